This is an optimization exercise on Yosys and OpenROAD, whose aim is small area, not a production implementation. RTL that was checked went through simulation tests only; none was proved equivalent to the original. Order is by start time. A run may have started before the one above it ended, and the first run may already hold edits. Not every run is shown, and edits may drop behaviour that the tests do not exercise. Only the layout flow was run in runs 4 and 5; the RTL was not checked for function there. No activity file was given, so power comes from the tool's default toggle rates.

`design/flow/design.v`:
```
`timescale 1ns / 1ps
module ROM(
    input [4:0] address,
    output reg [5:0] data
    );
	always @ (address)
	begin
		case(address)
			0: data = 6'b100000;
			1: data = 6'b100011;
			2: data = 6'b101001;
			3: data = 6'b110000;
			4: data = 6'b111010;
			5: data = 6'b111010;
			6: data = 6'b111010;
			7: data = 6'b111111;
			8: data = 6'b111111;
			9: data = 6'b111111;
			10: data = 6'b111010;
			11: data = 6'b111010;
			12: data = 6'b110000;
			13: data = 6'b101001;
			14: data = 6'b100100;
			15: data = 6'b011110;
			16: data = 6'b010110;
			17: data = 6'b010010;
			18: data = 6'b001100;
			19: data = 6'b001000;
			20: data = 6'b000100;
			21: data = 6'b000100;
			22: data = 6'b000010;
			23: data = 6'b000010;
			24: data = 6'b000010;
			25: data = 6'b000100;
			26: data = 6'b001100;
			27: data = 6'b010010;
			28: data = 6'b010110;
			29: data = 6'b110000;
			30: data = 6'b111110;
			31: data = 6'b100010;
			default: data = 6'b000000;
		endcase
	end
endmodule
`timescale 1ns / 1ps
module Clk_Div(
    input clk_in,
    input reset,
    output clk_out
    );
	parameter divider = 1;
	reg [31:0] counter;
	reg clk_div_buff;
	assign clk_out = clk_div_buff;
	always @ (posedge clk_in)
	begin
		if (reset)
		begin
			clk_div_buff = 1'b0;
			counter = 32'h0;
		end
		else if (counter == (50000000 / divider) / 2)
		begin
			clk_div_buff = !clk_div_buff;
			counter = 32'h0;
		end
		else
			counter = counter + 1;
		begin
		end
	end
endmodule
`timescale 1ns / 1ps
module MainSound(
    input clk,
    input reset,
    input [31:0] note,
    output reg [5:0] sample
    );
	 parameter
		DO4_FEQ_Key = 32'h80000000,
		DO4sot_FEQ_Key = 32'h40000000,
		RE4_FEQ_Key = 32'h20000000,
		RE4sot_FEQ_Key	= 32'h10000000,
		MI4_FEQ_Key =32'h08000000,
		FA4_FEQ_Key = 32'h04000000,
		FA4sot_FEQ_Key = 32'h02000000,
		SOL4_FEQ_Key =32'h01000000,
		SOL4sot_FEQ_Key = 32'h00800000,
		LA4_FEQ_Key = 32'h00400000,
		LA4sot_FEQ_Key = 32'h00200000,
		SI4_FEQ_Key = 32'h00100000,
		DO5_FEQ_Key = 32'h00080000,
		DO5sot_FEQ_Key = 32'h00040000,
		RE5_FEQ_Key =32'h00020000,
		RE5sot_FEQ_Key	= 32'h00010000,
		MI5_FEQ_Key = 32'h00008000,
		FA5_FEQ_Key =32'h00004000,
		FA5sot_FEQ_Key = 32'h00002000,
		SOL5_FEQ_Key = 32'h00001000,
		SOL5sot_FEQ_Key = 32'h00000800,
		LA5_FEQ_Key = 32'h00000400,
		LA5sot_FEQ_Key = 32'h00000200,
		SI5_FEQ_Key = 32'h00000100,
		DO6_FEQ_Key = 32'h00000080,
		DO6sot_FEQ_Key = 32'h00000040,
		RE6_FEQ_Key = 32'h00000020,
		RE6sot_FEQ_Key	=32'h00000010,
		MI6_FEQ_Key = 32'h00000008,
		FA6_FEQ_Key = 32'h00000004,
		FA6sot_FEQ_Key =32'h00000002,
		SOL6_FEQ_Key = 32'h00000001;
	reg current_clk;
	wire DO4_clk, DO4sot_clk,RE4_clk, RE4sot_clk,MI4_clk,FA4_clk, FA4sot_clk,SOL4_clk, SOL4sot_clk,LA4_clk, LA4sot_clk,SI4_clk;
	wire DO5_clk, DO5sot_clk,RE5_clk, RE5sot_clk,MI5_clk,FA5_clk, FA5sot_clk,SOL5_clk, SOL5sot_clk,LA5_clk, LA5sot_clk,SI5_clk;
	wire DO6_clk, DO6sot_clk,RE6_clk, RE6sot_clk,MI6_clk,FA6_clk, FA6sot_clk,SOL6_clk, SOL6sot_clk,LA6_clk, LA6sot_clk,SI6_clk;
	Clk_Div #(.divider(261 * 32)) DO4(.clk_in(clk), .reset(reset), .clk_out(DO4_clk));
	Clk_Div #(.divider(277 * 32)) DO4sot(.clk_in(clk), .reset(reset), .clk_out(DO4sot_clk));
	Clk_Div #(.divider(293 * 32)) RE4(.clk_in(clk), .reset(reset), .clk_out(RE4_clk));
	Clk_Div #(.divider(311 * 32)) RE4sot(.clk_in(clk), .reset(reset), .clk_out(RE4sot_clk));
	Clk_Div #(.divider(329 * 32)) MI4(.clk_in(clk), .reset(reset), .clk_out(MI4_clk));
	Clk_Div #(.divider(349 * 32)) FA4(.clk_in(clk), .reset(reset), .clk_out(FA4_clk));
	Clk_Div #(.divider(340 * 32)) FA4sot(.clk_in(clk), .reset(reset), .clk_out(FA4sot_clk));
	Clk_Div #(.divider(391 * 32)) SOL4(.clk_in(clk), .reset(reset), .clk_out(SOL4_clk));
	Clk_Div #(.divider(415 * 32)) SOL4sot(.clk_in(clk), .reset(reset), .clk_out(SOL4sot_clk));
	Clk_Div #(.divider(440 * 32)) LA4(.clk_in(clk), .reset(reset), .clk_out(LA4_clk));
	Clk_Div #(.divider(466 * 32)) LA4sot(.clk_in(clk), .reset(reset), .clk_out(LA4sot_clk));
	Clk_Div #(.divider(494 * 32)) SI4(.clk_in(clk), .reset(reset), .clk_out(SI4_clk));
	Clk_Div #(.divider(523 * 32)) DO5(.clk_in(clk), .reset(reset), .clk_out(DO5_clk));
	Clk_Div #(.divider(554 * 32)) DO5sot(.clk_in(clk), .reset(reset), .clk_out(DO5sot_clk));
	Clk_Div #(.divider(587 * 32)) RE5(.clk_in(clk), .reset(reset), .clk_out(RE5_clk));
	Clk_Div #(.divider(622 * 32)) RE5sot(.clk_in(clk), .reset(reset), .clk_out(RE5sot_clk));
	Clk_Div #(.divider(659 * 32)) MI5(.clk_in(clk), .reset(reset), .clk_out(MI5_clk));
	Clk_Div #(.divider(698 * 32)) FA5(.clk_in(clk), .reset(reset), .clk_out(FA5_clk));
	Clk_Div #(.divider(739 * 32)) FA5sot(.clk_in(clk), .reset(reset), .clk_out(FA5sot_clk));
	Clk_Div #(.divider(783 * 32)) SOL5(.clk_in(clk), .reset(reset), .clk_out(SOL5_clk));
	Clk_Div #(.divider(830 * 32)) SOL5sot(.clk_in(clk), .reset(reset), .clk_out(SOL5sot_clk));
	Clk_Div #(.divider(880 * 32)) LA5(.clk_in(clk), .reset(reset), .clk_out(LA5_clk));
	Clk_Div #(.divider(932 * 32)) LA5sot(.clk_in(clk), .reset(reset), .clk_out(LA5sot_clk));
	Clk_Div #(.divider(987 * 32)) SI5(.clk_in(clk), .reset(reset), .clk_out(SI5_clk));
	Clk_Div #(.divider(1046 * 32)) DO6(.clk_in(clk), .reset(reset), .clk_out(DO6_clk));
	Clk_Div #(.divider(1108 * 32)) DO6sot(.clk_in(clk), .reset(reset), .clk_out(DO6sot_clk));
	Clk_Div #(.divider(1174 * 32)) RE6(.clk_in(clk), .reset(reset), .clk_out(RE6_clk));
	Clk_Div #(.divider(1244 * 32)) RE6sot(.clk_in(clk), .reset(reset), .clk_out(RE6sot_clk));
	Clk_Div #(.divider(1318 * 32)) MI6(.clk_in(clk), .reset(reset), .clk_out(MI6_clk));
	Clk_Div #(.divider(1396 * 32)) FA6(.clk_in(clk), .reset(reset), .clk_out(FA6_clk));
	Clk_Div #(.divider(1479 * 32)) FA6sot(.clk_in(clk), .reset(reset), .clk_out(FA6sot_clk));
	Clk_Div #(.divider(1567 * 32)) SOL6(.clk_in(clk), .reset(reset), .clk_out(SOL6_clk));
	wire [5:0] current_sample;
	reg [4:0] current_address;
	ROM samples_rom(current_address, current_sample);
	reg next_clk;
	always @ (*)
	begin
		case(note)
		DO4_FEQ_Key:next_clk = DO4_clk;
		DO4sot_FEQ_Key:next_clk = DO4sot_clk;
		RE4_FEQ_Key :next_clk = RE4_clk;
		RE4sot_FEQ_Key	:next_clk = RE4sot_clk;
		MI4_FEQ_Key:next_clk = MI4_clk;
		FA4_FEQ_Key:next_clk = FA4_clk;
		FA4sot_FEQ_Key:next_clk = FA4sot_clk;
		SOL4_FEQ_Key :next_clk = SOL4_clk;
		SOL4sot_FEQ_Key:next_clk = SOL4sot_clk;
		LA4_FEQ_Key:next_clk = LA4_clk;
		LA4sot_FEQ_Key :next_clk = LA4sot_clk;
		SI4_FEQ_Key :next_clk = SI4_clk;
		DO5_FEQ_Key :next_clk = DO5_clk;
		DO5sot_FEQ_Key :next_clk = DO5sot_clk;
		RE5_FEQ_Key :next_clk = RE5_clk;
		RE5sot_FEQ_Key	:next_clk = RE5sot_clk;
		MI5_FEQ_Key :next_clk = MI5_clk;
		FA5_FEQ_Key :next_clk = FA5_clk;
		FA5sot_FEQ_Key :next_clk = FA5sot_clk;
		SOL5_FEQ_Key :next_clk = SOL5_clk;
		SOL5sot_FEQ_Key :next_clk = SOL5sot_clk;
		LA5_FEQ_Key :next_clk = LA5_clk;
		LA5sot_FEQ_Key :next_clk = LA5sot_clk;
		SI5_FEQ_Key :next_clk = SI5_clk;
		DO6_FEQ_Key:next_clk = DO6_clk;
		DO6sot_FEQ_Key :next_clk = DO6sot_clk;
		RE6_FEQ_Key :next_clk = RE6_clk;
		RE6sot_FEQ_Key	:next_clk = RE6sot_clk;
		MI6_FEQ_Key :next_clk = MI6_clk;
		FA6_FEQ_Key :next_clk = FA6_clk;
		FA6sot_FEQ_Key :next_clk = FA6sot_clk;
		SOL6_FEQ_Key :next_clk = SOL6_clk;
			default: next_clk = current_clk;
		endcase
	end
	always @ (posedge clk)
	begin
		if (reset)
		begin
			sample <= 6'b0;
			current_clk <= 1'b0;
			current_address <= 5'b0;
		end
		else
		begin
			current_clk <= next_clk;
			if (next_clk && !current_clk)
			begin
				sample <= current_sample;
				if(current_address < 32)
					current_address <= current_address + 1;
				else
					current_address <= 0;
			end
		end
	end
endmodule
`timescale 1ns / 1ps
module Logica_VGA(
    input clock,
	 input en,
	 input reset,
	 input [5:0]tecla,
    output reg [2:0] RGB,
	 output reg H_sync,
    output reg V_sync
    );
	reg[9:0] H_count;
	reg[9:0] V_count;
	always @ (posedge clock)
	if (en)
	begin
		if(reset)
			{H_count, V_count, RGB} = {10'd0, 10'd0, 3'b0};
		else
		begin
			if(H_count == 799)
			begin
				H_count = 0;
				if(V_count == 524)
					V_count = 0;
				else
					V_count = V_count + 1;
			end
			else
				H_count = H_count + 1;
		end
		if(V_count >= 490 && V_count < 492)
			V_sync = 0;
		else
			V_sync = 1;
		if(H_count >= 656 && H_count < 752)
			H_sync = 0;
		else
			H_sync = 1;
		if(H_count < 640 && V_count < 480)
		begin
		 	if(V_count > 12 && V_count <= 228||V_count > 252 && V_count <= 468)
			begin
				if(H_count >=12 && H_count <= 43) 
					begin
						if (tecla == 6'b000001 && V_count > 12 && V_count <= 228)
							RGB = 3'b101;
						else
						begin
							if (tecla == 6'b010001 && V_count > 252 && V_count <= 468)
								RGB = 3'b101;
							else
								RGB = 3'b111;
						end
					end
				else
				begin
					if(H_count >=51 && H_count <= 82) 
						begin
							if (tecla == 6'b000010 && V_count > 12 && V_count <= 228)
							RGB = 3'b101;
							else
							begin
								if (tecla == 6'b010010 && V_count > 252 && V_count <= 468)
									RGB = 3'b101;
								else
									RGB = 3'b111;
							end
						end
					else
					begin
						if(H_count >=90 && H_count <= 121) 
						begin	
							if (tecla == 6'b000011 && V_count > 12 && V_count <= 228)
								RGB = 3'b101;
							else
							begin
								if (tecla == 6'b010011 && V_count > 252 && V_count <= 468)
									RGB = 3'b101;
								else
									RGB = 3'b111;
							end
						end	
						else
						begin
							if(H_count >=129 && H_count <= 160) 
							begin
								if (tecla == 6'b000100 && V_count > 12 && V_count <= 228)
									RGB = 3'b101;
								else
								begin
									if (tecla == 6'b010100 && V_count > 252 && V_count <= 468)
										RGB = 3'b101;
									else
										RGB = 3'b111;
								end
							end	
							else
							begin
								if(H_count >=168 && H_count <= 199) 
								begin
									if (tecla == 6'b000101 && V_count > 12 && V_count <= 228)
										RGB = 3'b101;
									else
									begin
										if (tecla == 6'b010101 && V_count > 252 && V_count <= 468)
											RGB = 3'b101;
										else
											RGB = 3'b111;
									end
								end	
								else
								begin
									if(H_count >=207 && H_count <= 238) 
									begin
										if (tecla == 6'b000110 && V_count > 12 && V_count <= 228)
											RGB = 3'b101;
										else
										begin
											if (tecla == 6'b010110 && V_count > 252 && V_count <= 468)
												RGB = 3'b101;
											else
												RGB = 3'b111;
										end
									end
									else
									begin
										if(H_count >=246 && H_count <= 277) 
										begin
											if (tecla == 6'b000111 && V_count > 12 && V_count <= 228)
												RGB = 3'b101;
											else
											begin
												if (tecla == 6'b010111 && V_count > 252 && V_count <= 468)
													RGB = 3'b101;
												else
													RGB = 3'b111;
											end
										end	
										else
										begin
											if(H_count >=285 && H_count <= 316) 
											begin
												if (tecla == 6'b001000 && V_count > 12 && V_count <= 228)
													RGB = 3'b101;
												else
												begin
													if (tecla == 6'b011000 && V_count > 252 && V_count <= 468)
														RGB = 3'b101;
													else
														RGB = 3'b111;
												end
											end
											else 
											begin
												if(H_count >=324 && H_count <= 355) 
												begin
													if (tecla == 6'b001001 && V_count > 12 && V_count <= 228)
														RGB = 3'b101;
													else
													begin
														if (tecla == 6'b011001 && V_count > 252 && V_count <= 468)
															RGB = 3'b101;
														else
															RGB = 3'b111;
													end
												end
												else
												begin
													if(H_count >=363 && H_count <= 394) 
													begin
															if (tecla == 6'b001010 && V_count > 12 && V_count <= 228)
																RGB = 3'b101;
															else
															begin
																if (tecla == 6'b011010 && V_count > 252 && V_count <= 468)
																	RGB = 3'b101;
																else
																	RGB = 3'b111;
															end
													end	
													else
													begin
														if(H_count >=402 && H_count <= 433) 
														begin
															if (tecla == 6'b001011 && V_count > 12 && V_count <= 228)
																RGB = 3'b101;
															else
															begin
																if (tecla == 6'b011011 && V_count > 252 && V_count <= 468)
																	RGB = 3'b101;
																else
																	RGB = 3'b111;
															end
														end	
														else
														begin
															if(H_count >=441 && H_count <= 472) 
															begin
																if (tecla == 6'b001100 && V_count > 12 && V_count <= 228)
																	RGB = 3'b101;
																else
																begin
																	if (tecla == 6'b011100 && V_count > 252 && V_count <= 468)
																		RGB = 3'b101;
																	else
																		RGB = 3'b111;
																end
															end
															else
															begin
																if(H_count >=480 && H_count <= 511) 
																begin
																	if (tecla == 6'b001101 && V_count > 12 && V_count <= 228)
																		RGB = 3'b101;
																	else
																	begin
																		if (tecla == 6'b011101 && V_count > 252 && V_count <= 468)
																			RGB = 3'b101;
																		else
																			RGB = 3'b111;
																	end
																end
																else
																begin
																	if(H_count >=519 && H_count <= 550) 
																	begin
																		if (tecla == 6'b001110 && V_count > 12 && V_count <= 228)
																			RGB = 3'b101;
																		else
																		begin
																			if (tecla == 6'b011110 && V_count > 252 && V_count <= 468)
																				RGB = 3'b101;
																			else
																				RGB = 3'b111;
																		end
																	end
																	else 
																	begin
																		if(H_count >=558 && H_count <= 589) 
																		begin
																			if (tecla == 6'b001111 && V_count > 12 && V_count <= 228)
																				RGB = 3'b101;
																			else
																			begin
																				if (tecla == 6'b011111 && V_count > 252 && V_count <= 468)
																					RGB = 3'b101;
																				else
																					RGB = 3'b111;
																			end
																		end	
																		else
																		begin
																			if(H_count >= 597 && H_count <= 628) 
																			begin
																				if (tecla == 6'b010000 && V_count > 12 && V_count <= 228)
																					RGB = 3'b101;
																				else
																				begin
																					if (tecla == 6'b100000 && V_count > 252 && V_count <= 468)
																						RGB = 3'b101;
																					else
																						RGB = 3'b111;
																				end
																			end
																			else
																				RGB = 3'b000;	
																		end	
																	end	
																end		
															end		
														end				 
													end		
												end
											end
										end 		
									end
								end
							end
						end	
					end	
				end	
			end
			else 
			  RGB = 3'b000;	
		end
		else
			RGB = 3'b000;
	end
endmodule
`timescale 1ns / 1ps
module Piano_VGA(
    input clk50mhz,
    input reset,
	 input [5:0] tecla,
    output [2:0] RGB,
    output H_sync,
    output V_sync
    );
	reg vga_clk;
	always @ (posedge clk50mhz)
		begin
			if (reset)
				vga_clk <= 1'b0;
			else
				vga_clk <= !vga_clk;
		end
	wire vga_en = reset | !vga_clk;
	Logica_VGA vga_logic (clk50mhz, vga_en, reset, tecla, RGB, H_sync, V_sync);
endmodule
`timescale 1ns / 1ps
module Main_Piano_VGA(
	input clock,
	input reset,
	input [5:0] teclas,
	output H_sync,
	output V_sync,
	output [2:0]RGB,
	output [5:0]sound4
	 );
reg [31:0] teclasSound;
reg [31:0] teclasSound_q;	 
Piano_VGA vga(clock,reset, teclas, RGB, H_sync, V_sync);
always @(*)
begin
	case (teclas)
		6'b000000: teclasSound = 32'h00000000;
		6'b000001: teclasSound = 32'h00000001;
		6'b000010: teclasSound = 32'h00000002;
		6'b000011: teclasSound = 32'h00000004;
		6'b000100: teclasSound = 32'h00000008;
		6'b000101: teclasSound = 32'h00000010;
		6'b000110: teclasSound = 32'h00000020;
		6'b000111: teclasSound = 32'h00000040;
		6'b001000: teclasSound = 32'h00000080;
		6'b001001: teclasSound = 32'h00000100;
		6'b001010: teclasSound = 32'h00000200;
		6'b001011: teclasSound = 32'h00000400;
		6'b001100: teclasSound = 32'h00000800;
		6'b001101: teclasSound = 32'h00001000;
		6'b001110: teclasSound = 32'h00002000;
		6'b001111: teclasSound = 32'h00004000;
		6'b010000: teclasSound = 32'h00008000;
		6'b010001: teclasSound = 32'h00010000;
		6'b010010: teclasSound = 32'h00020000;
		6'b010011: teclasSound = 32'h00040000;
		6'b010100: teclasSound = 32'h00080000;
		6'b010101: teclasSound = 32'h00100000;
		6'b010110: teclasSound = 32'h00200000;
		6'b010111: teclasSound = 32'h00400000;
		6'b011000: teclasSound = 32'h00800000;
		6'b011001: teclasSound = 32'h01000000;
		6'b011010: teclasSound = 32'h02000000;
		6'b011011: teclasSound = 32'h04000000;
		6'b011100: teclasSound = 32'h08000000;
		6'b011101: teclasSound = 32'h10000000;
		6'b011110: teclasSound = 32'h20000000;
		6'b011111: teclasSound = 32'h40000000;
		6'b100000: teclasSound = 32'h80000000;
		default: teclasSound = teclasSound_q;
	endcase
end
always @(posedge clock)
begin
	if (reset)
		teclasSound_q <= 32'h00000000;
	else
		teclasSound_q <= teclasSound;
end
MainSound sound(clock,reset,teclasSound,sound4);
endmodule
```
`design/flow/run.sh`:
```
#!/bin/bash
# synth_recipe.tcl (not shown) runs the flow's synth.tcl, then flattens the netlist and writes it again
# the make line also repeats each setting of config.mk as NAME=value (left out here)
make -C /OpenROAD-flow-scripts/flow DESIGN_CONFIG=/design/flow/config.mk WORK_HOME=/design/flow/orfs CLKGATE_MAP_FILE= SYNTH_SCRIPT=/design/flow/synth_recipe.tcl finish
```
`design/flow/constraint.sdc`:
```
create_clock -name core_clock -period 20.0 [get_ports {clock}]
set_input_delay 4.0000 -clock core_clock [delete_from_list [all_inputs] [get_ports {clock}]]
set_output_delay 4.0000 -clock core_clock [all_outputs]
set_load 0.01 [all_outputs]
```
`design/flow/config.mk`:
```
export PLATFORM = sky130hd
export DESIGN_NAME = Main_Piano_VGA
export DESIGN_NICKNAME = Main_Piano_VGA
export VERILOG_FILES = /design/flow/design.v
export SDC_FILE = /design/flow/constraint.sdc
export NUM_CORES = 4
export LEC_CHECK = 0
export CAP_MARGIN = 20
export CORE_MARGIN = 2
export CORE_UTILIZATION = 40
export SLEW_MARGIN = 20
```
==> results of run 1 <==
## Yosys cell counts, types with 6 or more instances
master / count / area (um2)
clkbuf_1: 165 / 619.3
nor2_1: 1230 / 4617
a31oi_1: 17 / 106.4
ha_1: 74 / 925.9
or4_1: 13 / 97.59
nand3b_1: 9 / 67.56
a211oi_1: 21 / 157.7
and3_1: 202 / 1264
nor3_1: 116 / 580.6
nand2b_1: 23 / 143.9
a22o_1: 7 / 61.31
and2_1: 42 / 262.8
o21ai_1: 19 / 95.09
a22oi_1: 15 / 112.6
dfxtp_1: 1101 / 22040
mux2i_1: 10 / 100.1
o22ai_1: 16 / 100.1
o211ai_1: 15 / 112.6
o21ai_0: 150 / 750.7
and4_1: 65 / 569.3
buf_1: 7 / 26.28
or2_2: 25 / 156.4
a21oi_1: 157 / 785.8
edfxtp_1: 24 / 720.7
nor4b_1: 60 / 525.5
nand3_1: 411 / 2057
nand4_1: 220 / 1376
nand2_1: 461 / 1730
buf_2: 30 / 150.1
xnor2_1: 286 / 2505
nor2b_1: 35 / 219.0
a2bb2oi_1: 6 / 52.55
or3_1: 132 / 825.8
nor4_1: 156 / 975.9
inv_1: 120 / 450.4
xor2_1: 620 / 5430
a21o_1: 8 / 60.06
o221ai_1: 11 / 96.34
a21boi_0: 7 / 52.55
## stage by stage
step | instance area (um2) | setup slack [ps] | utilization, % | instances
5_1_grt | 58450 | 11450 | 45.02 | 8037
6_report | 58450 | 11690 | 45.02 | 8037
3_3_place_gp | 54250 | 11010 | 41.79 | 7816
2_1_floorplan | 52430 | 13220 | - | 6232
3_5_place_dp | 54250 | 11010 | 41.79 | 7816
4_1_cts | 58450 | 11840 | 45.02 | 8037
## cells in the final DEF (no fill, tap or decap), types with 14 or more instances in the layout
| cell | Yosys | routed |
|---|---|---|
| a31oi_1 | 17 | 17 |
| nor4_1 | 156 | 156 |
| o211ai_1 | 15 | 15 |
| nor3_1 | 116 | 116 |
| buf_4 | 5 | 32 |
| clkinv_2 | 0 | 28 |
| or3_1 | 132 | 132 |
| a21oi_1 | 157 | 156 |
| clkdlybuf4s50_1 | 0 | 16 |
| nand2_1 | 461 | 461 |
| dfxtp_1 | 1101 | 1101 |
| and4_1 | 65 | 65 |
| xor2_1 | 620 | 620 |
| o21ai_2 | 3 | 20 |
| o22ai_1 | 16 | 16 |
| nand2b_1 | 23 | 23 |
| clkbuf_1 | 165 | 14 |
| ha_1 | 74 | 74 |
| nand4_1 | 220 | 220 |
| a22oi_1 | 15 | 15 |
| nor2b_1 | 35 | 35 |
| nor2_1 | 1230 | 1230 |
| and3_1 | 202 | 202 |
| or2_2 | 25 | 25 |
| clkbuf_16 | 0 | 121 |
| clkbuf_8 | 0 | 30 |
| nor4b_1 | 60 | 60 |
| o21ai_0 | 150 | 150 |
| nand3_1 | 411 | 411 |
| a211oi_1 | 21 | 21 |
| and2_1 | 42 | 42 |
| xnor2_1 | 286 | 286 |
| inv_1 | 120 | 119 |
| edfxtp_1 | 24 | 24 |
## critical path: cells and delay by family
kind	cells	cell delay, ps
AO/OA/AOI/OAI	6	2540
AND/OR/NAND/NOR	3	1210
buffers and inverters	1	870
multiplexers	1	310
## logic make-up after synthesis
group / after synthesis / synth area share [%]
AO/OA/AOI/OAI: 549 / 6.706
XOR/XNOR: 907 / 15.17
adder cells (fa/ha/maj): 74 / 1.766
buffers and inverters: 328 / 2.456
flip-flops: 1125 / 43.42
multiplexers: 17 / 0.3413
AND/OR/NAND/NOR: 3232 / 30.15
## cell type report
type / count / area share (%)
clock buffer: 165 / 5.977
clock inverter: 56 / 1.210
inverter: 121 / 0.7771
multi-input combinational: 4779 / 48.67
sequential: 1125 / 38.94
tap: 1742 / 3.729
timing repair buffer: 49 / 0.6936
## final timing paths
kind	start	end	depth (start not counted)	slack [ps]
setup / recovery	teclas[4]	sound.current_address[4]	11	11690
hold / removal	vga.vga_clk	vga.vga_clk	1	410
setup reg to reg	vga.vga_logic.H_count[0]	vga.vga_logic.RGB[1]	11	15120
hold reg to reg	vga.vga_clk	vga.vga_clk	1	410
## power by group through the flow
stage / sequential [mW] / combinational, mW / clock [mW]
6_report: 2.30 / 0.187 / 2.32
5_1_grt: 2.31 / 0.208 / 2.49
4_1_cts: 2.30 / 0.187 / 2.40
3_5_place_dp: 2.35 / 0.186 / 0
3_3_place_gp: 2.35 / 0.186 / 0
2_1_floorplan: 2.34 / 0.146 / 0
## routing by layer
metal  vias up  global-route usage [%]  routed length [um]
met5         -                       0                   0
met4         0                   4.574                2245
met3       150                   2.577                4407
met2       588                   25.89               49450
met1     19560                   22.31               55010
li1      21490                       -                   -
==> results.json, run 1 <==
{
  "status": "no timing/DRC/antenna violations",
  "gp_congestion": 0.8685,
  "clockPowerShare_pct": 48.2,
  "grt_max_degree": 57,
  "drive_above_1_share_pct": 5.099,
  "detail_route.first_pass.iterations": 5,
  "min_period_ps": 8314,
  "cts.sinks": 1125,
  "grt_pass1_vias": 38670,
  "fin_hold_ws_ps": 411.0,
  "grt_antenna_before_repair": 0,
  "rows": 132,
  "ys_ff_latch": 1125,
  "cts-root-buf": "clkbuf_16",
  "cts_resized": 0,
  "p_switching_mw": 1.096,
  "drt_wl_total_mm": 111.1,
  "die-height_um": 366.0,
  "crit_path_end_kind": "flip-flop",
  "dieArea_um2": 134000,
  "vias_per_cell": 5.199,
  "ir_drop_mv": 0.07075,
  "cts_buffers": 118,
  "clock_skew_ps": 67.37,
  "swShare_pct": 22.81,
  "dr.first_iter.drc_count": 2280,
  "seq_area_um2": 22760,
  "yosys_warnings": 37,
  "slowest_stage": "clkdlybuf4s50_1",
  "cts_tree": "built",
  "fillers": 12600,
  "critPathLaunchType": "primary input",
  "ys_types": 98,
  "multiInputGateArea_um2": 28440,
  "pwr-share-seq_pct": 47.9,
  "drv_cap": 0,
  "via_count": 41780,
  "clk_path_buf_depth": 3,
  "syn_to_final_growth_pct": 11.48,
  "tightest_slew_ps": 1071,
  "p_leak_nw": 20.51,
  "synth_edf_count": 24,
  "tns_ps": 0,
  "postRouteAntennaNets": 0,
  "wl_per_cell_um": 13.83,
  "arrival_ps": 8950,
  "cp_max_fo": 22,
  "portBuffers": 18,
  "drc_errors": 0,
  "async_reset_ff_share_pct": 0,
  "ys.flop_type": "dfxtp_1",
  "timing.fmax_mhz": 120.3,
  "min_path_type": "reg2reg",
  "syn_nets": 6314,
  "htreeDepth": 3,
  "grt_setup_unrepaired": "no",
  "max_stage_delay_ps": 870,
  "diodes": 0,
  "grt_pass1_wl_mm": 188.4,
  "relSlewSlack_pct": 28.35,
  "coreArea_um2": 129800,
  "p_int_mw": 3.710,
  "overflow": 0,
  "timing_worst_setup_path_type": "in2reg",
  "ys_seq_area_share_pct": 43.42,
  "setup_viol": 0,
  "layout.nets": 6276,
  "hold_viol": 0,
  "clk_latency_ps": 750,
  "fin_crit_sh_pct": 41.57,
  "netlist_instances": 6232,
  "syn_area_per_cell_um2": 8.412,
  "clkTransAtPathRegs_ps": 60,
  "die_w_um": 366.0,
  "drv_slew": 0,
  "grt_usage_pct": 16.13,
  "p_per_area_nw_per_um2": 82.23,
  "worstPathRequired_ps": 20630,
  "p_total_mw": 4.806,
  "io_pins": 19,
  "crit_chain": "clkdlybuf4s50_1 -> or3_1 -> o21ai_2 -> o22ai_1 -> a311oi_2 -> nand3_1 -> o221ai_1 -> a2111oi_4 -> a21oi_4 -> and3_1 -> mux2_1",
  "initial_utilization_pct": 40.39,
  "dp.final_hpwl_mm": 75.25,
  "combinationalPowerShare_pct": 3.9,
  "post_cts_buffers": 0,
  "postCtsHoldBufs": 0,
  "syn-cell-area_um2": 52430
}
==> inputs of run 2 (changes only) <==
==> design/flow/design.v (replaced) <==
`timescale 1ns / 1ps
module ROM(
    input [4:0] address,
    output reg [5:0] data
    );
	always @(*)
	begin
		case(address)
			0: data = 6'b100000;
			1: data = 6'b100011;
			2: data = 6'b101001;
			3: data = 6'b110000;
			4: data = 6'b111010;
			5: data = 6'b111010;
			6: data = 6'b111010;
			7: data = 6'b111111;
			8: data = 6'b111111;
			9: data = 6'b111111;
			10: data = 6'b111010;
			11: data = 6'b111010;
			12: data = 6'b110000;
			13: data = 6'b101001;
			14: data = 6'b100100;
			15: data = 6'b011110;
			16: data = 6'b010110;
			17: data = 6'b010010;
			18: data = 6'b001100;
			19: data = 6'b001000;
			20: data = 6'b000100;
			21: data = 6'b000100;
			22: data = 6'b000010;
			23: data = 6'b000010;
			24: data = 6'b000010;
			25: data = 6'b000100;
			26: data = 6'b001100;
			27: data = 6'b010010;
			28: data = 6'b010110;
			29: data = 6'b110000;
			30: data = 6'b111110;
			31: data = 6'b100010;
			default: data = 6'b000000;
		endcase
	end
endmodule
`timescale 1ns / 1ps
module Clk_Div #(
	parameter W = 4,
	parameter [W-1:0] TAPS = 0,
	parameter [W-1:0] S0 = 1,
	parameter [W-1:0] TERM = 0,
	parameter [W-1:0] MASK = 0,
	parameter FULL = 0
	)(
	input clk,
	input reset,
	output tick
	);
	reg [W-1:0] s;
	assign tick = ((s ^ TERM) & MASK) == {W{1'b0}};
	wire fb = ^(s & TAPS);
	always @(posedge clk)
		if (reset || (FULL == 0 && tick))
			s <= S0;
		else
			s <= {s[W-2:0], fb};
endmodule
`timescale 1ns / 1ps
module MainSound(
    input clk,
    input reset,
    input [5:0] teclas,
    input t2,
    output [5:0] sample
    );
	reg [3:0] p16;
	always @(posedge clk)
		if (reset) p16 <= 4'd0;
		else p16 <= p16 + {3'd0, t2};
	wire t8 = t2 & p16[0] & p16[1];
	wire t16 = t8 & p16[2];
	wire t32 = t16 & p16[3];
	wire t3;
	Clk_Div #(.W(2), .TAPS(2'd3), .S0(2'd1), .TERM(2'd2), .MASK(2'd1), .FULL(1)) c3(.clk(clk), .reset(reset), .tick(t3));
	wire t5;
	Clk_Div #(.W(3), .TAPS(3'd5), .S0(3'd1), .TERM(3'd5), .MASK(3'd6), .FULL(0)) c5(.clk(clk), .reset(reset), .tick(t5));
	wire t7;
	Clk_Div #(.W(3), .TAPS(3'd5), .S0(3'd1), .TERM(3'd4), .MASK(3'd3), .FULL(1)) c7(.clk(clk), .reset(reset), .tick(t7));
	wire t11;
	Clk_Div #(.W(4), .TAPS(4'd9), .S0(4'd1), .TERM(4'd12), .MASK(4'd3), .FULL(0)) c11(.clk(clk), .reset(reset), .tick(t11));
	wire t13;
	Clk_Div #(.W(4), .TAPS(4'd9), .S0(4'd1), .TERM(4'd2), .MASK(4'd13), .FULL(0)) c13(.clk(clk), .reset(reset), .tick(t13));
	wire t17;
	Clk_Div #(.W(5), .TAPS(5'd18), .S0(5'd23), .TERM(5'd6), .MASK(5'd25), .FULL(0)) c17(.clk(clk), .reset(reset), .tick(t17));
	wire t31;
	Clk_Div #(.W(5), .TAPS(5'd18), .S0(5'd1), .TERM(5'd16), .MASK(5'd15), .FULL(1)) c31(.clk(clk), .reset(reset), .tick(t31));
	wire t37;
	Clk_Div #(.W(6), .TAPS(6'd33), .S0(6'd1), .TERM(6'd56), .MASK(6'd7), .FULL(0)) c37(.clk(clk), .reset(reset), .tick(t37));
	wire t43;
	Clk_Div #(.W(6), .TAPS(6'd33), .S0(6'd62), .TERM(6'd10), .MASK(6'd53), .FULL(0)) c43(.clk(clk), .reset(reset), .tick(t43));
	wire t83;
	Clk_Div #(.W(7), .TAPS(7'd65), .S0(7'd41), .TERM(7'd34), .MASK(7'd85), .FULL(0)) c83(.clk(clk), .reset(reset), .tick(t83));
	wire t113;
	Clk_Div #(.W(7), .TAPS(7'd65), .S0(7'd1), .TERM(7'd80), .MASK(7'd47), .FULL(0)) c113(.clk(clk), .reset(reset), .tick(t113));
	wire t127;
	Clk_Div #(.W(7), .TAPS(7'd65), .S0(7'd1), .TERM(7'd64), .MASK(7'd63), .FULL(1)) c127(.clk(clk), .reset(reset), .tick(t127));
	wire t157;
	Clk_Div #(.W(8), .TAPS(8'd195), .S0(8'd215), .TERM(8'd188), .MASK(8'd79), .FULL(0)) c157(.clk(clk), .reset(reset), .tick(t157));
	wire t269;
	Clk_Div #(.W(9), .TAPS(9'd264), .S0(9'd2), .TERM(9'd470), .MASK(9'd175), .FULL(0)) c269(.clk(clk), .reset(reset), .tick(t269));
	wire t353;
	Clk_Div #(.W(9), .TAPS(9'd264), .S0(9'd285), .TERM(9'd305), .MASK(9'd207), .FULL(0)) c353(.clk(clk), .reset(reset), .tick(t353));
	wire t359;
	Clk_Div #(.W(9), .TAPS(9'd264), .S0(9'd100), .TERM(9'd305), .MASK(9'd207), .FULL(0)) c359(.clk(clk), .reset(reset), .tick(t359));
	wire t383;
	Clk_Div #(.W(9), .TAPS(9'd264), .S0(9'd34), .TERM(9'd102), .MASK(9'd491), .FULL(0)) c383(.clk(clk), .reset(reset), .tick(t383));
	wire t419;
	Clk_Div #(.W(9), .TAPS(9'd264), .S0(9'd347), .TERM(9'd20), .MASK(9'd491), .FULL(0)) c419(.clk(clk), .reset(reset), .tick(t419));
	wire t499;
	Clk_Div #(.W(9), .TAPS(9'd264), .S0(9'd8), .TERM(9'd272), .MASK(9'd239), .FULL(0)) c499(.clk(clk), .reset(reset), .tick(t499));
	wire t529;
	Clk_Div #(.W(10), .TAPS(10'd516), .S0(10'd233), .TERM(10'd641), .MASK(10'd311), .FULL(0)) c529(.clk(clk), .reset(reset), .tick(t529));
	wire t593;
	Clk_Div #(.W(10), .TAPS(10'd516), .S0(10'd699), .TERM(10'd641), .MASK(10'd311), .FULL(0)) c593(.clk(clk), .reset(reset), .tick(t593));
	wire t839;
	Clk_Div #(.W(10), .TAPS(10'd516), .S0(10'd380), .TERM(10'd40), .MASK(10'd983), .FULL(0)) c839(.clk(clk), .reset(reset), .tick(t839));
	wire t1999;
	Clk_Div #(.W(11), .TAPS(11'd1026), .S0(11'd21), .TERM(11'd1028), .MASK(11'd1019), .FULL(0)) c1999(.clk(clk), .reset(reset), .tick(t1999));
	wire t2239;
	Clk_Div #(.W(12), .TAPS(12'd2179), .S0(12'd3062), .TERM(12'd154), .MASK(12'd2549), .FULL(0)) c2239(.clk(clk), .reset(reset), .tick(t2239));
	reg [1:0] q9;
	wire l9 = q9[1];
	wire t9 = t3 & l9;
	always @(posedge clk)
		if (reset | t9) q9 <= 2'd0;
		else q9 <= q9 + {1'd0, t3};
	reg [8:0] q2375;
	wire l2375 = q2375[1] & q2375[3] & q2375[4] & q2375[6] & q2375[7] & q2375[8];
	wire t2375 = t5 & l2375;
	always @(posedge clk)
		if (reset | t2375) q2375 <= 9'd0;
		else q2375 <= q2375 + {8'd0, t5};
	reg [6:0] q1331;
	wire l1331 = q1331[3] & q1331[4] & q1331[5] & q1331[6];
	wire t1331 = t11 & l1331;
	always @(posedge clk)
		if (reset | t1331) q1331 <= 7'd0;
		else q1331 <= q1331 + {6'd0, t11};
	reg [31:0] o;
	wire d0 = t2 & t3 & t499;   
	wire d1 = t499;   
	wire d2 = t529;   
	wire d3 = t16 & t5 & t7;   
	wire d4 = t593;   
	wire d5 = t17 & t37;   
	wire d6 = t2 & t9 & t37;   
	wire d7 = t2 & t353;   
	wire d8 = t9 & t83;   
	wire d9 = t8 & t9 & t11;   
	wire d10 = t839;   
	wire d11 = t8 & t3 & t37;   
	wire d12 = t2 & t3 & t157;   
	wire d13 = t2 & t499;   
	wire d14 = t2 & t529;   
	wire d15 = t32 & t5 & t7;   
	wire d16 = t2 & t593;   
	wire d17 = t3 & t419;   
	wire d18 = t1331;   
	wire d19 = t17 & t83;   
	wire d20 = t2 & t9 & t83;   
	wire d21 = t2 & t7 & t113;   
	wire d22 = t3 & t13 & t43;   
	wire d23 = t16 & t3 & t37;   
	wire d24 = t7 & t269;   
	wire d25 = t1999;   
	wire d26 = t2 & t3 & t383;   
	wire d27 = t2239;   
	wire d28 = t2375;   
	wire d29 = t7 & t359;   
	wire d30 = t3 & t7 & t127;   
	wire d31 = t7 & t13 & t31;   
	always @(posedge clk)
		if (reset) o <= 32'd0;
		else o <= o ^ {d31, d30, d29, d28, d27, d26, d25, d24, d23, d22, d21, d20, d19, d18, d17, d16, d15, d14, d13, d12, d11, d10, d9, d8, d7, d6, d5, d4, d3, d2, d1, d0};
	reg [5:0] sel_q;
	wire take = ~teclas[5] | (teclas[4:0] == 5'd0);
	wire [5:0] s = take ? teclas : sel_q;
	reg lvl;
	wire lvl_n = (s == 6'd0) ? lvl : o[s[4:0]];
	wire step = lvl_n & ~lvl;
	reg [4:0] addr;
	reg played;
	wire [5:0] rom_q;
	ROM samples_rom(addr, rom_q);
	assign sample = played ? rom_q : 6'd0;
	always @(posedge clk)
		if (reset)
		begin
			sel_q <= 6'd0;
			lvl <= 1'b0;
			addr <= 5'd31;
			played <= 1'b0;
		end
		else
		begin
			sel_q <= s;
			lvl <= lvl_n;
			if (step)
			begin
				addr <= addr + 5'd1;
				played <= 1'b1;
			end
		end
endmodule
`timescale 1ns / 1ps
module Logica_VGA(
	input clock,
	input reset,
	input [5:0] tecla,
	output [2:0] RGB,
	output H_sync,
	output V_sync,
	output t2
	);
	reg [6:0] r2;
	reg [4:0] q;
	reg [9:0] V_count;
	reg pressed;
	wire qlast = q[4] & q[2];                                    
	wire rwrap = qlast ? (r2[5] & r2[2] & r2[1] & r2[0])         
	                   : (r2[6] & r2[3] & r2[2] & r2[0]);        
	wire [6:0] r2_n = rwrap ? 7'd0 : r2 + 7'd1;
	wire [4:0] q_n = rwrap ? (qlast ? 5'd0 : q + 5'd1) : q;
	wire vinc = qlast & (r2[3:0] == 4'hF) & ~r2[4];              
	wire vlast = V_count[9] & V_count[3] & V_count[2];           
	wire valid = tecla[5] ? (tecla[4:0] == 5'd0) : (tecla[4:0] != 5'd0);
	wire [4:0] ti = tecla[4:0] - 5'd1;
	wire lower = V_count[9] | V_count[8] | (V_count[7:4] == 4'hF);  
	wire match = valid & (q_n[3:0] == ti[3:0]) & (ti[4] == lower);
	always @(posedge clock)
		if (reset)
		begin
			r2 <= 7'd17;
			q <= 5'd20;
			V_count <= 10'd0;
			pressed <= 1'b0;
		end
		else
		begin
			r2 <= r2_n;
			q <= q_n;
			if (vinc)
				V_count <= vlast ? 10'd0 : V_count + 10'd1;
			if (r2[0])
				pressed <= match;
		end
	wire rows = (V_count > 12 && V_count <= 228) || (V_count > 252 && V_count <= 468);
	wire lit = ~q[4] & ~r2[6] & rows;
	assign RGB = {lit, lit & ~pressed, lit};
	assign H_sync = ~((q == 5'd16 && r2 >= 7'd40) || q == 5'd17 || (q == 5'd18 && r2 < 7'd76));
	assign V_sync = ~(V_count[9:1] == 9'd245);
	assign t2 = ~r2[0];
endmodule
`timescale 1ns / 1ps
module Piano_VGA(
	input clk50mhz,
	input reset,
	input [5:0] tecla,
	output [2:0] RGB,
	output H_sync,
	output V_sync,
	output t2
	);
	Logica_VGA vga_logic (clk50mhz, reset, tecla, RGB, H_sync, V_sync, t2);
endmodule
`timescale 1ns / 1ps
module Main_Piano_VGA(
	input clock,
	input reset,
	input [5:0] teclas,
	output H_sync,
	output V_sync,
	output [2:0]RGB,
	output [5:0]sound4
	);
	wire t2;
	Piano_VGA vga(clock, reset, teclas, RGB, H_sync, V_sync, t2);
	MainSound sound(clock, reset, teclas, t2, sound4);
endmodule
==> results.json, run 2 <==
{
  "largest_register_ffs": 32,
  "grtUsageMet3_pct": 2.496,
  "regMostFlops": "sound.o",
  "top_regs": "sound.o: 32 flops, sound.c2239.s: 12 flops, sound.c1999.s: 11 flops",
  "dp_cells": 1324,
  "post_cts_buffers": 0,
  "synth_most_common_cell": "dfxtp_1",
  "clk_latency_ps": 530,
  "cts_tree": "built",
  "wl_per_cell_um": 12.30,
  "netlist_instances": 1010,
  "ys_top_cells_by_count": "dfxtp_1, nor2_1, nor2b_1",
  "grt_pass1_wl_mm": 29.35,
  "drc_errors": 0,
  "fillers": 2357,
  "cts-root-buf": "clkbuf_16",
  "async_reset_ff_share_pct": 0,
  "drv_slew": 0,
  "cts_resized": 0,
  "layout.nets": 1060,
  "busiest_layer": "met2",
  "synth_largest_area_cell": "dfxtp_1",
  "arrival_ps": 9170,
  "clk_path_buf_depth": 3,
  "initial_utilization_pct": 40.48,
  "timing_worst_setup_path_type": "in2reg",
  "yosys_warnings": 27,
  "syn-cell-area_um2": 10110,
  "tns_ps": 0,
  "grt_max_degree": 111,
  "via_count": 6510,
  "final_common_cell": "dfxtp_1",
  "use_met2_pct": 20.26,
  "dieArea_um2": 26550,
  "fin_crit_sh_pct": 43.72,
  "grt_setup_unrepaired": "no",
  "relSlewSlack_pct": 39.19,
  "synth_edf_count": 0,
  "ys.flop_type": "dfxtp_1",
  "grt_usage_pct": 13.09,
  "timing.fmax_mhz": 114.4,
  "layout.cells.non_filler": 1375,
  "postRouteAntennaNets": 0,
  "ir_drop_mv": 0.06269,
  "worst_slack_ps": 11260,
  "multiInputGateArea_um2": 4441,
  "vias_per_cell": 4.735,
  "die-height_um": 163.0,
  "rows": 58,
  "syn_nets": 1046,
  "portBuffers": 18,
  "drive_above_1_share_pct": 6.986,
  "gp_congestion": 0.7862,
  "overflow": 0,
  "grt_antenna_before_repair": 0,
  "coreArea_um2": 24960,
  "die_w_um": 163.0,
  "diodes": 0,
  "io_pins": 19,
  "use_met1_pct": 18.64,
  "p_per_area_nw_per_um2": 106.4,
  "drv_cap": 0,
  "crit_path_end_kind": "flip-flop",
  "clkTransAtPathRegs_ps": 60,
  "fin_hold_ws_ps": 405.3,
  "min_path_type": "reg2reg",
  "postCtsHoldBufs": 0,
  "status": "no timing/DRC/antenna violations",
  "hold_viol": 0,
  "setup_viol": 0,
  "syn_area_per_cell_um2": 10.01,
  "min_period_ps": 8745,
  "grt_pass1_vias": 6134,
  "critPathLaunchType": "primary input",
  "seq_area_um2": 5405,
  "preCtsSetupSlack_ps": 10670,
  "synth.area.top_cells": "dfxtp_1, nor2_1, nor2b_1, xnor2_1, xor2_1",
  "drt_wl_total_mm": 16.91,
  "ys_ff_latch": 270,
  "p_leak_nw": 4.472,
  "worstPathRequired_ps": 20420,
  "detail_route.first_pass.iterations": 4,
  "clock_skew_ps": 7.540,
  "cts.sinks": 270,
  "cts_buffers": 28,
  "ys_seq_area_share_pct": 53.49,
  "tightest_slew_ps": 903.8,
  "yosysTopAreaCellShare_pct": 53.49,
  "cp_max_fo": 14,
  "dr.first_iter.drc_count": 425,
  "syn_to_final_growth_pct": 13.69,
  "htreeDepth": 1,
  "ys_types": 70,
  "dp.final_hpwl_mm": 10.97,
  "layout_common_cells": "dfxtp_1, nor2_1, nor2b_1, nand2_1"
}
==> run 2: worst paths after layout <==
path | start | end | slack (ps) | cells after the start
worst max-delay path | teclas[0] | sound.rom_q[2] | 11260 | 14
worst max register to register | sound.sel_q[0] | sound.rom_q[2] | 16220 | 9
worst min register to register | sound.c2239.s[3] | sound.c2239.s[4] | 410 | 1
worst min-delay path | sound.c2239.s[3] | sound.c2239.s[4] | 410 | 1
==> run 2: logic make-up after synthesis <==
logic type	count (synthesis)	share of synthesized area, %
flops	270	53.49
fa+ha+maj	28	3.467
compound gates	73	5.015
buf+inv	62	2.575
mux	24	3.442
xor+xnor	90	7.800
simple gates	463	24.22
==> run 2: final cells by class <==
class / instances / area share (%)
flip-flops and latches: 270 / 47.04
multi-input cells: 678 / 38.65
clock buffers: 42 / 7.525
well taps: 330 / 3.594
repair buffers: 19 / 1.644
inverters: 27 / 0.8821
clock inverters: 9 / 0.6643
==> run 2: where the power goes <==
part	total [mW]	switching [mW]	internal [mW]	leakage (nW)
Sequential	0.593	0.0192	0.574	2.22
Clock	0.515	0.205	0.310	0.469
Combinational	0.114	0.0609	0.0526	1.78
==> run 2: routing by layer <==
metal	wire length (um)	vias up	share of wire, %
li1	-	3399	-
met1	8820	3025	52
met2	7166	57	42
met3	591	29	3.5
met4	328	0	1.9
met5	0	-	0
==> run 2: worst max-delay path, cell delays in order <==
cell             delay (ps)
clkdlybuf4s50_1         610
inv_1                   130
ha_1                    220
nand3b_1                 80
ha_1                    610
mux2i_4                 610
mux4_2                  600
a21oi_2                 240
a2111oi_4               110
o21ai_2                 460
mux2i_1                 570
ha_1                    380
a2111o_1                370
and3_1                  180
==> run 2: metrics by stage <==
stage                     cell area [um2]  power, mW  utilization [%]
after floorplan                     10110     0.6913                -
after global placement              10550     0.7162            42.26
after detailed placement            10550     0.7185            42.26
after CTS                           11490      1.239            46.03
after global routing                11490      1.281            46.03
final                               11490      1.222            46.03
==> inputs of run 3 (changes only) <==
--- a/design/flow/config.mk
+++ b/design/flow/config.mk
@@ -9,3 +9,5 @@
 export CORE_MARGIN = 2
-export CORE_UTILIZATION = 40
+export CORE_UTILIZATION = 60
+export CTS_BUF_LIST = sky130_fd_sc_hd__clkbuf_4
+export CTS_CLUSTER_SIZE = 20
 export SLEW_MARGIN = 20
==> results.json, run 3 <==
{
  "largest_register_ffs": 32,
  "rows": 47,
  "busiest_layer": "met2",
  "use_met1_pct": 26.46,
  "async_reset_ff_share_pct": 0,
  "layout_common_cells": "dfxtp_1, nor2_1, clkbuf_4, nor2b_1, nand2_1",
  "post_cts_buffers": 0,
  "ys_seq_area_share_pct": 53.49,
  "cts_tree": "built",
  "ir_drop_mv": 0.06948,
  "dp.final_hpwl_mm": 12.08,
  "wl_per_cell_um": 13.65,
  "syn-cell-area_um2": 10110,
  "grt_antenna_before_repair": 1,
  "portBuffers": 18,
  "p_int_mw": 0.8429,
  "seq_area_um2": 5405,
  "drc_errors": 0,
  "pwr-share-seq_pct": 52.5,
  "cts-root-buf": "clkbuf_4",
  "grt_setup_unrepaired": "no",
  "clk_latency_ps": 640,
  "grt_pass1_wl_mm": 30.97,
  "use_met2_pct": 34.30,
  "critPathTopFamily": "compound AO/OA/AOI/OAI gates",
  "p_per_area_nw_per_um2": 101.3,
  "initial_utilization_pct": 61.16,
  "postRouteAntennaNets": 0,
  "yosysTopAreaCellShare_pct": 53.49,
  "p_switching_mw": 0.2898,
  "ys_top_cells_by_count": "dfxtp_1, nor2_1, nor2b_1",
  "timing.fmax_mhz": 115.2,
  "crit_path_end_kind": "flip-flop",
  "fin_crit_sh_pct": 43.42,
  "syn_to_final_growth_pct": 10.67,
  "drt_wl_total_mm": 18.08,
  "layout.nets": 1103,
  "io_pins": 19,
  "drv_slew": 0,
  "synth_largest_area_cell": "dfxtp_1",
  "grt_pass1_vias": 6881,
  "coreArea_um2": 16520,
  "status": "no timing/DRC/antenna violations",
  "cts_resized": 0,
  "die-height_um": 133.8,
  "tightest_slew_ps": 958.3,
  "grtUsageMet3_pct": 5.556,
  "ys.flop_type": "dfxtp_1",
  "regMostFlops": "sound.o",
  "overflow": 0,
  "top_regs": "sound.o: 32 flops, sound.c2239.s: 12 flops, sound.c1999.s: 11 flops",
  "timing_worst_setup_path_type": "in2reg",
  "relSlewSlack_pct": 35.52,
  "cp_max_fo": 14,
  "vias_per_cell": 5.220,
  "yosys_warnings": 27,
  "clockPowerShare_pct": 37.3,
  "min_period_ps": 8684,
  "min_path_type": "reg2reg",
  "clk_path_buf_depth": 3,
  "crit_chain": "clkdlybuf4s50_1 -> inv_1 -> ha_1 -> nand3b_1 -> ha_1 -> mux2i_4 -> mux4_2 -> a21oi_2 -> a2111oi_4 -> o21ai_2 -> nor3_1 -> a21oi_1 -> inv_1 -> ha_1 -> o311ai_1 -> o211ai_1",
  "critPathLaunchType": "primary input",
  "syn_area_per_cell_um2": 10.01,
  "postCtsHoldBufs": 0,
  "ys_types": 70,
  "htreeDepth": 3,
  "max_stage_delay_ps": 620,
  "synth_most_common_cell": "dfxtp_1",
  "clkTransAtPathRegs_ps": 60,
  "cts_buffers": 71,
  "fillers": 1291,
  "setup_viol": 0,
  "final_common_cell": "dfxtp_1",
  "path_common_cell": "ha_1",
  "dr.first_iter.drc_count": 318,
  "syn_nets": 1046,
  "p_leak_nw": 4.461,
  "dieArea_um2": 17900,
  "synth.area.top_cells": "dfxtp_1, nor2_1, nor2b_1, xnor2_1, xor2_1",
  "tns_ps": 0,
  "die_w_um": 133.8,
  "arrival_ps": 9180,
  "cts.sinks": 270,
  "synth_edf_count": 0,
  "worstPathRequired_ps": 20500,
  "grt_usage_pct": 21.05,
  "drv_cap": 0,
  "fin_util_pct": 67.68,
  "grt_max_degree": 95,
  "combinationalPowerShare_pct": 10.3,
  "detail_route.first_pass.iterations": 4,
  "ys_ff_latch": 270,
  "multiInputGateArea_um2": 4441,
  "swShare_pct": 25.58,
  "slowest_stage": "mux2i_4",
  "critical_path_buf_inv_count": 3,
  "netlist_instances": 1010,
  "gp_congestion": 0.8720,
  "clock_skew_ps": 22.92,
  "via_count": 6911,
  "drive_above_1_share_pct": 11.42,
  "hold_viol": 0
}
-- run 3: cell counts after synthesis --
Identical to the previous run, type by type.
-- run 3: metrics by stage --
| step | hold slack [ps] | power, mW | instance area, um2 | instances | setup WS [ps] |
|---|---|---|---|---|---|
| floorplan | 386.3 | 0.6913 | 10110 | 1010 | 12410 |
| global placement | 389.1 | 0.7130 | 10410 | 1214 | 10910 |
| detailed placement | 395.9 | 0.7214 | 10410 | 1214 | 10690 |
| CTS | 400.2 | 1.147 | 11180 | 1323 | 11360 |
| global route | 421.1 | 1.195 | 11180 | 1324 | 10850 |
| finish | 394.7 | 1.133 | 11180 | 1324 | 11320 |
-- run 3: power by group through the flow --
stage,Combinational [mW],Sequential [mW],Clock (mW)
finish,0.116,0.594,0.422
global route,0.131,0.598,0.466
CTS,0.117,0.594,0.436
detailed placement,0.116,0.606,0
global placement,0.109,0.604,0
floorplan,0.0930,0.598,0
-- run 3: logic make-up after synthesis --
kind of cell / count (synthesis) / synth area share, %
AO/OA/AOI/OAI: 73 / 5.015
XOR/XNOR: 90 / 7.800
adder cells (fa/ha/maj): 28 / 3.467
buffers and inverters: 62 / 2.575
flip-flops: 270 / 53.49
multiplexers: 24 / 3.442
AND/OR/NAND/NOR: 463 / 24.22
-- run 3: area by class of cell --
type / count / share of cell area (%)
diodes: 1 / 0.02237
clock buffers: 94 / 6.309
clock inverters: 15 / 0.6153
inverters: 27 / 0.9061
multi-input cells: 678 / 39.70
flip-flops and latches: 270 / 48.33
well taps: 220 / 2.461
repair buffers: 19 / 1.656
-- run 3: layer usage --
layer  share of wire [%]  wire length [um]
met3                 4.1               750
met4                 2.2               398
met5                   0                 0
met2                  48              8599
met1                  46              8328
-- run 3: worst register-to-register path, cell delays in order, from the launching register on --
cell	delay, ps
dfxtp_1	340
mux2i_4	430
mux4_2	600
a21oi_2	240
a2111oi_4	110
o21ai_2	480
nor3_1	120
a21oi_1	450
inv_1	220
ha_1	270
o311ai_1	310
o211ai_1	130
-- run 3: path summary, 6_finish.rpt --
path / startpoint / depth (start not counted) / slack (ps) / to
min reg2reg: sound.c43.s[1] / 1 / 390 / sound.c43.s[2]
max: teclas[0] / 16 / 11320 / sound.rom_q[1]
min: sound.c43.s[1] / 1 / 390 / sound.c43.s[2]
max reg2reg: sound.sel_q[0] / 11 / 16150 / sound.rom_q[1]
==> inputs of run 4 (changes only) <==
--- a/design/flow/design.v
+++ b/design/flow/design.v
@@ -225,3 +225,4 @@
 	reg [4:0] q;
-	reg [9:0] V_count;
+	reg [1:0] m;
+	reg [7:0] l;
 	reg pressed;
@@ -233,7 +234,10 @@
 	wire vinc = qlast & (r2[3:0] == 4'hF) & ~r2[4];              
-	wire vlast = V_count[9] & V_count[3] & V_count[2];           
+	wire lwrap = m[1] ? (l[5] & l[3] & l[2])                     
+	                  : (l[7] & l[6] & l[5] & l[3] & l[2] & l[1] & l[0]);  
 	wire valid = tecla[5] ? (tecla[4:0] == 5'd0) : (tecla[4:0] != 5'd0);
 	wire [4:0] ti = tecla[4:0] - 5'd1;
-	wire lower = V_count[9] | V_count[8] | (V_count[7:4] == 4'hF);  
-	wire match = valid & (q_n[3:0] == ti[3:0]) & (ti[4] == lower);
+	wire match = valid & (q_n[3:0] == ti[3:0]) & (ti[4] == m[0]);
+	always @(posedge clock)
+		if (r2[0])
+			pressed <= match;
 	always @(posedge clock)
@@ -243,4 +247,4 @@
 			q <= 5'd20;
-			V_count <= 10'd0;
-			pressed <= 1'b0;
+			m <= 2'd2;
+			l <= 8'd32;
 		end
@@ -251,7 +255,9 @@
 			if (vinc)
-				V_count <= vlast ? 10'd0 : V_count + 10'd1;
-			if (r2[0])
-				pressed <= match;
-		end
-	wire rows = (V_count > 12 && V_count <= 228) || (V_count > 252 && V_count <= 468);
+			begin
+				l <= lwrap ? 8'd0 : l + 8'd1;
+				if (lwrap)
+					m <= m[1] ? 2'd0 : m + 2'd1;
+			end
+		end
+	wire rows = ~m[1] & ~(l[7] & l[6] & (l[5] | (l[4] & l[3])));   
 	wire lit = ~q[4] & ~r2[6] & rows;
@@ -259,3 +265,3 @@
 	assign H_sync = ~((q == 5'd16 && r2 >= 7'd40) || q == 5'd17 || (q == 5'd18 && r2 < 7'd76));
-	assign V_sync = ~(V_count[9:1] == 9'd245);
+	assign V_sync = ~(m[0] & (l == 8'd237 || l == 8'd238));       
 	assign t2 = ~r2[0];
--- a/design/flow/config.mk
+++ b/design/flow/config.mk
@@ -9,5 +9,6 @@
 export CORE_MARGIN = 2
-export CORE_UTILIZATION = 60
-export CTS_BUF_LIST = sky130_fd_sc_hd__clkbuf_4
-export CTS_CLUSTER_SIZE = 20
+export CORE_UTILIZATION = 40
+export CTS_BUF_LIST = sky130_fd_sc_hd__clkbuf_16
+export CTS_CLUSTER_DIAMETER = 60
+export CTS_CLUSTER_SIZE = 30
 export SLEW_MARGIN = 20
==> results.json, run 4 <==
{
  "yosysTopAreaCellShare_pct": 53.97,
  "via_count": 6312,
  "ys_ff_latch": 270,
  "grt_usage_pct": 12.91,
  "synth_edf_count": 1,
  "synth_largest_area_cell": "dfxtp_1",
  "fin_crit_sh_pct": 43.88,
  "timing_worst_setup_path_type": "in2reg",
  "htreeDepth": 1,
  "reg2reg_from": "sound.sel_q[0]",
  "grt_pass1_vias": 5958,
  "post_cts_buffers": 0,
  "rows": 57,
  "drt_wl_total_mm": 16.71,
  "min_from": "sound.c2239.s[10]",
  "gp_congestion": 0.7883,
  "async_reset_ff_share_pct": 0,
  "overflow": 0,
  "largest_register_ffs": 32,
  "ir_drop_mv": 0.05584,
  "ys.flop_type": "dfxtp_1",
  "critPathLaunchType": "primary input",
  "cts_tree": "built",
  "postRouteAntennaNets": 0,
  "tightest_slew_ps": 1031,
  "status": "no timing/DRC/antenna violations",
  "crit_path_start": "teclas[0]",
  "postCtsHoldBufs": 0,
  "p_leak_nw": 4.329,
  "syn_area_per_cell_um2": 10.11,
  "final_common_cell": "dfxtp_1",
  "r2r_setup_slack_ps": 16070,
  "dr.first_iter.drc_count": 420,
  "vias_per_cell": 4.728,
  "syn-cell-area_um2": 9978,
  "grt_antenna_before_repair": 0,
  "worst_hold_path.endpoint": "sound.c2239.s[11]",
  "timing.fmax_mhz": 113.9,
  "holdPathStages": 1,
  "ys_top_cells_by_count": "dfxtp_1, nor2_1, nand2_1",
  "clkTransAtPathRegs_ps": 90,
  "crit_path_end_kind": "flip-flop",
  "cts_buffers": 19,
  "tns_ps": 0,
  "yosys_warnings": 27,
  "io_pins": 19,
  "grt_pass1_wl_mm": 28.81,
  "detail_route.first_pass.iterations": 4,
  "cp_max_fo": 17,
  "regMostFlops": "sound.o",
  "hold_viol": 0,
  "clk_path_buf_depth": 3,
  "synth_most_common_cell": "dfxtp_1",
  "p_per_area_nw_per_um2": 101.1,
  "layout.nets": 1036,
  "reg2reg_to": "sound.rom_q[4]",
  "synth.area.top_cells": "dfxtp_1, nor2_1, xnor2_1, nor2b_1, xor2_1",
  "arrival_ps": 9160,
  "r2r_cells": 10,
  "layout_common_cells": "dfxtp_1, nor2_1, nand2_1, nor2b_1, xnor2_1",
  "fillers": 2327,
  "ys_types": 67,
  "syn_to_final_growth_pct": 11.51,
  "die-height_um": 161.9,
  "clock_skew_ps": 21.89,
  "drv_slew": 0,
  "dp.final_hpwl_mm": 11.10,
  "ys_seq_area_share_pct": 54.27,
  "diodes": 0,
  "wl_per_cell_um": 12.52,
  "clk_latency_ps": 510,
  "grt_max_degree": 71,
  "drc_errors": 0,
  "netlist_instances": 987,
  "min_path_type": "reg2reg",
  "p_total_mw": 1.125,
  "fin_hold_ws_ps": 391.1,
  "cts-root-buf": "clkbuf_16",
  "die_w_um": 161.9,
  "multiInputGateArea_um2": 4339,
  "drv_cap": 0,
  "setup_viol": 0,
  "initial_utilization_pct": 40.91,
  "drive_above_1_share_pct": 6.627,
  "portBuffers": 18,
  "cts.sinks": 270,
  "relSlewSlack_pct": 30.64,
  "dieArea_um2": 26220,
  "min_period_ps": 8776,
  "seq_area_um2": 5415,
  "worstPathRequired_ps": 20390,
  "top_regs": "sound.o: 32 flops, sound.c2239.s: 12 flops, sound.c1999.s: 11 flops",
  "coreArea_um2": 24390,
  "grt_setup_unrepaired": "no",
  "syn_nets": 1024,
  "cts_resized": 0
}
[run 4: metrics by stage]
stage / setup slack, ps / util (%) / instances / area, um2
3_5_place_dp: 10740 / 42.82 / 1302 / 10440
4_1_cts: 11250 / 45.60 / 1335 / 11120
3_3_place_gp: 10830 / 42.82 / 1302 / 10440
5_1_grt: 10880 / 45.62 / 1335 / 11130
6_report: 11220 / 45.62 / 1335 / 11130
2_1_floorplan: 12370 / - / 987 / 9978
[run 4: cell families after synthesis]
| family | synth area share [%] |
|---|---|
| DFF | 54.27 |
| muxes | 3.611 |
| buffers and inverters | 2.282 |
| and+or+nand+nor | 24.29 |
| xor gates and xnor gates | 7.812 |
| adders and majority gates | 3.636 |
| AOI/OAI and AO/OA | 4.101 |
[run 4: area by class of cell]
| cell class | count | area share (%) |
|---|---|---|
| inverter | 22 | 0.7871 |
| clock inverter | 14 | 1.833 |
| sequential | 270 | 48.67 |
| multi-input combinational | 665 | 39.00 |
| timing repair buffer | 21 | 1.799 |
| clock buffer | 19 | 4.273 |
| tap | 324 | 3.643 |
[run 4: how the worst max path moves through the flow]
stage,endpoint,slack [ps]
6_report,sound.rom_q[4],11220
4_1_cts,sound.rom_q[4],11250
2_1_floorplan,sound.rom_q[4],12370
5_1_grt,sound.rom_q[4],10880
3_3_place_gp,sound.rom_q[4],10830
3_5_place_dp,sound.rom_q[4],10740
[run 4: worst max-delay path, cell delays in order]
cell	delay, ps
clkdlybuf4s50_1	560
inv_1	90
ha_1	200
nand3b_1	80
ha_1	600
mux2i_2	770
mux4_1	390
nor2_1	50
or4_4	590
a211oi_4	370
mux2i_1	550
inv_1	210
ha_1	250
a22o_1	210
mux2_2	260
[run 4: layer usage]
metal	GRT usage (%)	share of wire, %
met3	2.171	2.5
met2	20.08	43
met5	0	0
met1	18.71	53
met4	3.097	2.0
[run 4: where the power goes]
part / leakage (nW) / switching (mW) / internal, mW
Clock: 0.325 / 0.219 / 0.194
Combinational: 1.78 / 0.0613 / 0.0574
Sequential: 2.23 / 0.0192 / 0.574
Total: 4.33 / 0.300 / 0.825
==> inputs of run 5 (changes only) <==
--- a/design/flow/config.mk
+++ b/design/flow/config.mk
@@ -10,5 +10,5 @@
 export CORE_UTILIZATION = 40
-export CTS_BUF_LIST = sky130_fd_sc_hd__clkbuf_16
-export CTS_CLUSTER_DIAMETER = 60
-export CTS_CLUSTER_SIZE = 30
+export CTS_BUF_LIST = sky130_fd_sc_hd__clkbuf_8
+export CTS_CLUSTER_DIAMETER = 50
+export CTS_CLUSTER_SIZE = 16
 export SLEW_MARGIN = 20
==> results.json, run 5 <==
{
  "largest_register_ffs": 32,
  "cts-root-buf": "clkbuf_8",
  "drt_wl_total_mm": 16.71,
  "use_met2_pct": 19.73,
  "busiest_layer": "met2",
  "tightest_slew_ps": 1019,
  "synth_edf_count": 1,
  "wl_per_cell_um": 12.38,
  "cts.sinks": 270,
  "yosys.area_share.simple_pct": 24.29,
  "syn_area_per_cell_um2": 10.11,
  "io_pins": 19,
  "min_path_type": "reg2reg",
  "final_common_cell": "dfxtp_1",
  "final_cell_area_um2": 11050,
  "r2r_setup_slack_ps": 16100,
  "use_met1_pct": 18.78,
  "overflow": 0,
  "drive_above_1_share_pct": 7.797,
  "htreeDepth": 1,
  "cts_tree": "built",
  "rows": 57,
  "synth_compound_area_share_pct": 4.100,
  "synth_xor_xnor_area_share_pct": 7.812,
  "ys_top_cells_by_count": "dfxtp_1, nor2_1, nand2_1",
  "dieArea_um2": 26220,
  "layout.cells.non_filler": 1350,
  "yosysTopAreaCellShare_pct": 53.97,
  "netlist_instances": 987,
  "fillers": 2351,
  "ys_types": 67,
  "drc_errors": 0,
  "crit_path_end_kind": "flip-flop",
  "crit_path_start": "teclas[0]",
  "grt_max_degree": 71,
  "min_period_ps": 8686,
  "ys.flop_type": "dfxtp_1",
  "fin_crit_sh_pct": 43.43,
  "clk_path_buf_depth": 3,
  "vias_per_cell": 4.711,
  "syn_nets": 1024,
  "p_leak_nw": 4.322,
  "grt_usage_pct": 12.92,
  "timing.fmax_mhz": 115.1,
  "postCtsHoldBufs": 0,
  "dr.first_iter.drc_count": 382,
  "placed_area_um2": 10440,
  "regMostFlops": "sound.o",
  "post_cts_buffers": 0,
  "arrival_ps": 9130,
  "drv_slew": 0,
  "grt_pass1_wl_mm": 28.85,
  "critPathLaunchType": "primary input",
  "ir_drop_mv": 0.05830,
  "setup_viol": 0,
  "grt_pass1_vias": 6021,
  "synth_largest_area_cell": "dfxtp_1",
  "grt_antenna_before_repair": 0,
  "cp_max_fo": 17,
  "clkTransAtPathRegs_ps": 90,
  "coreArea_um2": 24390,
  "reg2reg_to": "sound.rom_q[4]",
  "diodes": 0,
  "die-height_um": 161.9,
  "worst_slack_ps": 11310,
  "synthMuxAreaShare_pct": 3.611,
  "synth_top_family_by_area": "simple AND/OR/NAND/NOR gates",
  "clk_latency_ps": 580,
  "p_per_area_nw_per_um2": 98.00,
  "tns_ps": 0,
  "p_total_mw": 1.083,
  "timing_worst_setup_path_type": "in2reg",
  "syn-cell-area_um2": 9978,
  "dp.final_hpwl_mm": 11.10,
  "top_regs": "sound.o: 32 flops, sound.c2239.s: 12 flops, sound.c1999.s: 11 flops",
  "drv_cap": 0,
  "grt_setup_unrepaired": "no",
  "cts_resized": 0,
  "synth_most_common_cell": "dfxtp_1",
  "cts_buffers": 28,
  "relSlewSlack_pct": 31.42,
  "yosys.area_share.adder_pct": 3.636,
  "yosys_warnings": 27,
  "hold_viol": 0,
  "syn_to_final_growth_pct": 10.78,
  "die_w_um": 161.9,
  "async_reset_ff_share_pct": 0,
  "layout.nets": 1046,
  "ys_seq_area_share_pct": 54.27,
  "via_count": 6360,
  "ys_ff_latch": 270,
  "initial_utilization_pct": 40.91,
  "preCtsSetupSlack_ps": 10740,
  "grtUsageMet3_pct": 2.298,
  "crit_path_end": "sound.rom_q[4]",
  "synth.area.top_cells": "dfxtp_1, nor2_1, xnor2_1, nor2b_1, xor2_1",
  "worstPathRequired_ps": 20440,
  "reg2reg_from": "sound.sel_q[0]",
  "gp_congestion": 0.7883,
  "portBuffers": 18,
  "clock_skew_ps": 42.33,
  "layout_common_cells": "dfxtp_1, nor2_1, nand2_1, nor2b_1, xnor2_1",
  "detail_route.first_pass.iterations": 4,
  "status": "no timing/DRC/antenna violations",
  "dp_cells": 1302,
  "r2r_cells": 13,
  "postRouteAntennaNets": 0
}
run 5: cell families (layout without fill, tap and decap cells):
family	Yosys count	count (layout)
and+or+nand+nor	462	462
DFF	270	270
xor gates and xnor gates	89	89
AOI/OAI and AO/OA	59	59
buffers and inverters	52	91
adders and majority gates	29	29
muxes	26	26
run 5: metal layers:
metal / share of wire, % / up-vias / wire (um)
met5: 0 / - / 0
met4: 2.1 / 0 / 359
met3: 2.7 / 27 / 459
met2: 42 / 56 / 7096
met1: 53 / 2967 / 8798
li1: - / 3310 / -
run 5: power breakdown:
part	leakage (nW)	switching, mW	internal, mW
sequential	2.23	0.0191	0.574
clock	0.313	0.208	0.165
combinational	1.78	0.0604	0.0575
run 5: stage by stage:
step	utilization, %	hold WS [ps]
after floorplan	-	386.3
after global placement	42.82	390.5
after detailed placement	42.82	393.8
after CTS	45.29	381.6
after global routing	45.32	401.8
final	45.32	379.9
run 5: final cells by class:
cell class              count  area, um2  share of cell area (%)
flip-flops and latches    270       5415                   48.99
clock buffers              30      412.9                   3.735
inverters                  22      87.58                  0.7923
well taps                 324      405.4                   3.667
repair buffers             22      207.7                   1.879
clock inverters            17      190.2                   1.720
multi-input cells         665       4335                   39.22
run 5: worst max-delay path, stage by stage:
cell and delay [ps]:
clkdlybuf4s50_1 560, inv_1 90, ha_1 200, nand3b_1 80, ha_1 600, mux2i_2 730
mux4_1 390, nor2_1 50, or4_4 590, a211oi_4 370, xor2_1 120, nor2_1 300
inv_1 160, ha_1 270, inv_1 80, a21oi_1 60, a22o_1 210, mux2_2 260
run 5: worst min-delay path by stage:
stage,startpoint,endpoint,slack [ps],cells after the start
after global placement,sound.c2239.s[10],sound.c2239.s[11],390,1
final,sound.c2239.s[10],sound.c2239.s[11],380,1
after detailed placement,sound.c2239.s[10],sound.c2239.s[11],390,1
after CTS,sound.c2239.s[10],sound.c2239.s[11],380,1
after floorplan,sound.c2239.s[10],sound.c2239.s[11],390,1
after global routing,sound.c419.s[2],sound.c419.s[3],400,1
==> inputs of run 6 (changes only) <==
--- a/design/flow/design.v
+++ b/design/flow/design.v
@@ -3,42 +3,16 @@
     input [4:0] address,
-    output reg [5:0] data
+    output [5:0] data
     );
-	always @(*)
-	begin
-		case(address)
-			0: data = 6'b100000;
-			1: data = 6'b100011;
-			2: data = 6'b101001;
-			3: data = 6'b110000;
-			4: data = 6'b111010;
-			5: data = 6'b111010;
-			6: data = 6'b111010;
-			7: data = 6'b111111;
-			8: data = 6'b111111;
-			9: data = 6'b111111;
-			10: data = 6'b111010;
-			11: data = 6'b111010;
-			12: data = 6'b110000;
-			13: data = 6'b101001;
-			14: data = 6'b100100;
-			15: data = 6'b011110;
-			16: data = 6'b010110;
-			17: data = 6'b010010;
-			18: data = 6'b001100;
-			19: data = 6'b001000;
-			20: data = 6'b000100;
-			21: data = 6'b000100;
-			22: data = 6'b000010;
-			23: data = 6'b000010;
-			24: data = 6'b000010;
-			25: data = 6'b000100;
-			26: data = 6'b001100;
-			27: data = 6'b010010;
-			28: data = 6'b010110;
-			29: data = 6'b110000;
-			30: data = 6'b111110;
-			31: data = 6'b100010;
-			default: data = 6'b000000;
-		endcase
-	end
+	localparam [31:0] ROW0 = 32'b00000000000000000010001110000110;
+	localparam [31:0] ROW1 = 32'b11011001110000111000111111110010;
+	localparam [31:0] ROW2 = 32'b01010110001101011100001110000000;
+	localparam [31:0] ROW3 = 32'b01000100000011001010111111110100;
+	localparam [31:0] ROW4 = 32'b01111000000000111001111111111000;
+	localparam [31:0] ROW5 = 32'b11100000000000000111111111111111;
+	assign data[0] = ROW0[address];
+	assign data[1] = ROW1[address];
+	assign data[2] = ROW2[address];
+	assign data[3] = ROW3[address];
+	assign data[4] = ROW4[address];
+	assign data[5] = ROW5[address];
 endmodule
@@ -51,3 +25,3 @@
 	parameter [W-1:0] MASK = 0,
-	parameter FULL = 0
+	parameter [W-1:0] DIFF = 0
 	)(
@@ -57,10 +31,13 @@
 	);
-	reg [W-1:0] s;
+	localparam [W-1:0] POL = {((W+1)/2){2'b10}};
+	reg [W-1:0] r;
+	wire [W-1:0] s = r ^ POL;
 	assign tick = ((s ^ TERM) & MASK) == {W{1'b0}};
 	wire fb = ^(s & TAPS);
-	always @(posedge clk)
-		if (reset || (FULL == 0 && tick))
-			s <= S0;
+	wire [W-1:0] nxt = {s[W-2:0], fb} ^ (DIFF & {W{tick}});
+	always @(posedge clk)
+		if (reset)
+			r <= S0 ^ POL;
 		else
-			s <= {s[W-2:0], fb};
+			r <= nxt ^ POL;
 endmodule
@@ -82,49 +59,49 @@
 	wire t3;
-	Clk_Div #(.W(2), .TAPS(2'd3), .S0(2'd1), .TERM(2'd2), .MASK(2'd1), .FULL(1)) c3(.clk(clk), .reset(reset), .tick(t3));
+	Clk_Div #(.W(2), .TAPS(2'd3), .S0(2'd1), .TERM(2'd2), .MASK(2'd1), .DIFF(2'd0)) c3(.clk(clk), .reset(reset), .tick(t3));
 	wire t5;
-	Clk_Div #(.W(3), .TAPS(3'd5), .S0(3'd1), .TERM(3'd5), .MASK(3'd6), .FULL(0)) c5(.clk(clk), .reset(reset), .tick(t5));
+	Clk_Div #(.W(3), .TAPS(3'd5), .S0(3'd5), .TERM(3'd3), .MASK(3'd3), .DIFF(3'd2)) c5(.clk(clk), .reset(reset), .tick(t5));
 	wire t7;
-	Clk_Div #(.W(3), .TAPS(3'd5), .S0(3'd1), .TERM(3'd4), .MASK(3'd3), .FULL(1)) c7(.clk(clk), .reset(reset), .tick(t7));
+	Clk_Div #(.W(3), .TAPS(3'd5), .S0(3'd1), .TERM(3'd4), .MASK(3'd3), .DIFF(3'd0)) c7(.clk(clk), .reset(reset), .tick(t7));
 	wire t11;
-	Clk_Div #(.W(4), .TAPS(4'd9), .S0(4'd1), .TERM(4'd12), .MASK(4'd3), .FULL(0)) c11(.clk(clk), .reset(reset), .tick(t11));
+	Clk_Div #(.W(4), .TAPS(4'd9), .S0(4'd1), .TERM(4'd12), .MASK(4'd3), .DIFF(4'd8)) c11(.clk(clk), .reset(reset), .tick(t11));
 	wire t13;
-	Clk_Div #(.W(4), .TAPS(4'd9), .S0(4'd1), .TERM(4'd2), .MASK(4'd13), .FULL(0)) c13(.clk(clk), .reset(reset), .tick(t13));
+	Clk_Div #(.W(4), .TAPS(4'd9), .S0(4'd13), .TERM(4'd7), .MASK(4'd7), .DIFF(4'd2)) c13(.clk(clk), .reset(reset), .tick(t13));
 	wire t17;
-	Clk_Div #(.W(5), .TAPS(5'd18), .S0(5'd23), .TERM(5'd6), .MASK(5'd25), .FULL(0)) c17(.clk(clk), .reset(reset), .tick(t17));
+	Clk_Div #(.W(5), .TAPS(5'd18), .S0(5'd22), .TERM(5'd9), .MASK(5'd22), .DIFF(5'd4)) c17(.clk(clk), .reset(reset), .tick(t17));
 	wire t31;
-	Clk_Div #(.W(5), .TAPS(5'd18), .S0(5'd1), .TERM(5'd16), .MASK(5'd15), .FULL(1)) c31(.clk(clk), .reset(reset), .tick(t31));
+	Clk_Div #(.W(5), .TAPS(5'd18), .S0(5'd1), .TERM(5'd16), .MASK(5'd15), .DIFF(5'd0)) c31(.clk(clk), .reset(reset), .tick(t31));
 	wire t37;
-	Clk_Div #(.W(6), .TAPS(6'd33), .S0(6'd1), .TERM(6'd56), .MASK(6'd7), .FULL(0)) c37(.clk(clk), .reset(reset), .tick(t37));
+	Clk_Div #(.W(6), .TAPS(6'd33), .S0(6'd7), .TERM(6'd34), .MASK(6'd28), .DIFF(6'd2)) c37(.clk(clk), .reset(reset), .tick(t37));
 	wire t43;
-	Clk_Div #(.W(6), .TAPS(6'd33), .S0(6'd62), .TERM(6'd10), .MASK(6'd53), .FULL(0)) c43(.clk(clk), .reset(reset), .tick(t43));
+	Clk_Div #(.W(6), .TAPS(6'd33), .S0(6'd24), .TERM(6'd14), .MASK(6'd45), .DIFF(6'd4)) c43(.clk(clk), .reset(reset), .tick(t43));
 	wire t83;
-	Clk_Div #(.W(7), .TAPS(7'd65), .S0(7'd41), .TERM(7'd34), .MASK(7'd85), .FULL(0)) c83(.clk(clk), .reset(reset), .tick(t83));
+	Clk_Div #(.W(7), .TAPS(7'd68), .S0(7'd19), .TERM(7'd89), .MASK(7'd39), .DIFF(7'd32)) c83(.clk(clk), .reset(reset), .tick(t83));
 	wire t113;
-	Clk_Div #(.W(7), .TAPS(7'd65), .S0(7'd1), .TERM(7'd80), .MASK(7'd47), .FULL(0)) c113(.clk(clk), .reset(reset), .tick(t113));
+	Clk_Div #(.W(7), .TAPS(7'd65), .S0(7'd1), .TERM(7'd80), .MASK(7'd47), .DIFF(7'd32)) c113(.clk(clk), .reset(reset), .tick(t113));
 	wire t127;
-	Clk_Div #(.W(7), .TAPS(7'd65), .S0(7'd1), .TERM(7'd64), .MASK(7'd63), .FULL(1)) c127(.clk(clk), .reset(reset), .tick(t127));
+	Clk_Div #(.W(7), .TAPS(7'd65), .S0(7'd1), .TERM(7'd64), .MASK(7'd63), .DIFF(7'd0)) c127(.clk(clk), .reset(reset), .tick(t127));
 	wire t157;
-	Clk_Div #(.W(8), .TAPS(8'd195), .S0(8'd215), .TERM(8'd188), .MASK(8'd79), .FULL(0)) c157(.clk(clk), .reset(reset), .tick(t157));
+	Clk_Div #(.W(8), .TAPS(8'd149), .S0(8'd223), .TERM(8'd107), .MASK(8'd205), .DIFF(8'd8)) c157(.clk(clk), .reset(reset), .tick(t157));
 	wire t269;
-	Clk_Div #(.W(9), .TAPS(9'd264), .S0(9'd2), .TERM(9'd470), .MASK(9'd175), .FULL(0)) c269(.clk(clk), .reset(reset), .tick(t269));
+	Clk_Div #(.W(9), .TAPS(9'd264), .S0(9'd479), .TERM(9'd487), .MASK(9'd231), .DIFF(9'd16)) c269(.clk(clk), .reset(reset), .tick(t269));
 	wire t353;
-	Clk_Div #(.W(9), .TAPS(9'd264), .S0(9'd285), .TERM(9'd305), .MASK(9'd207), .FULL(0)) c353(.clk(clk), .reset(reset), .tick(t353));
+	Clk_Div #(.W(9), .TAPS(9'd264), .S0(9'd153), .TERM(9'd324), .MASK(9'd127), .DIFF(9'd16)) c353(.clk(clk), .reset(reset), .tick(t353));
 	wire t359;
-	Clk_Div #(.W(9), .TAPS(9'd264), .S0(9'd100), .TERM(9'd305), .MASK(9'd207), .FULL(0)) c359(.clk(clk), .reset(reset), .tick(t359));
+	Clk_Div #(.W(9), .TAPS(9'd272), .S0(9'd410), .TERM(9'd477), .MASK(9'd127), .DIFF(9'd32)) c359(.clk(clk), .reset(reset), .tick(t359));
 	wire t383;
-	Clk_Div #(.W(9), .TAPS(9'd264), .S0(9'd34), .TERM(9'd102), .MASK(9'd491), .FULL(0)) c383(.clk(clk), .reset(reset), .tick(t383));
+	Clk_Div #(.W(9), .TAPS(9'd264), .S0(9'd443), .TERM(9'd205), .MASK(9'd495), .DIFF(9'd32)) c383(.clk(clk), .reset(reset), .tick(t383));
 	wire t419;
-	Clk_Div #(.W(9), .TAPS(9'd264), .S0(9'd347), .TERM(9'd20), .MASK(9'd491), .FULL(0)) c419(.clk(clk), .reset(reset), .tick(t419));
+	Clk_Div #(.W(9), .TAPS(9'd264), .S0(9'd461), .TERM(9'd238), .MASK(9'd383), .DIFF(9'd16)) c419(.clk(clk), .reset(reset), .tick(t419));
 	wire t499;
-	Clk_Div #(.W(9), .TAPS(9'd264), .S0(9'd8), .TERM(9'd272), .MASK(9'd239), .FULL(0)) c499(.clk(clk), .reset(reset), .tick(t499));
+	Clk_Div #(.W(9), .TAPS(9'd264), .S0(9'd494), .TERM(9'd511), .MASK(9'd510), .DIFF(9'd16)) c499(.clk(clk), .reset(reset), .tick(t499));
 	wire t529;
-	Clk_Div #(.W(10), .TAPS(10'd516), .S0(10'd233), .TERM(10'd641), .MASK(10'd311), .FULL(0)) c529(.clk(clk), .reset(reset), .tick(t529));
+	Clk_Div #(.W(10), .TAPS(10'd516), .S0(10'd1008), .TERM(10'd248), .MASK(10'd471), .DIFF(10'd512)) c529(.clk(clk), .reset(reset), .tick(t529));
 	wire t593;
-	Clk_Div #(.W(10), .TAPS(10'd516), .S0(10'd699), .TERM(10'd641), .MASK(10'd311), .FULL(0)) c593(.clk(clk), .reset(reset), .tick(t593));
+	Clk_Div #(.W(10), .TAPS(10'd516), .S0(10'd536), .TERM(10'd524), .MASK(10'd755), .DIFF(10'd512)) c593(.clk(clk), .reset(reset), .tick(t593));
 	wire t839;
-	Clk_Div #(.W(10), .TAPS(10'd516), .S0(10'd380), .TERM(10'd40), .MASK(10'd983), .FULL(0)) c839(.clk(clk), .reset(reset), .tick(t839));
+	Clk_Div #(.W(10), .TAPS(10'd516), .S0(10'd220), .TERM(10'd106), .MASK(10'd1022), .DIFF(10'd8)) c839(.clk(clk), .reset(reset), .tick(t839));
 	wire t1999;
-	Clk_Div #(.W(11), .TAPS(11'd1026), .S0(11'd21), .TERM(11'd1028), .MASK(11'd1019), .FULL(0)) c1999(.clk(clk), .reset(reset), .tick(t1999));
+	Clk_Div #(.W(11), .TAPS(11'd1026), .S0(11'd1457), .TERM(11'd730), .MASK(11'd1535), .DIFF(11'd4)) c1999(.clk(clk), .reset(reset), .tick(t1999));
 	wire t2239;
-	Clk_Div #(.W(12), .TAPS(12'd2179), .S0(12'd3062), .TERM(12'd154), .MASK(12'd2549), .FULL(0)) c2239(.clk(clk), .reset(reset), .tick(t2239));
+	Clk_Div #(.W(12), .TAPS(12'd2179), .S0(12'd412), .TERM(12'd1230), .MASK(12'd3767), .DIFF(12'd2048)) c2239(.clk(clk), .reset(reset), .tick(t2239));
 	reg [1:0] q9;
--- a/design/flow/config.mk
+++ b/design/flow/config.mk
@@ -9,6 +9,6 @@
 export CORE_MARGIN = 2
-export CORE_UTILIZATION = 40
-export CTS_BUF_LIST = sky130_fd_sc_hd__clkbuf_8
+export CORE_UTILIZATION = 70
+export CTS_BUF_LIST = sky130_fd_sc_hd__clkbuf_16
 export CTS_CLUSTER_DIAMETER = 50
-export CTS_CLUSTER_SIZE = 16
+export CTS_CLUSTER_SIZE = 30
 export SLEW_MARGIN = 20
==> results.json, run 6 <==
{
  "cts-root-buf": "clkbuf_16",
  "dieArea_um2": 14850,
  "grt_usage_pct": 25.11,
  "critical_path_buf_inv_count": 2,
  "rows": 43,
  "io_pins": 19,
  "final_common_cell": "dfxtp_1",
  "die_w_um": 121.9,
  "tightest_slew_ps": 905.4,
  "largest_register_ffs": 32,
  "ys_types": 62,
  "detail_route.first_pass.iterations": 5,
  "timing_worst_setup_path_type": "in2reg",
  "dr.first_iter.drc_count": 341,
  "status": "no timing/DRC/antenna violations",
  "syn_area_per_cell_um2": 9.543,
  "setup_viol": 0,
  "critPathTopFamily": "multiplexers",
  "relSlewSlack_pct": 39.64,
  "vias_per_cell": 5.556,
  "clk_latency_ps": 520,
  "cts_buffers": 19,
  "async_reset_ff_share_pct": 0,
  "min_path_type": "reg2reg",
  "critPathLaunchType": "primary input",
  "drive_above_1_share_pct": 5.034,
  "cp_max_fo": 19,
  "overflow": 0,
  "clock_skew_ps": 42.32,
  "htreeDepth": 1,
  "synth.area.top_cells": "dfxtp_1, nor2_1, nand2_1, xor2_1, ha_1",
  "synth_largest_area_cell": "dfxtp_1",
  "timing.fmax_mhz": 127.3,
  "min_period_ps": 7853,
  "grt_antenna_before_repair": 0,
  "fin_crit_sh_pct": 39.27,
  "layout.nets": 1059,
  "post_cts_buffers": 0,
  "coreArea_um2": 13720,
  "synth_edf_count": 1,
  "p_leak_nw": 4.279,
  "crit_path_end_kind": "flip-flop",
  "crit_chain": "clkdlybuf4s50_1 -> inv_1 -> ha_1 -> nand3b_1 -> ha_1 -> mux2i_4 -> mux4_2 -> nor2_1 -> a221oi_2 -> a22oi_2 -> nor3_1 -> or3b_1",
  "gp_congestion": 0.8332,
  "layout_common_cells": "dfxtp_1, nor2_1, nand2_1, xor2_1, xnor2_1",
  "drt_wl_total_mm": 18.34,
  "wl_per_cell_um": 15.12,
  "drv_cap": 0,
  "portBuffers": 18,
  "grt_max_degree": 90,
  "hold_viol": 0,
  "postCtsHoldBufs": 0,
  "syn_nets": 1058,
  "netlist_instances": 1019,
  "p_per_area_nw_per_um2": 102.4,
  "dp_cells": 1179,
  "clkTransAtPathRegs_ps": 90,
  "drv_slew": 0,
  "path_common_cell": "ha_1",
  "cts_tree": "built",
  "clk_path_buf_depth": 3,
  "ys_seq_area_share_pct": 54.45,
  "worstPathRequired_ps": 20360,
  "grt_pass1_vias": 6543,
  "top_regs": "sound.o: 32 flops, sound.c2239.r: 12 flops, sound.c1999.r: 11 flops",
  "die-height_um": 121.9,
  "initial_utilization_pct": 70.88,
  "ys_top_cells_by_count": "dfxtp_1, nor2_1, nand2_1",
  "layout.cells.non_filler": 1213,
  "yosysTopAreaCellShare_pct": 54.14,
  "regMostFlops": "sound.o",
  "arrival_ps": 8220,
  "slowest_stage": "clkdlybuf4s50_1",
  "dp.final_hpwl_mm": 12.43,
  "via_count": 6739,
  "syn-cell-area_um2": 9724,
  "syn_to_final_growth_pct": 9.483,
  "ir_drop_mv": 0.09649,
  "grt_pass1_wl_mm": 30.50,
  "diodes": 0,
  "grt_setup_unrepaired": "no",
  "max_stage_delay_ps": 820,
  "ys.flop_type": "dfxtp_1",
  "synth_most_common_cell": "dfxtp_1",
  "cts.sinks": 264,
  "postRouteAntennaNets": 0,
  "tns_ps": 0,
  "ys_ff_latch": 264,
  "yosys_warnings": 26,
  "cts_resized": 0,
  "drc_errors": 0
}
==> run 6: cell types whose count changed in the layout (fill, tap and decap cells not counted), sizes merged, moves of 12 or more <==
cell / previous run / this run
nand2: 77 / 140
nor2: 115 / 173
nor2b: 65 / 16
and2: 39 / 11
nand2b: 30 / 6
or3: 24 / 4
o21ai: 10 / 29
clkbuf: 31 / 19
==> run 6: logic make-up (layout without fill, tap and decap cells) <==
family,after synthesis,in the layout,synth area share (%)
flops,264,264,54.45
simple gates,453,453,21.42
fa+ha+maj,31,31,3.989
buf+inv,70,84,2.959
compound gates,86,86,5.764
xor+xnor,96,96,8.646
mux,19,19,2.766
==> run 6: final cells by class <==
class | count | area (um2)
sequential | 264 | 5295
multi-input combinational | 685 | 4141
fill | 925 | 3073
clock buffer | 19 | 475.5
tap | 180 | 225.2
clock inverter | 15 | 200.2
timing repair buffer | 21 | 200.2
inverter | 29 | 108.9
==> run 6: metrics by stage <==
stage	hold slack (ps)	utilization, %	total power [mW]	setup WS (ps)	cell area, um2
finish	372.8	77.60	1.090	12150	10650
global route	380.5	77.60	1.134	11920	10650
CTS	367.9	77.60	1.098	12160	10650
detailed placement	352.9	72.68	0.6986	11700	9971
global placement	345.0	72.68	0.6897	11780	9971
floorplan	343.4	-	0.6691	13330	9724
==> run 6: power breakdown <==
part           switching (mW)  internal (mW)
logic                  0.0549         0.0485
registers              0.0270          0.556
clock network           0.209          0.194
total                   0.291          0.799
==> run 6: path summary, 6_finish.rpt <==
kind	endpoint	slack, ps	from	cells past startpoint
setup / recovery	sound.addr[4]	12150	teclas[0]	12
hold / removal	sound.c157.r[2]	370	sound.c157.r[1]	1
setup reg to reg	sound.addr[4]	17420	sound.sel_q[0]	7
hold reg to reg	sound.c157.r[2]	370	sound.c157.r[1]	1
==> run 6: routing by layer <==
metal / up-vias / global-route usage, % / share of wire, %
met4: 0 / 5.316 / 1.6
met1: 3244 / 33.35 / 47
li1: 3390 / - / -
met3: 26 / 3.277 / 2.7
met2: 79 / 44.10 / 49
met5: - / 0 / 0
==> inputs of run 7 (changes only) <==
--- a/design/flow/config.mk
+++ b/design/flow/config.mk
@@ -10,5 +10,5 @@
 export CORE_UTILIZATION = 70
-export CTS_BUF_LIST = sky130_fd_sc_hd__clkbuf_16
-export CTS_CLUSTER_DIAMETER = 50
-export CTS_CLUSTER_SIZE = 30
+export CTS_BUF_LIST = sky130_fd_sc_hd__clkbuf_8
+export CTS_CLUSTER_DIAMETER = 40
+export CTS_CLUSTER_SIZE = 22
 export SLEW_MARGIN = 20
==> results.json, run 7 <==
{
  "arrival_ps": 8170,
  "r2r_setup_slack_ps": 17450,
  "p_total_mw": 1.091,
  "ys_ff_latch": 264,
  "layout_common_cells": "dfxtp_1, nor2_1, nand2_1, xor2_1, xnor2_1",
  "detail_route.first_pass.iterations": 5,
  "synth_top_family_by_area": "simple AND/OR/NAND/NOR gates",
  "syn_nets": 1058,
  "cts-root-buf": "clkbuf_8",
  "diodes": 0,
  "r2r_cells": 7,
  "top_regs": "sound.o: 32 flops, sound.c2239.r: 12 flops, sound.c1999.r: 11 flops",
  "worst_slack_ps": 12250,
  "dr.first_iter.drc_count": 310,
  "initial_utilization_pct": 70.88,
  "timing_worst_setup_path_type": "in2reg",
  "die-height_um": 121.9,
  "largest_register_ffs": 32,
  "synth_most_common_cell": "dfxtp_1",
  "netlist_instances": 1019,
  "hold_viol": 0,
  "reg2reg_to": "sound.addr[4]",
  "drc_errors": 0,
  "ys_types": 62,
  "ys.flop_type": "dfxtp_1",
  "drv_slew": 0,
  "synth_largest_area_cell": "dfxtp_1",
  "fin_crit_sh_pct": 38.77,
  "clock_skew_ps": 44.88,
  "layout.cells.non_filler": 1228,
  "htreeDepth": 1,
  "synthMuxAreaShare_pct": 2.766,
  "portBuffers": 18,
  "grt_max_degree": 90,
  "io_pins": 19,
  "grt_pass1_vias": 6565,
  "clk_latency_ps": 570,
  "rows": 43,
  "drv_cap": 0,
  "dieArea_um2": 14850,
  "reg2reg_from": "sound.sel_q[0]",
  "regMostFlops": "sound.o",
  "tightest_slew_ps": 899.4,
  "p_leak_nw": 4.308,
  "ir_drop_mv": 0.08349,
  "yosys.area_share.simple_pct": 21.42,
  "dp.final_hpwl_mm": 12.43,
  "p_per_area_nw_per_um2": 102.4,
  "cts.sinks": 264,
  "gp_congestion": 0.8332,
  "grt_setup_unrepaired": "no",
  "cts_tree": "built",
  "synth_xor_xnor_area_share_pct": 8.646,
  "drt_wl_total_mm": 18.26,
  "crit_path_start": "teclas[0]",
  "timing.fmax_mhz": 129.0,
  "crit_path_end": "sound.addr[4]",
  "layout.nets": 1068,
  "wl_per_cell_um": 14.87,
  "placed_area_um2": 9971,
  "via_count": 6761,
  "fin_hold_ws_ps": 347.5,
  "syn_to_final_growth_pct": 9.573,
  "ys_top_cells_by_count": "dfxtp_1, nor2_1, nand2_1",
  "synth.area.top_cells": "dfxtp_1, nor2_1, nand2_1, xor2_1, ha_1",
  "syn_area_per_cell_um2": 9.543,
  "crit_path_end_kind": "flip-flop",
  "overflow": 0,
  "die_w_um": 121.9,
  "cts_resized": 0,
  "post_cts_buffers": 0,
  "drive_above_1_share_pct": 6.202,
  "preCtsSetupSlack_ps": 11700,
  "yosysTopAreaCellShare_pct": 54.14,
  "cts_buffers": 28,
  "postCtsHoldBufs": 0,
  "syn-cell-area_um2": 9724,
  "grt_antenna_before_repair": 0,
  "grt_usage_pct": 24.75,
  "vias_per_cell": 5.506,
  "ys_seq_area_share_pct": 54.45,
  "synth_compound_area_share_pct": 5.764,
  "critPathLaunchType": "primary input",
  "setup_viol": 0,
  "yosys.area_share.adder_pct": 3.989,
  "min_path_type": "reg2reg",
  "worstPathRequired_ps": 20420,
  "async_reset_ff_share_pct": 0,
  "final_cell_area_um2": 10660,
  "fin_util_pct": 77.67,
  "status": "no timing/DRC/antenna violations",
  "relSlewSlack_pct": 40.04,
  "clkTransAtPathRegs_ps": 90,
  "final_common_cell": "dfxtp_1",
  "postRouteAntennaNets": 0,
  "coreArea_um2": 13720,
  "yosys_warnings": 26,
  "grt_pass1_wl_mm": 30.19,
  "tns_ps": 0,
  "synth_edf_count": 1,
  "cp_max_fo": 19,
  "dp_cells": 1179,
  "clk_path_buf_depth": 3,
  "min_period_ps": 7753
}
[run 7: cell counts after synthesis]
No cell type changed its count.
[run 7: how the worst min path moves through the flow]
stage / start / to / slack (ps) / cells after the start
floorplan: sound.c157.r[1] / sound.c157.r[2] / 340 / 1
CTS: sound.c529.r[5] / sound.c529.r[6] / 350 / 1
global route: sound.c529.r[5] / sound.c529.r[6] / 360 / 1
finish: sound.c529.r[5] / sound.c529.r[6] / 350 / 1
detailed placement: sound.c529.r[3] / sound.c529.r[4] / 350 / 1
global placement: sound.c2239.r[8] / sound.c2239.r[9] / 350 / 1
[run 7: power breakdown]
group	internal, mW	leakage, nW	switching [mW]
clock	0.221	0.355	0.183
sequential	0.557	2.18	0.0269
combinational	0.0485	1.77	0.0549
[run 7: kinds of logic after synthesis]
family          after synthesis
flops                       264
buf+inv                      70
compound gates               86
simple gates                453
mux                          19
xor+xnor                     96
fa+ha+maj                    31
[run 7: per-layer routing]
layer | global-route usage [%] | vias to the layer above | routed length, um
li1 | - | 3400 | -
met3 | 3.792 | 29 | 528
met4 | 5.172 | 0 | 255
met5 | 0 | - | 0
met1 | 32.72 | 3241 | 8602
met2 | 43.26 | 91 | 8874
[run 7: final cells by class]
type | count | area, um2
clock buffers | 34 | 467.9
multi-input cells | 685 | 4141
flip-flops and latches | 264 | 5295
clock inverters | 15 | 216.5
fillers | 947 | 3064
well taps | 180 | 225.2
repair buffers | 21 | 200.2
inverters | 29 | 108.9
[run 7: critical path: stages]
cell             delay (ps)
clkdlybuf4s50_1         820
inv_1                   180
ha_1                    230
nand3b_1                 80
ha_1                    730
mux2i_4                 520
mux4_2                  550
nor2_1                  130
a221oi_2                 50
a22oi_2                 400
nor3_1                  110
or3b_1                  350
==> inputs of run 8 (changes only) <==
==> design/flow/flow/run.sh (new file) <==
#!/bin/bash
# Standard layout with these changes: clock tree synthesis without dummy
# loads and with larger sink clusters, the smallest buffer on the ports, and
# power recovery (downsizing) after global routing.
export CTS_ARGS="-sink_clustering_enable -repair_clock_nets -dont_use_dummy_load -buf_list sky130_fd_sc_hd__clkbuf_8 -root_buf sky130_fd_sc_hd__clkbuf_16 -sink_clustering_buffer sky130_fd_sc_hd__clkbuf_16 -sink_clustering_size 45 -sink_clustering_max_diameter 45"
export BUFFER_PORTS_ARGS="-buffer_cell sky130_fd_sc_hd__buf_1"
export RECOVER_POWER=100
bash standard.sh > standard.log 2>&1
==> design/flow/standard.sh (new file) <==
#!/bin/bash
# synth_recipe.tcl (not shown) runs the flow's synth.tcl, then flattens the netlist and writes it again
# the make line also repeats each setting of config.mk as NAME=value (left out here)
make -C /OpenROAD-flow-scripts/flow DESIGN_CONFIG=/design/flow/config.mk WORK_HOME=/design/flow/orfs CLKGATE_MAP_FILE= SYNTH_SCRIPT=/design/flow/synth_recipe.tcl "${@:-finish}"
--- a/design/flow/config.mk
+++ b/design/flow/config.mk
@@ -9,6 +9,3 @@
 export CORE_MARGIN = 2
-export CORE_UTILIZATION = 70
-export CTS_BUF_LIST = sky130_fd_sc_hd__clkbuf_8
-export CTS_CLUSTER_DIAMETER = 40
-export CTS_CLUSTER_SIZE = 22
+export CORE_UTILIZATION = 80
 export SLEW_MARGIN = 20
removed: design/flow/run.sh
==> results.json, run 8 <==
{
  "yosysTopAreaCellShare_pct": 54.14,
  "cp_max_fo": 63,
  "combinationalPowerShare_pct": 9.9,
  "clk_path_buf_depth": 3,
  "failed_checks": "capacitance limit, slew limit",
  "clockPowerShare_pct": 33.1,
  "clk_latency_ps": 510,
  "fin_hold_ws_ps": 364.6,
  "pwr-share-seq_pct": 57.0,
  "min_path_type": "reg2reg",
  "layout_common_cells": "dfxtp_1, nor2_1, nand2_1, xor2_1, xnor2_1",
  "dp.final_hpwl_mm": 12.43,
  "cts_tree": "built",
  "r2r_cells": 6,
  "drv_slew": 201,
  "grt_pass1_vias": 6817,
  "htreeDepth": 1,
  "syn_area_per_cell_um2": 9.543,
  "dp_cells": 1145,
  "syn-cell-area_um2": 9724,
  "diodes": 0,
  "detail_route.first_pass.iterations": 5,
  "largest_register_ffs": 32,
  "crit_chain": "clkbuf_1 -> inv_1 -> clkbuf_1 -> o21ai_0 -> nor2_1",
  "final_common_cell": "dfxtp_1",
  "ys_seq_area_share_pct": 54.45,
  "top_regs": "sound.o: 32 flops, sound.c2239.r: 12 flops, sound.c1999.r: 11 flops",
  "via_count": 6822,
  "p_leak_nw": 4.140,
  "cts-root-buf": "clkbuf_16",
  "regMostFlops": "sound.o",
  "cts_buffers": 20,
  "ir_drop_mv": 0.09994,
  "grt_antenna_before_repair": 0,
  "tightest_slew_ps": 4201,
  "synth.area.top_cells": "dfxtp_1, nor2_1, nand2_1, xor2_1, ha_1",
  "cts.sinks": 264,
  "clkTransAtPathRegs_ps": 70,
  "p_int_mw": 0.7791,
  "async_reset_ff_share_pct": 0,
  "synth_most_common_cell": "dfxtp_1",
  "worst_slack_ps": 11150,
  "syn_nets": 1058,
  "preCtsSetupSlack_ps": 12120,
  "synth_largest_area_cell": "dfxtp_1",
  "initial_utilization_pct": 81.30,
  "relSlewSlack_pct": -180.1,
  "postCtsHoldBufs": 0,
  "status": "finished with violations",
  "ys_top_cells_by_count": "dfxtp_1, nor2_1, nand2_1",
  "die-height_um": 114.3,
  "grt_usage_pct": 29.29,
  "path_common_cell": "clkbuf_1",
  "clock_skew_ps": 57.34,
  "tns_ps": 0,
  "layout.nets": 1059,
  "netlist_instances": 1019,
  "slowest_stage": "clkbuf_1",
  "grt_pass1_wl_mm": 31.37,
  "holdPathStages": 1,
  "die_w_um": 114.3,
  "p_per_area_nw_per_um2": 99.65,
  "syn_to_final_growth_pct": 5.970,
  "fin_crit_sh_pct": 44.27,
  "dieArea_um2": 13050,
  "postRouteAntennaNets": 0,
  "p_total_mw": 1.027,
  "p_switching_mw": 0.2478,
  "io_pins": 19,
  "timing.fmax_mhz": 112.9,
  "layout.cells.non_filler": 1165,
  "drv_cap": 3,
  "drive_above_1_share_pct": 3.340,
  "min_from": "sound.c593.r[3]",
  "worstPathRequired_ps": 20370,
  "overflow": 0,
  "cts_resized": 0,
  "crit_path_start": "reset",
  "ys_ff_latch": 264,
  "timing_worst_setup_path_type": "in2reg",
  "ys_types": 62,
  "drt_wl_total_mm": 18.87,
  "drc_errors": 0,
  "reg2reg_from": "vga.vga_logic.r2[0]",
  "min_period_ps": 8854,
  "yosys_warnings": 26,
  "critPathLaunchType": "primary input",
  "hold_viol": 0,
  "vias_per_cell": 5.856,
  "max_stage_delay_ps": 1890,
  "grt_max_degree": 99,
  "rows": 40,
  "coreArea_um2": 11960,
  "post_cts_buffers": 0,
  "grt_setup_unrepaired": "no",
  "swShare_pct": 24.13,
  "ys.flop_type": "dfxtp_1",
  "dr.first_iter.drc_count": 589,
  "gp_congestion": 1.002,
  "crit_path_end_kind": "flip-flop",
  "wl_per_cell_um": 16.20,
  "arrival_ps": 9220,
  "synth_edf_count": 1,
  "portBuffers": 18,
  "setup_viol": 0
}
-- run 8: cell type report --
| type | instances | area, um2 |
|---|---|---|
| inverter | 29 | 108.9 |
| fill | 632 | 1657 |
| tap | 147 | 183.9 |
| multi-input combinational | 685 | 4141 |
| clock buffer | 20 | 500.5 |
| sequential | 264 | 5295 |
| timing repair buffer | 20 | 75.07 |
-- run 8: worst max-delay path: cells and delay by family --
family	cells	cell delay [ps]
buffers and inverters	3	3790
and+or+nand+nor	1	280
AOI/OAI and AO/OA	1	1060
-- run 8: kinds of logic (layout without fill, tap and decap cells) --
group                      Yosys count  count (layout)  synth area share, %
buffers and inverters               70              69                2.959
and+or+nand+nor                    453             453                21.42
adders and majority gates           31              31                3.989
muxes                               19              19                2.766
xor gates and xnor gates            96              96                8.646
AOI/OAI and AO/OA                   86              86                5.764
DFF                                264             264                54.45
-- run 8: per-layer routing --
metal	vias up	global-route usage, %	part of all wire, %
li1	3358	-	-
met4	0	10.16	2.8
met5	-	0	0
met2	183	52.02	50
met3	53	3.864	4.2
met1	3228	36.88	43
-- run 8: stage by stage --
step                utilization (%)  instance area (um2)
floorplan                         -                 9724
detailed placement            82.06                 9816
finish                        86.15                10300
global route                  86.15                10300
CTS                           86.24                10320
global placement              82.06                 9816
-- run 8: power groups by stage --
stage / logic [mW] / registers (mW) / clock network, mW
CTS: 0.101 / 0.585 / 0.344
global route: 0.113 / 0.589 / 0.362
detailed placement: 0.0970 / 0.596 / 0
global placement: 0.0908 / 0.593 / 0
floorplan: 0.0861 / 0.583 / 0
finish: 0.101 / 0.586 / 0.340
-- run 8: worst paths after layout --
check | slack [ps] | end
worst max-delay path | 11150 | sound.q2375[4]
worst min-delay path | 360 | sound.c593.r[4]
worst max register to register | 16780 | vga.vga_logic.l[3]
worst min register to register | 360 | sound.c593.r[4]
==> inputs of run 9 (changes only) <==
==> design/flow/flow/run.sh (replaced) <==
#!/bin/bash
# Standard layout with two changes: clock tree synthesis without dummy loads
# and with larger sink clusters, and the smallest buffer on the ports.
export CTS_ARGS="-sink_clustering_enable -repair_clock_nets -dont_use_dummy_load -buf_list sky130_fd_sc_hd__clkbuf_8 -root_buf sky130_fd_sc_hd__clkbuf_16 -sink_clustering_buffer sky130_fd_sc_hd__clkbuf_16 -sink_clustering_size 40 -sink_clustering_max_diameter 60"
export BUFFER_PORTS_ARGS="-buffer_cell sky130_fd_sc_hd__buf_1"
bash standard.sh > standard.log 2>&1
--- a/design/flow/config.mk
+++ b/design/flow/config.mk
@@ -9,3 +9,3 @@
 export CORE_MARGIN = 2
-export CORE_UTILIZATION = 80
+export CORE_UTILIZATION = 70
 export SLEW_MARGIN = 20
==> results.json, run 9 <==
{
  "grt_setup_unrepaired": "no",
  "crit_path_end_kind": "flip-flop",
  "cts_buffers": 15,
  "clk_latency_ps": 510,
  "critPathTopFamily": "multiplexers",
  "ys.flop_type": "dfxtp_1",
  "io_pins": 19,
  "grt_usage_pct": 24.47,
  "cp_max_fo": 19,
  "min_path_type": "reg2reg",
  "min_period_ps": 7555,
  "critPathLaunchType": "primary input",
  "pwr-share-seq_pct": 60.2,
  "dr.first_iter.drc_count": 396,
  "rows": 43,
  "p_switching_mw": 0.2343,
  "synth_largest_area_cell": "dfxtp_1",
  "yosys.area_share.adder_pct": 3.989,
  "cts_resized": 0,
  "clockPowerShare_pct": 29.7,
  "postRouteAntennaNets": 0,
  "largest_register_ffs": 32,
  "regMostFlops": "sound.o",
  "holdPathStages": 1,
  "swShare_pct": 24.15,
  "synth_most_common_cell": "dfxtp_1",
  "relSlewSlack_pct": 41.61,
  "async_reset_ff_share_pct": 0,
  "drv_cap": 0,
  "ys_top_cells_by_count": "dfxtp_1, nor2_1, nand2_1",
  "synth_top_family_by_area": "simple AND/OR/NAND/NOR gates",
  "p_total_mw": 0.9701,
  "overflow": 0,
  "grt_pass1_wl_mm": 29.81,
  "diodes": 0,
  "status": "no timing/DRC/antenna violations",
  "cts-root-buf": "clkbuf_16",
  "p_int_mw": 0.7358,
  "ys_types": 62,
  "ys_ff_latch": 264,
  "slowest_stage": "ha_1",
  "clk_path_buf_depth": 3,
  "layout_common_cells": "dfxtp_1, nor2_1, nand2_1, xor2_1, xnor2_1",
  "vias_per_cell": 5.580,
  "r2r_setup_slack_ps": 17130,
  "crit_chain": "buf_1 -> inv_1 -> ha_1 -> nand3b_1 -> ha_1 -> mux2i_4 -> mux4_2 -> nor2_1 -> a221oi_2 -> a22oi_2 -> nor3_1 -> or3b_1",
  "top_regs": "sound.o: 32 flops, sound.c2239.r: 12 flops, sound.c1999.r: 11 flops",
  "worstPathRequired_ps": 20290,
  "cts_tree": "built",
  "r2r_cells": 6,
  "postCtsHoldBufs": 0,
  "preCtsSetupSlack_ps": 12040,
  "combinationalPowerShare_pct": 10.1,
  "max_stage_delay_ps": 730,
  "via_count": 6663,
  "setup_viol": 0,
  "critical_path_buf_inv_count": 2,
  "tightest_slew_ps": 875.8,
  "syn_to_final_growth_pct": 5.429,
  "p_leak_nw": 4.099,
  "drt_wl_total_mm": 17.81,
  "fin_crit_sh_pct": 37.77,
  "synth.area.top_cells": "dfxtp_1, nor2_1, nand2_1, xor2_1, ha_1",
  "yosys_warnings": 26,
  "yosysTopAreaCellShare_pct": 54.14,
  "p_per_area_nw_per_um2": 94.63,
  "htreeDepth": 1,
  "drive_above_1_share_pct": 3.353,
  "syn_area_per_cell_um2": 9.543,
  "grt_pass1_vias": 6545,
  "gp_congestion": 0.8143,
  "ys_seq_area_share_pct": 54.45,
  "grt_antenna_before_repair": 0,
  "portBuffers": 18,
  "post_cts_buffers": 0,
  "worst_slack_ps": 12450,
  "layout.nets": 1055,
  "ir_drop_mv": 0.1063,
  "hold_viol": 0,
  "clock_skew_ps": 94.66,
  "cts.sinks": 264,
  "dp.final_hpwl_mm": 12.34,
  "syn-cell-area_um2": 9724,
  "arrival_ps": 7850,
  "wl_per_cell_um": 14.92,
  "synth_edf_count": 1,
  "dieArea_um2": 14850,
  "netlist_instances": 1019,
  "coreArea_um2": 13720,
  "synth_compound_area_share_pct": 5.764,
  "drv_slew": 0,
  "initial_utilization_pct": 70.88,
  "yosys.area_share.simple_pct": 21.42,
  "fin_hold_ws_ps": 328.0,
  "timing.fmax_mhz": 132.4,
  "path_common_cell": "ha_1",
  "synth_xor_xnor_area_share_pct": 8.646,
  "grt_max_degree": 110,
  "tns_ps": 0,
  "timing_worst_setup_path_type": "in2reg",
  "clkTransAtPathRegs_ps": 90,
  "die-height_um": 121.9,
  "die_w_um": 121.9,
  "reg2reg_from": "vga.vga_logic.r2[0]",
  "syn_nets": 1058,
  "min_from": "sound.c2239.r[4]",
  "detail_route.first_pass.iterations": 7,
  "worst_hold_path.endpoint": "sound.c2239.r[5]",
  "final_common_cell": "dfxtp_1",
  "reg2reg_to": "vga.vga_logic.l[6]",
  "synthMuxAreaShare_pct": 2.766,
  "drc_errors": 0
}
## run 9: worst reg2reg max path, cell delays in order, from the launching register on
cell     delay [ps]
dfxtp_1         850
ha_1            350
nand2_1         100
nor3_1          570
nand4_1         250
o21ai_1         480
nor2_1          100
## run 9: area by class of cell
type	instances	area, um2
multi-input cells	685	4141
repair buffers	21	106.4
flip-flops and latches	264	5295
inverters	29	108.9
well taps	180	225.2
clock buffers	15	375.4
fillers	985	3467
## run 9: metal layers
layer  part of all wire, %  vias to the layer above  track usage, %  routed length (um)
met5                     0                        -               0                   0
met4                   1.7                        0           5.891                 303
met3                   3.8                       30           4.026                 672
met2                    48                      109           42.81                8572
met1                    46                     3182           31.78                8260
li1                      -                     3342               -                   -
## run 9: worst max path at each step
stage,to,start,cells after the start,slack (ps)
finish,sound.addr[3],teclas[0],12,12450
global route,sound.addr[3],teclas[0],12,12120
CTS,sound.addr[3],teclas[0],12,12450
floorplan,sound.addr[4],teclas[0],13,13330
detailed placement,sound.addr[3],teclas[0],12,12040
global placement,sound.addr[3],teclas[0],12,12100
## run 9: logic make-up after synthesis
family,count (synthesis)
muxes,19
DFF,264
and+or+nand+nor,453
xor gates and xnor gates,96
buffers and inverters,70
AOI/OAI and AO/OA,86
adders and majority gates,31
## run 9: power groups by stage
stage / Sequential [mW] / Combinational (mW) / Clock (mW)
2_1_floorplan: 0.583 / 0.0861 / 0
3_3_place_gp: 0.593 / 0.0918 / 0
3_5_place_dp: 0.596 / 0.0979 / 0
4_1_cts: 0.584 / 0.0989 / 0.294
5_1_grt: 0.588 / 0.111 / 0.312
6_report: 0.584 / 0.0983 / 0.288
## run 9: per-stage QoR
stage,utilization (%),std cells,cell area (um2)
after floorplan,-,1019,9724
after global placement,71.85,1178,9857
after detailed placement,71.85,1178,9857
after CTS,74.58,1193,10230
after global routing,74.73,1194,10250
final,74.73,1194,10250
==> inputs of run 10 (changes only) <==
--- a/design/flow/design.v
+++ b/design/flow/design.v
@@ -5,8 +5,8 @@
     );
-	localparam [31:0] ROW0 = 32'b00000000000000000010001110000110;
-	localparam [31:0] ROW1 = 32'b11011001110000111000111111110010;
-	localparam [31:0] ROW2 = 32'b01010110001101011100001110000000;
-	localparam [31:0] ROW3 = 32'b01000100000011001010111111110100;
-	localparam [31:0] ROW4 = 32'b01111000000000111001111111111000;
-	localparam [31:0] ROW5 = 32'b11100000000000000111111111111111;
+	localparam [31:0] ROW0 = 32'b10001000010010001000000010000000;
+	localparam [31:0] ROW1 = 32'b11011101101100111110010010001011;
+	localparam [31:0] ROW2 = 32'b10000100101000001010001111110100;
+	localparam [31:0] ROW3 = 32'b11010001110011101010001010101000;
+	localparam [31:0] ROW4 = 32'b11010111101100101011110010001000;
+	localparam [31:0] ROW5 = 32'b11111011110010101101100011001000;
 	assign data[0] = ROW0[address];
@@ -167,2 +167,3 @@
 	reg [4:0] addr;
+	wire addr_fb = addr[4] ^ addr[1] ^ (addr[3:0] == 4'd0);
 	reg played;
@@ -176,3 +177,3 @@
 			lvl <= 1'b0;
-			addr <= 5'd31;
+			addr <= 5'd14;
 			played <= 1'b0;
@@ -185,3 +186,3 @@
 			begin
-				addr <= addr + 5'd1;
+				addr <= {addr[3:0], addr_fb};
 				played <= 1'b1;
==> results.json, run 10 <==
{
  "synth.area.top_cells": "dfxtp_1, nor2_1, xor2_1, nand2_1, xnor2_1",
  "worstPathRequired_ps": 20320,
  "final_common_cell": "dfxtp_1",
  "hold_viol": 0,
  "ys_ff_latch": 264,
  "drv_cap": 0,
  "clkTransAtPathRegs_ps": 90,
  "yosysTopAreaCellShare_pct": 56.08,
  "top_regs": "sound.o: 32 flops, sound.c2239.r: 12 flops, sound.c1999.r: 11 flops",
  "reg2reg_to": "vga.vga_logic.l[1]",
  "io_pins": 19,
  "initial_utilization_pct": 71.17,
  "fillers": 938,
  "clk_path_buf_depth": 3,
  "synth_edf_count": 1,
  "min_path_type": "reg2reg",
  "placed_area_um2": 9492,
  "portBuffers": 18,
  "ys_top_cells_by_count": "dfxtp_1, nor2_1, nand2_1",
  "ir_drop_mv": 0.07063,
  "ys_seq_area_share_pct": 56.40,
  "cts_resized": 0,
  "p_per_area_nw_per_um2": 94.17,
  "drv_slew": 0,
  "critPathLaunchType": "primary input",
  "diodes": 0,
  "worst_slack_ps": 12930,
  "grt_pass1_vias": 6049,
  "ys_types": 62,
  "preCtsSetupSlack_ps": 12500,
  "dp.final_hpwl_mm": 10.86,
  "layout_common_cells": "dfxtp_1, nor2_1, nand2_1, xor2_1, xnor2_1",
  "tns_ps": 0,
  "dr.first_iter.drc_count": 319,
  "p_leak_nw": 3.955,
  "grt_setup_unrepaired": "no",
  "rows": 42,
  "coreArea_um2": 13190,
  "dieArea_um2": 14350,
  "yosys_warnings": 26,
  "cp_max_fo": 15,
  "ys.flop_type": "dfxtp_1",
  "layout.nets": 985,
  "tightest_slew_ps": 802.2,
  "multiInputGateArea_um2": 3811,
  "grt_max_degree": 81,
  "setup_viol": 0,
  "min_period_ps": 7067,
  "clock_skew_ps": 78.61,
  "timing.fmax_mhz": 141.5,
  "synth_largest_area_cell": "dfxtp_1",
  "timing_worst_setup_path_type": "in2reg",
  "via_count": 6266,
  "htreeDepth": 1,
  "wl_per_cell_um": 13.93,
  "r2r_setup_slack_ps": 17180,
  "grt_usage_pct": 22.75,
  "drt_wl_total_mm": 15.74,
  "relSlewSlack_pct": 46.52,
  "crit_path_end_kind": "flip-flop",
  "clk_latency_ps": 510,
  "fin_util_pct": 74.81,
  "regMostFlops": "sound.o",
  "arrival_ps": 7390,
  "gp_congestion": 0.8718,
  "grt_antenna_before_repair": 0,
  "vias_per_cell": 5.545,
  "min_from": "sound.c83.r[3]",
  "netlist_instances": 964,
  "fin_crit_sh_pct": 35.34,
  "drc_errors": 0,
  "syn_to_final_growth_pct": 5.105,
  "cts_tree": "built",
  "seq_area_um2": 5295,
  "postRouteAntennaNets": 0,
  "final_cell_area_um2": 9867,
  "cts_buffers": 15,
  "synth_most_common_cell": "dfxtp_1",
  "largest_register_ffs": 32,
  "syn_nets": 993,
  "detail_route.first_pass.iterations": 4,
  "syn-cell-area_um2": 9388,
  "syn_area_per_cell_um2": 9.738,
  "die_w_um": 119.8,
  "worst_hold_path.endpoint": "sound.c83.r[4]",
  "drive_above_1_share_pct": 3.878,
  "p_total_mw": 0.9292,
  "r2r_cells": 6,
  "grt_pass1_wl_mm": 27.44,
  "cts.sinks": 264,
  "holdPathStages": 1,
  "status": "no timing/DRC/antenna violations",
  "async_reset_ff_share_pct": 0,
  "reg2reg_from": "vga.vga_logic.r2[0]",
  "overflow": 0,
  "postCtsHoldBufs": 0,
  "die-height_um": 119.8,
  "cts-root-buf": "clkbuf_16",
  "post_cts_buffers": 0
}
run 10: cell families after synthesis:
family	share of synthesized area, %
DFF	56.40
muxes	3.359
adders and majority gates	2.799
buffers and inverters	2.999
AOI/OAI and AO/OA	4.785
xor gates and xnor gates	8.956
and+or+nand+nor	20.70
run 10: through the flow:
stage,std cells,hold slack (ps)
6_report,1130,347.7
5_1_grt,1130,369.0
4_1_cts,1130,349.6
3_5_place_dp,1115,347.5
3_3_place_gp,1115,344.0
2_1_floorplan,964,343.4
run 10: routing by layer:
metal | wire length [um] | global-route usage [%]
met5 | 0 | 0
met2 | 7331 | 38.43
met3 | 372 | 2.947
met4 | 311 | 5.074
met1 | 7727 | 31.53
run 10: how the worst max path moves through the flow:
stage	slack [ps]	cells after the start	from	endpoint
finish	12930	12	teclas[0]	sound.addr[0]
CTS	12940	11	teclas[0]	sound.addr[0]
floorplan	13580	13	teclas[1]	sound.addr[0]
global placement	12630	11	teclas[0]	sound.addr[0]
global route	12690	12	teclas[0]	sound.addr[0]
detailed placement	12500	11	teclas[0]	sound.addr[0]
run 10: worst max-delay path, stage by stage:
cell and delay (ps):
buf_1 230, inv_1 100, ha_1 200, nand3b_1 80, ha_1 570, mux2i_4 610
mux2i_1 180, o22ai_1 220, a211oi_2 50, nor4_1 390, o21ba_1 410, mux2_4 330
run 10: area by class of cell:
class                   instances  share of cell area (%)
well taps                     176                   2.232
inverters                      21                  0.7989
clock buffers                  15                   3.804
multi-input cells             634                   38.63
repair buffers                 20                  0.8750
flip-flops and latches        264                   53.66
run 10: where the power goes:
part | switching, mW | total [mW] | internal, mW
registers | 0.0223 | 0.577 | 0.555
logic | 0.0364 | 0.0662 | 0.0298
clock network | 0.151 | 0.286 | 0.134
total | 0.210 | 0.929 | 0.719
==> inputs of run 11 (changes only) <==
==> design/flow/flow/run.sh (replaced) <==
#!/bin/bash
# Standard layout with two changes: clock tree synthesis without dummy loads
# and with larger sink clusters, and the smallest buffer on the ports.
export CTS_ARGS="-sink_clustering_enable -repair_clock_nets -dont_use_dummy_load -buf_list sky130_fd_sc_hd__clkbuf_8 -root_buf sky130_fd_sc_hd__clkbuf_16 -sink_clustering_buffer sky130_fd_sc_hd__clkbuf_16 -sink_clustering_size 35 -sink_clustering_max_diameter 45"
export BUFFER_PORTS_ARGS="-buffer_cell sky130_fd_sc_hd__buf_1"
bash standard.sh > standard.log 2>&1
--- a/design/flow/config.mk
+++ b/design/flow/config.mk
@@ -9,3 +9,3 @@
 export CORE_MARGIN = 2
-export CORE_UTILIZATION = 70
+export CORE_UTILIZATION = 75
 export SLEW_MARGIN = 20
==> results.json, run 11 <==
{
  "synth_most_common_cell": "dfxtp_1",
  "crit_path_end_kind": "flip-flop",
  "arrival_ps": 7420,
  "grt_max_degree": 94,
  "synth_edf_count": 1,
  "portBuffers": 18,
  "yosysTopAreaCellShare_pct": 56.08,
  "grt_pass1_vias": 6375,
  "clk_latency_ps": 520,
  "reg2reg_from": "vga.vga_logic.r2[0]",
  "overflow": 0,
  "p_leak_nw": 4.053,
  "postRouteAntennaNets": 0,
  "critPathTopFamily": "multiplexers",
  "clkTransAtPathRegs_ps": 70,
  "status": "no timing/DRC/antenna violations",
  "grt_antenna_before_repair": 0,
  "ys_top_cells_by_count": "dfxtp_1, nor2_1, nand2_1",
  "cts.sinks": 264,
  "netlist_instances": 964,
  "yosys_warnings": 26,
  "dp_cells": 1107,
  "fillers": 756,
  "regMostFlops": "sound.o",
  "holdPathStages": 1,
  "synth_largest_area_cell": "dfxtp_1",
  "coreArea_um2": 12110,
  "via_count": 6480,
  "grt_usage_pct": 27.09,
  "detail_route.first_pass.iterations": 5,
  "critical_path_buf_inv_count": 2,
  "cts_tree": "built",
  "path_common_cell": "ha_1",
  "reg2reg_to": "vga.vga_logic.l[2]",
  "die-height_um": 115.9,
  "async_reset_ff_share_pct": 0,
  "fin_crit_sh_pct": 35.21,
  "tightest_slew_ps": 948.0,
  "cts_buffers": 23,
  "wl_per_cell_um": 15.63,
  "vias_per_cell": 5.735,
  "post_cts_buffers": 0,
  "fin_hold_ws_ps": 367.2,
  "cts_resized": 0,
  "fin_util_pct": 83.04,
  "clk_path_buf_depth": 3,
  "initial_utilization_pct": 77.51,
  "r2r_cells": 6,
  "syn_nets": 993,
  "final_cell_area_um2": 10060,
  "final_common_cell": "dfxtp_1",
  "syn_to_final_growth_pct": 7.130,
  "min_path_type": "reg2reg",
  "dieArea_um2": 13430,
  "slowest_stage": "mux2i_4",
  "drv_slew": 0,
  "drt_wl_total_mm": 17.66,
  "worst_slack_ps": 12960,
  "layout.cells.non_filler": 1130,
  "ys_ff_latch": 264,
  "rows": 40,
  "largest_register_ffs": 32,
  "crit_path_start": "teclas[0]",
  "syn-cell-area_um2": 9388,
  "diodes": 0,
  "timing_worst_setup_path_type": "in2reg",
  "crit_path_end": "sound.addr[0]",
  "min_period_ps": 7042,
  "grt_setup_unrepaired": "no",
  "r2r_setup_slack_ps": 17250,
  "ys_seq_area_share_pct": 56.40,
  "io_pins": 19,
  "cts-root-buf": "clkbuf_16",
  "ys.flop_type": "dfxtp_1",
  "gp_congestion": 0.8490,
  "syn_area_per_cell_um2": 9.738,
  "grt_pass1_wl_mm": 29.35,
  "max_stage_delay_ps": 620,
  "die_w_um": 115.9,
  "dp.final_hpwl_mm": 11.52,
  "timing.fmax_mhz": 142.0,
  "tns_ps": 0,
  "ys_types": 62,
  "relSlewSlack_pct": 36.80,
  "preCtsSetupSlack_ps": 12500,
  "p_per_area_nw_per_um2": 100.8,
  "cp_max_fo": 15,
  "critPathLaunchType": "primary input",
  "setup_viol": 0,
  "synth.area.top_cells": "dfxtp_1, nor2_1, xor2_1, nand2_1, xnor2_1",
  "drc_errors": 0,
  "ir_drop_mv": 0.1033,
  "top_regs": "sound.o: 32 flops, sound.c2239.r: 12 flops, sound.c1999.r: 11 flops",
  "p_total_mw": 1.014,
  "placed_area_um2": 9482,
  "postCtsHoldBufs": 0,
  "drv_cap": 0,
  "dr.first_iter.drc_count": 413,
  "clock_skew_ps": 56.67,
  "layout_common_cells": "dfxtp_1, nor2_1, nand2_1, xor2_1, xnor2_1",
  "hold_viol": 0,
  "htreeDepth": 1,
  "worstPathRequired_ps": 20370,
  "drive_above_1_share_pct": 4.678,
  "crit_chain": "buf_1 -> inv_1 -> ha_1 -> nand3b_1 -> ha_1 -> mux2i_4 -> mux4_2 -> a211oi_1 -> nor3_1 -> o21ba_1 -> mux2_4",
  "layout.nets": 993,
  "cp.depth": 11
}
-- run 11: worst register-to-register path: stages, from the launching register on --
cell and delay [ps]:
dfxtp_1 790, ha_1 350, nand2_1 130, nor3_2 340, nor3b_1 580, or2_1 320
nor2_1 90
-- run 11: worst min-delay path by stage --
stage | from | end | slack [ps]
floorplan | sound.c157.r[1] | sound.c157.r[2] | 340
CTS | sound.c529.r[0] | sound.c529.r[1] | 370
global placement | sound.c157.r[5] | sound.c157.r[6] | 350
detailed placement | sound.c839.r[0] | sound.c839.r[1] | 350
finish | sound.c2239.r[8] | sound.c2239.r[9] | 370
global route | sound.c2239.r[8] | sound.c2239.r[9] | 370
-- run 11: cells by family (layout without fill, tap and decap cells) --
kind of cell    count (synthesis)  in the layout  synth area share [%]
compound gates                 67             67                 4.785
simple gates                  428            428                 20.70
xor+xnor                       96             96                 8.956
flops                         264            264                 56.40
mux                            22             22                 3.359
fa+ha+maj                      21             21                 2.799
buf+inv                        66             64                 2.999
-- run 11: cell type report --
| cell class | instances | area (um2) | share of cell area [%] |
|---|---|---|---|
| flip-flops and latches | 264 | 5295 | 52.65 |
| multi-input cells | 634 | 3811 | 37.90 |
| clock buffers | 23 | 575.6 | 5.723 |
| well taps | 168 | 210.2 | 2.090 |
| repair buffers | 20 | 86.33 | 0.8584 |
| inverters | 21 | 78.83 | 0.7838 |
-- run 11: report_power, final --
group	internal, mW	leakage (nW)	total [mW]	switching, mW
clock network	0.202	0.283	0.366	0.165
registers	0.556	2.18	0.579	0.0235
logic	0.0299	1.59	0.0683	0.0384
total	0.787	4.05	1.01	0.226
-- run 11: metal layers --
metal  vias to the layer above  track usage, %  share of wire [%]
met1                      3150           34.64                 44
li1                       3159               -                  -
met2                       139           47.33                 50
met3                        32           5.387                4.2
met4                         0           7.222                1.9
met5                         -               0                  0
==> inputs of run 12 (changes only) <==
==> design/flow/flow/run.sh (replaced) <==
#!/bin/bash
# Standard layout with two changes: clock tree synthesis without dummy loads
# and with larger sink clusters, and the smallest buffer on the ports.
export CTS_ARGS="-sink_clustering_enable -repair_clock_nets -dont_use_dummy_load -buf_list sky130_fd_sc_hd__clkbuf_8 -root_buf sky130_fd_sc_hd__clkbuf_8 -sink_clustering_buffer sky130_fd_sc_hd__clkbuf_8 -sink_clustering_size 20 -sink_clustering_max_diameter 40"
export BUFFER_PORTS_ARGS="-buffer_cell sky130_fd_sc_hd__buf_1"
bash standard.sh > standard.log 2>&1
--- a/design/flow/config.mk
+++ b/design/flow/config.mk
@@ -9,3 +9,3 @@
 export CORE_MARGIN = 2
-export CORE_UTILIZATION = 75
+export CORE_UTILIZATION = 70
 export SLEW_MARGIN = 20
==> results.json, run 12 <==
{
  "ys_top_cells_by_count": "dfxtp_1, nor2_1, nand2_1",
  "grt_pass1_vias": 6133,
  "arrival_ps": 7390,
  "cts_buffers": 28,
  "cts_resized": 0,
  "timing_worst_setup_path_type": "in2reg",
  "min_path_type": "reg2reg",
  "hold_viol": 0,
  "reg2reg_to": "vga.vga_logic.l[7]",
  "drv_slew": 0,
  "setup_viol": 0,
  "worst_hold_path.endpoint": "sound.c157.r[7]",
  "yosys_warnings": 26,
  "pwr-share-seq_pct": 62.4,
  "portBuffers": 18,
  "cts.sinks": 264,
  "status": "no timing/DRC/antenna violations",
  "top_regs": "sound.o: 32 flops, sound.c2239.r: 12 flops, sound.c1999.r: 11 flops",
  "gp_congestion": 0.8718,
  "crit_path_end_kind": "flip-flop",
  "largest_register_ffs": 32,
  "ys_ff_latch": 264,
  "overflow": 0,
  "async_reset_ff_share_pct": 0,
  "ys_seq_area_share_pct": 56.40,
  "die-height_um": 119.8,
  "post_cts_buffers": 0,
  "diodes": 0,
  "syn_to_final_growth_pct": 5.211,
  "synth_top_family_by_area": "simple AND/OR/NAND/NOR gates",
  "holdPathStages": 1,
  "yosysTopAreaCellShare_pct": 56.08,
  "netlist_instances": 964,
  "postCtsHoldBufs": 0,
  "ys_types": 62,
  "drv_cap": 0,
  "synth_edf_count": 1,
  "critPathLaunchType": "primary input",
  "min_period_ps": 6977,
  "htreeDepth": 1,
  "layout_common_cells": "dfxtp_1, nor2_1, nand2_1, xor2_1, xnor2_1",
  "syn-cell-area_um2": 9388,
  "combinationalPowerShare_pct": 7.1,
  "p_total_mw": 0.9258,
  "regMostFlops": "sound.o",
  "grt_setup_unrepaired": "no",
  "initial_utilization_pct": 71.17,
  "fin_hold_ws_ps": 340.9,
  "clk_path_buf_depth": 3,
  "reg2reg_from": "vga.vga_logic.r2[0]",
  "wl_per_cell_um": 14.06,
  "synth_xor_xnor_area_share_pct": 8.956,
  "clock_skew_ps": 60.69,
  "final_common_cell": "dfxtp_1",
  "coreArea_um2": 13190,
  "die_w_um": 119.8,
  "syn_nets": 993,
  "worstPathRequired_ps": 20410,
  "p_int_mw": 0.7090,
  "synth_most_common_cell": "dfxtp_1",
  "drt_wl_total_mm": 16.07,
  "drive_above_1_share_pct": 5.171,
  "relSlewSlack_pct": 46.42,
  "syn_area_per_cell_um2": 9.738,
  "multiInputGateArea_um2": 3811,
  "min_from": "sound.c157.r[6]",
  "fin_crit_sh_pct": 34.89,
  "seq_area_um2": 5295,
  "via_count": 6314,
  "detail_route.first_pass.iterations": 5,
  "fillers": 947,
  "synth_compound_area_share_pct": 4.785,
  "cts-root-buf": "clkbuf_8",
  "timing.fmax_mhz": 143.3,
  "tns_ps": 0,
  "yosys.area_share.adder_pct": 2.799,
  "clockPowerShare_pct": 30.4,
  "vias_per_cell": 5.524,
  "tightest_slew_ps": 803.6,
  "synth_largest_area_cell": "dfxtp_1",
  "rows": 42,
  "r2r_cells": 6,
  "swShare_pct": 23.42,
  "yosys.area_share.simple_pct": 20.70,
  "synthMuxAreaShare_pct": 3.359,
  "clkTransAtPathRegs_ps": 100,
  "p_per_area_nw_per_um2": 93.73,
  "layout.nets": 998,
  "postRouteAntennaNets": 0,
  "grt_usage_pct": 22.99,
  "cp_max_fo": 15,
  "cts_tree": "built",
  "grt_antenna_before_repair": 0,
  "grt_pass1_wl_mm": 27.66,
  "p_switching_mw": 0.2168,
  "dp.final_hpwl_mm": 10.86,
  "r2r_setup_slack_ps": 17210,
  "drc_errors": 0,
  "grt_max_degree": 81,
  "p_leak_nw": 3.971,
  "io_pins": 19,
  "dieArea_um2": 14350,
  "ir_drop_mv": 0.06777,
  "dr.first_iter.drc_count": 339,
  "synth.area.top_cells": "dfxtp_1, nor2_1, xor2_1, nand2_1, xnor2_1",
  "ys.flop_type": "dfxtp_1",
  "clk_latency_ps": 560
}
-- run 12: logic make-up after synthesis --
logic type / Yosys count
fa+ha+maj: 21
flops: 264
xor+xnor: 96
simple gates: 428
mux: 22
compound gates: 67
buf+inv: 66
-- run 12: worst max-delay path: stages --
cell      delay, ps
buf_1           230
inv_1           100
ha_1            200
nand3b_1         80
ha_1            570
mux2i_4         610
mux4_2          570
a211oi_1        280
nor3_1          110
o21ba_1         300
mux2_4          330
-- run 12: worst max-delay path by stage --
stage,slack (ps),cells past startpoint,endpoint,start
2_1_floorplan,13580,13,sound.addr[0],teclas[1]
3_3_place_gp,12630,11,sound.addr[0],teclas[0]
3_5_place_dp,12500,11,sound.addr[0],teclas[0]
4_1_cts,13060,11,sound.addr[0],teclas[0]
5_1_grt,12820,12,sound.addr[0],teclas[0]
6_report,13020,11,sound.addr[0],teclas[0]
-- run 12: layout make-up --
class | instances | area share [%]
Multi-Input combinational cell | 634 | 38.59
Sequential cell | 264 | 53.61
Inverter | 21 | 0.7981
Timing Repair Buffer | 20 | 0.8741
Tap cell | 176 | 2.230
Clock buffer | 28 | 3.902
-- run 12: layer usage --
metal  part of all wire, %  global-route usage (%)
met4                   1.8                   5.735
met5                     0                       0
met3                   3.2                   3.470
met2                    47                   38.79
met1                    48                   31.31
-- run 12: power groups by stage --
| stage | registers (mW) | logic (mW) | clock network (mW) |
|---|---|---|---|
| 2_1_floorplan | 0.579 | 0.0611 | 0 |
| 5_1_grt | 0.582 | 0.0756 | 0.311 |
| 3_5_place_dp | 0.589 | 0.0664 | 0 |
| 6_report | 0.578 | 0.0662 | 0.282 |
| 4_1_cts | 0.578 | 0.0669 | 0.290 |
| 3_3_place_gp | 0.587 | 0.0627 | 0 |
-- run 12: through the flow --
step	area (um2)	util, %	worst slack [ps]	cells
finish	9877	74.88	13020	1143
floorplan	9388	-	13580	964
detailed placement	9492	71.96	12500	1115
global placement	9492	71.96	12630	1115
global route	9877	74.88	12820	1143
CTS	9877	74.88	13060	1143
==> inputs of run 13 (changes only) <==
==> design/flow/flow/run.sh (replaced) <==
#!/bin/bash
export CTS_ARGS="-sink_clustering_enable -repair_clock_nets -dont_use_dummy_load -buf_list sky130_fd_sc_hd__clkbuf_16 -root_buf sky130_fd_sc_hd__clkbuf_16 -sink_clustering_buffer sky130_fd_sc_hd__clkbuf_16 -sink_clustering_size 34 -sink_clustering_max_diameter 90 -sink_clustering_levels 1"
export BUFFER_PORTS_ARGS="-buffer_cell sky130_fd_sc_hd__buf_1"
bash standard.sh > standard.log 2>&1
==> results.json, run 13 <==
{
  "tightest_slew_ps": 797.7,
  "syn-cell-area_um2": 9388,
  "syn_to_final_growth_pct": 4.038,
  "grt_pass1_wl_mm": 27.01,
  "setup_viol": 0,
  "ys_top_cells_by_count": "dfxtp_1, nor2_1, nand2_1",
  "dieArea_um2": 14350,
  "cts.sinks": 264,
  "min_period_ps": 7015,
  "tns_ps": 0,
  "layout_common_cells": "dfxtp_1, nor2_1, nand2_1, xor2_1, xnor2_1",
  "yosys_warnings": 26,
  "fin_crit_sh_pct": 35.07,
  "grt_usage_pct": 22.18,
  "arrival_ps": 7370,
  "min_path_type": "reg2reg",
  "syn_area_per_cell_um2": 9.738,
  "path_common_cell": "ha_1",
  "p_leak_nw": 3.906,
  "clkTransAtPathRegs_ps": 110,
  "ys.flop_type": "dfxtp_1",
  "drv_cap": 0,
  "portBuffers": 18,
  "rows": 42,
  "crit_chain": "buf_1 -> inv_1 -> ha_1 -> nand3b_1 -> ha_1 -> mux2i_4 -> mux4_2 -> a211oi_1 -> nor3_1 -> o21ba_1 -> mux2_4",
  "drc_errors": 0,
  "htreeDepth": 1,
  "ys_types": 62,
  "synth_largest_area_cell": "dfxtp_1",
  "fin_util_pct": 74.05,
  "grt_pass1_vias": 5975,
  "async_reset_ff_share_pct": 0,
  "cts-root-buf": "clkbuf_16",
  "final_common_cell": "dfxtp_1",
  "drv_slew": 0,
  "post_cts_buffers": 0,
  "grt_antenna_before_repair": 0,
  "ys_ff_latch": 264,
  "postRouteAntennaNets": 0,
  "ir_drop_mv": 0.08014,
  "critPathLaunchType": "primary input",
  "worstPathRequired_ps": 20360,
  "gp_congestion": 0.8718,
  "yosysTopAreaCellShare_pct": 56.08,
  "ys_seq_area_share_pct": 56.40,
  "wl_per_cell_um": 13.87,
  "regMostFlops": "sound.o",
  "cts_tree": "built",
  "timing.fmax_mhz": 142.6,
  "cp_max_fo": 15,
  "die_w_um": 119.8,
  "postCtsHoldBufs": 0,
  "clock_skew_ps": 23.48,
  "slowest_stage": "mux2i_4",
  "synth_edf_count": 1,
  "layout.nets": 981,
  "crit_path_end_kind": "flip-flop",
  "dp.final_hpwl_mm": 10.86,
  "critical_path_buf_inv_count": 2,
  "detail_route.first_pass.iterations": 5,
  "synth.area.top_cells": "dfxtp_1, nor2_1, xor2_1, nand2_1, xnor2_1",
  "placed_area_um2": 9492,
  "synth_most_common_cell": "dfxtp_1",
  "timing_worst_setup_path_type": "in2reg",
  "die-height_um": 119.8,
  "top_regs": "sound.o: 32 flops, sound.c2239.r: 12 flops, sound.c1999.r: 11 flops",
  "io_pins": 19,
  "drt_wl_total_mm": 15.62,
  "largest_register_ffs": 32,
  "vias_per_cell": 5.538,
  "via_count": 6236,
  "cts_buffers": 11,
  "cts_resized": 0,
  "drive_above_1_share_pct": 3.474,
  "max_stage_delay_ps": 610,
  "initial_utilization_pct": 71.17,
  "grt_max_degree": 81,
  "status": "no timing/DRC/antenna violations",
  "netlist_instances": 964,
  "clk_latency_ps": 460,
  "coreArea_um2": 13190,
  "hold_viol": 0,
  "clk_path_buf_depth": 3,
  "syn_nets": 993,
  "p_per_area_nw_per_um2": 90.82,
  "grt_setup_unrepaired": "no",
  "diodes": 0,
  "relSlewSlack_pct": 46.82,
  "critPathTopFamily": "multiplexers",
  "dr.first_iter.drc_count": 306,
  "overflow": 0,
  "final_cell_area_um2": 9767
}
[run 13: cell counts after synthesis]
No cell type changed its count.
[run 13: final timing paths]
kind                       start                 end  slack (ps)  cells after the start
min              sound.c269.r[4]     sound.c269.r[5]         370                      1
max reg2reg  vga.vga_logic.r2[0]  vga.vga_logic.l[7]       17240                      6
max                    teclas[0]       sound.addr[0]       12990                     11
min reg2reg      sound.c269.r[4]     sound.c269.r[5]         370                      1
[run 13: cell type report]
cell class	instances	area, um2
sequential	264	5295
tap	176	220.2
fill	954	3423
timing repair buffer	20	86.33
multi-input combinational	634	3811
clock buffer	11	275.3
inverter	21	78.83
[run 13: cell families after synthesis]
logic type	Yosys count	synth area share, %
AOI/OAI and AO/OA	67	4.785
xor gates and xnor gates	96	8.956
adders and majority gates	21	2.799
buffers and inverters	66	2.999
DFF	264	56.40
muxes	22	3.359
and+or+nand+nor	428	20.70
[run 13: through the flow]
stage / total power, mW / setup slack (ps) / std cells / hold WS (ps)
6_report: 0.8870 / 12990 / 1126 / 372.3
5_1_grt: 0.9253 / 12750 / 1126 / 383.9
4_1_cts: 0.8944 / 12990 / 1126 / 373.7
3_5_place_dp: 0.6556 / 12500 / 1115 / 347.5
3_3_place_gp: 0.6501 / 12630 / 1115 / 344.0
2_1_floorplan: 0.6399 / 13580 / 964 / 343.4
[run 13: routing by layer]
metal | vias up | GRT usage [%] | part of all wire, % | routed length (um)
met5 | - | 0 | 0 | 0
met4 | 0 | 2.868 | 0.70 | 110
met3 | 9 | 2.091 | 2.9 | 460
met2 | 65 | 38.46 | 47 | 7404
met1 | 3021 | 31.24 | 49 | 7642
li1 | 3141 | - | - | -
[run 13: power breakdown]
part / switching, mW / internal [mW] / total, mW
sequential: 0.0223 / 0.555 / 0.578
clock: 0.143 / 0.100 / 0.244
combinational: 0.0362 / 0.0298 / 0.0660
total: 0.202 / 0.685 / 0.887
==> inputs of run 14 (changes only) <==
==> design/flow/flow/run.sh (replaced) <==
#!/bin/bash
export CTS_ARGS="-sink_clustering_enable -repair_clock_nets -dont_use_dummy_load -buf_list sky130_fd_sc_hd__clkbuf_16 -root_buf sky130_fd_sc_hd__clkbuf_16 -sink_clustering_buffer sky130_fd_sc_hd__clkbuf_16 -sink_clustering_levels 1 -sink_clustering_size 30 -sink_clustering_max_diameter 120"
export BUFFER_PORTS_ARGS="-buffer_cell sky130_fd_sc_hd__buf_1"
bash standard.sh > standard.log 2>&1
==> results.json, run 14 <==
{
  "via_count": 6233,
  "timing_worst_setup_path_type": "in2reg",
  "largest_register_ffs": 32,
  "grt_pass1_vias": 6015,
  "synth_top_family_by_area": "simple AND/OR/NAND/NOR gates",
  "ir_drop_mv": 0.09194,
  "cts_tree": "built",
  "clockPowerShare_pct": 28.4,
  "syn-cell-area_um2": 9388,
  "syn_area_per_cell_um2": 9.738,
  "cts_buffers": 12,
  "critPathLaunchType": "primary input",
  "p_per_area_nw_per_um2": 91.79,
  "die_w_um": 119.8,
  "p_leak_nw": 3.918,
  "min_path_type": "reg2reg",
  "drv_slew": 0,
  "p_switching_mw": 0.2051,
  "grt_max_degree": 81,
  "coreArea_um2": 13190,
  "synth_largest_area_cell": "dfxtp_1",
  "cts-root-buf": "clkbuf_16",
  "async_reset_ff_share_pct": 0,
  "timing.fmax_mhz": 142.8,
  "grt_usage_pct": 22.58,
  "initial_utilization_pct": 71.17,
  "dieArea_um2": 14350,
  "clk_path_buf_depth": 3,
  "cts.sinks": 264,
  "synth.area.top_cells": "dfxtp_1, nor2_1, xor2_1, nand2_1, xnor2_1",
  "dr.first_iter.drc_count": 311,
  "synth_edf_count": 1,
  "pwr-share-seq_pct": 64.3,
  "fin_crit_sh_pct": 35.01,
  "drt_wl_total_mm": 15.78,
  "arrival_ps": 7360,
  "worst_slack_ps": 13000,
  "yosys.area_share.simple_pct": 20.70,
  "min_period_ps": 7001,
  "worstPathRequired_ps": 20360,
  "diodes": 0,
  "crit_path_end_kind": "flip-flop",
  "post_cts_buffers": 0,
  "rows": 42,
  "cp_max_fo": 15,
  "dp.final_hpwl_mm": 10.86,
  "die-height_um": 119.8,
  "synth_most_common_cell": "dfxtp_1",
  "tns_ps": 0,
  "preCtsSetupSlack_ps": 12500,
  "p_int_mw": 0.6937,
  "hold_viol": 0,
  "portBuffers": 18,
  "ys_seq_area_share_pct": 56.40,
  "gp_congestion": 0.8718,
  "placed_area_um2": 9492,
  "drv_cap": 0,
  "combinationalPowerShare_pct": 7.4,
  "drc_errors": 0,
  "grt_setup_unrepaired": "no",
  "yosys.area_share.adder_pct": 2.799,
  "final_common_cell": "dfxtp_1",
  "layout_common_cells": "dfxtp_1, nor2_1, nand2_1, xor2_1, xnor2_1",
  "drive_above_1_share_pct": 3.575,
  "ys_ff_latch": 264,
  "clock_skew_ps": 24.03,
  "synthMuxAreaShare_pct": 3.359,
  "detail_route.first_pass.iterations": 5,
  "setup_viol": 0,
  "ys.flop_type": "dfxtp_1",
  "yosys_warnings": 26,
  "grt_pass1_wl_mm": 27.28,
  "syn_to_final_growth_pct": 4.305,
  "grt_antenna_before_repair": 0,
  "regMostFlops": "sound.o",
  "io_pins": 19,
  "postCtsHoldBufs": 0,
  "syn_nets": 993,
  "layout.nets": 982,
  "vias_per_cell": 5.531,
  "postRouteAntennaNets": 0,
  "synth_compound_area_share_pct": 4.785,
  "htreeDepth": 1,
  "tightest_slew_ps": 801.8,
  "ys_top_cells_by_count": "dfxtp_1, nor2_1, nand2_1",
  "status": "no timing/DRC/antenna violations",
  "overflow": 0,
  "ys_types": 62,
  "netlist_instances": 964,
  "clk_latency_ps": 460,
  "yosysTopAreaCellShare_pct": 56.08,
  "synth_xor_xnor_area_share_pct": 8.956,
  "final_cell_area_um2": 9792,
  "clkTransAtPathRegs_ps": 100,
  "top_regs": "sound.o: 32 flops, sound.c2239.r: 12 flops, sound.c1999.r: 11 flops",
  "swShare_pct": 22.82,
  "relSlewSlack_pct": 46.55,
  "wl_per_cell_um": 14.00,
  "cts_resized": 0
}
[run 14: cell counts after synthesis]
Identical to the previous run, type by type.
[run 14: metrics by stage]
step / hold WS (ps) / utilization, % / power, mW / instances
finish: 359.7 / 74.24 / 0.8988 / 1127
global route: 385.7 / 74.24 / 0.9384 / 1127
CTS: 362.8 / 74.24 / 0.9070 / 1127
detailed placement: 347.5 / 71.96 / 0.6556 / 1115
global placement: 344.0 / 71.96 / 0.6501 / 1115
floorplan: 343.4 / - / 0.6399 / 964
[run 14: cell type report]
type	count	area, um2
timing repair buffer	20	86.33
clock buffer	12	300.3
multi-input combinational	634	3811
sequential	264	5295
tap	176	220.2
inverter	21	78.83
fill	957	3398
[run 14: metal layers]
layer  routed length, um  GRT usage, %
met1                7772         31.41
met2                7459         38.75
met3                 419         2.614
met4                 127         3.897
met5                   0             0
[run 14: power by group through the flow]
stage	sequential, mW	clock [mW]	combinational [mW]
2_1_floorplan	0.579	0	0.0611
3_3_place_gp	0.587	0	0.0627
3_5_place_dp	0.589	0	0.0664
4_1_cts	0.577	0.262	0.0673
5_1_grt	0.582	0.281	0.0760
6_report	0.578	0.255	0.0664
[run 14: final timing paths]
check	startpoint	end	slack (ps)	cells after the start
hold reg to reg	sound.c83.r[3]	sound.c83.r[4]	360	1
setup / recovery	teclas[0]	sound.addr[0]	13000	12
hold / removal	sound.c83.r[3]	sound.c83.r[4]	360	1
setup reg to reg	vga.vga_logic.r2[0]	vga.vga_logic.l[7]	17250	6
[run 14: cell families after synthesis]
group                    after synthesis
AO/OA/AOI/OAI                         67
XOR/XNOR                              96
AND/OR/NAND/NOR                      428
adder cells (fa/ha/maj)               21
flip-flops                           264
buffers and inverters                 66
multiplexers                          22
[run 14: critical path: stages]
cell	delay [ps]
buf_1	220
inv_1	100
ha_1	200
nand3b_1	80
ha_1	570
mux2i_4	610
mux2i_1	180
o22ai_1	220
a211oi_2	50
nor4_1	380
o21ba_1	410
mux2_4	330
==> inputs of run 15 (changes only) <==
==> design/flow/flow/run.sh (replaced) <==
#!/bin/bash
export CTS_ARGS="-sink_clustering_enable -repair_clock_nets -dont_use_dummy_load -buf_list sky130_fd_sc_hd__clkbuf_16 -root_buf sky130_fd_sc_hd__clkbuf_16 -sink_clustering_buffer sky130_fd_sc_hd__clkbuf_16 -sink_clustering_levels 1 -sink_clustering_size 34 -sink_clustering_max_diameter 90 -branching_point_buffers_distance 2000 -distance_between_buffers 2000"
export BUFFER_PORTS_ARGS="-buffer_cell sky130_fd_sc_hd__buf_1"
bash standard.sh > standard.log 2>&1
==> results.json, run 15 <==
{
  "clk_path_buf_depth": 3,
  "dieArea_um2": 14350,
  "synthMuxAreaShare_pct": 3.359,
  "largest_register_ffs": 32,
  "cts.sinks": 264,
  "fillers": 954,
  "dp.final_hpwl_mm": 10.86,
  "r2r_setup_slack_ps": 17240,
  "tns_ps": 0,
  "fin_hold_ws_ps": 372.3,
  "final_common_cell": "dfxtp_1",
  "portBuffers": 18,
  "wl_per_cell_um": 13.87,
  "clkTransAtPathRegs_ps": 110,
  "synth_largest_area_cell": "dfxtp_1",
  "gp_congestion": 0.8718,
  "drc_errors": 0,
  "grt_pass1_vias": 5975,
  "timing_worst_setup_path_type": "in2reg",
  "ys.flop_type": "dfxtp_1",
  "fin_crit_sh_pct": 35.07,
  "ys_types": 62,
  "synth_xor_xnor_area_share_pct": 8.956,
  "postCtsHoldBufs": 0,
  "yosys.area_share.simple_pct": 20.70,
  "drv_slew": 0,
  "layout_common_cells": "dfxtp_1, nor2_1, nand2_1, xor2_1, xnor2_1",
  "cts_buffers": 11,
  "diodes": 0,
  "cp_max_fo": 15,
  "cts_resized": 0,
  "timing.fmax_mhz": 142.6,
  "coreArea_um2": 13190,
  "overflow": 0,
  "vias_per_cell": 5.538,
  "netlist_instances": 964,
  "min_period_ps": 7015,
  "synth_compound_area_share_pct": 4.785,
  "tightest_slew_ps": 797.7,
  "grt_pass1_wl_mm": 27.01,
  "layout.nets": 981,
  "top_regs": "sound.o: 32 flops, sound.c2239.r: 12 flops, sound.c1999.r: 11 flops",
  "critPathLaunchType": "primary input",
  "grt_usage_pct": 22.18,
  "status": "no timing/DRC/antenna violations",
  "crit_path_end_kind": "flip-flop",
  "worstPathRequired_ps": 20360,
  "drive_above_1_share_pct": 3.474,
  "initial_utilization_pct": 71.17,
  "htreeDepth": 1,
  "arrival_ps": 7370,
  "via_count": 6236,
  "cts_tree": "built",
  "preCtsSetupSlack_ps": 12500,
  "syn-cell-area_um2": 9388,
  "drt_wl_total_mm": 15.62,
  "regMostFlops": "sound.o",
  "yosys_warnings": 26,
  "grt_max_degree": 81,
  "io_pins": 19,
  "ys_seq_area_share_pct": 56.40,
  "post_cts_buffers": 0,
  "syn_nets": 993,
  "postRouteAntennaNets": 0,
  "min_path_type": "reg2reg",
  "hold_viol": 0,
  "die_w_um": 119.8,
  "grt_setup_unrepaired": "no",
  "synth_top_family_by_area": "simple AND/OR/NAND/NOR gates",
  "yosysTopAreaCellShare_pct": 56.08,
  "worst_slack_ps": 12990,
  "die-height_um": 119.8,
  "p_total_mw": 0.8870,
  "setup_viol": 0,
  "grt_antenna_before_repair": 0,
  "relSlewSlack_pct": 46.82,
  "synth_most_common_cell": "dfxtp_1",
  "p_leak_nw": 3.906,
  "syn_area_per_cell_um2": 9.738,
  "ir_drop_mv": 0.08014,
  "yosys.area_share.adder_pct": 2.799,
  "clock_skew_ps": 23.48,
  "detail_route.first_pass.iterations": 5,
  "clk_latency_ps": 460,
  "p_per_area_nw_per_um2": 90.82,
  "dr.first_iter.drc_count": 306,
  "drv_cap": 0,
  "async_reset_ff_share_pct": 0,
  "ys_ff_latch": 264,
  "ys_top_cells_by_count": "dfxtp_1, nor2_1, nand2_1",
  "syn_to_final_growth_pct": 4.038,
  "synth.area.top_cells": "dfxtp_1, nor2_1, xor2_1, nand2_1, xnor2_1",
  "synth_edf_count": 1,
  "rows": 42,
  "cts-root-buf": "clkbuf_16"
}
[run 15: cell types whose count changed in the layout (fill, tap and decap cells not counted)]
cell	before	now
clkbuf_16	12	11
[run 15: area by class of cell]
type                            instances  area [um2]  share of cell area [%]
Multi-Input combinational cell        634        3811                   39.02
Inverter                               21       78.83                  0.8071
Tap cell                              176       220.2                   2.255
Clock buffer                           11       275.3                   2.818
Timing Repair Buffer                   20       86.33                  0.8839
Sequential cell                       264        5295                   54.21
[run 15: logic make-up after synthesis]
family                     Yosys count
AOI/OAI and AO/OA                   67
adders and majority gates           21
xor gates and xnor gates            96
buffers and inverters               66
and+or+nand+nor                    428
DFF                                264
muxes                               22
[run 15: final timing paths]
check,start,to,cells after the start
max,teclas[0],sound.addr[0],11
min,sound.c269.r[4],sound.c269.r[5],1
max reg2reg,vga.vga_logic.r2[0],vga.vga_logic.l[7],6
min reg2reg,sound.c269.r[4],sound.c269.r[5],1
[run 15: critical path, cell delays in order]
cell and delay [ps]:
buf_1 230, inv_1 100, ha_1 200, nand3b_1 80, ha_1 570, mux2i_4 610, mux4_2 570, a211oi_1 260
nor3_1 110, o21ba_1 290, mux2_4 330
[run 15: routing by layer]
metal  share of wire (%)  GRT usage, %  vias to the layer above
met3                 2.9         2.091                        9
met4                0.70         2.868                        0
met1                  49         31.24                     3021
li1                    -             -                     3141
met2                  47         38.46                       65
met5                   0             0                        -
[run 15: power breakdown]
part / total [mW] / switching, mW / internal [mW]
combinational: 0.0660 / 0.0362 / 0.0298
sequential: 0.578 / 0.0223 / 0.555
clock: 0.244 / 0.143 / 0.100
total: 0.887 / 0.202 / 0.685
[run 15: stage by stage]
step           instances  utilization, %  instance area (um2)
2_1_floorplan        964               -                 9388
3_3_place_gp        1115           71.96                 9492
3_5_place_dp        1115           71.96                 9492
4_1_cts             1126           74.05                 9767
5_1_grt             1126           74.05                 9767
6_report            1126           74.05                 9767
==> inputs of run 16 (changes only) <==
==> design/flow/flow/run.sh (replaced) <==
#!/bin/bash
# The standard layout (standard.sh) with two changes:
# - clock tree synthesis without dummy loads, with one level of sink
#   clusters of up to 34 flip-flops within 90 um, all on clkbuf_16;
# - the smallest buffer (buf_1) on the input and output ports.
export CTS_ARGS="-sink_clustering_enable -repair_clock_nets -dont_use_dummy_load -buf_list sky130_fd_sc_hd__clkbuf_16 -root_buf sky130_fd_sc_hd__clkbuf_16 -sink_clustering_buffer sky130_fd_sc_hd__clkbuf_16 -sink_clustering_levels 1 -sink_clustering_size 34 -sink_clustering_max_diameter 90"
export BUFFER_PORTS_ARGS="-buffer_cell sky130_fd_sc_hd__buf_1"
bash standard.sh > standard.log 2>&1
==> results.json, run 16 <==
{
  "status": "no timing/DRC/antenna violations",
  "p_int_mw": 0.6852,
  "ys.flop_type": "dfxtp_1",
  "netlist_instances": 964,
  "synth_largest_area_cell": "dfxtp_1",
  "rows": 42,
  "min_path_type": "reg2reg",
  "cp.depth": 11,
  "io_pins": 19,
  "dieArea_um2": 14350,
  "syn_nets": 993,
  "placed_area_um2": 9492,
  "fin_crit_sh_pct": 35.07,
  "ys_ff_latch": 264,
  "drc_errors": 0,
  "ir_drop_mv": 0.08014,
  "tns_ps": 0,
  "yosys.area_share.adder_pct": 2.799,
  "top_regs": "sound.o: 32 flops, sound.c2239.r: 12 flops, sound.c1999.r: 11 flops",
  "layout.nets": 981,
  "regMostFlops": "sound.o",
  "syn_to_final_growth_pct": 4.038,
  "drv_cap": 0,
  "synth.area.top_cells": "dfxtp_1, nor2_1, xor2_1, nand2_1, xnor2_1",
  "via_count": 6236,
  "combinationalPowerShare_pct": 7.4,
  "cts_buffers": 11,
  "pwr-share-seq_pct": 65.1,
  "timing_worst_setup_path_type": "in2reg",
  "p_leak_nw": 3.906,
  "p_per_area_nw_per_um2": 90.82,
  "timing.fmax_mhz": 142.6,
  "grt_setup_unrepaired": "no",
  "dp.final_hpwl_mm": 10.86,
  "gp_congestion": 0.8718,
  "p_switching_mw": 0.2018,
  "layout_common_cells": "dfxtp_1, nor2_1, nand2_1, xor2_1, xnor2_1",
  "die-height_um": 119.8,
  "synth_edf_count": 1,
  "synth_most_common_cell": "dfxtp_1",
  "critPathTopFamily": "multiplexers",
  "fillers": 954,
  "yosysTopAreaCellShare_pct": 56.08,
  "synth_xor_xnor_area_share_pct": 8.956,
  "coreArea_um2": 13190,
  "die_w_um": 119.8,
  "diodes": 0,
  "synthMuxAreaShare_pct": 3.359,
  "ys_types": 62,
  "postCtsHoldBufs": 0,
  "cts_resized": 0,
  "drt_wl_total_mm": 15.62,
  "postRouteAntennaNets": 0,
  "ys_top_cells_by_count": "dfxtp_1, nor2_1, nand2_1",
  "crit_chain": "buf_1 -> inv_1 -> ha_1 -> nand3b_1 -> ha_1 -> mux2i_4 -> mux4_2 -> a211oi_1 -> nor3_1 -> o21ba_1 -> mux2_4",
  "cp_max_fo": 15,
  "cts_tree": "built",
  "syn_area_per_cell_um2": 9.738,
  "portBuffers": 18,
  "yosys.area_share.simple_pct": 20.70,
  "setup_viol": 0,
  "clockPowerShare_pct": 27.5,
  "holdPathStages": 1,
  "cts.sinks": 264,
  "clkTransAtPathRegs_ps": 110,
  "post_cts_buffers": 0,
  "cts-root-buf": "clkbuf_16",
  "dr.first_iter.drc_count": 306,
  "grt_usage_pct": 22.18,
  "min_period_ps": 7015,
  "synth_top_family_by_area": "simple AND/OR/NAND/NOR gates",
  "drive_above_1_share_pct": 3.474,
  "path_common_cell": "ha_1",
  "drv_slew": 0,
  "crit_path_end_kind": "flip-flop",
  "r2r_cells": 6,
  "final_common_cell": "dfxtp_1",
  "grt_antenna_before_repair": 0,
  "swShare_pct": 22.75,
  "grt_pass1_vias": 5975,
  "clock_skew_ps": 23.48,
  "syn-cell-area_um2": 9388,
  "clk_path_buf_depth": 3,
  "grt_max_degree": 81,
  "yosys_warnings": 26,
  "hold_viol": 0,
  "synth_compound_area_share_pct": 4.785,
  "largest_register_ffs": 32,
  "slowest_stage": "mux2i_4",
  "overflow": 0,
  "vias_per_cell": 5.538,
  "ys_seq_area_share_pct": 56.40,
  "final_cell_area_um2": 9767,
  "clk_latency_ps": 460,
  "detail_route.first_pass.iterations": 5,
  "max_stage_delay_ps": 610,
  "tightest_slew_ps": 797.7,
  "worstPathRequired_ps": 20360,
  "grt_pass1_wl_mm": 27.01,
  "critical_path_buf_inv_count": 2,
  "initial_utilization_pct": 71.17,
  "relSlewSlack_pct": 46.82,
  "async_reset_ff_share_pct": 0,
  "wl_per_cell_um": 13.87,
  "htreeDepth": 1,
  "arrival_ps": 7370,
  "critPathLaunchType": "primary input"
}
run 16: area by class of cell:
type / instances / area (um2) / share of cell area, %
repair buffers: 20 / 86.33 / 0.8839
multi-input cells: 634 / 3811 / 39.02
clock buffers: 11 / 275.3 / 2.818
flip-flops and latches: 264 / 5295 / 54.21
inverters: 21 / 78.83 / 0.8071
well taps: 176 / 220.2 / 2.255
run 16: routing by layer:
layer	up-vias	track usage [%]	share of wire, %
met4	0	2.868	0.70
li1	3141	-	-
met5	-	0	0
met2	65	38.46	47
met1	3021	31.24	49
met3	9	2.091	2.9
run 16: power by group through the flow:
stage / sequential [mW] / combinational, mW / clock [mW]
3_5_place_dp: 0.589 / 0.0664 / 0
2_1_floorplan: 0.579 / 0.0611 / 0
4_1_cts: 0.577 / 0.0670 / 0.250
5_1_grt: 0.582 / 0.0757 / 0.268
6_report: 0.578 / 0.0660 / 0.244
3_3_place_gp: 0.587 / 0.0627 / 0
run 16: logic make-up after synthesis:
group | count (synthesis)
and+or+nand+nor | 428
DFF | 264
xor gates and xnor gates | 96
AOI/OAI and AO/OA | 67
buffers and inverters | 66
muxes | 22
adders and majority gates | 21
run 16: worst paths after layout:
path | startpoint | slack [ps] | endpoint
hold / removal | sound.c269.r[4] | 370 | sound.c269.r[5]
setup / recovery | teclas[0] | 12990 | sound.addr[0]
setup reg to reg | vga.vga_logic.r2[0] | 17240 | vga.vga_logic.l[7]
hold reg to reg | sound.c269.r[4] | 370 | sound.c269.r[5]
run 16: metrics by stage:
step	setup WS [ps]	utilization [%]	instances	hold slack, ps	total power [mW]
2_1_floorplan	13580	-	964	343.4	0.6399
3_3_place_gp	12630	71.96	1115	344.0	0.6501
3_5_place_dp	12500	71.96	1115	347.5	0.6556
4_1_cts	12990	74.05	1126	373.7	0.8944
5_1_grt	12750	74.05	1126	383.9	0.9253
6_report	12990	74.05	1126	372.3	0.8870
run 16: worst reg2reg max path, stage by stage (launching register included):
cell     delay (ps)
dfxtp_1         800
ha_1            350
nand2_1         130
nor3_2          360
nor3b_1         570
or2_1           330
nor2_1          110
==> inputs of run 17 (changes only) <==
--- a/design/flow/design.v
+++ b/design/flow/design.v
@@ -36,8 +36,6 @@
 	wire fb = ^(s & TAPS);
-	wire [W-1:0] nxt = {s[W-2:0], fb} ^ (DIFF & {W{tick}});
-	always @(posedge clk)
-		if (reset)
-			r <= S0 ^ POL;
-		else
-			r <= nxt ^ POL;
+	wire [W-1:0] nxt = {s[W-2:0], fb};
+	wire [W-1:0] ld = {W{reset}} | (DIFF & {W{tick}});
+	always @(posedge clk)
+		r <= (ld & (S0 ^ POL)) | (~ld & (nxt ^ POL));
 endmodule
==> results.json, run 17 <==
{
  "rows": 42,
  "dieArea_um2": 14300,
  "fin_util_pct": 74.20,
  "r2r_cells": 6,
  "p_per_area_nw_per_um2": 91.02,
  "crit_path_start": "teclas[0]",
  "swShare_pct": 22.95,
  "clk_latency_ps": 460,
  "synth_largest_area_cell": "dfxtp_1",
  "fillers": 983,
  "portBuffers": 18,
  "cp_max_fo": 17,
  "cts.sinks": 264,
  "p_leak_nw": 3.890,
  "tightest_slew_ps": 853.6,
  "arrival_ps": 7570,
  "ys_ff_latch": 264,
  "htreeDepth": 1,
  "fin_hold_ws_ps": 372.7,
  "regMostFlops": "sound.o",
  "async_reset_ff_share_pct": 0,
  "vias_per_cell": 5.599,
  "combinationalPowerShare_pct": 7.4,
  "grt_usage_pct": 23.70,
  "cts_buffers": 11,
  "critPathLaunchType": "primary input",
  "syn-cell-area_um2": 9351,
  "wl_per_cell_um": 14.67,
  "min_path_type": "reg2reg",
  "p_total_mw": 0.8873,
  "final_cell_area_um2": 9748,
  "postRouteAntennaNets": 0,
  "synth.area.top_cells": "dfxtp_1, nor2_1, nand2_1, xor2_1, xnor2_1",
  "netlist_instances": 961,
  "relSlewSlack_pct": 43.09,
  "overflow": 0,
  "dp.final_hpwl_mm": 11.50,
  "die-height_um": 119.6,
  "clk_path_buf_depth": 3,
  "largest_register_ffs": 32,
  "reg2reg_from": "vga.vga_logic.r2[0]",
  "min_from": "sound.c43.r[4]",
  "synth_compound_area_share_pct": 4.643,
  "grt_pass1_vias": 6031,
  "min_period_ps": 7201,
  "cts_resized": 0,
  "synth_edf_count": 1,
  "clock_skew_ps": 21.55,
  "post_cts_buffers": 0,
  "coreArea_um2": 13140,
  "drv_slew": 0,
  "postCtsHoldBufs": 0,
  "worstPathRequired_ps": 20370,
  "io_pins": 19,
  "setup_viol": 0,
  "synth_most_common_cell": "dfxtp_1",
  "gp_congestion": 0.8928,
  "syn_area_per_cell_um2": 9.731,
  "ys_top_cells_by_count": "dfxtp_1, nor2_1, nand2_1",
  "diodes": 0,
  "syn_nets": 990,
  "top_regs": "sound.o: 32 flops, sound.c2239.r: 12 flops, sound.c1999.r: 11 flops",
  "grt_setup_unrepaired": "no",
  "final_common_cell": "dfxtp_1",
  "holdPathStages": 1,
  "ir_drop_mv": 0.08909,
  "ys_seq_area_share_pct": 56.62,
  "placed_area_um2": 9473,
  "p_switching_mw": 0.2036,
  "timing.fmax_mhz": 138.9,
  "grt_max_degree": 74,
  "grt_pass1_wl_mm": 28.41,
  "p_int_mw": 0.6837,
  "ys.flop_type": "dfxtp_1",
  "drv_cap": 0,
  "drive_above_1_share_pct": 2.947,
  "layout.nets": 981,
  "grt_antenna_before_repair": 1,
  "ys_types": 61,
  "yosys.area_share.simple_pct": 20.98,
  "clockPowerShare_pct": 27.6,
  "drc_errors": 0,
  "dr.first_iter.drc_count": 468,
  "cts_tree": "built",
  "yosys_warnings": 26,
  "detail_route.first_pass.iterations": 5,
  "timing_worst_setup_path_type": "in2reg",
  "crit_path_end_kind": "flip-flop",
  "cts-root-buf": "clkbuf_16",
  "via_count": 6305,
  "syn_to_final_growth_pct": 4.241,
  "pwr-share-seq_pct": 65.0,
  "fin_crit_sh_pct": 36.00,
  "clkTransAtPathRegs_ps": 120,
  "tns_ps": 0,
  "synth_xor_xnor_area_share_pct": 8.148,
  "hold_viol": 0,
  "synth_top_family_by_area": "simple AND/OR/NAND/NOR gates",
  "die_w_um": 119.6,
  "status": "no timing/DRC/antenna violations",
  "yosysTopAreaCellShare_pct": 56.30,
  "yosys.area_share.adder_pct": 2.810,
  "synthMuxAreaShare_pct": 3.813,
  "drt_wl_total_mm": 16.51,
  "layout_common_cells": "dfxtp_1, nor2_1, nand2_1, xor2_1, xnor2_1",
  "initial_utilization_pct": 71.18
}
==> run 17: worst max-delay path, cell delays in order <==
cell and delay [ps]:
buf_1 230, inv_1 100, ha_1 200, nand3b_1 80
ha_1 640, mux2i_4 590, mux2i_1 140, o22ai_1 160
a211oi_1 70, or4_4 580, a211oi_4 430, mux2_4 330
==> run 17: final timing paths <==
check,slack [ps],to
setup / recovery,12800,sound.addr[0]
hold / removal,370,sound.c43.r[5]
setup reg to reg,17200,vga.vga_logic.l[1]
hold reg to reg,370,sound.c43.r[5]
==> run 17: layout make-up <==
type | count | area, um2 | area share, %
clock buffers | 11 | 275.3 | 2.824
inverters | 25 | 93.84 | 0.9626
multi-input cells | 630 | 3777 | 38.75
flip-flops and latches | 264 | 5295 | 54.32
well taps | 176 | 220.2 | 2.259
repair buffers | 20 | 86.33 | 0.8856
==> run 17: power by group through the flow <==
stage                     sequential (mW)  clock, mW  combinational, mW
after floorplan                     0.578          0             0.0584
after global placement              0.586          0             0.0618
after detailed placement            0.588          0             0.0656
after CTS                           0.576      0.251             0.0660
after global routing                0.580      0.268             0.0744
final                               0.576      0.245             0.0656
==> run 17: per-stage QoR <==
stage                     setup slack, ps  std cells
after floorplan                     13250        961
after global placement              12460       1115
after detailed placement            12320       1115
after CTS                           12820       1126
after global routing                12560       1126
final                               12800       1126
==> run 17: cells by family (layout without fill, tap and decap cells) <==
kind of cell    Yosys count  in the layout
fa+ha+maj                21             21
compound gates           68             68
simple gates            430            430
flops                   264            264
buf+inv                  67             56
mux                      24             24
xor+xnor                 87             87
==> run 17: routing by layer <==
layer | vias up | share of wire, % | global-route usage, %
met5 | - | 0 | 0
met4 | 0 | 1.1 | 3.456
met3 | 21 | 3.7 | 2.614
met2 | 109 | 47 | 40.54
met1 | 3029 | 48 | 33.43
li1 | 3146 | - | -
==> inputs of run 18 (changes only) <==
==> design/flow/flow/run.sh (replaced) <==
#!/bin/bash
export CTS_ARGS="-sink_clustering_enable -repair_clock_nets -dont_use_dummy_load -buf_list sky130_fd_sc_hd__clkbuf_8 -root_buf sky130_fd_sc_hd__clkbuf_8 -sink_clustering_buffer sky130_fd_sc_hd__clkbuf_16 -sink_clustering_levels 1 -sink_clustering_size 34 -sink_clustering_max_diameter 90"
export BUFFER_PORTS_ARGS="-buffer_cell sky130_fd_sc_hd__buf_1"
bash standard.sh > standard.log 2>&1
==> results.json, run 18 <==
{
  "netlist_instances": 961,
  "arrival_ps": 7560,
  "grt_pass1_vias": 6053,
  "die-height_um": 119.6,
  "fillers": 991,
  "overflow": 0,
  "io_pins": 19,
  "crit_path_end_kind": "flip-flop",
  "vias_per_cell": 5.613,
  "grt_max_degree": 74,
  "layout.nets": 981,
  "synth.area.top_cells": "dfxtp_1, nor2_1, nand2_1, xor2_1, xnor2_1",
  "p_leak_nw": 3.875,
  "ys.flop_type": "dfxtp_1",
  "layout_common_cells": "dfxtp_1, nor2_1, nand2_1, xor2_1, xnor2_1",
  "coreArea_um2": 13140,
  "grt_antenna_before_repair": 1,
  "final_common_cell": "dfxtp_1",
  "ys_ff_latch": 264,
  "r2r_setup_slack_ps": 17210,
  "post_cts_buffers": 0,
  "clk_path_buf_depth": 3,
  "ir_drop_mv": 0.08897,
  "final_cell_area_um2": 9714,
  "clkTransAtPathRegs_ps": 120,
  "setup_viol": 0,
  "timing.fmax_mhz": 139.5,
  "holdPathStages": 1,
  "fin_crit_sh_pct": 35.84,
  "yosys_warnings": 26,
  "syn_area_per_cell_um2": 9.731,
  "drv_cap": 0,
  "p_per_area_nw_per_um2": 89.75,
  "postCtsHoldBufs": 0,
  "regMostFlops": "sound.o",
  "cts_resized": 0,
  "syn_to_final_growth_pct": 3.880,
  "min_period_ps": 7169,
  "fin_util_pct": 73.94,
  "synth_edf_count": 1,
  "p_switching_mw": 0.2015,
  "cts_tree": "built",
  "syn_nets": 990,
  "initial_utilization_pct": 71.18,
  "synth_largest_area_cell": "dfxtp_1",
  "worstPathRequired_ps": 20390,
  "swShare_pct": 23.12,
  "grt_pass1_wl_mm": 28.40,
  "critPathLaunchType": "primary input",
  "via_count": 6320,
  "clockPowerShare_pct": 26.4,
  "ys_types": 61,
  "min_from": "sound.c43.r[4]",
  "cts.sinks": 264,
  "drive_above_1_share_pct": 2.947,
  "async_reset_ff_share_pct": 0,
  "htreeDepth": 1,
  "detail_route.first_pass.iterations": 5,
  "placed_area_um2": 9473,
  "grt_usage_pct": 23.67,
  "postRouteAntennaNets": 0,
  "worst_hold_path.endpoint": "sound.c43.r[5]",
  "cp_max_fo": 17,
  "tns_ps": 0,
  "dp.final_hpwl_mm": 11.50,
  "reg2reg_from": "vga.vga_logic.r2[0]",
  "grt_setup_unrepaired": "no",
  "reg2reg_to": "vga.vga_logic.l[1]",
  "cts_buffers": 11,
  "gp_congestion": 0.8928,
  "top_regs": "sound.o: 32 flops, sound.c2239.r: 12 flops, sound.c1999.r: 11 flops",
  "synth_most_common_cell": "dfxtp_1",
  "hold_viol": 0,
  "diodes": 0,
  "relSlewSlack_pct": 43.47,
  "yosysTopAreaCellShare_pct": 56.30,
  "drc_errors": 0,
  "min_path_type": "reg2reg",
  "p_int_mw": 0.6703,
  "drt_wl_total_mm": 16.50,
  "status": "no timing/DRC/antenna violations",
  "dieArea_um2": 14300,
  "portBuffers": 18,
  "pwr-share-seq_pct": 66.1,
  "ys_top_cells_by_count": "dfxtp_1, nor2_1, nand2_1",
  "clk_latency_ps": 490,
  "wl_per_cell_um": 14.65,
  "tightest_slew_ps": 848.0,
  "rows": 42,
  "timing_worst_setup_path_type": "in2reg",
  "dr.first_iter.drc_count": 543,
  "syn-cell-area_um2": 9351,
  "cts-root-buf": "clkbuf_8",
  "clock_skew_ps": 21.14,
  "r2r_cells": 6,
  "drv_slew": 0,
  "die_w_um": 119.6,
  "ys_seq_area_share_pct": 56.62,
  "largest_register_ffs": 32,
  "combinationalPowerShare_pct": 7.5
}
## run 18: cell counts after synthesis
No cell type changed its count.
## run 18: final cells by class
type / count / area (um2) / area share (%)
tap: 176 / 220.2 / 2.267
clock buffer: 11 / 241.5 / 2.486
inverter: 25 / 93.84 / 0.9660
timing repair buffer: 20 / 86.33 / 0.8887
multi-input combinational: 630 / 3777 / 38.88
sequential: 264 / 5295 / 54.51
## run 18: cells by family after synthesis
family	Yosys count	share of synthesized area [%]
AND/OR/NAND/NOR	430	20.98
flip-flops	264	56.62
XOR/XNOR	87	8.148
AO/OA/AOI/OAI	68	4.643
buffers and inverters	67	2.984
multiplexers	24	3.813
adder cells (fa/ha/maj)	21	2.810
## run 18: critical path, cell delays in order
cell and delay (ps):
buf_1 230, inv_1 110, ha_1 200, nand3b_1 80
ha_1 630, mux2i_4 590, mux2i_1 140, o22ai_1 160
a211oi_1 70, or4_4 580, a211oi_4 430, mux2_4 330
## run 18: layer usage
layer | vias to the layer above | GRT usage (%) | share of wire [%]
li1 | 3143 | - | -
met1 | 3043 | 33.36 | 48
met2 | 119 | 40.64 | 48
met3 | 15 | 2.329 | 3.5
met4 | 0 | 3.603 | 0.82
met5 | - | 0 | 0
## run 18: power groups by stage
stage	Combinational, mW	Sequential [mW]	Clock, mW
after floorplan	0.0584	0.578	0
after global placement	0.0618	0.586	0
after detailed placement	0.0656	0.588	0
after CTS	0.0661	0.576	0.236
after global routing	0.0744	0.580	0.253
final	0.0655	0.576	0.230
## run 18: per-stage QoR
| stage | setup slack, ps | total power [mW] | hold WS [ps] | std cells |
|---|---|---|---|---|
| 5_1_grt | 12580 | 0.9072 | 397.4 | 1126 |
| 6_report | 12830 | 0.8718 | 372.5 | 1126 |
| 2_1_floorplan | 13250 | 0.6367 | 351.7 | 961 |
| 3_5_place_dp | 12320 | 0.6534 | 359.1 | 1115 |
| 4_1_cts | 12850 | 0.8780 | 381.4 | 1126 |
| 3_3_place_gp | 12460 | 0.6475 | 354.0 | 1115 |
## run 18: worst max-delay path by stage
stage	slack (ps)	cells after the start	from	end
after global placement	12460	12	teclas[0]	sound.addr[0]
after floorplan	13250	13	teclas[2]	sound.addr[0]
after CTS	12850	12	teclas[0]	sound.addr[0]
final	12830	12	teclas[0]	sound.addr[0]
after global routing	12580	12	teclas[0]	sound.addr[0]
after detailed placement	12320	12	teclas[0]	sound.addr[0]
==> inputs of run 19 (changes only) <==
==> design/flow/flow/run.sh (replaced) <==
#!/bin/bash
export CTS_ARGS="-sink_clustering_enable -repair_clock_nets -dont_use_dummy_load -buf_list sky130_fd_sc_hd__clkbuf_8 -root_buf sky130_fd_sc_hd__clkbuf_8 -sink_clustering_buffer sky130_fd_sc_hd__clkbuf_16 -sink_clustering_levels 1 -sink_clustering_size 36 -sink_clustering_max_diameter 100"
export BUFFER_PORTS_ARGS="-buffer_cell sky130_fd_sc_hd__buf_1"
bash standard.sh > standard.log 2>&1
==> results.json, run 19 <==
{
  "cp.depth": 12,
  "syn-cell-area_um2": 9351,
  "io_pins": 19,
  "detail_route.first_pass.iterations": 5,
  "fin_crit_sh_pct": 35.78,
  "clkTransAtPathRegs_ps": 120,
  "yosys.area_share.adder_pct": 2.810,
  "yosys_warnings": 26,
  "die_w_um": 119.6,
  "final_common_cell": "dfxtp_1",
  "crit_path_end": "sound.addr[0]",
  "min_from": "sound.c419.r[7]",
  "regMostFlops": "sound.o",
  "fillers": 984,
  "grt_pass1_vias": 6000,
  "cts.sinks": 264,
  "vias_per_cell": 5.594,
  "slowest_stage": "ha_1",
  "cp_max_fo": 17,
  "p_leak_nw": 3.875,
  "cts_buffers": 11,
  "max_stage_delay_ps": 630,
  "grt_setup_unrepaired": "no",
  "seq_area_um2": 5295,
  "synth_largest_area_cell": "dfxtp_1",
  "via_count": 6299,
  "layout_common_cells": "dfxtp_1, nor2_1, nand2_1, xor2_1, xnor2_1",
  "dp_cells": 1115,
  "wl_per_cell_um": 14.69,
  "rows": 42,
  "r2r_cells": 6,
  "ys_seq_area_share_pct": 56.62,
  "layout.nets": 981,
  "critPathLaunchType": "primary input",
  "cts-root-buf": "clkbuf_8",
  "drt_wl_total_mm": 16.54,
  "drv_cap": 0,
  "diodes": 0,
  "synth_xor_xnor_area_share_pct": 8.148,
  "min_period_ps": 7156,
  "layout.cells.non_filler": 1126,
  "preCtsSetupSlack_ps": 12320,
  "hold_viol": 0,
  "clk_path_buf_depth": 3,
  "status": "no timing/DRC/antenna violations",
  "setup_viol": 0,
  "drv_slew": 0,
  "dieArea_um2": 14300,
  "cts_tree": "built",
  "crit_path_start": "teclas[0]",
  "clock_skew_ps": 26.85,
  "gp_congestion": 0.8928,
  "worst_slack_ps": 12840,
  "async_reset_ff_share_pct": 0,
  "min_path_type": "reg2reg",
  "yosys.area_share.simple_pct": 20.98,
  "htreeDepth": 1,
  "die-height_um": 119.6,
  "fin_hold_ws_ps": 357.6,
  "synthMuxAreaShare_pct": 3.813,
  "overflow": 0,
  "synth_compound_area_share_pct": 4.643,
  "p_per_area_nw_per_um2": 89.83,
  "timing.fmax_mhz": 139.7,
  "post_cts_buffers": 0,
  "ys.flop_type": "dfxtp_1",
  "critical_path_buf_inv_count": 2,
  "worstPathRequired_ps": 20400,
  "ir_drop_mv": 0.09280,
  "postCtsHoldBufs": 0,
  "initial_utilization_pct": 71.18,
  "dp.final_hpwl_mm": 11.50,
  "cts_resized": 0,
  "synth_top_family_by_area": "simple AND/OR/NAND/NOR gates",
  "grt_usage_pct": 23.78,
  "syn_to_final_growth_pct": 3.880,
  "reg2reg_from": "vga.vga_logic.r2[0]",
  "arrival_ps": 7560,
  "crit_path_end_kind": "flip-flop",
  "relSlewSlack_pct": 43.14,
  "netlist_instances": 961,
  "postRouteAntennaNets": 0,
  "grt_pass1_wl_mm": 28.43,
  "portBuffers": 18,
  "coreArea_um2": 13140,
  "grt_max_degree": 74,
  "synth_most_common_cell": "dfxtp_1",
  "reg2reg_to": "vga.vga_logic.l[1]",
  "synth.area.top_cells": "dfxtp_1, nor2_1, nand2_1, xor2_1, xnor2_1",
  "ys_top_cells_by_count": "dfxtp_1, nor2_1, nand2_1",
  "critPathTopFamily": "multiplexers",
  "ys_types": 61,
  "largest_register_ffs": 32,
  "drive_above_1_share_pct": 2.947,
  "syn_nets": 990,
  "grt_antenna_before_repair": 1,
  "ys_ff_latch": 264,
  "p_total_mw": 0.8726,
  "synth_edf_count": 1,
  "path_common_cell": "ha_1",
  "drc_errors": 0,
  "clk_latency_ps": 500,
  "multiInputGateArea_um2": 3777,
  "yosysTopAreaCellShare_pct": 56.30,
  "r2r_setup_slack_ps": 17210,
  "tightest_slew_ps": 853.0,
  "timing_worst_setup_path_type": "in2reg",
  "top_regs": "sound.o: 32 flops, sound.c2239.r: 12 flops, sound.c1999.r: 11 flops",
  "syn_area_per_cell_um2": 9.731,
  "tns_ps": 0,
  "crit_chain": "buf_1 -> inv_1 -> ha_1 -> nand3b_1 -> ha_1 -> mux2i_4 -> mux2i_1 -> o22ai_1 -> a211oi_1 -> or4_4 -> a211oi_4 -> mux2_4",
  "dr.first_iter.drc_count": 461
}
run 19: cell counts after synthesis:
No cell type changed its count.
run 19: area by class of cell:
class,instances,area share (%)
clock buffer,11,2.486
tap,176,2.267
inverter,25,0.9660
sequential,264,54.51
timing repair buffer,20,0.8887
multi-input combinational,630,38.88
run 19: worst min path at each step:
stage | end | depth (start not counted)
6_report | sound.c419.r[8] | 1
2_1_floorplan | sound.c157.r[2] | 1
3_5_place_dp | sound.c157.r[2] | 1
3_3_place_gp | sound.c157.r[2] | 1
4_1_cts | sound.c419.r[8] | 1
5_1_grt | sound.c419.r[8] | 1
run 19: through the flow:
stage,instance area (um2),util [%]
2_1_floorplan,9351,-
3_3_place_gp,9473,72.10
3_5_place_dp,9473,72.10
4_1_cts,9714,73.94
5_1_grt,9714,73.94
6_report,9714,73.94
run 19: logic make-up (layout without fill, tap and decap cells):
group,after synthesis,in the layout
mux,24,24
flops,264,264
simple gates,430,430
compound gates,68,68
xor+xnor,87,87
fa+ha+maj,21,21
buf+inv,67,56
run 19: report_power, final:
group          internal, mW  switching [mW]  leakage (nW)
sequential            0.555          0.0216          2.18
combinational        0.0287          0.0367          1.58
clock                0.0868           0.144         0.120
total                 0.670           0.202          3.87
run 19: routing by layer:
| layer | wire length [um] | GRT usage, % |
|---|---|---|
| met1 | 7769 | 33.62 |
| met2 | 7882 | 40.50 |
| met3 | 630 | 2.424 |
| met4 | 254 | 3.971 |
| met5 | 0 | 0 |
==> inputs of run 20 (changes only) <==
==> design/flow/flow/run.sh (replaced) <==
#!/bin/bash
export CTS_ARGS="-sink_clustering_enable -repair_clock_nets -dont_use_dummy_load -buf_list sky130_fd_sc_hd__clkbuf_4 -root_buf sky130_fd_sc_hd__clkbuf_4 -sink_clustering_buffer sky130_fd_sc_hd__clkbuf_16 -sink_clustering_levels 1 -sink_clustering_size 34 -sink_clustering_max_diameter 90"
export BUFFER_PORTS_ARGS="-buffer_cell sky130_fd_sc_hd__buf_1"
bash standard.sh > standard.log 2>&1
==> results.json, run 20 <==
{
  "yosys_warnings": 26,
  "tightest_slew_ps": 853.7,
  "dp_cells": 1115,
  "dr.first_iter.drc_count": 451,
  "synth_edf_count": 1,
  "cts.sinks": 264,
  "layout.nets": 981,
  "synth_largest_area_cell": "dfxtp_1",
  "clk_path_buf_depth": 3,
  "hold_viol": 0,
  "holdPathStages": 1,
  "worst_hold_path.endpoint": "sound.c43.r[5]",
  "drv_slew": 0,
  "coreArea_um2": 13140,
  "fin_crit_sh_pct": 35.46,
  "syn_to_final_growth_pct": 3.706,
  "grt_setup_unrepaired": "no",
  "layout_common_cells": "dfxtp_1, nor2_1, nand2_1, xor2_1, xnor2_1",
  "via_count": 6315,
  "layout.cells.non_filler": 1127,
  "timing.fmax_mhz": 141.0,
  "fin_util_pct": 73.82,
  "p_per_area_nw_per_um2": 89.08,
  "ys_ff_latch": 264,
  "cts_buffers": 11,
  "vias_per_cell": 5.603,
  "cts_resized": 0,
  "final_common_cell": "dfxtp_1",
  "clk_latency_ps": 570,
  "worstPathRequired_ps": 20470,
  "final_cell_area_um2": 9698,
  "arrival_ps": 7560,
  "status": "no timing/DRC/antenna violations",
  "placed_area_um2": 9473,
  "yosysTopAreaCellShare_pct": 56.30,
  "portBuffers": 18,
  "r2r_cells": 6,
  "dieArea_um2": 14300,
  "io_pins": 19,
  "p_leak_nw": 3.867,
  "reg2reg_from": "vga.vga_logic.r2[0]",
  "fin_hold_ws_ps": 374.8,
  "relSlewSlack_pct": 43.08,
  "detail_route.first_pass.iterations": 5,
  "dp.final_hpwl_mm": 11.50,
  "synth.area.top_cells": "dfxtp_1, nor2_1, nand2_1, xor2_1, xnor2_1",
  "netlist_instances": 961,
  "p_total_mw": 0.8639,
  "synth_most_common_cell": "dfxtp_1",
  "rows": 42,
  "die-height_um": 119.6,
  "min_period_ps": 7091,
  "critPathLaunchType": "primary input",
  "ir_drop_mv": 0.08871,
  "post_cts_buffers": 0,
  "gp_congestion": 0.8928,
  "ys_types": 61,
  "syn-cell-area_um2": 9351,
  "die_w_um": 119.6,
  "postRouteAntennaNets": 0,
  "clock_skew_ps": 21.89,
  "tns_ps": 0,
  "setup_viol": 0,
  "cp_max_fo": 17,
  "drv_cap": 0,
  "grt_max_degree": 74,
  "grt_pass1_vias": 6045,
  "largest_register_ffs": 32,
  "grt_usage_pct": 23.64,
  "grt_pass1_wl_mm": 28.34,
  "preCtsSetupSlack_ps": 12320,
  "min_from": "sound.c43.r[4]",
  "cts-root-buf": "clkbuf_4",
  "htreeDepth": 1,
  "postCtsHoldBufs": 0,
  "grt_antenna_before_repair": 2,
  "timing_worst_setup_path_type": "in2reg",
  "ys_top_cells_by_count": "dfxtp_1, nor2_1, nand2_1",
  "regMostFlops": "sound.o",
  "syn_nets": 990,
  "overflow": 0,
  "clkTransAtPathRegs_ps": 120,
  "drive_above_1_share_pct": 2.947,
  "crit_path_end_kind": "flip-flop",
  "async_reset_ff_share_pct": 0,
  "wl_per_cell_um": 14.59,
  "min_path_type": "reg2reg",
  "top_regs": "sound.o: 32 flops, sound.c2239.r: 12 flops, sound.c1999.r: 11 flops",
  "drt_wl_total_mm": 16.45,
  "initial_utilization_pct": 71.18,
  "worst_slack_ps": 12910,
  "fillers": 994,
  "reg2reg_to": "vga.vga_logic.l[1]",
  "r2r_setup_slack_ps": 17230,
  "ys_seq_area_share_pct": 56.62,
  "drc_errors": 0,
  "ys.flop_type": "dfxtp_1",
  "syn_area_per_cell_um2": 9.731,
  "cts_tree": "built"
}
run 20: cell count changes in the layout (fill, tap and decap cells not counted):
cell	before	now
clkbuf_4	1	4
clkbuf_8	3	0
diode_2	0	1
run 20: kinds of logic (layout without fill, tap and decap cells):
| group | Yosys count | count (layout) | synth area share, % |
|---|---|---|---|
| AO/OA/AOI/OAI | 68 | 68 | 4.643 |
| XOR/XNOR | 87 | 87 | 8.148 |
| adder cells (fa/ha/maj) | 21 | 21 | 2.810 |
| buffers and inverters | 67 | 56 | 2.984 |
| flip-flops | 264 | 264 | 56.62 |
| multiplexers | 24 | 24 | 3.813 |
| other | 0 | 1 | 0 |
| AND/OR/NAND/NOR | 430 | 430 | 20.98 |
run 20: area by class of cell:
cell class              instances  area, um2  area share (%)
diodes                          1      2.502         0.02580
clock buffers                  11      222.7           2.296
inverters                      25      93.84          0.9676
multi-input cells             630       3777           38.95
flip-flops and latches        264       5295           54.60
well taps                     176      220.2           2.271
repair buffers                 20      86.33          0.8902
run 20: per-layer routing:
| layer | track usage [%] | vias to the layer above | routed length [um] |
|---|---|---|---|
| met3 | 2.281 | 17 | 481 |
| li1 | - | 3150 | - |
| met5 | 0 | - | 0 |
| met2 | 40.54 | 100 | 7819 |
| met1 | 33.33 | 3048 | 7985 |
| met4 | 3.824 | 0 | 161 |
run 20: report_power, final:
| group | internal (mW) | total (mW) | switching [mW] | leakage [nW] |
|---|---|---|---|---|
| sequential | 0.555 | 0.576 | 0.0216 | 2.18 |
| combinational | 0.0287 | 0.0656 | 0.0368 | 1.58 |
| clock | 0.0797 | 0.222 | 0.142 | 0.112 |
| total | 0.663 | 0.864 | 0.201 | 3.87 |
run 20: how the worst max path moves through the flow:
stage,from,endpoint,slack (ps)
floorplan,teclas[2],sound.addr[0],13250
global placement,teclas[0],sound.addr[0],12460
detailed placement,teclas[0],sound.addr[0],12320
CTS,teclas[0],sound.addr[0],12940
global route,teclas[0],sound.addr[0],12680
finish,teclas[0],sound.addr[0],12910
run 20: worst max-delay path: stages:
cell and delay [ps]:
buf_1 230, inv_1 110, ha_1 200, nand3b_1 80, ha_1 630, mux2i_4 590, mux2i_1 140, o22ai_1 160
a211oi_1 70, or4_4 580, a211oi_4 430, mux2_4 330
==> inputs of run 21 (changes only) <==
--- a/design/flow/flow/run.sh
+++ b/design/flow/flow/run.sh
@@ -1,2 +1,8 @@
 #!/bin/bash
+# The standard layout (standard.sh, standard synthesis included) with two
+# changes:
+# - clock tree synthesis without dummy loads, with one level of sink
+#   clusters of up to 34 flip-flops within 90 um on clkbuf_16, and clkbuf_4
+#   above them;
+# - the smallest buffer (buf_1) on the input and output ports.
 export CTS_ARGS="-sink_clustering_enable -repair_clock_nets -dont_use_dummy_load -buf_list sky130_fd_sc_hd__clkbuf_4 -root_buf sky130_fd_sc_hd__clkbuf_4 -sink_clustering_buffer sky130_fd_sc_hd__clkbuf_16 -sink_clustering_levels 1 -sink_clustering_size 34 -sink_clustering_max_diameter 90"
==> results.json, run 21 <==
{
  "status": "no timing/DRC/antenna violations",
  "ys_seq_area_share_pct": 56.62,
  "cts-root-buf": "clkbuf_4",
  "syn_nets": 990,
  "final_common_cell": "dfxtp_1",
  "drive_above_1_share_pct": 2.947,
  "synth_edf_count": 1,
  "min_from": "sound.c43.r[4]",
  "postRouteAntennaNets": 0,
  "cts.sinks": 264,
  "ys_ff_latch": 264,
  "crit_path_end_kind": "flip-flop",
  "grt_setup_unrepaired": "no",
  "clock_skew_ps": 21.89,
  "min_period_ps": 7091,
  "async_reset_ff_share_pct": 0,
  "synth_most_common_cell": "dfxtp_1",
  "largest_register_ffs": 32,
  "wl_per_cell_um": 14.59,
  "fin_crit_sh_pct": 35.46,
  "portBuffers": 18,
  "postCtsHoldBufs": 0,
  "critPathLaunchType": "primary input",
  "drv_cap": 0,
  "holdPathStages": 1,
  "cts_buffers": 11,
  "min_path_type": "reg2reg",
  "overflow": 0,
  "cts_tree": "built",
  "worst_slack_ps": 12910,
  "synth.area.top_cells": "dfxtp_1, nor2_1, nand2_1, xor2_1, xnor2_1",
  "top_regs": "sound.o: 32 flops, sound.c2239.r: 12 flops, sound.c1999.r: 11 flops",
  "grt_antenna_before_repair": 2,
  "worst_hold_path.endpoint": "sound.c43.r[5]",
  "yosys_warnings": 26,
  "drc_errors": 0,
  "clkTransAtPathRegs_ps": 120,
  "layout.nets": 981,
  "yosysTopAreaCellShare_pct": 56.30,
  "gp_congestion": 0.8928,
  "grt_usage_pct": 23.64,
  "p_per_area_nw_per_um2": 89.08,
  "rows": 42,
  "tightest_slew_ps": 853.7,
  "detail_route.first_pass.iterations": 5,
  "die-height_um": 119.6,
  "fin_util_pct": 73.82,
  "coreArea_um2": 13140,
  "cts_resized": 0,
  "relSlewSlack_pct": 43.08,
  "syn_to_final_growth_pct": 3.706,
  "dp.final_hpwl_mm": 11.50,
  "drt_wl_total_mm": 16.45,
  "tns_ps": 0,
  "cp_max_fo": 17,
  "grt_max_degree": 74,
  "hold_viol": 0,
  "worstPathRequired_ps": 20470,
  "ys_top_cells_by_count": "dfxtp_1, nor2_1, nand2_1",
  "dr.first_iter.drc_count": 451,
  "ir_drop_mv": 0.08871,
  "reg2reg_to": "vga.vga_logic.l[1]",
  "r2r_cells": 6,
  "r2r_setup_slack_ps": 17230,
  "drv_slew": 0,
  "fillers": 994,
  "clk_path_buf_depth": 3,
  "via_count": 6315,
  "setup_viol": 0,
  "arrival_ps": 7560,
  "initial_utilization_pct": 71.18,
  "synth_largest_area_cell": "dfxtp_1",
  "htreeDepth": 1,
  "syn_area_per_cell_um2": 9.731,
  "grt_pass1_vias": 6045,
  "die_w_um": 119.6,
  "preCtsSetupSlack_ps": 12320,
  "timing_worst_setup_path_type": "in2reg",
  "clk_latency_ps": 570,
  "syn-cell-area_um2": 9351,
  "p_leak_nw": 3.867,
  "p_total_mw": 0.8639,
  "reg2reg_from": "vga.vga_logic.r2[0]",
  "layout_common_cells": "dfxtp_1, nor2_1, nand2_1, xor2_1, xnor2_1",
  "ys_types": 61,
  "dieArea_um2": 14300,
  "netlist_instances": 961,
  "grt_pass1_wl_mm": 28.34,
  "io_pins": 19,
  "ys.flop_type": "dfxtp_1",
  "post_cts_buffers": 0,
  "regMostFlops": "sound.o",
  "timing.fmax_mhz": 141.0,
  "vias_per_cell": 5.603,
  "fin_hold_ws_ps": 374.8
}
-- run 21: cell counts in the layout (fill, tap and decap cells not counted) --
No cell type changed its count.
-- run 21: how the worst max path moves through the flow --
stage / from / end / slack, ps / depth (start not counted)
floorplan: teclas[2] / sound.addr[0] / 13250 / 13
global placement: teclas[0] / sound.addr[0] / 12460 / 12
detailed placement: teclas[0] / sound.addr[0] / 12320 / 12
CTS: teclas[0] / sound.addr[0] / 12940 / 12
global route: teclas[0] / sound.addr[0] / 12680 / 12
finish: teclas[0] / sound.addr[0] / 12910 / 12
-- run 21: area by class of cell --
type / instances / area [um2] / share of cell area (%)
Timing Repair Buffer: 20 / 86.33 / 0.8902
Multi-Input combinational cell: 630 / 3777 / 38.95
Antenna cell: 1 / 2.502 / 0.02580
Inverter: 25 / 93.84 / 0.9676
Tap cell: 176 / 220.2 / 2.271
Sequential cell: 264 / 5295 / 54.60
Clock buffer: 11 / 222.7 / 2.296
-- run 21: routing by layer --
| metal | track usage [%] | wire length [um] | up-vias | share of wire (%) |
|---|---|---|---|---|
| li1 | - | - | 3150 | - |
| met1 | 33.33 | 7985 | 3048 | 49 |
| met2 | 40.54 | 7819 | 100 | 48 |
| met3 | 2.281 | 481 | 17 | 2.9 |
| met4 | 3.824 | 161 | 0 | 0.98 |
| met5 | 0 | 0 | - | 0 |
-- run 21: report_power, final --
group          switching (mW)  leakage [nW]  internal, mW
clock                   0.142         0.112        0.0797
sequential             0.0216          2.18         0.555
combinational          0.0368          1.58        0.0287
-- run 21: critical path, stage by stage --
cell	delay, ps
buf_1	230
inv_1	110
ha_1	200
nand3b_1	80
ha_1	630
mux2i_4	590
mux2i_1	140
o22ai_1	160
a211oi_1	70
or4_4	580
a211oi_4	430
mux2_4	330
-- run 21: kinds of logic after synthesis --
logic type	after synthesis	share of synthesized area (%)
AOI/OAI and AO/OA	68	4.643
and+or+nand+nor	430	20.98
DFF	264	56.62
buffers and inverters	67	2.984
xor gates and xnor gates	87	8.148
adders and majority gates	21	2.810
muxes	24	3.813
-- run 21: through the flow --
step	cell area (um2)	cells
final	9698	1127
after global routing	9698	1127
after CTS	9696	1126
after detailed placement	9473	1115
after global placement	9473	1115
after floorplan	9351	961
==> inputs of run 22 (changes only) <==
--- a/design/flow/design.v
+++ b/design/flow/design.v
@@ -29,2 +29,3 @@
 	input reset,
+	input en,
 	output tick
@@ -34,3 +35,3 @@
 	wire [W-1:0] s = r ^ POL;
-	assign tick = ((s ^ TERM) & MASK) == {W{1'b0}};
+	assign tick = en & (((s ^ TERM) & MASK) == {W{1'b0}});
 	wire fb = ^(s & TAPS);
@@ -39,3 +40,3 @@
 	always @(posedge clk)
-		r <= (ld & (S0 ^ POL)) | (~ld & (nxt ^ POL));
+		r <= (ld & (S0 ^ POL)) | (~ld & (en ? nxt ^ POL : r));
 endmodule
@@ -57,67 +58,55 @@
 	wire t3;
-	Clk_Div #(.W(2), .TAPS(2'd3), .S0(2'd1), .TERM(2'd2), .MASK(2'd1), .DIFF(2'd0)) c3(.clk(clk), .reset(reset), .tick(t3));
+	Clk_Div #(.W(2), .TAPS(2'd3), .S0(2'd1), .TERM(2'd2), .MASK(2'd1), .DIFF(2'd0)) c3(.clk(clk), .reset(reset), .en(1'b1), .tick(t3));
 	wire t5;
-	Clk_Div #(.W(3), .TAPS(3'd5), .S0(3'd5), .TERM(3'd3), .MASK(3'd3), .DIFF(3'd2)) c5(.clk(clk), .reset(reset), .tick(t5));
+	Clk_Div #(.W(3), .TAPS(3'd5), .S0(3'd5), .TERM(3'd3), .MASK(3'd3), .DIFF(3'd2)) c5(.clk(clk), .reset(reset), .en(1'b1), .tick(t5));
 	wire t7;
-	Clk_Div #(.W(3), .TAPS(3'd5), .S0(3'd1), .TERM(3'd4), .MASK(3'd3), .DIFF(3'd0)) c7(.clk(clk), .reset(reset), .tick(t7));
+	Clk_Div #(.W(3), .TAPS(3'd5), .S0(3'd1), .TERM(3'd4), .MASK(3'd3), .DIFF(3'd0)) c7(.clk(clk), .reset(reset), .en(1'b1), .tick(t7));
 	wire t11;
-	Clk_Div #(.W(4), .TAPS(4'd9), .S0(4'd1), .TERM(4'd12), .MASK(4'd3), .DIFF(4'd8)) c11(.clk(clk), .reset(reset), .tick(t11));
+	Clk_Div #(.W(4), .TAPS(4'd12), .S0(4'd3), .TERM(4'd8), .MASK(4'd6), .DIFF(4'd2)) c11(.clk(clk), .reset(reset), .en(1'b1), .tick(t11));
 	wire t13;
-	Clk_Div #(.W(4), .TAPS(4'd9), .S0(4'd13), .TERM(4'd7), .MASK(4'd7), .DIFF(4'd2)) c13(.clk(clk), .reset(reset), .tick(t13));
+	Clk_Div #(.W(4), .TAPS(4'd9), .S0(4'd13), .TERM(4'd7), .MASK(4'd7), .DIFF(4'd2)) c13(.clk(clk), .reset(reset), .en(1'b1), .tick(t13));
 	wire t17;
-	Clk_Div #(.W(5), .TAPS(5'd18), .S0(5'd22), .TERM(5'd9), .MASK(5'd22), .DIFF(5'd4)) c17(.clk(clk), .reset(reset), .tick(t17));
+	Clk_Div #(.W(5), .TAPS(5'd18), .S0(5'd22), .TERM(5'd9), .MASK(5'd22), .DIFF(5'd4)) c17(.clk(clk), .reset(reset), .en(1'b1), .tick(t17));
 	wire t31;
-	Clk_Div #(.W(5), .TAPS(5'd18), .S0(5'd1), .TERM(5'd16), .MASK(5'd15), .DIFF(5'd0)) c31(.clk(clk), .reset(reset), .tick(t31));
+	Clk_Div #(.W(5), .TAPS(5'd18), .S0(5'd1), .TERM(5'd16), .MASK(5'd15), .DIFF(5'd0)) c31(.clk(clk), .reset(reset), .en(1'b1), .tick(t31));
 	wire t37;
-	Clk_Div #(.W(6), .TAPS(6'd33), .S0(6'd7), .TERM(6'd34), .MASK(6'd28), .DIFF(6'd2)) c37(.clk(clk), .reset(reset), .tick(t37));
+	Clk_Div #(.W(6), .TAPS(6'd33), .S0(6'd7), .TERM(6'd34), .MASK(6'd28), .DIFF(6'd2)) c37(.clk(clk), .reset(reset), .en(1'b1), .tick(t37));
 	wire t43;
-	Clk_Div #(.W(6), .TAPS(6'd33), .S0(6'd24), .TERM(6'd14), .MASK(6'd45), .DIFF(6'd4)) c43(.clk(clk), .reset(reset), .tick(t43));
+	Clk_Div #(.W(6), .TAPS(6'd33), .S0(6'd24), .TERM(6'd14), .MASK(6'd45), .DIFF(6'd4)) c43(.clk(clk), .reset(reset), .en(1'b1), .tick(t43));
 	wire t83;
-	Clk_Div #(.W(7), .TAPS(7'd68), .S0(7'd19), .TERM(7'd89), .MASK(7'd39), .DIFF(7'd32)) c83(.clk(clk), .reset(reset), .tick(t83));
+	Clk_Div #(.W(7), .TAPS(7'd68), .S0(7'd19), .TERM(7'd89), .MASK(7'd39), .DIFF(7'd32)) c83(.clk(clk), .reset(reset), .en(1'b1), .tick(t83));
 	wire t113;
-	Clk_Div #(.W(7), .TAPS(7'd65), .S0(7'd1), .TERM(7'd80), .MASK(7'd47), .DIFF(7'd32)) c113(.clk(clk), .reset(reset), .tick(t113));
+	Clk_Div #(.W(7), .TAPS(7'd65), .S0(7'd1), .TERM(7'd80), .MASK(7'd47), .DIFF(7'd32)) c113(.clk(clk), .reset(reset), .en(1'b1), .tick(t113));
 	wire t127;
-	Clk_Div #(.W(7), .TAPS(7'd65), .S0(7'd1), .TERM(7'd64), .MASK(7'd63), .DIFF(7'd0)) c127(.clk(clk), .reset(reset), .tick(t127));
+	Clk_Div #(.W(7), .TAPS(7'd65), .S0(7'd1), .TERM(7'd64), .MASK(7'd63), .DIFF(7'd0)) c127(.clk(clk), .reset(reset), .en(1'b1), .tick(t127));
 	wire t157;
-	Clk_Div #(.W(8), .TAPS(8'd149), .S0(8'd223), .TERM(8'd107), .MASK(8'd205), .DIFF(8'd8)) c157(.clk(clk), .reset(reset), .tick(t157));
+	Clk_Div #(.W(8), .TAPS(8'd150), .S0(8'd13), .TERM(8'd6), .MASK(8'd59), .DIFF(8'd1)) c157(.clk(clk), .reset(reset), .en(1'b1), .tick(t157));
 	wire t269;
-	Clk_Div #(.W(9), .TAPS(9'd264), .S0(9'd479), .TERM(9'd487), .MASK(9'd231), .DIFF(9'd16)) c269(.clk(clk), .reset(reset), .tick(t269));
+	Clk_Div #(.W(9), .TAPS(9'd264), .S0(9'd479), .TERM(9'd487), .MASK(9'd231), .DIFF(9'd16)) c269(.clk(clk), .reset(reset), .en(1'b1), .tick(t269));
 	wire t353;
-	Clk_Div #(.W(9), .TAPS(9'd264), .S0(9'd153), .TERM(9'd324), .MASK(9'd127), .DIFF(9'd16)) c353(.clk(clk), .reset(reset), .tick(t353));
+	Clk_Div #(.W(9), .TAPS(9'd264), .S0(9'd153), .TERM(9'd324), .MASK(9'd127), .DIFF(9'd16)) c353(.clk(clk), .reset(reset), .en(1'b1), .tick(t353));
 	wire t359;
-	Clk_Div #(.W(9), .TAPS(9'd272), .S0(9'd410), .TERM(9'd477), .MASK(9'd127), .DIFF(9'd32)) c359(.clk(clk), .reset(reset), .tick(t359));
+	Clk_Div #(.W(9), .TAPS(9'd272), .S0(9'd410), .TERM(9'd477), .MASK(9'd127), .DIFF(9'd32)) c359(.clk(clk), .reset(reset), .en(1'b1), .tick(t359));
 	wire t383;
-	Clk_Div #(.W(9), .TAPS(9'd264), .S0(9'd443), .TERM(9'd205), .MASK(9'd495), .DIFF(9'd32)) c383(.clk(clk), .reset(reset), .tick(t383));
+	Clk_Div #(.W(9), .TAPS(9'd264), .S0(9'd443), .TERM(9'd205), .MASK(9'd495), .DIFF(9'd32)) c383(.clk(clk), .reset(reset), .en(1'b1), .tick(t383));
 	wire t419;
-	Clk_Div #(.W(9), .TAPS(9'd264), .S0(9'd461), .TERM(9'd238), .MASK(9'd383), .DIFF(9'd16)) c419(.clk(clk), .reset(reset), .tick(t419));
+	Clk_Div #(.W(9), .TAPS(9'd264), .S0(9'd461), .TERM(9'd238), .MASK(9'd383), .DIFF(9'd16)) c419(.clk(clk), .reset(reset), .en(1'b1), .tick(t419));
 	wire t499;
-	Clk_Div #(.W(9), .TAPS(9'd264), .S0(9'd494), .TERM(9'd511), .MASK(9'd510), .DIFF(9'd16)) c499(.clk(clk), .reset(reset), .tick(t499));
+	Clk_Div #(.W(9), .TAPS(9'd264), .S0(9'd494), .TERM(9'd511), .MASK(9'd510), .DIFF(9'd16)) c499(.clk(clk), .reset(reset), .en(1'b1), .tick(t499));
 	wire t529;
-	Clk_Div #(.W(10), .TAPS(10'd516), .S0(10'd1008), .TERM(10'd248), .MASK(10'd471), .DIFF(10'd512)) c529(.clk(clk), .reset(reset), .tick(t529));
+	Clk_Div #(.W(10), .TAPS(10'd516), .S0(10'd1008), .TERM(10'd248), .MASK(10'd471), .DIFF(10'd512)) c529(.clk(clk), .reset(reset), .en(1'b1), .tick(t529));
 	wire t593;
-	Clk_Div #(.W(10), .TAPS(10'd516), .S0(10'd536), .TERM(10'd524), .MASK(10'd755), .DIFF(10'd512)) c593(.clk(clk), .reset(reset), .tick(t593));
+	Clk_Div #(.W(10), .TAPS(10'd516), .S0(10'd536), .TERM(10'd524), .MASK(10'd755), .DIFF(10'd512)) c593(.clk(clk), .reset(reset), .en(1'b1), .tick(t593));
 	wire t839;
-	Clk_Div #(.W(10), .TAPS(10'd516), .S0(10'd220), .TERM(10'd106), .MASK(10'd1022), .DIFF(10'd8)) c839(.clk(clk), .reset(reset), .tick(t839));
+	Clk_Div #(.W(10), .TAPS(10'd516), .S0(10'd882), .TERM(10'd425), .MASK(10'd1007), .DIFF(10'd32)) c839(.clk(clk), .reset(reset), .en(1'b1), .tick(t839));
 	wire t1999;
-	Clk_Div #(.W(11), .TAPS(11'd1026), .S0(11'd1457), .TERM(11'd730), .MASK(11'd1535), .DIFF(11'd4)) c1999(.clk(clk), .reset(reset), .tick(t1999));
+	Clk_Div #(.W(11), .TAPS(11'd1026), .S0(11'd1457), .TERM(11'd730), .MASK(11'd1535), .DIFF(11'd4)) c1999(.clk(clk), .reset(reset), .en(1'b1), .tick(t1999));
 	wire t2239;
-	Clk_Div #(.W(12), .TAPS(12'd2179), .S0(12'd412), .TERM(12'd1230), .MASK(12'd3767), .DIFF(12'd2048)) c2239(.clk(clk), .reset(reset), .tick(t2239));
-	reg [1:0] q9;
-	wire l9 = q9[1];
-	wire t9 = t3 & l9;
-	always @(posedge clk)
-		if (reset | t9) q9 <= 2'd0;
-		else q9 <= q9 + {1'd0, t3};
-	reg [8:0] q2375;
-	wire l2375 = q2375[1] & q2375[3] & q2375[4] & q2375[6] & q2375[7] & q2375[8];
-	wire t2375 = t5 & l2375;
-	always @(posedge clk)
-		if (reset | t2375) q2375 <= 9'd0;
-		else q2375 <= q2375 + {8'd0, t5};
-	reg [6:0] q1331;
-	wire l1331 = q1331[3] & q1331[4] & q1331[5] & q1331[6];
-	wire t1331 = t11 & l1331;
-	always @(posedge clk)
-		if (reset | t1331) q1331 <= 7'd0;
-		else q1331 <= q1331 + {6'd0, t11};
+	Clk_Div #(.W(12), .TAPS(12'd2179), .S0(12'd412), .TERM(12'd1230), .MASK(12'd3767), .DIFF(12'd2048)) c2239(.clk(clk), .reset(reset), .en(1'b1), .tick(t2239));
+	wire t9;
+	Clk_Div #(.W(2), .TAPS(2'd3), .S0(2'd1), .TERM(2'd2), .MASK(2'd1), .DIFF(2'd0)) c9(.clk(clk), .reset(reset), .en(t3), .tick(t9));
+	wire t2375;
+	Clk_Div #(.W(9), .TAPS(9'd264), .S0(9'd100), .TERM(9'd114), .MASK(9'd431), .DIFF(9'd128)) c2375(.clk(clk), .reset(reset), .en(t5), .tick(t2375));
+	wire t1331;
+	Clk_Div #(.W(7), .TAPS(7'd65), .S0(7'd2), .TERM(7'd67), .MASK(7'd125), .DIFF(7'd4)) c1331(.clk(clk), .reset(reset), .en(t11), .tick(t1331));
 	reg [31:0] o;
==> results.json, run 22 <==
{
  "status": "no timing/DRC/antenna violations",
  "grt_max_degree": 112,
  "drv_slew": 0,
  "dieArea_um2": 14250,
  "holdPathStages": 1,
  "detail_route.first_pass.iterations": 5,
  "synth.area.top_cells": "dfxtp_1, nor2_1, nand2_1, xor2_1, xnor2_1",
  "p_leak_nw": 3.854,
  "drc_errors": 0,
  "clkTransAtPathRegs_ps": 110,
  "tns_ps": 0,
  "dp_cells": 1100,
  "rows": 42,
  "reg2reg_to": "sound.addr[0]",
  "fin_crit_sh_pct": 34.78,
  "timing_worst_setup_path_type": "in2reg",
  "cts.sinks": 264,
  "top_regs": "sound.o: 32 flops, sound.c2239.r: 12 flops, sound.c1999.r: 11 flops",
  "die-height_um": 119.4,
  "ir_drop_mv": 0.07633,
  "ys_types": 61,
  "io_pins": 19,
  "regMostFlops": "sound.o",
  "overflow": 0,
  "cts-root-buf": "clkbuf_4",
  "setup_viol": 0,
  "yosysTopAreaCellShare_pct": 56.52,
  "htreeDepth": 1,
  "netlist_instances": 953,
  "clk_path_buf_depth": 3,
  "grt_antenna_before_repair": 1,
  "cts_buffers": 12,
  "drive_above_1_share_pct": 3.629,
  "postCtsHoldBufs": 0,
  "gp_congestion": 0.8427,
  "reg2reg_from": "sound.sel_q[0]",
  "cts_tree": "built",
  "postRouteAntennaNets": 0,
  "ys.flop_type": "dfxtp_1",
  "dp.final_hpwl_mm": 10.79,
  "initial_utilization_pct": 70.90,
  "tightest_slew_ps": 912.7,
  "crit_path_end_kind": "flip-flop",
  "fin_hold_ws_ps": 337.1,
  "timing.fmax_mhz": 143.7,
  "cts_resized": 0,
  "post_cts_buffers": 0,
  "syn_area_per_cell_um2": 9.775,
  "die_w_um": 119.4,
  "ys_top_cells_by_count": "dfxtp_1, nor2_1, nand2_1",
  "drt_wl_total_mm": 15.82,
  "min_from": "sound.c157.r[6]",
  "drv_cap": 0,
  "async_reset_ff_share_pct": 0,
  "layout.nets": 962,
  "coreArea_um2": 13140,
  "grt_usage_pct": 22.53,
  "ys_seq_area_share_pct": 56.84,
  "synth_largest_area_cell": "dfxtp_1",
  "cp_max_fo": 16,
  "min_period_ps": 6957,
  "r2r_cells": 6,
  "grt_pass1_vias": 5947,
  "layout_common_cells": "dfxtp_1, nor2_1, nand2_1, xor2_1, xnor2_1",
  "clk_latency_ps": 600,
  "syn-cell-area_um2": 9315,
  "grt_setup_unrepaired": "no",
  "arrival_ps": 7440,
  "grt_pass1_wl_mm": 27.09,
  "min_path_type": "reg2reg",
  "worstPathRequired_ps": 20480,
  "fin_util_pct": 73.76,
  "synth_most_common_cell": "dfxtp_1",
  "final_common_cell": "dfxtp_1",
  "synth_edf_count": 1,
  "syn_to_final_growth_pct": 4.030,
  "largest_register_ffs": 32,
  "clock_skew_ps": 48.23,
  "via_count": 6214,
  "r2r_setup_slack_ps": 17550,
  "dr.first_iter.drc_count": 439,
  "vias_per_cell": 5.578,
  "ys_ff_latch": 264,
  "wl_per_cell_um": 14.20,
  "layout.cells.non_filler": 1114,
  "hold_viol": 0,
  "worst_hold_path.endpoint": "sound.c157.r[7]",
  "yosys_warnings": 28,
  "crit_path_start": "teclas[0]",
  "syn_nets": 976,
  "portBuffers": 18,
  "relSlewSlack_pct": 39.15,
  "critPathLaunchType": "primary input",
  "p_per_area_nw_per_um2": 91.36
}
[run 22: cell count changes in the layout (fill, tap and decap cells not counted), moves of 4 or more]
cell / before / now
nand3_1: 31 / 22
ha_1: 21 / 15
a211oi_1: 8 / 12
and3_1: 7 / 1
inv_1: 24 / 19
o211ai_1: 3 / 7
nor2_1: 172 / 159
nor2b_1: 9 / 13
xor2_1: 49 / 45
nand2b_1: 1 / 11
[run 22: power breakdown]
part / switching, mW / internal, mW / leakage, nW
logic: 0.0398 / 0.0325 / 1.55
clock network: 0.143 / 0.0879 / 0.125
registers: 0.0245 / 0.557 / 2.18
total: 0.207 / 0.678 / 3.85
[run 22: kinds of logic after synthesis]
kind of cell / synth area share (%)
XOR/XNOR: 7.522
AND/OR/NAND/NOR: 20.77
buffers and inverters: 3.049
adder cells (fa/ha/maj): 2.015
flip-flops: 56.84
AO/OA/AOI/OAI: 5.964
multiplexers: 3.841
[run 22: area by class of cell]
| type | instances | area [um2] |
|---|---|---|
| multi-input cells | 620 | 3736 |
| diodes | 1 | 2.502 |
| inverters | 20 | 75.07 |
| fillers | 1000 | 3447 |
| flip-flops and latches | 264 | 5295 |
| clock buffers | 12 | 247.7 |
| well taps | 176 | 220.2 |
| repair buffers | 21 | 113.9 |
[run 22: per-layer routing]
metal	part of all wire (%)	wire [um]	global-route usage, %
met1	49	7703	31.70
met2	46	7309	37.79
met3	3.2	506	2.347
met4	1.9	302	5.294
met5	0	0	0
[run 22: worst max path at each step]
stage | endpoint | depth (start not counted)
global route | sound.addr[0] | 11
global placement | sound.addr[0] | 11
CTS | sound.addr[0] | 11
floorplan | sound.addr[0] | 12
finish | sound.addr[0] | 11
detailed placement | sound.addr[0] | 11
[run 22: through the flow]
step / setup WS (ps) / area, um2 / power, mW
final: 13040 / 9691 / 0.8853
after global placement: 12540 / 9413 / 0.6601
after floorplan: 13490 / 9315 / 0.6483
after detailed placement: 12420 / 9413 / 0.6656
after CTS: 13070 / 9661 / 0.8920
after global routing: 12860 / 9691 / 0.9258
[run 22: critical path, stage by stage]
cell and delay (ps):
buf_1 230, inv_1 110, ha_1 200, nand3b_1 90
ha_1 600, mux2i_4 600, mux4_1 600, o21ai_0 240
a211oi_2 100, a22oi_4 340, mux2_4 330
==> inputs of run 23 (changes only) <==
==> design/flow/flow/run.sh (replaced) <==
#!/bin/bash
export CTS_ARGS="-sink_clustering_enable -repair_clock_nets -dont_use_dummy_load -buf_list sky130_fd_sc_hd__clkbuf_4 -root_buf sky130_fd_sc_hd__clkbuf_4 -sink_clustering_buffer sky130_fd_sc_hd__clkbuf_16 -sink_clustering_levels 1 -sink_clustering_size 36 -sink_clustering_max_diameter 95"
export BUFFER_PORTS_ARGS="-buffer_cell sky130_fd_sc_hd__buf_1"
bash standard.sh > standard.log 2>&1
==> results.json, run 23 <==
{
  "die-height_um": 119.4,
  "ir_drop_mv": 0.08826,
  "ys_seq_area_share_pct": 56.84,
  "min_period_ps": 6968,
  "clock_skew_ps": 22.73,
  "min_from": "sound.c83.r[3]",
  "ys_ff_latch": 264,
  "syn-cell-area_um2": 9315,
  "cts_resized": 0,
  "top_regs": "sound.o: 32 flops, sound.c2239.r: 12 flops, sound.c1999.r: 11 flops",
  "syn_nets": 976,
  "arrival_ps": 7440,
  "drive_above_1_share_pct": 3.526,
  "layout_common_cells": "dfxtp_1, nor2_1, nand2_1, xor2_1, xnor2_1",
  "reg2reg_to": "sound.addr[0]",
  "critPathLaunchType": "primary input",
  "cts-root-buf": "clkbuf_4",
  "cts.sinks": 264,
  "syn_area_per_cell_um2": 9.775,
  "dp.final_hpwl_mm": 10.79,
  "clk_path_buf_depth": 3,
  "drv_slew": 0,
  "yosys_warnings": 28,
  "rows": 42,
  "htreeDepth": 1,
  "ys_types": 61,
  "dr.first_iter.drc_count": 485,
  "multiInputGateArea_um2": 3736,
  "netlist_instances": 953,
  "reg2reg_from": "sound.sel_q[0]",
  "timing.fmax_mhz": 143.5,
  "synth_edf_count": 1,
  "io_pins": 19,
  "preCtsSetupSlack_ps": 12420,
  "seq_area_um2": 5295,
  "crit_path_end_kind": "flip-flop",
  "holdPathStages": 1,
  "initial_utilization_pct": 70.90,
  "drv_cap": 0,
  "cp_max_fo": 16,
  "clk_latency_ps": 570,
  "detail_route.first_pass.iterations": 4,
  "hold_viol": 0,
  "synth_most_common_cell": "dfxtp_1",
  "syn_to_final_growth_pct": 3.734,
  "coreArea_um2": 13140,
  "r2r_setup_slack_ps": 17550,
  "synth_largest_area_cell": "dfxtp_1",
  "synth.area.top_cells": "dfxtp_1, nor2_1, nand2_1, xor2_1, xnor2_1",
  "setup_viol": 0,
  "grt_pass1_vias": 5952,
  "final_common_cell": "dfxtp_1",
  "largest_register_ffs": 32,
  "placed_area_um2": 9413,
  "drc_errors": 0,
  "timing_worst_setup_path_type": "in2reg",
  "overflow": 0,
  "worst_hold_path.endpoint": "sound.c83.r[4]",
  "r2r_cells": 6,
  "grt_max_degree": 112,
  "via_count": 6191,
  "vias_per_cell": 5.567,
  "min_path_type": "reg2reg",
  "tightest_slew_ps": 932.9,
  "clkTransAtPathRegs_ps": 110,
  "portBuffers": 18,
  "layout.nets": 961,
  "cts_buffers": 11,
  "ys.flop_type": "dfxtp_1",
  "postRouteAntennaNets": 0,
  "p_per_area_nw_per_um2": 90.67,
  "worst_slack_ps": 13030,
  "wl_per_cell_um": 14.28,
  "tns_ps": 0,
  "dieArea_um2": 14250,
  "grt_antenna_before_repair": 0,
  "cts_tree": "built",
  "grt_usage_pct": 22.42,
  "grt_pass1_wl_mm": 27.10,
  "p_leak_nw": 3.842,
  "die_w_um": 119.4,
  "final_cell_area_um2": 9663,
  "gp_congestion": 0.8427,
  "drt_wl_total_mm": 15.88,
  "yosysTopAreaCellShare_pct": 56.52,
  "grt_setup_unrepaired": "no",
  "regMostFlops": "sound.o",
  "status": "no timing/DRC/antenna violations",
  "ys_top_cells_by_count": "dfxtp_1, nor2_1, nand2_1",
  "fillers": 1009,
  "async_reset_ff_share_pct": 0,
  "fin_crit_sh_pct": 34.84,
  "postCtsHoldBufs": 0,
  "post_cts_buffers": 0,
  "worstPathRequired_ps": 20470,
  "diodes": 0,
  "relSlewSlack_pct": 37.80
}
==> run 23: cell count changes in the layout (fill, tap and decap cells not counted), sizes merged <==
| cell | delta |
|---|---|
| clkbuf | -1 |
| diode | -1 |
==> run 23: cells by family (layout without fill, tap and decap cells) <==
logic type	Yosys count	after routing	share of synthesized area, %
AOI/OAI and AO/OA	80	80	5.964
xor gates and xnor gates	80	80	7.522
adders and majority gates	15	15	2.015
buffers and inverters	69	52	3.049
DFF	264	264	56.84
muxes	24	24	3.841
and+or+nand+nor	421	421	20.77
==> run 23: layout make-up <==
class | instances | area share (%)
Tap cell | 176 | 2.279
Timing Repair Buffer | 21 | 1.178
Multi-Input combinational cell | 620 | 38.66
Clock buffer | 11 | 2.305
Inverter | 20 | 0.7769
Sequential cell | 264 | 54.80
==> run 23: through the flow <==
stage	cells	util (%)	hold slack, ps	power [mW]
4_1_cts	1111	73.34	387.9	0.8827
5_1_grt	1112	73.55	399.2	0.9157
3_5_place_dp	1100	71.65	358.9	0.6656
2_1_floorplan	953	-	351.7	0.6483
6_report	1112	73.55	384.7	0.8761
3_3_place_gp	1100	71.65	355.1	0.6601
==> run 23: worst max-delay path, cell delays in order <==
cell	delay [ps]
buf_1	230
inv_1	100
ha_1	200
nand3b_1	90
ha_1	600
mux2i_4	610
mux4_1	600
o21ai_0	240
a211oi_2	100
a22oi_4	340
mux2_4	330
==> run 23: routing by layer <==
metal | share of wire [%] | track usage, % | up-vias
met2 | 47 | 37.90 | 98
met5 | 0 | 0 | -
li1 | - | - | 3127
met4 | 1.5 | 4.559 | 0
met3 | 3.4 | 2.443 | 22
met1 | 48 | 31.54 | 2944
==> run 23: worst max-delay path by stage <==
| stage | startpoint | to | slack (ps) | cells after the start |
|---|---|---|---|---|
| floorplan | teclas[2] | sound.addr[0] | 13490 | 12 |
| global placement | teclas[0] | sound.addr[0] | 12540 | 11 |
| detailed placement | teclas[0] | sound.addr[0] | 12420 | 11 |
| CTS | teclas[0] | sound.addr[0] | 13040 | 11 |
| global route | teclas[0] | sound.addr[0] | 12840 | 11 |
| finish | teclas[0] | sound.addr[0] | 13030 | 11 |
==> run 23: report_power, final <==
| part | switching [mW] | total [mW] | internal [mW] |
|---|---|---|---|
| clock | 0.142 | 0.222 | 0.0796 |
| sequential | 0.0245 | 0.582 | 0.557 |
| combinational | 0.0399 | 0.0724 | 0.0325 |
| total | 0.207 | 0.876 | 0.670 |
==> inputs of run 24 (changes only) <==
==> design/flow/flow/run.sh (replaced) <==
#!/bin/bash
export CTS_ARGS="-sink_clustering_enable -repair_clock_nets -dont_use_dummy_load -buf_list sky130_fd_sc_hd__clkbuf_2 -root_buf sky130_fd_sc_hd__clkbuf_2 -sink_clustering_buffer sky130_fd_sc_hd__clkbuf_16 -sink_clustering_levels 1 -sink_clustering_size 34 -sink_clustering_max_diameter 90"
export BUFFER_PORTS_ARGS="-buffer_cell sky130_fd_sc_hd__buf_1"
bash standard.sh > standard.log 2>&1
==> results.json, run 24 <==
{
  "busiest_layer": "met2",
  "yosysTopAreaCellShare_pct": 56.52,
  "clkTransAtPathRegs_ps": 110,
  "cts.sinks": 264,
  "grt_setup_unrepaired": "no",
  "yosys.area_share.adder_pct": 2.015,
  "cp_max_fo": 16,
  "slowest_stage": "ha_1",
  "synth_most_common_cell": "dfxtp_1",
  "dr.first_iter.drc_count": 492,
  "final_common_cell": "dfxtp_1",
  "synth_compound_area_share_pct": 5.964,
  "postCtsHoldBufs": 0,
  "synth_xor_xnor_area_share_pct": 7.522,
  "placed_area_um2": 9413,
  "drt_wl_total_mm": 15.77,
  "grt_antenna_before_repair": 1,
  "cts_resized": 0,
  "regMostFlops": "sound.o",
  "top_regs": "sound.o: 32 flops, sound.c2239.r: 12 flops, sound.c1999.r: 11 flops",
  "tightest_slew_ps": 913.2,
  "htreeDepth": 1,
  "drv_cap": 0,
  "netlist_instances": 953,
  "fin_crit_sh_pct": 34.25,
  "initial_utilization_pct": 70.90,
  "arrival_ps": 7440,
  "syn-cell-area_um2": 9315,
  "post_cts_buffers": 0,
  "p_total_mw": 0.8804,
  "synth_edf_count": 1,
  "synthMuxAreaShare_pct": 3.842,
  "layout_common_cells": "dfxtp_1, nor2_1, nand2_1, xor2_1, xnor2_1",
  "grt_max_degree": 112,
  "yosys_warnings": 28,
  "coreArea_um2": 13140,
  "path_common_cell": "ha_1",
  "p_leak_nw": 3.853,
  "yosys.area_share.simple_pct": 20.77,
  "tns_ps": 0,
  "crit_path_end_kind": "flip-flop",
  "min_period_ps": 6850,
  "critPathTopFamily": "multiplexers",
  "portBuffers": 18,
  "synth.area.top_cells": "dfxtp_1, nor2_1, nand2_1, xor2_1, xnor2_1",
  "cts_buffers": 12,
  "hold_viol": 0,
  "cts-root-buf": "clkbuf_2",
  "status": "no timing/DRC/antenna violations",
  "relSlewSlack_pct": 39.12,
  "ys_top_cells_by_count": "dfxtp_1, nor2_1, nand2_1",
  "critical_path_buf_inv_count": 2,
  "timing_worst_setup_path_type": "in2reg",
  "ys_types": 61,
  "clock_skew_ps": 71.75,
  "synth_top_family_by_area": "simple AND/OR/NAND/NOR gates",
  "overflow": 0,
  "grt_usage_pct": 22.49,
  "syn_area_per_cell_um2": 9.775,
  "crit_chain": "buf_1 -> inv_1 -> ha_1 -> nand3b_1 -> ha_1 -> mux2i_4 -> mux4_1 -> o21ai_0 -> a211oi_2 -> a22oi_4 -> mux2_4",
  "dp_cells": 1100,
  "worstPathRequired_ps": 20590,
  "wl_per_cell_um": 14.16,
  "dieArea_um2": 14250,
  "dp.final_hpwl_mm": 10.79,
  "grt_pass1_vias": 5947,
  "async_reset_ff_share_pct": 0,
  "die-height_um": 119.4,
  "ys.flop_type": "dfxtp_1",
  "p_per_area_nw_per_um2": 90.92,
  "vias_per_cell": 5.584,
  "rows": 42,
  "timing.fmax_mhz": 146.0,
  "gp_congestion": 0.8427,
  "detail_route.first_pass.iterations": 5,
  "cts_tree": "built",
  "ys_ff_latch": 264,
  "ys_seq_area_share_pct": 56.84,
  "syn_nets": 976,
  "max_stage_delay_ps": 600,
  "largest_register_ffs": 32,
  "grt_pass1_wl_mm": 27.08,
  "io_pins": 19,
  "syn_to_final_growth_pct": 3.949,
  "use_met1_pct": 31.70,
  "grtUsageMet3_pct": 2.203,
  "layout.nets": 962,
  "clk_path_buf_depth": 3,
  "clk_latency_ps": 690,
  "ir_drop_mv": 0.07609,
  "drv_slew": 0,
  "drive_above_1_share_pct": 3.629,
  "use_met2_pct": 37.79,
  "setup_viol": 0,
  "drc_errors": 0,
  "postRouteAntennaNets": 0,
  "layout.cells.non_filler": 1114,
  "synth_largest_area_cell": "dfxtp_1",
  "min_path_type": "reg2reg",
  "critPathLaunchType": "primary input",
  "die_w_um": 119.4,
  "final_cell_area_um2": 9683,
  "via_count": 6221
}
-- run 24: worst paths after layout --
kind,startpoint,endpoint,slack (ps),depth (start not counted)
max,teclas[0],sound.addr[0],13150,11
min,sound.c157.r[6],sound.c157.r[7],340,1
max reg2reg,sound.sel_q[0],sound.addr[0],17550,6
min reg2reg,sound.c157.r[6],sound.c157.r[7],340,1
-- run 24: report_power, final --
| group | leakage (nW) | switching [mW] | internal [mW] |
|---|---|---|---|
| clock network | 0.123 | 0.143 | 0.0837 |
| logic | 1.55 | 0.0397 | 0.0325 |
| registers | 2.18 | 0.0246 | 0.557 |
-- run 24: per-stage QoR --
step	hold WS, ps	setup slack (ps)	utilization, %
after floorplan	351.7	13490	-
after global placement	355.1	12540	71.65
after detailed placement	358.9	12420	71.65
after CTS	333.1	13190	73.48
after global routing	336.4	12980	73.70
final	337.7	13150	73.70
-- run 24: cells by family (layout without fill, tap and decap cells) --
logic type / Yosys count / after routing
DFF: 264 / 264
AOI/OAI and AO/OA: 80 / 80
xor gates and xnor gates: 80 / 80
adders and majority gates: 15 / 15
buffers and inverters: 69 / 53
and+or+nand+nor: 421 / 421
other: 0 / 1
muxes: 24 / 24
-- run 24: final cells by class --
class                           instances  area, um2
Antenna cell                            1      2.502
Multi-Input combinational cell        620       3736
Timing Repair Buffer                   21      113.9
Tap cell                              176      220.2
Inverter                               20      75.07
Fill cell                            1000       3455
Sequential cell                       264       5295
Clock buffer                           12      240.2
-- run 24: routing by layer --
metal | routed length [um] | vias up
met5 | 0 | -
met4 | 295 | 0
met1 | 7648 | 2946
li1 | - | 3138
met3 | 501 | 27
met2 | 7328 | 110
==> inputs of run 25 (changes only) <==
==> design/flow/flow/run.sh (replaced) <==
#!/bin/bash
export CTS_ARGS="-sink_clustering_enable -repair_clock_nets -dont_use_dummy_load -buf_list sky130_fd_sc_hd__clkbuf_2 -root_buf sky130_fd_sc_hd__clkbuf_2 -sink_clustering_buffer sky130_fd_sc_hd__clkbuf_16 -sink_clustering_levels 1 -sink_clustering_size 36 -sink_clustering_max_diameter 95"
export BUFFER_PORTS_ARGS="-buffer_cell sky130_fd_sc_hd__buf_1"
bash standard.sh > standard.log 2>&1
==> results.json, run 25 <==
{
  "status": "no timing/DRC/antenna violations",
  "cts.sinks": 264,
  "clkTransAtPathRegs_ps": 120,
  "clk_path_buf_depth": 3,
  "synth_edf_count": 1,
  "holdPathStages": 1,
  "dr.first_iter.drc_count": 479,
  "hold_viol": 0,
  "reg2reg_from": "sound.sel_q[0]",
  "drive_above_1_share_pct": 3.526,
  "ir_drop_mv": 0.08790,
  "netlist_instances": 953,
  "post_cts_buffers": 0,
  "tightest_slew_ps": 932.0,
  "diodes": 0,
  "detail_route.first_pass.iterations": 5,
  "portBuffers": 18,
  "grt_setup_unrepaired": "no",
  "tns_ps": 0,
  "ys_types": 61,
  "wl_per_cell_um": 14.29,
  "cp.depth": 11,
  "reg2reg_to": "sound.addr[0]",
  "postCtsHoldBufs": 0,
  "syn-cell-area_um2": 9315,
  "ys_top_cells_by_count": "dfxtp_1, nor2_1, nand2_1",
  "timing.fmax_mhz": 145.0,
  "die-height_um": 119.4,
  "dp.final_hpwl_mm": 10.79,
  "coreArea_um2": 13140,
  "min_period_ps": 6898,
  "max_stage_delay_ps": 610,
  "min_from": "sound.c83.r[3]",
  "cts-root-buf": "clkbuf_2",
  "cp_max_fo": 16,
  "synth_most_common_cell": "dfxtp_1",
  "r2r_setup_slack_ps": 17550,
  "cts_tree": "built",
  "ys_seq_area_share_pct": 56.84,
  "top_regs": "sound.o: 32 flops, sound.c2239.r: 12 flops, sound.c1999.r: 11 flops",
  "grt_antenna_before_repair": 0,
  "timing_worst_setup_path_type": "in2reg",
  "path_common_cell": "ha_1",
  "drc_errors": 0,
  "rows": 42,
  "critPathLaunchType": "primary input",
  "grt_pass1_vias": 5952,
  "grt_pass1_wl_mm": 27.10,
  "drt_wl_total_mm": 15.89,
  "syn_nets": 976,
  "final_cell_area_um2": 9656,
  "critical_path_buf_inv_count": 2,
  "drv_cap": 0,
  "clock_skew_ps": 23.02,
  "final_common_cell": "dfxtp_1",
  "worstPathRequired_ps": 20550,
  "dieArea_um2": 14250,
  "seq_area_um2": 5295,
  "grt_usage_pct": 22.42,
  "p_leak_nw": 3.840,
  "cts_resized": 0,
  "postRouteAntennaNets": 0,
  "setup_viol": 0,
  "arrival_ps": 7450,
  "synth.area.top_cells": "dfxtp_1, nor2_1, nand2_1, xor2_1, xnor2_1",
  "ys_ff_latch": 264,
  "cts_buffers": 11,
  "crit_path_end_kind": "flip-flop",
  "async_reset_ff_share_pct": 0,
  "synth_largest_area_cell": "dfxtp_1",
  "die_w_um": 119.4,
  "largest_register_ffs": 32,
  "fillers": 1011,
  "htreeDepth": 1,
  "clk_latency_ps": 660,
  "layout_common_cells": "dfxtp_1, nor2_1, nand2_1, xor2_1, xnor2_1",
  "ys.flop_type": "dfxtp_1",
  "regMostFlops": "sound.o",
  "via_count": 6196,
  "worst_hold_path.endpoint": "sound.c83.r[4]",
  "fin_crit_sh_pct": 34.49,
  "min_path_type": "reg2reg",
  "p_per_area_nw_per_um2": 90.30,
  "syn_to_final_growth_pct": 3.653,
  "grt_max_degree": 112,
  "relSlewSlack_pct": 37.87,
  "initial_utilization_pct": 70.90,
  "yosys_warnings": 28,
  "gp_congestion": 0.8427,
  "yosysTopAreaCellShare_pct": 56.52,
  "drv_slew": 0,
  "critPathTopFamily": "multiplexers",
  "syn_area_per_cell_um2": 9.775,
  "r2r_cells": 6,
  "multiInputGateArea_um2": 3736,
  "io_pins": 19,
  "placed_area_um2": 9413,
  "slowest_stage": "ha_1",
  "crit_chain": "buf_1 -> inv_1 -> ha_1 -> nand3b_1 -> ha_1 -> mux2i_4 -> mux4_1 -> o21ai_0 -> a211oi_2 -> a22oi_4 -> mux2_4",
  "overflow": 0,
  "layout.nets": 961,
  "vias_per_cell": 5.572
}
## run 25: cell counts after synthesis
No cell type changed its count.
## run 25: cell type report
type	instances	area share, %
multi-input cells	620	38.69
flip-flops and latches	264	54.84
well taps	176	2.281
inverters	20	0.7775
clock buffers	11	2.229
repair buffers	21	1.179
## run 25: how the worst max path moves through the flow
stage                     startpoint       endpoint  slack (ps)
after detailed placement   teclas[0]  sound.addr[0]       12420
after CTS                  teclas[0]  sound.addr[0]       13140
after global routing       teclas[0]  sound.addr[0]       12940
after floorplan            teclas[2]  sound.addr[0]       13490
after global placement     teclas[0]  sound.addr[0]       12540
final                      teclas[0]  sound.addr[0]       13100
## run 25: layer usage
| metal | global-route usage (%) | wire (um) | vias up |
|---|---|---|---|
| met5 | 0 | 0 | - |
| met4 | 4.559 | 235 | 0 |
| met3 | 2.443 | 593 | 22 |
| met2 | 37.90 | 7429 | 100 |
| met1 | 31.54 | 7634 | 2942 |
| li1 | - | - | 3132 |
## run 25: worst register-to-register path, cell delays in order (launching register included)
cell      delay (ps)
dfxtp_1          340
mux2i_4          410
mux4_1           600
o21ai_0          240
a211oi_2         100
a22oi_4          340
mux2_4           330
## run 25: metrics by stage
| step | std cells | util (%) | power, mW | hold WS, ps | setup WS (ps) |
|---|---|---|---|---|---|
| floorplan | 953 | - | 0.6483 | 351.7 | 13490 |
| global placement | 1100 | 71.65 | 0.6601 | 355.1 | 12540 |
| detailed placement | 1100 | 71.65 | 0.6656 | 358.9 | 12420 |
| CTS | 1111 | 73.29 | 0.8786 | 388.3 | 13140 |
| global route | 1112 | 73.50 | 0.9115 | 399.4 | 12940 |
| finish | 1112 | 73.50 | 0.8719 | 385.1 | 13100 |
## run 25: cell families after synthesis
logic type / synth area share (%)
xor+xnor: 7.522
simple gates: 20.77
mux: 3.841
compound gates: 5.964
fa+ha+maj: 2.015
flops: 56.84
buf+inv: 3.049
## run 25: power breakdown
part | internal [mW] | total [mW] | switching, mW
Combinational | 0.0325 | 0.0725 | 0.0399
Sequential | 0.557 | 0.582 | 0.0245
Clock | 0.0754 | 0.217 | 0.142
Total | 0.665 | 0.872 | 0.207
==> inputs of run 26 (changes only) <==
--- a/design/flow/flow/run.sh
+++ b/design/flow/flow/run.sh
@@ -1,2 +1,9 @@
 #!/bin/bash
+# The standard layout (standard.sh, standard synthesis included) with two
+# changes:
+# - clock tree synthesis without dummy loads, with one level of sink
+#   clusters of up to 36 flip-flops within 95 um on clkbuf_16, and clkbuf_2
+#   above them;
+# - the smallest buffer (buf_1) on the input and output ports.
+# Its full output goes to standard.log; ORFS's own logs stay under orfs/logs.
 export CTS_ARGS="-sink_clustering_enable -repair_clock_nets -dont_use_dummy_load -buf_list sky130_fd_sc_hd__clkbuf_2 -root_buf sky130_fd_sc_hd__clkbuf_2 -sink_clustering_buffer sky130_fd_sc_hd__clkbuf_16 -sink_clustering_levels 1 -sink_clustering_size 36 -sink_clustering_max_diameter 95"
==> results.json, run 26 <==
{
  "status": "no timing/DRC/antenna violations",
  "setup_viol": 0,
  "p_leak_nw": 3.840,
  "cts_resized": 0,
  "diodes": 0,
  "relSlewSlack_pct": 37.87,
  "tns_ps": 0,
  "syn_to_final_growth_pct": 3.653,
  "syn_area_per_cell_um2": 9.775,
  "p_int_mw": 0.6653,
  "fin_crit_sh_pct": 34.49,
  "cts_tree": "built",
  "ir_drop_mv": 0.08790,
  "ys_types": 61,
  "dp_cells": 1100,
  "worstPathRequired_ps": 20550,
  "critPathLaunchType": "primary input",
  "layout.nets": 961,
  "p_per_area_nw_per_um2": 90.30,
  "synth_largest_area_cell": "dfxtp_1",
  "arrival_ps": 7450,
  "crit_path_start": "teclas[0]",
  "initial_utilization_pct": 70.90,
  "dr.first_iter.drc_count": 479,
  "grt_usage_pct": 22.42,
  "r2r_cells": 6,
  "dp.final_hpwl_mm": 10.79,
  "p_switching_mw": 0.2065,
  "yosys_warnings": 28,
  "clk_latency_ps": 660,
  "wl_per_cell_um": 14.29,
  "fin_util_pct": 73.50,
  "swShare_pct": 23.69,
  "regMostFlops": "sound.o",
  "synth_edf_count": 1,
  "crit_path_end_kind": "flip-flop",
  "die_w_um": 119.4,
  "r2r_setup_slack_ps": 17550,
  "drive_above_1_share_pct": 3.526,
  "coreArea_um2": 13140,
  "grt_pass1_vias": 5952,
  "syn-cell-area_um2": 9315,
  "final_common_cell": "dfxtp_1",
  "fillers": 1011,
  "largest_register_ffs": 32,
  "post_cts_buffers": 0,
  "ys_top_cells_by_count": "dfxtp_1, nor2_1, nand2_1",
  "layout.cells.non_filler": 1112,
  "synth_most_common_cell": "dfxtp_1",
  "clk_path_buf_depth": 3,
  "grt_pass1_wl_mm": 27.10,
  "async_reset_ff_share_pct": 0,
  "combinationalPowerShare_pct": 8.3,
  "pwr-share-seq_pct": 66.7,
  "rows": 42,
  "layout_common_cells": "dfxtp_1, nor2_1, nand2_1, xor2_1, xnor2_1",
  "netlist_instances": 953,
  "vias_per_cell": 5.572,
  "hold_viol": 0,
  "clock_skew_ps": 23.02,
  "detail_route.first_pass.iterations": 5,
  "drv_slew": 0,
  "ys_seq_area_share_pct": 56.84,
  "syn_nets": 976,
  "postCtsHoldBufs": 0,
  "cts_buffers": 11,
  "min_path_type": "reg2reg",
  "via_count": 6196,
  "overflow": 0,
  "portBuffers": 18,
  "yosysTopAreaCellShare_pct": 56.52,
  "synth.area.top_cells": "dfxtp_1, nor2_1, nand2_1, xor2_1, xnor2_1",
  "grt_setup_unrepaired": "no",
  "io_pins": 19,
  "min_period_ps": 6898,
  "min_from": "sound.c83.r[3]",
  "gp_congestion": 0.8427,
  "ys_ff_latch": 264,
  "htreeDepth": 1,
  "cp_max_fo": 16,
  "clkTransAtPathRegs_ps": 120,
  "grt_max_degree": 112,
  "drv_cap": 0,
  "reg2reg_from": "sound.sel_q[0]",
  "drt_wl_total_mm": 15.89,
  "die-height_um": 119.4,
  "timing_worst_setup_path_type": "in2reg",
  "drc_errors": 0,
  "timing.fmax_mhz": 145.0,
  "ys.flop_type": "dfxtp_1",
  "cts-root-buf": "clkbuf_2",
  "top_regs": "sound.o: 32 flops, sound.c2239.r: 12 flops, sound.c1999.r: 11 flops",
  "holdPathStages": 1,
  "grt_antenna_before_repair": 0,
  "postRouteAntennaNets": 0,
  "dieArea_um2": 14250,
  "tightest_slew_ps": 932.0,
  "cts.sinks": 264,
  "clockPowerShare_pct": 24.9
}
run 26: kinds of logic (layout without fill, tap and decap cells):
family / Yosys count / in the layout / share of synthesized area (%)
AOI/OAI and AO/OA: 80 / 80 / 5.964
buffers and inverters: 69 / 52 / 3.049
and+or+nand+nor: 421 / 421 / 20.77
adders and majority gates: 15 / 15 / 2.015
muxes: 24 / 24 / 3.841
xor gates and xnor gates: 80 / 80 / 7.522
DFF: 264 / 264 / 56.84
run 26: worst max-delay path: stages:
cell      delay [ps]
buf_1            230
inv_1            100
ha_1             200
nand3b_1          90
ha_1             610
mux2i_4          610
mux4_1           600
o21ai_0          240
a211oi_2         100
a22oi_4          340
mux2_4           330
run 26: stage by stage:
stage / setup WS [ps] / instance area, um2 / power [mW] / hold WS (ps)
2_1_floorplan: 13490 / 9315 / 0.6483 / 351.7
3_3_place_gp: 12540 / 9413 / 0.6601 / 355.1
3_5_place_dp: 12420 / 9413 / 0.6656 / 358.9
4_1_cts: 13140 / 9628 / 0.8786 / 388.3
5_1_grt: 12940 / 9656 / 0.9115 / 399.4
6_report: 13100 / 9656 / 0.8719 / 385.1
run 26: power groups by stage:
stage	clock network, mW	registers [mW]	logic (mW)
after floorplan	0	0.583	0.0655
after global placement	0	0.592	0.0684
after detailed placement	0	0.594	0.0720
after CTS	0.224	0.582	0.0723
after global routing	0.243	0.587	0.0816
final	0.217	0.582	0.0725
run 26: layout make-up:
| cell class | count | area, um2 | area share [%] |
|---|---|---|---|
| Inverter | 20 | 75.07 | 0.7775 |
| Tap cell | 176 | 220.2 | 2.281 |
| Clock buffer | 11 | 215.2 | 2.229 |
| Timing Repair Buffer | 21 | 113.9 | 1.179 |
| Sequential cell | 264 | 5295 | 54.84 |
| Multi-Input combinational cell | 620 | 3736 | 38.69 |
run 26: worst paths after layout:
path,to
min,sound.c83.r[4]
max reg2reg,sound.addr[0]
min reg2reg,sound.c83.r[4]
max,sound.addr[0]
run 26: routing by layer:
| metal | share of wire (%) | vias up | global-route usage [%] |
|---|---|---|---|
| met5 | 0 | - | 0 |
| met4 | 1.5 | 0 | 4.559 |
| met3 | 3.7 | 22 | 2.443 |
| met2 | 47 | 100 | 37.90 |
| met1 | 48 | 2942 | 31.54 |
| li1 | - | 3132 | - |
==> inputs of run 27 (changes only) <==
==> design/flow/flow/run.sh (replaced) <==
#!/bin/bash
# The standard layout (standard.sh, standard synthesis included) with two
# changes:
# - clock tree synthesis without dummy loads, with one level of sink
#   clusters of up to 36 flip-flops within 95 um on clkbuf_16, and clkbuf_2
#   above them;
# - the smallest buffer (buf_1) on the input and output ports.
# Its full output goes to standard.log; ORFS's own logs stay under orfs/logs.
export CTS_ARGS="-sink_clustering_enable -repair_clock_nets -dont_use_dummy_load -buf_list sky130_fd_sc_hd__clkbuf_2 -root_buf sky130_fd_sc_hd__clkbuf_2 -sink_clustering_buffer sky130_fd_sc_hd__buf_12 -sink_clustering_levels 1 -sink_clustering_size 30 -sink_clustering_max_diameter 80"
export BUFFER_PORTS_ARGS="-buffer_cell sky130_fd_sc_hd__buf_1"
bash standard.sh > standard.log 2>&1
==> results.json, run 27 <==
{
  "synth_top_family_by_area": "simple AND/OR/NAND/NOR gates",
  "syn_nets": 976,
  "p_total_mw": 0.8826,
  "wl_met2_mm": 7.442,
  "critPathLaunchType": "primary input",
  "cts_tree": "built",
  "ir_drop_mv": 0.09635,
  "crit_path_end_kind": "flip-flop",
  "via_count": 6272,
  "dr.first_iter.drc_count": 475,
  "grt_antenna_before_repair": 0,
  "wl_met1_mm": 7.650,
  "io_pins": 19,
  "path_common_cell": "ha_1",
  "syn_area_per_cell_um2": 9.775,
  "synth_xor_xnor_area_share_pct": 7.522,
  "overflow": 0,
  "clock_skew_ps": 146.0,
  "min_path_type": "reg2reg",
  "synth_edf_count": 1,
  "p_leak_nw": 3.833,
  "seq_area_um2": 5295,
  "yosysTopAreaCellShare_pct": 56.52,
  "cts.sinks": 264,
  "critical_path_buf_inv_count": 2,
  "post_cts_buffers": 0,
  "yosys.area_share.simple_pct": 20.77,
  "layout.nets": 963,
  "wl_per_cell_um": 14.20,
  "grt_usage_pct": 22.44,
  "grt_pass1_vias": 5942,
  "rows": 42,
  "die_w_um": 119.4,
  "max_stage_delay_ps": 600,
  "status": "no timing/DRC/antenna violations",
  "crit_chain": "buf_1 -> inv_1 -> ha_1 -> nand3b_1 -> ha_1 -> mux2i_4 -> mux4_1 -> o21ai_0 -> a211oi_2 -> a22oi_4 -> mux2_4",
  "portBuffers": 18,
  "clk_path_buf_depth": 3,
  "netlist_instances": 953,
  "clk_latency_ps": 730,
  "vias_per_cell": 5.630,
  "dp.final_hpwl_mm": 10.79,
  "grt_pass1_wl_mm": 27.13,
  "timing.fmax_mhz": 147.1,
  "drv_slew": 0,
  "multiInputGateArea_um2": 3736,
  "grt_max_degree": 112,
  "fin_hold_ws_ps": 260.6,
  "worstPathRequired_ps": 20630,
  "ys_ff_latch": 264,
  "ys_top_cells_by_count": "dfxtp_1, nor2_1, nand2_1",
  "clkTransAtPathRegs_ps": 110,
  "synth_largest_area_cell": "dfxtp_1",
  "fillers": 1011,
  "tightest_slew_ps": 935.3,
  "synth_most_common_cell": "dfxtp_1",
  "regMostFlops": "sound.o",
  "yosys_warnings": 28,
  "drt_wl_total_mm": 15.82,
  "postRouteAntennaNets": 0,
  "async_reset_ff_share_pct": 0,
  "critPathTopFamily": "multiplexers",
  "syn-cell-area_um2": 9315,
  "topRoutingLayerUsed": "met4",
  "htreeDepth": 1,
  "cts_resized": 0,
  "relSlewSlack_pct": 37.65,
  "ys.flop_type": "dfxtp_1",
  "synthMuxAreaShare_pct": 3.842,
  "ys_seq_area_share_pct": 56.84,
  "coreArea_um2": 13140,
  "postCtsHoldBufs": 0,
  "cts_buffers": 13,
  "die-height_um": 119.4,
  "hold_viol": 0,
  "wl_met3_um": 464,
  "synth.area.top_cells": "dfxtp_1, nor2_1, nand2_1, xor2_1, xnor2_1",
  "p_per_area_nw_per_um2": 91.48,
  "top_regs": "sound.o: 32 flops, sound.c2239.r: 12 flops, sound.c1999.r: 11 flops",
  "min_period_ps": 6799,
  "ys_types": 61,
  "synth_compound_area_share_pct": 5.964,
  "diodes": 0,
  "timing_worst_setup_path_type": "in2reg",
  "cts-root-buf": "clkbuf_2",
  "layout_common_cells": "dfxtp_1, nor2_1, nand2_1, xor2_1, xnor2_1",
  "fin_crit_sh_pct": 33.99,
  "drc_errors": 0,
  "cp_max_fo": 16,
  "final_cell_area_um2": 9648,
  "tns_ps": 0,
  "dieArea_um2": 14250,
  "drv_cap": 0,
  "drive_above_1_share_pct": 3.731,
  "yosys.area_share.adder_pct": 2.015,
  "detail_route.first_pass.iterations": 4,
  "syn_to_final_growth_pct": 3.573,
  "largest_register_ffs": 32,
  "fin_util_pct": 73.44,
  "gp_congestion": 0.8427,
  "placed_area_um2": 9413,
  "setup_viol": 0,
  "final_common_cell": "dfxtp_1",
  "initial_utilization_pct": 70.90,
  "grt_setup_unrepaired": "no",
  "slowest_stage": "ha_1",
  "arrival_ps": 7430
}
==> run 27: cell counts after synthesis <==
No cell type changed its count.
==> run 27: stage by stage <==
step	setup WS, ps	cells
floorplan	13490	953
global placement	12540	1100
detailed placement	12420	1100
CTS	13220	1113
global route	13020	1114
finish	13200	1114
==> run 27: where the power goes <==
part | switching, mW | internal [mW] | leakage [nW]
clock | 0.148 | 0.0807 | 0.106
combinational | 0.0399 | 0.0324 | 1.55
sequential | 0.0245 | 0.557 | 2.18
total | 0.212 | 0.670 | 3.83
==> run 27: path summary, 6_finish.rpt <==
| check | from | slack (ps) | cells after the start | to |
|---|---|---|---|---|
| setup / recovery | teclas[0] | 13200 | 11 | sound.addr[0] |
| hold / removal | sound.c43.r[1] | 260 | 1 | sound.c43.r[2] |
| setup reg to reg | sound.sel_q[0] | 17570 | 6 | sound.addr[0] |
| hold reg to reg | sound.c43.r[1] | 260 | 1 | sound.c43.r[2] |
==> run 27: routing by layer <==
layer / vias to the layer above / GRT usage [%]
met5: - / 0
li1: 3140 / -
met2: 92 / 37.79
met1: 3017 / 32.06
met4: 0 / 4.118
met3: 23 / 2.203
==> run 27: final cells by class <==
| class | count | area share, % |
|---|---|---|
| Sequential cell | 264 | 54.88 |
| Multi-Input combinational cell | 620 | 38.72 |
| Tap cell | 176 | 2.282 |
| Clock buffer | 13 | 2.231 |
| Timing Repair Buffer | 21 | 1.102 |
| Inverter | 20 | 0.7781 |
==> run 27: cell families (layout without fill, tap and decap cells) <==
family / count (synthesis) / count (layout)
buf+inv: 69 / 54
simple gates: 421 / 421
compound gates: 80 / 80
flops: 264 / 264
fa+ha+maj: 15 / 15
xor+xnor: 80 / 80
mux: 24 / 24
==> inputs of run 28 (changes only) <==
==> design/flow/flow/run.sh (replaced) <==
#!/bin/bash
# The standard layout (standard.sh, standard synthesis included) with two
# changes:
# - clock tree synthesis without dummy loads, with one level of sink
#   clusters of up to 36 flip-flops within 95 um on clkbuf_16, and clkbuf_2
#   above them;
# - the smallest buffer (buf_1) on the input and output ports.
# Its full output goes to standard.log; ORFS's own logs stay under orfs/logs.
export CTS_ARGS="-sink_clustering_enable -repair_clock_nets -dont_use_dummy_load -buf_list sky130_fd_sc_hd__clkbuf_2 -root_buf sky130_fd_sc_hd__clkbuf_2 -sink_clustering_buffer sky130_fd_sc_hd__buf_12 -sink_clustering_levels 1 -sink_clustering_size 34 -sink_clustering_max_diameter 90"
export BUFFER_PORTS_ARGS="-buffer_cell sky130_fd_sc_hd__buf_1"
bash standard.sh > standard.log 2>&1
==> results.json, run 28 <==
{
  "top_regs": "sound.o: 32 flops, sound.c2239.r: 12 flops, sound.c1999.r: 11 flops",
  "postRouteAntennaNets": 0,
  "final_cell_area_um2": 9638,
  "grt_max_degree": 112,
  "status": "no timing/DRC/antenna violations",
  "grt_pass1_wl_mm": 27.04,
  "worstPathRequired_ps": 20550,
  "syn_area_per_cell_um2": 9.775,
  "rows": 42,
  "swShare_pct": 24.06,
  "timing.fmax_mhz": 145.5,
  "syn_nets": 976,
  "detail_route.first_pass.iterations": 7,
  "path_common_cell": "ha_1",
  "syn-cell-area_um2": 9315,
  "p_per_area_nw_per_um2": 90.58,
  "synth_edf_count": 1,
  "crit_chain": "buf_1 -> inv_1 -> ha_1 -> nand3b_1 -> ha_1 -> mux2i_4 -> mux4_1 -> o21ai_0 -> a211oi_2 -> a22oi_4 -> mux2_4",
  "coreArea_um2": 13140,
  "cts_resized": 0,
  "setup_viol": 0,
  "vias_per_cell": 5.547,
  "ys_top_cells_by_count": "dfxtp_1, nor2_1, nand2_1",
  "wl_per_cell_um": 14.23,
  "syn_to_final_growth_pct": 3.465,
  "cts.sinks": 264,
  "post_cts_buffers": 0,
  "clockPowerShare_pct": 25.0,
  "min_path_type": "reg2reg",
  "ir_drop_mv": 0.06636,
  "grt_setup_unrepaired": "no",
  "clkTransAtPathRegs_ps": 110,
  "netlist_instances": 953,
  "combinationalPowerShare_pct": 8.3,
  "ys_seq_area_share_pct": 56.84,
  "tns_ps": 0,
  "dr.first_iter.drc_count": 417,
  "clk_path_buf_depth": 3,
  "dieArea_um2": 14250,
  "max_stage_delay_ps": 610,
  "layout.nets": 962,
  "ys_types": 61,
  "placed_area_um2": 9413,
  "p_leak_nw": 3.826,
  "regMostFlops": "sound.o",
  "hold_viol": 0,
  "min_period_ps": 6871,
  "final_common_cell": "dfxtp_1",
  "relSlewSlack_pct": 37.84,
  "grt_pass1_vias": 5924,
  "fin_crit_sh_pct": 34.36,
  "synth.area.top_cells": "dfxtp_1, nor2_1, nand2_1, xor2_1, xnor2_1",
  "arrival_ps": 7420,
  "cp_max_fo": 16,
  "layout_common_cells": "dfxtp_1, nor2_1, nand2_1, xor2_1, xnor2_1",
  "cts-root-buf": "clkbuf_2",
  "initial_utilization_pct": 70.90,
  "ys_ff_latch": 264,
  "die_w_um": 119.4,
  "crit_path_end_kind": "flip-flop",
  "timing_worst_setup_path_type": "in2reg",
  "gp_congestion": 0.8427,
  "yosysTopAreaCellShare_pct": 56.52,
  "p_int_mw": 0.6629,
  "htreeDepth": 1,
  "drv_cap": 0,
  "ys.flop_type": "dfxtp_1",
  "drv_slew": 0,
  "portBuffers": 18,
  "synth_most_common_cell": "dfxtp_1",
  "crit_path_start": "teclas[0]",
  "reg2reg_from": "sound.sel_q[0]",
  "dp.final_hpwl_mm": 10.79,
  "tightest_slew_ps": 932.4,
  "cts_tree": "built",
  "yosys_warnings": 28,
  "io_pins": 19,
  "grt_usage_pct": 22.49,
  "async_reset_ff_share_pct": 0,
  "drive_above_1_share_pct": 3.629,
  "die-height_um": 119.4,
  "critPathTopFamily": "multiplexers",
  "pwr-share-seq_pct": 66.7,
  "synth_largest_area_cell": "dfxtp_1",
  "via_count": 6179,
  "reg2reg_to": "sound.addr[0]",
  "clk_latency_ps": 660,
  "p_switching_mw": 0.2101,
  "drc_errors": 0,
  "slowest_stage": "mux2i_4",
  "overflow": 0,
  "critical_path_buf_inv_count": 2,
  "postCtsHoldBufs": 0,
  "crit_path_end": "sound.addr[0]",
  "largest_register_ffs": 32,
  "cp.depth": 11,
  "drt_wl_total_mm": 15.86,
  "grt_antenna_before_repair": 1,
  "cts_buffers": 12,
  "critPathLaunchType": "primary input",
  "r2r_setup_slack_ps": 17560,
  "r2r_cells": 6,
  "clock_skew_ps": 45.40
}
[run 28: cell counts after synthesis]
Identical to the previous run, type by type.
[run 28: how the worst min path moves through the flow]
stage | from | end | slack (ps) | cells after the start
2_1_floorplan | sound.c157.r[6] | sound.c157.r[7] | 350 | 1
3_3_place_gp | sound.c157.r[6] | sound.c157.r[7] | 360 | 1
3_5_place_dp | sound.c83.r[3] | sound.c83.r[4] | 360 | 1
4_1_cts | sound.c157.r[6] | sound.c157.r[7] | 330 | 1
5_1_grt | sound.c157.r[6] | sound.c157.r[7] | 340 | 1
6_report | sound.c157.r[6] | sound.c157.r[7] | 330 | 1
[run 28: cells by family after synthesis]
| family | Yosys count | synth area share (%) |
|---|---|---|
| AOI/OAI and AO/OA | 80 | 5.964 |
| xor gates and xnor gates | 80 | 7.522 |
| adders and majority gates | 15 | 2.015 |
| buffers and inverters | 69 | 3.049 |
| DFF | 264 | 56.84 |
| muxes | 24 | 3.841 |
| and+or+nand+nor | 421 | 20.77 |
[run 28: layout make-up]
class,instances,area (um2)
Inverter,20,75.07
Antenna cell,1,2.502
Sequential cell,264,5295
Tap cell,176,220.2
Timing Repair Buffer,21,113.9
Multi-Input combinational cell,620,3736
Fill cell,1007,3500
Clock buffer,12,195.2
[run 28: through the flow]
step	setup WS (ps)	hold slack [ps]	instances	util [%]	total power, mW
after detailed placement	12420	358.9	1100	71.65	0.6656
after global placement	12540	355.1	1100	71.65	0.6601
after CTS	13150	330.9	1112	73.13	0.8795
final	13130	332.9	1114	73.36	0.8730
after global routing	12960	338.3	1114	73.36	0.9132
after floorplan	13490	351.7	953	-	0.6483
[run 28: power by group through the flow]
stage / registers (mW) / clock network, mW / logic [mW]
floorplan: 0.583 / 0 / 0.0655
global placement: 0.592 / 0 / 0.0684
detailed placement: 0.594 / 0 / 0.0720
CTS: 0.582 / 0.225 / 0.0723
global route: 0.587 / 0.245 / 0.0815
finish: 0.582 / 0.219 / 0.0724
[run 28: per-layer routing]
layer  vias up  share of wire (%)  wire length, um  track usage, %
li1       3129                  -                -               -
met2        84                 46             7345           38.04
met3        22                3.1              489           2.155
met5         -                  0                0               0
met1      2944                 49             7756           31.66
met4         0                1.7              264           4.926
==> inputs of run 29 (changes only) <==
--- a/design/flow/flow/run.sh
+++ b/design/flow/flow/run.sh
@@ -4,3 +4,3 @@
 # - clock tree synthesis without dummy loads, with one level of sink
-#   clusters of up to 36 flip-flops within 95 um on clkbuf_16, and clkbuf_2
+#   clusters of up to 34 flip-flops within 90 um on buf_12, and clkbuf_2
 #   above them;
==> results.json, run 29 <==
{
  "drc_errors": 0,
  "syn-cell-area_um2": 9315,
  "p_int_mw": 0.6629,
  "ys_seq_area_share_pct": 56.84,
  "layout.nets": 962,
  "min_path_type": "reg2reg",
  "swShare_pct": 24.06,
  "clock_skew_ps": 45.40,
  "placed_area_um2": 9413,
  "synth_largest_area_cell": "dfxtp_1",
  "dieArea_um2": 14250,
  "drv_cap": 0,
  "netlist_instances": 953,
  "drv_slew": 0,
  "wl_per_cell_um": 14.23,
  "hold_viol": 0,
  "drt_wl_total_mm": 15.86,
  "ir_drop_mv": 0.06636,
  "setup_viol": 0,
  "worstPathRequired_ps": 20550,
  "drive_above_1_share_pct": 3.629,
  "dr.first_iter.drc_count": 417,
  "cts_buffers": 12,
  "fin_crit_sh_pct": 34.36,
  "combinationalPowerShare_pct": 8.3,
  "syn_area_per_cell_um2": 9.775,
  "grt_antenna_before_repair": 1,
  "die-height_um": 119.4,
  "gp_congestion": 0.8427,
  "io_pins": 19,
  "p_per_area_nw_per_um2": 90.58,
  "p_switching_mw": 0.2101,
  "vias_per_cell": 5.547,
  "clk_latency_ps": 660,
  "grt_setup_unrepaired": "no",
  "syn_to_final_growth_pct": 3.465,
  "ys_top_cells_by_count": "dfxtp_1, nor2_1, nand2_1",
  "overflow": 0,
  "yosysTopAreaCellShare_pct": 56.52,
  "clkTransAtPathRegs_ps": 110,
  "cts_tree": "built",
  "cts.sinks": 264,
  "rows": 42,
  "synth_edf_count": 1,
  "timing.fmax_mhz": 145.5,
  "pwr-share-seq_pct": 66.7,
  "fin_util_pct": 73.36,
  "grt_usage_pct": 22.49,
  "postRouteAntennaNets": 0,
  "timing_worst_setup_path_type": "in2reg",
  "min_period_ps": 6871,
  "r2r_cells": 6,
  "clockPowerShare_pct": 25.0,
  "dp.final_hpwl_mm": 10.79,
  "cp_max_fo": 16,
  "layout_common_cells": "dfxtp_1, nor2_1, nand2_1, xor2_1, xnor2_1",
  "ys_ff_latch": 264,
  "via_count": 6179,
  "relSlewSlack_pct": 37.84,
  "fillers": 1007,
  "clk_path_buf_depth": 3,
  "synth.area.top_cells": "dfxtp_1, nor2_1, nand2_1, xor2_1, xnor2_1",
  "final_common_cell": "dfxtp_1",
  "htreeDepth": 1,
  "post_cts_buffers": 0,
  "synth_most_common_cell": "dfxtp_1",
  "crit_path_end_kind": "flip-flop",
  "tightest_slew_ps": 932.4,
  "ys_types": 61,
  "coreArea_um2": 13140,
  "detail_route.first_pass.iterations": 7,
  "critPathLaunchType": "primary input",
  "grt_pass1_vias": 5924,
  "die_w_um": 119.4,
  "status": "no timing/DRC/antenna violations",
  "regMostFlops": "sound.o",
  "postCtsHoldBufs": 0,
  "initial_utilization_pct": 70.90,
  "holdPathStages": 1,
  "cts_resized": 0,
  "tns_ps": 0,
  "p_leak_nw": 3.826,
  "grt_pass1_wl_mm": 27.04,
  "ys.flop_type": "dfxtp_1",
  "async_reset_ff_share_pct": 0,
  "top_regs": "sound.o: 32 flops, sound.c2239.r: 12 flops, sound.c1999.r: 11 flops",
  "dp_cells": 1100,
  "final_cell_area_um2": 9638,
  "portBuffers": 18,
  "yosys_warnings": 28,
  "arrival_ps": 7420,
  "grt_max_degree": 112,
  "largest_register_ffs": 32,
  "syn_nets": 976,
  "cts-root-buf": "clkbuf_2",
  "layout.cells.non_filler": 1114
}
run 29: cell counts in the layout (fill, tap and decap cells not counted):
Identical to the previous run, type by type.
run 29: worst paths after layout:
kind                                 startpoint              end  slack [ps]
worst max-delay path                  teclas[0]    sound.addr[0]       13130
worst min-delay path            sound.c157.r[6]  sound.c157.r[7]         330
worst max register to register   sound.sel_q[0]    sound.addr[0]       17560
worst min register to register  sound.c157.r[6]  sound.c157.r[7]         330
run 29: kinds of logic (layout without fill, tap and decap cells):
kind of cell,Yosys count,in the layout,synth area share (%)
muxes,24,24,3.841
DFF,264,264,56.84
AOI/OAI and AO/OA,80,80,5.964
adders and majority gates,15,15,2.015
and+or+nand+nor,421,421,20.77
xor gates and xnor gates,80,80,7.522
buffers and inverters,69,53,3.049
other,0,1,0
run 29: per-stage QoR:
stage	hold slack (ps)	worst slack (ps)	power [mW]
after global placement	355.1	12540	0.6601
final	332.9	13130	0.8730
after CTS	330.9	13150	0.8795
after detailed placement	358.9	12420	0.6656
after global routing	338.3	12960	0.9132
after floorplan	351.7	13490	0.6483
run 29: area by class of cell:
cell class | instances | area (um2) | share of cell area (%)
clock buffers | 12 | 195.2 | 2.025
repair buffers | 21 | 113.9 | 1.181
well taps | 176 | 220.2 | 2.285
flip-flops and latches | 264 | 5295 | 54.94
diodes | 1 | 2.502 | 0.02596
inverters | 20 | 75.07 | 0.7789
multi-input cells | 620 | 3736 | 38.76
run 29: worst max-delay path, cell delays in order:
cell and delay, ps:
buf_1 230, inv_1 100, ha_1 200, nand3b_1 90, ha_1 590, mux2i_4 610, mux4_1 600, o21ai_0 230
a211oi_2 90, a22oi_4 340, mux2_4 330
run 29: metal layers:
layer | part of all wire [%] | track usage (%) | vias to the layer above
met2 | 46 | 38.04 | 84
met5 | 0 | 0 | -
met3 | 3.1 | 2.155 | 22
met1 | 49 | 31.66 | 2944
met4 | 1.7 | 4.926 | 0
li1 | - | - | 3129
run 29: power groups by stage:
stage	clock network, mW	registers (mW)	logic [mW]
floorplan	0	0.583	0.0655
global placement	0	0.592	0.0684
detailed placement	0	0.594	0.0720
CTS	0.225	0.582	0.0723
global route	0.245	0.587	0.0815
finish	0.219	0.582	0.0724

-- what the ideal ports hide --
The flow's constraints put no driver on any port. The routed layouts listed below were extracted and timed again, unchanged, in two steps.
Step 1, drivers: a clkbuf_16 drives clock and a buf_2 each remaining input, both assumed.
Step 2 adds t to the input delays and takes it off the output delays; t is the mean of the earliest and latest rising clock arrival at the registers after step 1. Input paths then give back, and output paths get back, about the clock's delay inside the block.
Slacks: ideal / step 1 / step 2; pairs: ideal / step 1.
run	t, ns	setup slack, ns	cell pins on the clock port's net
run 1	0.796	11.686 / 11.714 / 10.918	1
run 2	0.569	11.255 / 11.275 / 10.705	1
run 3	0.664	11.316 / 11.322 / 10.658	1
run 4	0.542	11.224 / 11.218 / 10.676	1
run 5	0.593	11.314 / 11.304 / 10.710	1
run 6	0.541	12.147 / 12.154 / 11.613	1
run 7	0.590	12.247 / 12.246 / 11.656	1
run 8	0.520	11.146 / 11.161 / 10.641	1
run 9	0.508	12.445 / 12.443 / 11.935	1
run 10	0.507	12.933 / 12.953 / 12.446	1
run 11	0.533	12.958 / 12.976 / 12.443	1
run 12	0.565	13.023 / 13.037 / 12.472	1
run 13	0.492	12.985 / 13.003 / 12.511	1
run 14	0.491	12.999 / 13.017 / 12.525	1
run 15	0.492	12.985 / 13.003 / 12.511	1
run 16	0.492	12.985 / 13.003 / 12.511	1
run 17	0.499	12.799 / 12.818 / 12.319	1
run 18	0.514	12.831 / 12.842 / 12.328	1
run 19	0.522	12.844 / 12.856 / 12.333	1
run 20	0.589	12.909 / 12.916 / 12.327	1
run 21	0.589	12.909 / 12.916 / 12.327	1
run 22	0.609	13.043 / 13.027 / 12.418	1
run 23	0.595	13.032 / 13.011 / 12.416	1
run 24	0.692	13.150 / 13.132 / 12.440	1
run 25	0.679	13.102 / 13.081 / 12.402	1
run 26	0.679	13.102 / 13.081 / 12.402	1
run 27	0.688	13.201 / 13.184 / 12.496	1
run 28	0.670	13.129 / 13.111 / 12.441	1
run 29	0.670	13.129 / 13.111 / 12.441	1
For run 1, which loses most, drivers alone change the setup slack by +0.028 ns; drivers and shift together by -0.768 ns.
